Background: an optimization exercise with open tools, aiming at small area. Do not read the settings as production practice.
RTL that was checked went through simulation tests only; none was proved equivalent to the original.
The runs stand in the order in which they began. Some may have run side by side, so a run need not build on the results above it, and the first need not be the original design.
Some runs may be left out. An edit can pass the tests and still lose a function that they never use.
For runs 1 to 7, only the layout was checked, not whether the RTL still works.
No activity file was given, so power comes from the tool's default toggle rates.

`flow/run.sh`:
```
#!/bin/bash
# synth_recipe.tcl (not shown) runs the flow's synth.tcl, then flattens the netlist and writes it again
# the make line also repeats each setting of config.mk as NAME=value (left out here)
make -C /OpenROAD-flow-scripts/flow DESIGN_CONFIG=/design/flow/config.mk WORK_HOME=/design/flow/orfs CLKGATE_MAP_FILE= SYNTH_SCRIPT=/design/flow/synth_recipe.tcl finish
```
`flow/config.mk`:
```
export PLATFORM = sky130hd
export DESIGN_NAME = udma_adc_rx_top
export DESIGN_NICKNAME = udma_adc_rx_top
export VERILOG_FILES = /design/flow/design.v
export SDC_FILE = /design/flow/constraint.sdc
export NUM_CORES = 4
export LEC_CHECK = 0
export CAP_MARGIN = 20
export CORE_AREA = 10 10 340 340
export DIE_AREA = 0 0 350 350
export SLEW_MARGIN = 20
```
`flow/constraint.sdc`:
```
create_clock -name core_clock -period 10.0 [get_ports {sys_clk_i}]
set_input_delay 2.0000 -clock core_clock [delete_from_list [all_inputs] [get_ports {sys_clk_i}]]
set_output_delay 2.0000 -clock core_clock [all_outputs]
set_load 0.01 [all_outputs]
```
`flow/design.v`:
```
module udma_adc_rx_reg_if #(
    parameter L2_AWIDTH_NOAL  = 12,
    parameter UDMA_TRANS_SIZE = 16,
    parameter TRANS_SIZE      = 16,
    parameter ADC_NUM_CHS     = 8
) (
	input  logic 	                  clk_i,
	input  logic   	                  rstn_i,
	input  logic               [31:0] cfg_data_i,
	input  logic                [7:0] cfg_addr_i,
	input  logic                      cfg_valid_i,
	input  logic                      cfg_rwn_i,
    output logic               [31:0] cfg_data_o,
	output logic                      cfg_ready_o,
    output logic [ADC_NUM_CHS-1:0] [L2_AWIDTH_NOAL-1:0] cfg_rx_startaddr_o,
    output logic [ADC_NUM_CHS-1:0][UDMA_TRANS_SIZE-1:0] cfg_rx_size_o,
    output logic [ADC_NUM_CHS-1:0]                [1:0] cfg_rx_datasize_o,
    output logic [ADC_NUM_CHS-1:0]                      cfg_rx_continuous_o,
    output logic [ADC_NUM_CHS-1:0]                      cfg_rx_en_o,
    output logic [ADC_NUM_CHS-1:0]                      cfg_rx_clr_o,
    input  logic [ADC_NUM_CHS-1:0]                      cfg_rx_en_i,
    input  logic [ADC_NUM_CHS-1:0]                      cfg_rx_pending_i,
    input  logic [ADC_NUM_CHS-1:0] [L2_AWIDTH_NOAL-1:0] cfg_rx_curr_addr_i,
    input  logic [ADC_NUM_CHS-1:0][UDMA_TRANS_SIZE-1:0] cfg_rx_bytes_left_i,
    output logic cfg_single_ch_mode_o
);
    logic [ADC_NUM_CHS-1:0][L2_AWIDTH_NOAL-1:0] r_rx_startaddr;
    logic [ADC_NUM_CHS-1:0]    [TRANS_SIZE-1:0] r_rx_size;
    logic [ADC_NUM_CHS-1:0]                     r_rx_continuous;
    logic [ADC_NUM_CHS-1:0]                     r_rx_en;
    logic [ADC_NUM_CHS-1:0]                     r_rx_clr;
    logic        r_single_ch_mode;
    logic  [2:0] s_reg_sel_w, s_reg_sel_r;
    logic  [4:0] s_ch_sel_w, s_ch_sel_r;
    assign s_reg_sel_w = (cfg_valid_i & ~cfg_rwn_i) ? cfg_addr_i[2:0] : 'h0;
    assign s_reg_sel_r = (cfg_valid_i &  cfg_rwn_i) ? cfg_addr_i[2:0] : 'h0;
    assign s_ch_sel_w  = (cfg_valid_i & ~cfg_rwn_i) ? cfg_addr_i[7:3] : 'h0;
    assign s_ch_sel_r  = (cfg_valid_i &  cfg_rwn_i) ? cfg_addr_i[7:3] : 'h0;
    assign cfg_rx_startaddr_o   = r_rx_startaddr;
    assign cfg_rx_datasize_o    = {ADC_NUM_CHS{2'b10}};
    assign cfg_rx_continuous_o  = r_rx_continuous;
    assign cfg_rx_en_o          = r_rx_en;
    assign cfg_rx_clr_o         = r_rx_clr;
    assign cfg_single_ch_mode_o = r_single_ch_mode;
    generate
        for (genvar I=0; I<ADC_NUM_CHS; I++) begin
            assign cfg_rx_size_o[I][TRANS_SIZE-1:0] = r_rx_size[I];
            if (UDMA_TRANS_SIZE > TRANS_SIZE)
                assign cfg_rx_size_o[I][UDMA_TRANS_SIZE-1:TRANS_SIZE] = '0;
        end
    endgenerate
    always_ff @(posedge clk_i, negedge rstn_i) begin
        if(~rstn_i) begin
            r_rx_startaddr  <=  'h0;
            r_rx_size       <=  'h0;
            r_rx_continuous <=  'h0;
            r_rx_en         <=  'h0;
            r_rx_clr        <=  'h0;
            r_single_ch_mode <= 1'b0;
        end 
        else begin
            r_rx_en         <=  'h0;
            r_rx_clr        <=  'h0;
            if (cfg_valid_i & ~cfg_rwn_i) begin
               case (s_reg_sel_w)
                    3'b000:
                      if (s_ch_sel_w < ADC_NUM_CHS)
                        r_rx_startaddr[s_ch_sel_w]   <= cfg_data_i[L2_AWIDTH_NOAL-1:0];
                    3'b001:
                      if (s_ch_sel_w < ADC_NUM_CHS)
                        r_rx_size[s_ch_sel_w]        <= cfg_data_i[TRANS_SIZE-1:0];
                    3'b010:
                      if (s_ch_sel_w < ADC_NUM_CHS)
                    begin
                        r_rx_clr[s_ch_sel_w]         <= cfg_data_i[5];
                        r_rx_en[s_ch_sel_w]          <= cfg_data_i[4];
                        r_rx_continuous[s_ch_sel_w]  <= cfg_data_i[0];
                    end
                    3'b100:
                        r_single_ch_mode             <= cfg_data_i[0];
               endcase
            end
        end
    end  
    always_comb begin
        cfg_data_o = '0;
        case (s_reg_sel_r)
            3'b000:
              if (s_ch_sel_r < ADC_NUM_CHS)
                cfg_data_o = cfg_rx_curr_addr_i[s_ch_sel_r];
            3'b001:
              if (s_ch_sel_r < ADC_NUM_CHS)
                cfg_data_o[UDMA_TRANS_SIZE-1:0] = cfg_rx_bytes_left_i[s_ch_sel_r];
            3'b010:
              if (s_ch_sel_r < ADC_NUM_CHS)
                cfg_data_o = {26'h0,cfg_rx_pending_i[s_ch_sel_r],cfg_rx_en_i[s_ch_sel_r],1'b0,2'b10,r_rx_continuous[s_ch_sel_r]};
            3'b100:
                cfg_data_o = {31'h0,r_single_ch_mode};
            default:
                cfg_data_o = '0;
        endcase
    end
    assign cfg_ready_o  = 1'b1;
endmodule 
module udma_adc_rx_top #(
  parameter L2_AWIDTH_NOAL  = 12,
  parameter UDMA_TRANS_SIZE = 16,
  parameter TRANS_SIZE      = 16,
  parameter ADC_DATA_WIDTH  = 32,
  parameter ADC_NUM_CHS     = 8,
  parameter CH_ID_LSB       = 28,
  parameter CH_ID_WIDTH     = 4  )
(
  input  logic                      sys_clk_i,       
  input  logic                      rst_ni,          
  input  logic               [31:0] cfg_data_i,
  input  logic                [7:0] cfg_addr_i,
  input  logic                      cfg_valid_i,
  input  logic                      cfg_rwn_i,
  output logic               [31:0] cfg_data_o,
  output logic                      cfg_ready_o,
  output logic [ADC_NUM_CHS-1:0] [L2_AWIDTH_NOAL-1:0] cfg_rx_startaddr_o,
  output logic [ADC_NUM_CHS-1:0][UDMA_TRANS_SIZE-1:0] cfg_rx_size_o,
  output logic [ADC_NUM_CHS-1:0]                      cfg_rx_continuous_o,
  output logic [ADC_NUM_CHS-1:0]                      cfg_rx_en_o,
  output logic [ADC_NUM_CHS-1:0]                      cfg_rx_clr_o,
  input  logic [ADC_NUM_CHS-1:0]                      cfg_rx_en_i,
  input  logic [ADC_NUM_CHS-1:0]                      cfg_rx_pending_i,
  input  logic [ADC_NUM_CHS-1:0] [L2_AWIDTH_NOAL-1:0] cfg_rx_curr_addr_i,
  input  logic [ADC_NUM_CHS-1:0][UDMA_TRANS_SIZE-1:0] cfg_rx_bytes_left_i,
  output logic [ADC_NUM_CHS-1:0]                [1:0] data_rx_datasize_o,
  output logic [ADC_NUM_CHS-1:0]               [31:0] data_rx_o,
  output logic [ADC_NUM_CHS-1:0]                      data_rx_valid_o,
  input  logic [ADC_NUM_CHS-1:0]                      data_rx_ready_i,
  input  logic                      adc_rx_valid_async_i,
  output logic                      adc_rx_valid_sync_o,
  input  logic [ADC_DATA_WIDTH-1:0] adc_rx_data_i,
  output logic [ADC_DATA_WIDTH-1:0] adc_rx_data_reg_o
);
  logic                 [2:0] adc_data_valid_sync;
  logic  [ADC_DATA_WIDTH-1:0] adc_data_sync;
  logic     [ADC_NUM_CHS-1:0] adc_udma_valid_SP, adc_udma_valid_SN;
  logic     adc_vld_edge, adc_vld_edge_del;
  logic     single_ch_mode;
  assign adc_rx_valid_sync_o = adc_vld_edge_del;
  assign adc_rx_data_reg_o   = adc_data_sync;
  assign data_rx_valid_o     = adc_udma_valid_SP;
  always_comb begin
    for (int i=0; i<ADC_NUM_CHS; i++) data_rx_o[i] = {{(32-ADC_DATA_WIDTH){1'b0}}, adc_data_sync};
  end
  always_ff @(posedge sys_clk_i, negedge rst_ni) begin
    if ( rst_ni == 1'b0 ) begin
      adc_data_valid_sync    <= '0;
      adc_data_sync          <= '0;
      adc_vld_edge_del       <= '0;
      adc_udma_valid_SP      <= '0;
    end
    else begin
      adc_data_valid_sync[0] <= adc_rx_valid_async_i;
      adc_data_valid_sync[1] <= adc_data_valid_sync[0];
      adc_data_valid_sync[2] <= adc_data_valid_sync[1];
      adc_vld_edge_del       <= adc_vld_edge;
      adc_udma_valid_SP      <= adc_udma_valid_SN;
      if (adc_vld_edge) adc_data_sync <= adc_rx_data_i;
    end
  end
  assign adc_vld_edge = adc_data_valid_sync[1] & ~adc_data_valid_sync[2];
  generate
    if (ADC_NUM_CHS == 1) begin
      always_comb begin
        adc_udma_valid_SN = adc_udma_valid_SP;
        if (adc_vld_edge)
          adc_udma_valid_SN[0] = 1'b1;
        else if (data_rx_ready_i[0])
          adc_udma_valid_SN[0] = 1'b0;
      end
    end
    else begin
      always_comb begin
        adc_udma_valid_SN = adc_udma_valid_SP;
        if (single_ch_mode) begin
          if (adc_vld_edge)
            adc_udma_valid_SN[0] = 1'b1;
          else if (data_rx_ready_i[0])
            adc_udma_valid_SN[0] = 1'b0;
        end
        else begin
          for (int i=0; i<ADC_NUM_CHS; i++) begin
            if ( (adc_vld_edge) && (adc_rx_data_i[CH_ID_LSB+CH_ID_WIDTH-1:CH_ID_LSB] == i) )
              adc_udma_valid_SN[i] = 1'b1;
            else if (data_rx_ready_i[i])
              adc_udma_valid_SN[i] = 1'b0;
          end
        end
      end
    end
  endgenerate
  udma_adc_rx_reg_if #(
    .L2_AWIDTH_NOAL  ( L2_AWIDTH_NOAL  ),
    .UDMA_TRANS_SIZE ( UDMA_TRANS_SIZE ),
    .TRANS_SIZE      ( TRANS_SIZE      ),
    .ADC_NUM_CHS     ( ADC_NUM_CHS     )
  ) udma_adc_rx_reg_if_i
  (
    .clk_i               ( sys_clk_i            ),
    .rstn_i              ( rst_ni               ),
    .cfg_data_i          ( cfg_data_i           ),
    .cfg_addr_i          ( cfg_addr_i           ),
    .cfg_valid_i         ( cfg_valid_i          ),
    .cfg_rwn_i           ( cfg_rwn_i            ),
    .cfg_data_o          ( cfg_data_o           ),
    .cfg_ready_o         ( cfg_ready_o          ),
    .cfg_rx_startaddr_o  ( cfg_rx_startaddr_o   ),
    .cfg_rx_size_o       ( cfg_rx_size_o        ),
    .cfg_rx_datasize_o   ( data_rx_datasize_o   ),
    .cfg_rx_continuous_o ( cfg_rx_continuous_o  ),
    .cfg_rx_en_o         ( cfg_rx_en_o          ),
    .cfg_rx_clr_o        ( cfg_rx_clr_o         ),
    .cfg_rx_en_i         ( cfg_rx_en_i          ),
    .cfg_rx_pending_i    ( cfg_rx_pending_i     ),
    .cfg_rx_curr_addr_i  ( cfg_rx_curr_addr_i   ),
    .cfg_rx_bytes_left_i ( cfg_rx_bytes_left_i  ),
    .cfg_single_ch_mode_o( single_ch_mode       )
  );
endmodule
```
==> impl_summary.txt, run 1 <==
----------------------------------------------------
[Synth]
  Synth top area share ... 0.4287
  Library cell with the highest instance count after synthesis ... sky130_fd_sc_hd__dfrtp_1
  Post-synthesis register bit count ... 293
  Synth top area cells ... sky130_fd_sc_hd__dfrtp_1, sky130_fd_sc_hd__buf_4, sky130_fd_sc_hd__mux2_2
  Synthesized area ... 17100 um^2
  Count of flip-flops with a built-in enable after synthesis ... 0
  Post-synthesis area per instance ... 10.35 um^2
  Most frequent cells after synthesis ... sky130_fd_sc_hd__dfrtp_1, sky130_fd_sc_hd__buf_4, sky130_fd_sc_hd__nand2_1
  Count of synthesis-stage warnings from yosys ... 2
  Async S/R FF share, synth ... 1.000
  Ys flop type ... sky130_fd_sc_hd__dfrtp_1
  Number of library cell types mapped by synthesis ... 82
  Sequential cell area fraction in the yosys report ... 0.4287
  Area leader, netlist ... sky130_fd_sc_hd__dfrtp_1
  Post-Syn Instances ... 1652

[Power]
  Leakage power ... ~11 nW
  Peak supply drop ... 114.4 uV
  Total power per unit cell area ... 145.7 nW/um^2

[Floorplan]
  CORE AREA ... between 100000 and 150000 um^2
  Die area ... about 120000 um^2
  Starting density of the core ... 0.1576
  Top Ports ... 919
  Horizontal die dimension ... 350 um
  Height of the chip ... 350 um
  Row count ... 121

[Worst setup path]
  Peak per-stage delay on the critical path ... 0.77 ns
  Arrival time reported for the critical path endpoint ... 7.97 ns
  Largest fanout on the critical path ... 30
  Type of destination of the critical path ... register
  Classification of the worst setup path ... in -> reg
  Slowest stage cell, crit path ... sky130_fd_sc_hd__inv_2
  Startpoint type of the worst setup path ... input pin
  Required arrival time at the worst endpoint ... approximately 10 ns
  Top Family by Delay on Critical Path ... simple AND/OR/NAND/NOR gates
  Critical path, cell by cell ... clkdlybuf4s50_1 -> nor2b_2 -> nand2_4 -> inv_2 -> ha_1 -> fa_1 -> nand3_1 -> a21o_1 -> nand2_1 -> nand3_1 -> ha_1 -> nand2b_1 -> nor2_1 -> o211ai_1 -> a311oi_1 -> a21oi_1 -> a32o_1
  Buffer and inverter count on the worst path ... 2

[CTS]
  TritonCTS clock tree ... yes
  Bufs on Longest Clock Path ... 3
  Number of sinks handled by clock tree synthesis ... 293
  Clock transition time at the flip-flop clock pins of the worst setup and hold paths ... 0.06 ns
  # Post-CTS Setup Buffers ... 0
  Root Driver ... sky130_fd_sc_hd__clkbuf_16
  Number of clock buffers inserted by TritonCTS ... 37
  Post-cts gate resize count ... 0
  Post-CTS Hold Fix Bufs ... 0
  Htree depth ... 2
  Clock latency reported for the late side of the worst-skew pair ... 0.59 ns

[STA]
  Accumulated negative setup slack ... 0 ns
  Normalized max-slew margin ... 0.2872
  Setup Skew ... 0.02022 ns
  Hold violation count in the final report ... 0
  Fmax ... 133.3 MHz
  Worst slew pin tran ... 1.062 ns
  Number of pins with negative max-slew slack in the final report ... 0
  Crit path time final ... 7.502 ns
  Setup Viol. Count Final ... 0
  Fin worst setup slack ... 2.498 ns
  RSZ-0062 raised after global routing ... no
  Share of the clock period used by the worst path after layout ... 0.7502

[Placed design]
  Buffers added on ports ... 869
  Last weighted congestion value of the routability-driven placer ... 0.9019
  HPWL after detailed placement ... 85.05 mm
  Placed standard-cell area ... 25450 um^2
  Worst slack after detailed placement ... 1.947 ns

[Detailed routing]
  Vias ... 15900
  First DRT Iteration DRCs ... 1080
  DR WL/cell ... between 20 and 30 um
  Total Routed Length ... 105.9 mm
  DRC ... 0
  Ratio of routed vias to standard cells ... 4.305
  Router iterations before antenna repair ... 5
  ANT nets after route ... 0

[GRT]
  Vias in the first global route ... 16550
  Wire length of the first global-routing pass ... 141.7 mm
  Pin count of the biggest net entering global routing ... 159
  All-layer global routing usage ... 0.1639
  Number of antenna violations at the first check in global routing ... 13
  Overflow left after global routing ... 0

[Outcome]
  Outcome ... timing/DRC/antenna clean

[Job]
  Number of max-cap violations ... 0

[Finish]
  Post-synthesis to final-layout area growth ... 56.60%
  Ratio of cells with drive above 1 in the final layout ... 0.1199
  Nets ... roughly 2600
  Post-layout instance area ... between 20000 and 30000 um^2

[Min path]
  Tightest Hold Check Type ... reg -> reg

----------------------------------------------------
## cell families (layout without fill, tap and decap cells)
| logic type | after synthesis | in the layout | share of synthesized area |
|---|---|---|---|
| flops | 293 | 293 | 0.4287 |
| mux | 161 | 161 | 0.1231 |
| other cells | 2 | 43 | 0.0004391 |
| buf+inv | 419 | 1005 | 0.1579 |
| fa+ha+maj | 16 | 16 | 0.01214 |
| compound gates | 422 | 422 | 0.1788 |
| simple gates | 328 | 328 | 0.09210 |
| xor+xnor | 11 | 11 | 0.006877 |
## power by group
part           leakage, nW  switching (mW)  total [mW]  internal (mW)
Clock                0.623           0.588        1.45          0.865
Sequential            3.98           0.148        1.38           1.23
Combinational         6.01           0.521        1.07          0.552
## worst reg2reg max path, cell delays in order, from the launching register on
cell	delay, ns
sky130_fd_sc_hd__dfrtp_1	0.39
sky130_fd_sc_hd__nor2b_4	0.10
sky130_fd_sc_hd__buf_4	0.47
sky130_fd_sc_hd__nor3b_1	0.53
sky130_fd_sc_hd__nand2_1	0.14
sky130_fd_sc_hd__o31ai_1	0.22
## final cells by class
| type | instances | area (um^2) |
|---|---|---|
| repair buffers | 914 | 9042 |
| clock inverters | 12 | 214.0 |
| clock buffers | 54 | 1081 |
| well taps | 1414 | 1769 |
| diodes | 10 | 25.02 |
| inverters | 25 | 93.84 |
| flip-flops and latches | 293 | 7332 |
| fillers | 11620 | 81770 |
| multi-input cells | 971 | 7227 |
## sequential cells by signal (all words and copies together), names as in the netlist, 3 cells and up
| signal | flops |
|---|---|
| adc_udma_valid_SP | 8 |
| udma_adc_rx_reg_if_i.r_rx_clr | 8 |
| adc_data_sync | 32 |
| udma_adc_rx_reg_if_i.r_rx_continuous | 8 |
| udma_adc_rx_reg_if_i.r_rx_startaddr | 96 |
| udma_adc_rx_reg_if_i.r_rx_size | 128 |
| udma_adc_rx_reg_if_i.r_rx_en | 8 |
| adc_data_valid_sync | 3 |
## worst paths after layout
path	startpoint	to	slack (ns)	depth (start not counted)
max	cfg_valid_i	udma_adc_rx_reg_if_i.r_rx_startaddr[74]	2.50	17
min	adc_data_valid_sync[0]	adc_data_valid_sync[1]	0.35	0
max reg2reg	adc_data_valid_sync[2]	adc_udma_valid_SP[2]	8.06	5
min reg2reg	adc_data_valid_sync[0]	adc_data_valid_sync[1]	0.35	0
max in group asynchronous	rst_ni	adc_data_sync[23]	7.18	2
min in group asynchronous	rst_ni	udma_adc_rx_reg_if_i.r_rx_size[91]	1.38	1
## metrics by stage
step / utilization / hold WS, ns / cells / total power, mW
final: 0.2467 / 0.3541 / 3693 / 3.902
after global routing: 0.2465 / 0.3680 / 3684 / 4.078
after CTS: 0.2463 / 0.3567 / 3681 / 3.975
after detailed placement: 0.2344 / 0.3433 / 3615 / 2.483
after global placement: 0.2344 / 0.3357 / 3615 / 2.478
after floorplan: - / 0.3312 / 1683 / 1.869
## per-layer routing
metal	wire, um	GRT usage
met1	45300	0.2114
met2	46790	0.2540
met4	2215	0.03798
met3	11530	0.06568
met5	60	0
## placed cells by master, fill, tap and decap left out, types with 14 or more instances in the layout
cell / n
sky130_fd_sc_hd__a21oi_1: 28
sky130_fd_sc_hd__a22o_1: 66
sky130_fd_sc_hd__a31oi_1: 14
sky130_fd_sc_hd__a32o_1: 14
sky130_fd_sc_hd__buf_4: 42
sky130_fd_sc_hd__clkbuf_16: 38
sky130_fd_sc_hd__clkdlybuf4s50_1: 865
sky130_fd_sc_hd__conb_1: 33
sky130_fd_sc_hd__dfrtp_1: 293
sky130_fd_sc_hd__ha_1: 15
sky130_fd_sc_hd__inv_1: 23
sky130_fd_sc_hd__mux2_2: 104
sky130_fd_sc_hd__mux2i_1: 27
sky130_fd_sc_hd__mux4_2: 29
sky130_fd_sc_hd__nand2_1: 120
sky130_fd_sc_hd__nand3_1: 34
sky130_fd_sc_hd__nor2_1: 66
sky130_fd_sc_hd__nor3_1: 28
sky130_fd_sc_hd__o211ai_1: 32
sky130_fd_sc_hd__o21ai_0: 107
sky130_fd_sc_hd__o221ai_1: 18
sky130_fd_sc_hd__o22ai_1: 25
sky130_fd_sc_hd__o2bb2ai_1: 15
sky130_fd_sc_hd__o41ai_1: 24
==> run 2, diff against run 1 <==
==> flow/design.v (replaced) <==
module udma_adc_rx_top #(
  parameter L2_AWIDTH_NOAL  = 12,
  parameter UDMA_TRANS_SIZE = 16,
  parameter TRANS_SIZE      = 16,
  parameter ADC_DATA_WIDTH  = 32,
  parameter ADC_NUM_CHS     = 8,
  parameter CH_ID_LSB       = 28,
  parameter CH_ID_WIDTH     = 4  )
(
  input  logic                      sys_clk_i,
  input  logic                      rst_ni,
  input  logic               [31:0] cfg_data_i,
  input  logic                [7:0] cfg_addr_i,
  input  logic                      cfg_valid_i,
  input  logic                      cfg_rwn_i,
  output logic               [31:0] cfg_data_o,
  output logic                      cfg_ready_o,
  output logic [ADC_NUM_CHS-1:0] [L2_AWIDTH_NOAL-1:0] cfg_rx_startaddr_o,
  output logic [ADC_NUM_CHS-1:0][UDMA_TRANS_SIZE-1:0] cfg_rx_size_o,
  output logic [ADC_NUM_CHS-1:0]                      cfg_rx_continuous_o,
  output logic [ADC_NUM_CHS-1:0]                      cfg_rx_en_o,
  output logic [ADC_NUM_CHS-1:0]                      cfg_rx_clr_o,
  input  logic [ADC_NUM_CHS-1:0]                      cfg_rx_en_i,
  input  logic [ADC_NUM_CHS-1:0]                      cfg_rx_pending_i,
  input  logic [ADC_NUM_CHS-1:0] [L2_AWIDTH_NOAL-1:0] cfg_rx_curr_addr_i,
  input  logic [ADC_NUM_CHS-1:0][UDMA_TRANS_SIZE-1:0] cfg_rx_bytes_left_i,
  output logic [ADC_NUM_CHS-1:0]                [1:0] data_rx_datasize_o,
  output logic [ADC_NUM_CHS-1:0]               [31:0] data_rx_o,
  output logic [ADC_NUM_CHS-1:0]                      data_rx_valid_o,
  input  logic [ADC_NUM_CHS-1:0]                      data_rx_ready_i,
  input  logic                      adc_rx_valid_async_i,
  output logic                      adc_rx_valid_sync_o,
  input  logic [ADC_DATA_WIDTH-1:0] adc_rx_data_i,
  output logic [ADC_DATA_WIDTH-1:0] adc_rx_data_reg_o
);
  logic [2:0] reg_sel;
  logic [2:0] ch_sel;
  logic       ch_ok;       
  logic       wr;
  assign reg_sel = cfg_addr_i[2:0];
  assign ch_sel  = cfg_addr_i[5:3];
  assign ch_ok   = ~cfg_addr_i[7] & ~cfg_addr_i[6];
  assign wr      = cfg_valid_i & ~cfg_rwn_i;
  logic [ADC_NUM_CHS-1:0][L2_AWIDTH_NOAL-1:0] r_rx_startaddr;
  logic [ADC_NUM_CHS-1:0]    [TRANS_SIZE-1:0] r_rx_size;
  logic [ADC_NUM_CHS-1:0]                     r_rx_continuous;
  logic                                       r_single_ch_mode;
  logic       r_en_pulse, r_clr_pulse;
  logic [2:0] r_pulse_ch;
  always_ff @(posedge sys_clk_i, negedge rst_ni) begin
    if (~rst_ni) begin
      r_rx_startaddr   <= '0;
      r_rx_size        <= '0;
      r_rx_continuous  <= '0;
      r_single_ch_mode <= 1'b0;
    end else begin
      for (int i = 0; i < ADC_NUM_CHS; i++) begin
        if (wr && ch_ok && ch_sel == i && reg_sel == 3'd0)
          r_rx_startaddr[i] <= cfg_data_i[L2_AWIDTH_NOAL-1:0];
        if (wr && ch_ok && ch_sel == i && reg_sel == 3'd1)
          r_rx_size[i] <= cfg_data_i[TRANS_SIZE-1:0];
        if (wr && ch_ok && ch_sel == i && reg_sel == 3'd2)
          r_rx_continuous[i] <= cfg_data_i[0];
      end
      if (wr && reg_sel == 3'd4)
        r_single_ch_mode <= cfg_data_i[0];
    end
  end
  always_ff @(posedge sys_clk_i, negedge rst_ni) begin
    if (~rst_ni) begin
      r_en_pulse  <= 1'b0;
      r_clr_pulse <= 1'b0;
      r_pulse_ch  <= '0;
    end else begin
      r_en_pulse  <= wr & ch_ok & (reg_sel == 3'd2) & cfg_data_i[4];
      r_clr_pulse <= wr & ch_ok & (reg_sel == 3'd2) & cfg_data_i[5];
      r_pulse_ch  <= ch_sel;
    end
  end
  always_comb begin
    for (int i = 0; i < ADC_NUM_CHS; i++) begin
      cfg_rx_en_o[i]  = r_en_pulse  & (r_pulse_ch == i);
      cfg_rx_clr_o[i] = r_clr_pulse & (r_pulse_ch == i);
    end
  end
  assign cfg_rx_startaddr_o  = r_rx_startaddr;
  assign cfg_rx_continuous_o = r_rx_continuous;
  assign cfg_ready_o         = 1'b1;
  always_comb begin
    for (int i = 0; i < ADC_NUM_CHS; i++) begin
      cfg_rx_size_o[i]      = r_rx_size[i];
      data_rx_datasize_o[i] = 2'b10;
    end
  end
  always_comb begin
    cfg_data_o = '0;
    for (int i = 0; i < ADC_NUM_CHS; i++) begin
      if (ch_ok && ch_sel == i) begin
        if (reg_sel == 3'd0)
          cfg_data_o[L2_AWIDTH_NOAL-1:0] = cfg_data_o[L2_AWIDTH_NOAL-1:0] | cfg_rx_curr_addr_i[i];
        if (reg_sel == 3'd1)
          cfg_data_o[UDMA_TRANS_SIZE-1:0] = cfg_data_o[UDMA_TRANS_SIZE-1:0] | cfg_rx_bytes_left_i[i];
        if (reg_sel == 3'd2)
          cfg_data_o[5:0] = cfg_data_o[5:0] |
                            {cfg_rx_pending_i[i], cfg_rx_en_i[i], 1'b0, 2'b10, r_rx_continuous[i]};
      end
    end
    if (reg_sel == 3'd4)
      cfg_data_o[0] = cfg_data_o[0] | r_single_ch_mode;
  end
  logic r_vld_s0, r_vld_s1, r_vld_edge, r_vld_del;
  logic [ADC_DATA_WIDTH-1:0] r_adc_data;
  logic [ADC_NUM_CHS-1:0]    r_udma_valid;
  logic [CH_ID_WIDTH-1:0]    adc_id;
  assign adc_id = adc_rx_data_i[CH_ID_LSB+CH_ID_WIDTH-1:CH_ID_LSB];
  always_ff @(posedge sys_clk_i, negedge rst_ni) begin
    if (~rst_ni) begin
      r_vld_s0     <= 1'b0;
      r_vld_s1     <= 1'b0;
      r_vld_edge   <= 1'b0;
      r_vld_del    <= 1'b0;
      r_adc_data   <= '0;
      r_udma_valid <= '0;
    end else begin
      r_vld_s0   <= adc_rx_valid_async_i;
      r_vld_s1   <= r_vld_s0;
      r_vld_edge <= r_vld_s0 & ~r_vld_s1;
      r_vld_del  <= r_vld_edge;
      if (r_vld_edge) r_adc_data <= adc_rx_data_i;
      for (int i = 0; i < ADC_NUM_CHS; i++) begin
        if (r_vld_edge && (r_single_ch_mode ? (i == 0) : (adc_id == i)))
          r_udma_valid[i] <= 1'b1;
        else if (data_rx_ready_i[i] && (!r_single_ch_mode || i == 0))
          r_udma_valid[i] <= 1'b0;
      end
    end
  end
  assign adc_rx_valid_sync_o = r_vld_del;
  assign adc_rx_data_reg_o   = r_adc_data;
  assign data_rx_valid_o     = r_udma_valid;
  always_comb begin
    for (int i = 0; i < ADC_NUM_CHS; i++) data_rx_o[i] = r_adc_data;
  end
endmodule
==> flow/flow/run.sh (new file) <==
#!/bin/bash
# Own layout flow: the standard flow (standard synthesis unchanged), with
# the port buffers made of the smallest buffer cell and a clock tree without
# dummy loads. The make output goes to flow_make.log; ORFS keeps each step's
# full log under orfs/logs/.
set -euo pipefail
export BUFFER_PORTS_ARGS="-buffer_cell sky130_fd_sc_hd__buf_1"
export CTS_ARGS="-sink_clustering_enable -repair_clock_nets -dont_use_dummy_load -buf_list {sky130_fd_sc_hd__clkbuf_4 sky130_fd_sc_hd__clkbuf_8}"
bash standard.sh finish > flow_make.log 2>&1
==> flow/standard.sh (new file) <==
#!/bin/bash
# synth_recipe.tcl (not shown) runs the flow's synth.tcl, then flattens the netlist and writes it again
# the make line also repeats each setting of config.mk as NAME=value (left out here)
make -C /OpenROAD-flow-scripts/flow DESIGN_CONFIG=/design/flow/config.mk WORK_HOME=/design/flow/orfs CLKGATE_MAP_FILE= SYNTH_SCRIPT=/design/flow/synth_recipe.tcl "${@:-finish}"
--- a/flow/config.mk
+++ b/flow/config.mk
@@ -7,2 +7,3 @@
 export LEC_CHECK = 0
+export ABC_AREA = 1
 export CAP_MARGIN = 20
removed: flow/run.sh
==> impl_summary.txt, run 2 <==
----------------------------------------------------
[Synth]
  Post-Syn Instances ... a little under 2000
  Async S/R FF share, synth ... 1.000
  Post-synthesis area per instance ... 7.697 um^2
  Synthesized area ... 14940 um^2
  Area leader, netlist ... sky130_fd_sc_hd__dfrtp_1
  Count of flip-flops with a built-in enable after synthesis ... 0
  Synth top area share ... 0.4724
  Number of library cell types mapped by synthesis ... 22
  Library cell with the highest instance count after synthesis ... sky130_fd_sc_hd__nand2_1
  Sequential cell area fraction in the yosys report ... 0.4724
  Synth top area cells ... sky130_fd_sc_hd__dfrtp_1, sky130_fd_sc_hd__nand2_1, sky130_fd_sc_hd__buf_4
  Ys flop type ... sky130_fd_sc_hd__dfrtp_1
  Count of synthesis-stage warnings from yosys ... 1
  Most frequent cells after synthesis ... sky130_fd_sc_hd__nand2_1, sky130_fd_sc_hd__buf_4, sky130_fd_sc_hd__dfrtp_1
  Post-synthesis register bit count ... 282

[CTS]
  TritonCTS clock tree ... yes
  # Post-CTS Setup Buffers ... 0
  Number of sinks handled by clock tree synthesis ... 282
  Post-CTS Hold Fix Bufs ... 0
  Number of clock buffers inserted by TritonCTS ... 50
  Root Driver ... sky130_fd_sc_hd__clkbuf_8
  Clock transition time at the flip-flop clock pins of the worst setup and hold paths ... 0.06 ns
  Htree depth ... 2
  Post-cts gate resize count ... 0
  Clock latency reported for the late side of the worst-skew pair ... 0.63 ns
  Bufs on Longest Clock Path ... 3

[STA]
  Share of the clock period used by the worst path after layout ... 0.6883
  Number of pins with negative max-slew slack in the final report ... 0
  RSZ-0062 raised after global routing ... no
  Fin worst setup slack ... roughly 3.1 ns
  Normalized max-slew margin ... 0.3186
  Hold violation count in the final report ... 0
  Crit path time final ... 6.883 ns
  Setup Skew ... around 0.08 ns
  Setup Viol. Count Final ... 0
  Accumulated negative setup slack ... 0 ns
  Worst slew pin tran ... a little over 1 ns
  Fmax ... around 150 MHz

[Detailed routing]
  DRC ... 0
  First DRT Iteration DRCs ... 1218
  Router iterations before antenna repair ... 5
  DR WL/cell ... 21.80 um
  Ratio of routed vias to standard cells ... 3.834
  Vias ... 15150
  Total Routed Length ... 86.17 mm
  ANT nets after route ... 0

[Min path]
  Tightest Hold Check Type ... reg -> reg
  Worst hold start ... r_vld_s0
  Hold-critical path endpoint ... r_vld_s1
  Worst hold stages ... 0

[GRT]
  Wire length of the first global-routing pass ... 114.2 mm
  Number of antenna violations at the first check in global routing ... 20
  Overflow left after global routing ... 0
  Vias in the first global route ... 14580
  All-layer global routing usage ... 0.1306
  Pin count of the biggest net entering global routing ... 125

[Placed design]
  Worst slack after detailed placement ... 3.079 ns
  HPWL after detailed placement ... between 60 and 70 mm
  Last weighted congestion value of the routability-driven placer ... 0.9204
  Buffers added on ports ... ~870

[Floorplan]
  Die area ... 122500 um^2
  Starting density of the core ... 0.1376
  Row count ... 121
  CORE AREA ... 108600 um^2
  Top Ports ... 919
  Height of the chip ... 350 um
  Horizontal die dimension ... 350 um

[Finish]
  Number of fill cells in the layout ... roughly 12000
  Post-synthesis to final-layout area growth ... 23.78%
  Nets ... 2856
  Number of flip-flops in the largest register ... 128
  Top reg by flops ... r_rx_size
  Most frequent standard cell in the layout excluding fill and tap cells ... sky130_fd_sc_hd__buf_1
  Largest registers ... r_rx_size: 128 flops, r_rx_startaddr: 96 flops, r_adc_data: 32 flops
  Highest-count cells in the layout ignoring fill and taps ... sky130_fd_sc_hd__buf_1, sky130_fd_sc_hd__nand2_1, sky130_fd_sc_hd__dfrtp_1
  Ratio of cells with drive above 1 in the final layout ... 0.04350

[Worst setup path]
  Source of the worst register-to-register timing path ... r_vld_edge
  Largest fanout on the critical path ... 57
  Depth of the worst register-to-register path ... 5
  Type of destination of the critical path ... output port
  Required arrival time at the worst endpoint ... 8.00 ns
  Peak per-stage delay on the critical path ... 0.66 ns
  Capture point of the worst reg-to-reg path ... r_udma_valid[4]
  Cell seen most often among critical-path stages ... sky130_fd_sc_hd__nand2_1
  Classification of the worst setup path ... in -> out
  Arrival time reported for the critical path endpoint ... 4.88 ns
  Critical path, cell by cell ... clkbuf_2 -> nand2_1 -> inv_2 -> buf_12 -> nand2_1 -> nand2_1 -> nand2_1 -> nand2_1 -> nor2_1 -> nand2_1 -> buf_1
  Slowest stage cell, crit path ... sky130_fd_sc_hd__inv_2
  Startpoint type of the worst setup path ... input pin
  Worst-case register-to-register setup slack ... ~8 ns

[Power]
  Total power per unit cell area ... 144.2 nW/um^2
  Peak supply drop ... 108.2 uV
  Overall power after layout ... ~2.7 mW
  Leakage power ... 8.069 nW

[Outcome]
  Outcome ... timing/DRC/antenna clean

[Job]
  Number of max-cap violations ... 0

----------------------------------------------------
## run 2: logic make-up after synthesis
kind of cell,Yosys count,synth area share
AOI/OAI and AO/OA,249,0.08358
buffers and inverters,431,0.1845
DFF,282,0.4724
other,2,0.0005027
and+or+nand+nor,977,0.2590
## run 2: worst max-delay path by stage
stage	start	endpoint	slack (ns)
floorplan	cfg_addr_i[6]	cfg_data_o[8]	4.88
global placement	cfg_addr_i[0]	cfg_data_o[11]	3.11
detailed placement	cfg_addr_i[0]	cfg_data_o[11]	3.08
CTS	cfg_addr_i[0]	cfg_data_o[11]	3.08
global route	cfg_addr_i[0]	cfg_data_o[11]	2.86
finish	cfg_addr_i[0]	cfg_data_o[11]	3.12
## run 2: stage by stage
stage	cells	utilization	hold slack, ns	instance area, um^2
CTS	3943	0.1700	0.3795	18460
detailed placement	3893	0.1637	0.3729	17770
floorplan	1972	-	0.3537	15060
global placement	3893	0.1637	0.3594	17770
global route	3944	0.1702	0.3904	18470
finish	3952	0.1703	0.3746	18490
## run 2: critical path, delay by kind of cell
kind	cells	cell delay, ns
and+or+nand+nor	7	0.85
buffers and inverters	4	1.93
## run 2: metal layers
layer,global-route usage,wire [um],vias up,part of all wire
met3,0.05401,10780,133,0.13
li1,-,-,6942,-
met4,0.03746,2143,16,0.025
met1,0.1686,35860,7116,0.42
met5,0,99,-,0.0011
met2,0.1977,37280,945,0.43
## run 2: layout make-up
type / count / area [um^2] / area share
Antenna cell: 9 / 22.52 / 0.001218
Timing Repair Buffer: 895 / 3487 / 0.1886
Sequential cell: 282 / 7057 / 0.3816
Tap cell: 1414 / 1769 / 0.09568
Inverter: 43 / 161.4 / 0.008729
Multi-Input combinational cell: 1259 / 5306 / 0.2870
Clock buffer: 50 / 688.2 / 0.03721
## run 2: where the power goes
part           internal [mW]  switching (mW)  leakage [nW]
sequential              1.19           0.108          3.85
clock                  0.438           0.450         0.360
combinational          0.137           0.348          3.86
total                   1.76           0.906          8.07
==> run 3, diff against run 2 <==
==> flow/run.sh (new file) <==
#!/bin/bash
# synth_recipe.tcl (not shown) runs the flow's synth.tcl, then flattens the netlist and writes it again
# the make line also repeats each setting of config.mk as NAME=value (left out here)
make -C /OpenROAD-flow-scripts/flow DESIGN_CONFIG=/design/flow/config.mk WORK_HOME=/design/flow/orfs CLKGATE_MAP_FILE= SYNTH_SCRIPT=/design/flow/synth_recipe.tcl finish
removed: flow/flow/run.sh
removed: flow/standard.sh
==> impl_summary.txt, run 3 <==
----------------------------------------------------
[GRT]
  Overflow left after global routing ... 0
  Pin count of the biggest net entering global routing ... about 130
  All-layer global routing usage ... 0.1399
  Vias in the first global route ... 14760
  Number of antenna violations at the first check in global routing ... 15
  Wire length of the first global-routing pass ... 121.4 mm

[Synth]
  Synth top area cells ... sky130_fd_sc_hd__dfrtp_1, sky130_fd_sc_hd__nand2_1, sky130_fd_sc_hd__buf_4
  Area leader, netlist ... sky130_fd_sc_hd__dfrtp_1
  Post-synthesis register bit count ... 282
  Sequential cell area fraction in the yosys report ... 0.4724
  Post-Syn Instances ... 1941
  Combinational family with the most area after synthesis ... simple AND/OR/NAND/NOR gates
  Synthesized area ... 14940 um^2
  Library cell with the highest instance count after synthesis ... sky130_fd_sc_hd__nand2_1
  Adder-cell area share of the yosys netlist ... 0
  Most frequent cells after synthesis ... sky130_fd_sc_hd__nand2_1, sky130_fd_sc_hd__buf_4, sky130_fd_sc_hd__dfrtp_1
  Ys flop type ... sky130_fd_sc_hd__dfrtp_1
  Count of flip-flops with a built-in enable after synthesis ... 0
  Synth top area share ... 0.4724
  Multiplexer fraction of the synthesized cell area ... 0
  Parity-gate share of the synthesized area counting xor and xnor cells ... 0
  Post-synthesis area per instance ... 7.697 um^2
  Async S/R FF share, synth ... 1.000
  Number of library cell types mapped by synthesis ... 22
  Compound-gate portion of the synthesized area ... 0.08358
  Count of synthesis-stage warnings from yosys ... 1
  Simple logic cell fraction of the synthesized area ... 0.2590

[Detailed routing]
  Length of routed wiring on met1 ... 37.93 mm
  Router iterations before antenna repair ... 5
  DRC ... 0
  Vias ... between 10000 and 15000
  Met2 wire len ... a little under 40 mm
  Uppermost signal routing layer after detailed routing ... met5
  ANT nets after route ... 0
  Routed length on met3 ... 10.66 mm
  First DRT Iteration DRCs ... 1136
  DR WL/cell ... 22.97 um
  Ratio of routed vias to standard cells ... 3.746
  Total Routed Length ... between 90 and 100 mm

[Placed design]
  Buffers added on ports ... 869
  HPWL after detailed placement ... 73.60 mm
  Last weighted congestion value of the routability-driven placer ... 0.8540

[Power]
  Int Pwr ... 2.375 mW
  Overall power after layout ... roughly 3.4 mW
  Net switching power ... 1.013 mW
  Leakage power ... approximately 11 nW
  Total power per unit cell area ... 138.5 nW/um^2
  Clk pwr share ... 0.386
  Power share of the combinational group ... 0.233
  Switching fraction of total power ... 0.2989
  Peak supply drop ... 96.01 uV
  Proportion of power drawn by flip-flops and latches ... 0.382

[CTS]
  Root Driver ... sky130_fd_sc_hd__clkbuf_16
  Number of clock buffers inserted by TritonCTS ... 36
  TritonCTS clock tree ... yes
  # Post-CTS Setup Buffers ... 0
  Clock latency reported for the late side of the worst-skew pair ... 0.56 ns
  Htree depth ... 2
  Post-cts gate resize count ... 0
  Number of sinks handled by clock tree synthesis ... around 280
  Post-CTS Hold Fix Bufs ... 0
  Bufs on Longest Clock Path ... 3
  Clock transition time at the flip-flop clock pins of the worst setup and hold paths ... 0.05 ns

[STA]
  Hold violation count in the final report ... 0
  Crit path time final ... about 7.3 ns
  Worst slew pin tran ... 1.167 ns
  Fmax ... between 100 and 150 MHz
  RSZ-0062 raised after global routing ... no
  Number of pins with negative max-slew slack in the final report ... 0
  Setup Viol. Count Final ... 0
  Final hold slack ... 0.3750 ns
  Accumulated negative setup slack ... 0 ns
  Share of the clock period used by the worst path after layout ... 0.7256
  Setup Skew ... 0.02391 ns
  Normalized max-slew margin ... 0.2159

[Worst setup path]
  Startpoint type of the worst setup path ... input pin
  Largest fanout on the critical path ... 46
  Type of destination of the critical path ... output port
  Classification of the worst setup path ... in -> out
  Required arrival time at the worst endpoint ... 8.00 ns
  Arrival time reported for the critical path endpoint ... 5.26 ns

[Floorplan]
  Height of the chip ... 350 um
  Die area ... ~120000 um^2
  Horizontal die dimension ... 350 um
  Starting density of the core ... 0.1376
  Top Ports ... 919
  Row count ... 121
  CORE AREA ... approximately 110000 um^2

[Job]
  Number of max-cap violations ... 0

[Finish]
  Most frequent standard cell in the layout excluding fill and tap cells ... sky130_fd_sc_hd__clkdlybuf4s50_1
  Top reg by flops ... r_rx_size
  Number of flip-flops in the largest register ... 128
  Largest registers ... r_rx_size: 128 flops, r_rx_startaddr: 96 flops, r_adc_data: 32 flops
  Nets ... 2843
  Post-synthesis to final-layout area growth ... 63.77%
  Ratio of cells with drive above 1 in the final layout ... 0.04601
  Highest-count cells in the layout ignoring fill and taps ... sky130_fd_sc_hd__clkdlybuf4s50_1, sky130_fd_sc_hd__nand2_1, sky130_fd_sc_hd__dfrtp_1

[Min path]
  Tightest Hold Check Type ... reg -> reg

[Outcome]
  Outcome ... timing/DRC/antenna clean

----------------------------------------------------
[run 3: final cells by class]
class / instances / area, um^2
fill: 11900 / 84080
clock inverter: 15 / 156.4
tap: 1414 / 1769
sequential: 282 / 7057
antenna: 9 / 22.52
inverter: 43 / 161.4
multi-input combinational: 1259 / 5301
timing repair buffer: 896 / 8971
clock buffer: 48 / 1027
[run 3: critical path, cell delays in order]
cell                              delay, ns
sky130_fd_sc_hd__clkdlybuf4s50_1       0.75
sky130_fd_sc_hd__nand2_1               0.30
sky130_fd_sc_hd__inv_2                 0.70
sky130_fd_sc_hd__buf_4                 0.37
sky130_fd_sc_hd__nand2_1               0.07
sky130_fd_sc_hd__nand2_1               0.09
sky130_fd_sc_hd__nand2_1               0.05
sky130_fd_sc_hd__nand2_1               0.18
sky130_fd_sc_hd__nor2_1                0.08
sky130_fd_sc_hd__nand2_1               0.07
sky130_fd_sc_hd__clkdlybuf4s50_1       0.56
[run 3: worst paths after layout]
kind,start,to,slack [ns],cells past startpoint
max,cfg_addr_i[0],cfg_data_o[9],2.74,11
min,r_vld_s0,r_vld_s1,0.37,0
max reg2reg,r_vld_edge,r_udma_valid[2],7.50,5
min reg2reg,r_vld_s0,r_vld_s1,0.37,0
max in group asynchronous,rst_ni,r_vld_del,7.08,2
min in group asynchronous,rst_ni,r_rx_startaddr[11],1.45,1
[run 3: logic make-up after synthesis]
family                 Yosys count
DFF                            282
buffers and inverters          431
and+or+nand+nor                977
other                            2
AOI/OAI and AO/OA              249
[run 3: through the flow]
stage               instances  worst slack (ns)  utilization  area (um^2)
global placement         3892             2.693       0.2137        23190
detailed placement       3893             2.676       0.2139        23220
finish                   3966             2.744       0.2254        24470
floorplan                1972             4.877            -        15060
CTS                      3956             2.674       0.2248        24410
global route             3957             2.506       0.2252        24440
[run 3: power by group through the flow]
stage               Combinational [mW]  Sequential, mW  Clock [mW]
floorplan                        0.364            1.28           0
global placement                 0.795            1.31           0
detailed placement               0.799            1.32           0
CTS                              0.801            1.30        1.35
global route                     0.840            1.30        1.41
finish                           0.788            1.29        1.31
[run 3: routing by layer]
metal	up-vias	global-route usage
met5	-	0
met2	735	0.2131
met1	7039	0.1762
li1	6954	-
met3	113	0.06159
met4	16	0.04248
==> run 4, diff against run 3 <==
==> flow/flow/run.sh (new file) <==
#!/bin/bash
# Own layout flow: the standard flow with
#  - synthesis as standard.sh's, but with an area-oriented ABC mapping script
#    (flow/area.abc) in place of ORFS's (flow/synth_wrap.tcl);
#  - port buffers made of the smallest buffer cell;
#  - a clock tree without dummy loads.
# Output of make goes to flow_make.log; ORFS keeps each step's full log
# under orfs/logs/.
set -euo pipefail
here=$(pwd)
export FLOW_ABC_SCRIPT="$here/flow/area.abc"
export BUFFER_PORTS_ARGS="-buffer_cell sky130_fd_sc_hd__buf_1"
export CTS_ARGS="-sink_clustering_enable -repair_clock_nets -dont_use_dummy_load -buf_list {sky130_fd_sc_hd__clkbuf_4 sky130_fd_sc_hd__clkbuf_8}"
grep -q "SYNTH_SCRIPT=$here/synth_recipe.tcl" standard.sh
sed "s#SYNTH_SCRIPT=$here/synth_recipe.tcl#SYNTH_SCRIPT=$here/flow/synth_wrap.tcl#" standard.sh > own.sh
bash own.sh finish > flow_make.log 2>&1
==> flow/flow/area.abc (new file) <==
strash
dc2
dch -f
map -a
==> flow/flow/synth_wrap.tcl (new file) <==
# Same synthesis as synth_recipe.tcl (ORFS synth.tcl, synth -nofsm -noshare,
# flatten, rename), except that the ABC mapping script is FLOW_ABC_SCRIPT,
# an area-oriented one. Registers are mapped exactly as in the standard
# synthesis; only the combinational mapping differs.
proc synth {args} { yosys synth -nofsm -noshare {*}$args }
set fh [open $::env(SCRIPTS_DIR)/synth.tcl]
set body [read $fh]
close $fh
set hook "source \$::env(SCRIPTS_DIR)/synth_preamble.tcl"
if { [string first $hook $body] < 0 } { error "synth.tcl hook not found" }
set body [string map [list $hook "$hook\nset abc_args \[lreplace \$abc_args 1 1 $::env(FLOW_ABC_SCRIPT)\]"] $body]
eval $body
# left out here: clear keep_hierarchy, flatten, clean up, hide names made inside functions, write 1_2_yosys.v
==> flow/standard.sh (new file) <==
#!/bin/bash
# synth_recipe.tcl (not shown) runs the flow's synth.tcl, then flattens the netlist and writes it again
# the make line also repeats each setting of config.mk as NAME=value (left out here)
make -C /OpenROAD-flow-scripts/flow DESIGN_CONFIG=/design/flow/config.mk WORK_HOME=/design/flow/orfs CLKGATE_MAP_FILE= SYNTH_SCRIPT=/design/flow/synth_recipe.tcl "${@:-finish}"
removed: flow/run.sh
==> impl_summary.txt, run 4 <==
----------------------------------------------------
[Outcome]
  Outcome ... timing/DRC/antenna clean

[Finish]
  Most frequent standard cell in the layout excluding fill and tap cells ... sky130_fd_sc_hd__buf_1
  Number of fill cells in the layout ... around 12000
  Post-layout instance area ... 17720 um^2
  FF+latch area ... slightly above 7000 um^2
  End-of-flow core utilization ... 0.1632
  Ratio of cells with drive above 1 in the final layout ... 0.04764
  Post-synthesis to final-layout area growth ... 29.15%
  Top reg by flops ... r_rx_size
  Area occupied by multi-input gates ... 4476 um^2
  Nets ... 2531
  Largest registers ... r_rx_size: 128 flops, r_rx_startaddr: 96 flops, r_adc_data: 32 flops
  Number of flip-flops in the largest register ... 128
  Highest-count cells in the layout ignoring fill and taps ... sky130_fd_sc_hd__buf_1, sky130_fd_sc_hd__nand2_1, sky130_fd_sc_hd__dfrtp_1

[Placed design]
  HPWL after detailed placement ... 62.87 mm
  Buffers added on ports ... 869
  Placed standard-cell area ... about 17000 um^2
  Last weighted congestion value of the routability-driven placer ... 0.9097
  Worst slack after detailed placement ... 2.775 ns

[Power]
  Peak supply drop ... 82.01 uV
  Int Pwr ... 1.783 mW
  Power share of the combinational group ... 0.174
  Clk pwr share ... 0.350
  Total power per unit cell area ... 152.0 nW/um^2
  Net switching power ... 0.9107 mW
  Leakage power ... 6.823 nW
  Switching fraction of total power ... 0.3381
  Proportion of power drawn by flip-flops and latches ... 0.475

[Worst setup path]
  Capture point of the worst reg-to-reg path ... r_udma_valid[4]
  Arrival time reported for the critical path endpoint ... about 5.5 ns
  Critical path, cell by cell ... buf_1 -> clkinv_1 -> nand3_1 -> clkinv_1 -> a22oi_1 -> a21oi_1 -> nor4_1 -> nand3_1 -> buf_1
  Required arrival time at the worst endpoint ... around 8.0 ns
  Type of destination of the critical path ... output port
  Largest fanout on the critical path ... 9
  Depth of the worst register-to-register path ... 3
  Source of the worst register-to-register timing path ... r_vld_edge
  Slowest stage cell, crit path ... sky130_fd_sc_hd__nor4_1
  Startpoint type of the worst setup path ... input pin
  Classification of the worst setup path ... in -> out
  Worst-case register-to-register setup slack ... 8.47 ns
  Peak per-stage delay on the critical path ... 0.96 ns

[Synth]
  Post-synthesis register bit count ... between 200 and 300
  Most frequent cells after synthesis ... sky130_fd_sc_hd__nand2_1, sky130_fd_sc_hd__buf_4, sky130_fd_sc_hd__dfrtp_1
  Count of synthesis-stage warnings from yosys ... 1
  Async S/R FF share, synth ... 1.000
  Post-synthesis area per instance ... approximately 9 um^2
  Sequential cell area fraction in the yosys report ... 0.5144
  Area leader, netlist ... sky130_fd_sc_hd__dfrtp_1
  Synth top area cells ... sky130_fd_sc_hd__dfrtp_1, sky130_fd_sc_hd__buf_4, sky130_fd_sc_hd__nand2_1
  Count of flip-flops with a built-in enable after synthesis ... 0
  Library cell with the highest instance count after synthesis ... sky130_fd_sc_hd__nand2_1
  Number of library cell types mapped by synthesis ... 23
  Synth top area share ... 0.5144
  Post-Syn Instances ... 1514
  Synthesized area ... 13720 um^2
  Ys flop type ... sky130_fd_sc_hd__dfrtp_1

[Detailed routing]
  Router iterations before antenna repair ... 8
  DR WL/cell ... 22.77 um
  DRC ... 0
  ANT nets after route ... 0
  Ratio of routed vias to standard cells ... 3.870
  Vias ... between 10000 and 15000
  Total Routed Length ... about 83 mm
  First DRT Iteration DRCs ... 1276

[STA]
  Setup Skew ... 0.03823 ns
  Setup Viol. Count Final ... 0
  Accumulated negative setup slack ... 0 ns
  Normalized max-slew margin ... 0.2771
  Fmax ... 134.0 MHz
  Worst slew pin tran ... 1.084 ns
  Share of the clock period used by the worst path after layout ... 0.7463
  Hold violation count in the final report ... 0
  Crit path time final ... 7.463 ns
  RSZ-0062 raised after global routing ... no
  Number of pins with negative max-slew slack in the final report ... 0
  Fin worst setup slack ... 2.537 ns

[CTS]
  Clock transition time at the flip-flop clock pins of the worst setup and hold paths ... 0.05 ns
  Root Driver ... sky130_fd_sc_hd__clkbuf_8
  Post-CTS Hold Fix Bufs ... 0
  # Post-CTS Setup Buffers ... 0
  Htree depth ... 2
  Post-cts gate resize count ... 0
  TritonCTS clock tree ... yes
  Number of clock buffers inserted by TritonCTS ... 53
  Number of sinks handled by clock tree synthesis ... 282
  Clock latency reported for the late side of the worst-skew pair ... 0.66 ns
  Bufs on Longest Clock Path ... 3

[GRT]
  Pin count of the biggest net entering global routing ... 120
  Number of antenna violations at the first check in global routing ... 25
  Vias in the first global route ... 13820
  All-layer global routing usage ... 0.1257
  Overflow left after global routing ... 0
  Wire length of the first global-routing pass ... 109.7 mm

[Floorplan]
  Horizontal die dimension ... 350 um
  Top Ports ... 919
  CORE AREA ... 108600 um^2
  Die area ... 122500 um^2
  Row count ... 121
  Height of the chip ... 350 um
  Starting density of the core ... 0.1264

[Min path]
  Hold-critical path endpoint ... r_vld_edge
  Worst hold start ... r_vld_s1
  Tightest Hold Check Type ... reg -> reg
  Worst hold stages ... 1

[Job]
  Number of max-cap violations ... 0

----------------------------------------------------
-- run 4: layer usage --
layer | track usage | up-vias | part of all wire
met5 | 0 | - | 0.0020
met4 | 0.04646 | 24 | 0.033
met3 | 0.04632 | 151 | 0.12
met2 | 0.2049 | 909 | 0.46
met1 | 0.1500 | 6712 | 0.39
li1 | - | 6233 | -
-- run 4: kinds of logic after synthesis --
family	synth area share
buffers and inverters	0.1715
flip-flops	0.5144
AND/OR/NAND/NOR	0.1415
other	0.0005474
AO/OA/AOI/OAI	0.1720
-- run 4: cell type report --
cell class,instances,area share
flip-flops and latches,282,0.3983
multi-input cells,925,0.2526
repair buffers,895,0.1967
well taps,1414,0.09985
clock buffers,53,0.04117
inverters,49,0.01038
diodes,7,0.0009886
-- run 4: stage by stage --
step / power [mW] / hold slack [ns] / std cells
after floorplan: 1.626 / 0.3609 / 1545
after global placement: 1.773 / 0.3720 / 3565
after detailed placement: 1.777 / 0.3782 / 3565
after CTS: 2.755 / 0.3981 / 3618
after global routing: 2.839 / 0.4075 / 3619
final: 2.693 / 0.3947 / 3625
-- run 4: power by group through the flow --
| stage | registers [mW] | logic [mW] | clock network, mW |
|---|---|---|---|
| global placement | 1.30 | 0.476 | 0 |
| CTS | 1.28 | 0.478 | 0.996 |
| detailed placement | 1.30 | 0.477 | 0 |
| global route | 1.29 | 0.511 | 1.04 |
| finish | 1.28 | 0.469 | 0.944 |
| floorplan | 1.28 | 0.346 | 0 |
-- run 4: how the worst max path moves through the flow --
stage             startpoint             end  slack, ns  cells past startpoint
2_1_floorplan  cfg_addr_i[1]  cfg_data_o[12]       1.25                      3
3_3_place_gp   cfg_addr_i[2]   cfg_data_o[0]       2.76                      9
3_5_place_dp   cfg_addr_i[2]   cfg_data_o[0]       2.77                      9
4_1_cts        cfg_addr_i[2]   cfg_data_o[0]       2.77                      9
5_1_grt        cfg_addr_i[2]   cfg_data_o[0]       2.38                      9
6_report       cfg_addr_i[2]   cfg_data_o[0]       2.54                      9
-- run 4: worst max-delay path, delay by kind of cell --
family / cells / cell delay, ns
AO/OA/AOI/OAI: 2 / 0.57
buffers and inverters: 4 / 1.17
AND/OR/NAND/NOR: 3 / 1.71
==> run 5, diff against run 4 <==
--- a/flow/config.mk
+++ b/flow/config.mk
@@ -9,4 +9,4 @@
 export CAP_MARGIN = 20
-export CORE_AREA = 10 10 340 340
-export DIE_AREA = 0 0 350 350
+export CORE_AREA = 5 5 195 195
+export DIE_AREA = 0 0 200 200
 export SLEW_MARGIN = 20
==> impl_summary.txt, run 5 <==
----------------------------------------------------
[Floorplan]
  Starting density of the core ... 0.3857
  Horizontal die dimension ... 200 um
  Row count ... 69
  Height of the chip ... 200 um

[Synth]
  Count of synthesis-stage warnings from yosys ... 1
  Async S/R FF share, synth ... 1.000
  Post-synthesis area per instance ... 9.062 um^2
  Ys flop type ... sky130_fd_sc_hd__dfrtp_1
  Synth top area cells ... sky130_fd_sc_hd__dfrtp_1, sky130_fd_sc_hd__buf_4, sky130_fd_sc_hd__nand2_1
  Number of library cell types mapped by synthesis ... 23
  Most frequent cells after synthesis ... sky130_fd_sc_hd__nand2_1, sky130_fd_sc_hd__buf_4, sky130_fd_sc_hd__dfrtp_1
  Post-Syn Instances ... 1514
  Count of flip-flops with a built-in enable after synthesis ... 0
  Synth top area share ... 0.5144
  Synthesized area ... between 10000 and 15000 um^2
  Post-synthesis register bit count ... ~280
  Sequential cell area fraction in the yosys report ... 0.5144
  Area leader, netlist ... sky130_fd_sc_hd__dfrtp_1
  Library cell with the highest instance count after synthesis ... sky130_fd_sc_hd__nand2_1

[Outcome]
  Outcome ... did not finish
  First error in the log ... [ERROR PPL-0024] Number of IO pins (919) exceeds maximum number of available positions (718). Increase the die perimeter from 800.00um to 1249.84um.
  Last stage reached ... I/O pin placement (3_2_place_iop)

----------------------------------------------------
-- run 5: cell counts after synthesis --
Identical to the previous run, type by type.
-- run 5: cells by family after synthesis --
family          synth area share
other cells            0.0005474
simple gates              0.1415
compound gates            0.1720
buf+inv                   0.1715
flops                     0.5144
==> run 6, diff against run 5 <==
--- a/flow/config.mk
+++ b/flow/config.mk
@@ -9,4 +9,4 @@
 export CAP_MARGIN = 20
-export CORE_AREA = 5 5 195 195
-export DIE_AREA = 0 0 200 200
+export CORE_AREA = 5 5 165 165
+export DIE_AREA = 0 0 170 170
 export SLEW_MARGIN = 20
==> impl_summary.txt, run 6 <==
----------------------------------------------------
[Outcome]
  Last stage reached ... I/O pin placement (3_2_place_iop)
  Outcome ... did not finish
  First error in the log ... [ERROR PPL-0024] Number of IO pins (919) exceeds maximum number of available positions (608). Increase the die perimeter from 680.00um to 1249.84um.

[Synth]
  Synth top area cells ... sky130_fd_sc_hd__dfrtp_1, sky130_fd_sc_hd__buf_4, sky130_fd_sc_hd__nand2_1
  Count of flip-flops with a built-in enable after synthesis ... 0
  Sequential cell area fraction in the yosys report ... 0.5144
  Most frequent cells after synthesis ... sky130_fd_sc_hd__nand2_1, sky130_fd_sc_hd__buf_4, sky130_fd_sc_hd__dfrtp_1
  Library cell with the highest instance count after synthesis ... sky130_fd_sc_hd__nand2_1
  Count of synthesis-stage warnings from yosys ... 1
  Area leader, netlist ... sky130_fd_sc_hd__dfrtp_1
  Post-synthesis area per instance ... 9.062 um^2
  Post-synthesis register bit count ... 282
  Synthesized area ... ~14000 um^2
  Number of library cell types mapped by synthesis ... 23
  Post-Syn Instances ... between 1500 and 2000
  Synth top area share ... 0.5144
  Ys flop type ... sky130_fd_sc_hd__dfrtp_1
  Async S/R FF share, synth ... 1.000

[Floorplan]
  Starting density of the core ... 0.5448
  Row count ... 58
  Horizontal die dimension ... around 170 um
  Height of the chip ... 170 um

----------------------------------------------------
run 6: cell counts after synthesis:
No cell type changed its count.
run 6: kinds of logic after synthesis:
| group | after synthesis | synth area share |
|---|---|---|
| AO/OA/AOI/OAI | 403 | 0.1720 |
| buffers and inverters | 338 | 0.1715 |
| other | 2 | 0.0005474 |
| flip-flops | 282 | 0.5144 |
| AND/OR/NAND/NOR | 489 | 0.1415 |
==> run 7, diff against run 6 <==
--- a/flow/design.v
+++ b/flow/design.v
@@ -94,17 +94,21 @@
   end
+  logic [ADC_NUM_CHS-1:0] rd_saddr, rd_size, rd_cfg;
   always_comb begin
+    for (int i = 0; i < ADC_NUM_CHS; i++) begin
+      rd_saddr[i] = ch_ok & (ch_sel == i) & (reg_sel == 3'd0);
+      rd_size[i]  = ch_ok & (ch_sel == i) & (reg_sel == 3'd1);
+      rd_cfg[i]   = ch_ok & (ch_sel == i) & (reg_sel == 3'd2);
+    end
     cfg_data_o = '0;
     for (int i = 0; i < ADC_NUM_CHS; i++) begin
-      if (ch_ok && ch_sel == i) begin
-        if (reg_sel == 3'd0)
-          cfg_data_o[L2_AWIDTH_NOAL-1:0] = cfg_data_o[L2_AWIDTH_NOAL-1:0] | cfg_rx_curr_addr_i[i];
-        if (reg_sel == 3'd1)
-          cfg_data_o[UDMA_TRANS_SIZE-1:0] = cfg_data_o[UDMA_TRANS_SIZE-1:0] | cfg_rx_bytes_left_i[i];
-        if (reg_sel == 3'd2)
-          cfg_data_o[5:0] = cfg_data_o[5:0] |
-                            {cfg_rx_pending_i[i], cfg_rx_en_i[i], 1'b0, 2'b10, r_rx_continuous[i]};
-      end
+      for (int k = 0; k < L2_AWIDTH_NOAL; k++)
+        cfg_data_o[k] = cfg_data_o[k] | (rd_saddr[i] & cfg_rx_curr_addr_i[i][k]);
+      for (int k = 0; k < UDMA_TRANS_SIZE; k++)
+        cfg_data_o[k] = cfg_data_o[k] | (rd_size[i] & cfg_rx_bytes_left_i[i][k]);
+      cfg_data_o[0] = cfg_data_o[0] | (rd_cfg[i] & r_rx_continuous[i]);
+      cfg_data_o[2] = cfg_data_o[2] | rd_cfg[i];
+      cfg_data_o[4] = cfg_data_o[4] | (rd_cfg[i] & cfg_rx_en_i[i]);
+      cfg_data_o[5] = cfg_data_o[5] | (rd_cfg[i] & cfg_rx_pending_i[i]);
     end
-    if (reg_sel == 3'd4)
-      cfg_data_o[0] = cfg_data_o[0] | r_single_ch_mode;
+    cfg_data_o[0] = cfg_data_o[0] | ((reg_sel == 3'd4) & r_single_ch_mode);
   end
--- a/flow/flow/run.sh
+++ b/flow/flow/run.sh
@@ -5,3 +5,4 @@
 #  - port buffers made of the smallest buffer cell;
-#  - a clock tree without dummy loads.
+#  - a clock tree of small buffers without dummy loads;
+#  - one tie cell per constant instead of one per constant output.
 # Output of make goes to flow_make.log; ORFS keeps each step's full log
@@ -12,3 +13,4 @@
 export BUFFER_PORTS_ARGS="-buffer_cell sky130_fd_sc_hd__buf_1"
-export CTS_ARGS="-sink_clustering_enable -repair_clock_nets -dont_use_dummy_load -buf_list {sky130_fd_sc_hd__clkbuf_4 sky130_fd_sc_hd__clkbuf_8}"
+export CTS_ARGS="-sink_clustering_enable -repair_clock_nets -dont_use_dummy_load -sink_clustering_size 8 -sink_clustering_max_diameter 40 -buf_list {sky130_fd_sc_hd__clkbuf_4}"
+export SKIP_REPAIR_TIE_FANOUT=1
 grep -q "SYNTH_SCRIPT=$here/synth_recipe.tcl" standard.sh
==> flow/flow/area.abc (replaced) <==
strash
dch
map -a
strash
dch
map -a
strash
dch
map -a
--- a/flow/config.mk
+++ b/flow/config.mk
@@ -8,5 +8,5 @@
 export ABC_AREA = 1
-export CAP_MARGIN = 20
-export CORE_AREA = 5 5 165 165
-export DIE_AREA = 0 0 170 170
-export SLEW_MARGIN = 20
+export CAP_MARGIN = 0
+export CORE_AREA = 10 10 340 340
+export DIE_AREA = 0 0 350 350
+export SLEW_MARGIN = 0
==> impl_summary.txt, run 7 <==
----------------------------------------------------
[Outcome]
  Outcome ... timing/DRC/antenna clean

[CTS]
  Bufs on Longest Clock Path ... 3
  Root Driver ... sky130_fd_sc_hd__clkbuf_4
  # Post-CTS Setup Buffers ... 0
  Post-CTS Hold Fix Bufs ... 0
  Number of sinks handled by clock tree synthesis ... roughly 280
  Htree depth ... 2
  Number of clock buffers inserted by TritonCTS ... 56
  Clock transition time at the flip-flop clock pins of the worst setup and hold paths ... 0.08 ns
  Clock latency reported for the late side of the worst-skew pair ... ~0.86 ns
  TritonCTS clock tree ... yes
  Post-cts gate resize count ... 0

[Power]
  Clk pwr share ... 0.286
  Power share of the combinational group ... 0.182
  Leakage power ... 6.688 nW
  Net switching power ... 0.8458 mW
  Total power per unit cell area ... 140.0 nW/um^2
  Int Pwr ... 1.563 mW
  Proportion of power drawn by flip-flops and latches ... 0.532
  Peak supply drop ... 75.94 uV
  Switching fraction of total power ... 0.3512

[Synth]
  Sequential cell area fraction in the yosys report ... 0.5213
  Synth top area cells ... sky130_fd_sc_hd__dfrtp_1, sky130_fd_sc_hd__buf_4, sky130_fd_sc_hd__nand2_1
  Synth top area share ... 0.5213
  Library cell with the highest instance count after synthesis ... sky130_fd_sc_hd__nand2_1
  Post-Syn Instances ... 1476
  Number of library cell types mapped by synthesis ... 22
  Async S/R FF share, synth ... 1.000
  Ys flop type ... sky130_fd_sc_hd__dfrtp_1
  Synthesized area ... around 14000 um^2
  Post-synthesis area per instance ... about 9.2 um^2
  Count of flip-flops with a built-in enable after synthesis ... 0
  Post-synthesis register bit count ... 282
  Most frequent cells after synthesis ... sky130_fd_sc_hd__nand2_1, sky130_fd_sc_hd__buf_4, sky130_fd_sc_hd__dfrtp_1
  Area leader, netlist ... sky130_fd_sc_hd__dfrtp_1
  Count of synthesis-stage warnings from yosys ... 1

[Worst setup path]
  Startpoint type of the worst setup path ... input pin
  Capture point of the worst reg-to-reg path ... r_adc_data[25]
  Arrival time reported for the critical path endpoint ... ~5.5 ns
  Depth of the worst register-to-register path ... 5
  Worst-case register-to-register setup slack ... 8.45 ns
  Required arrival time at the worst endpoint ... 8.00 ns
  Type of destination of the critical path ... output port
  Source of the worst register-to-register timing path ... r_vld_edge
  Buffer and inverter count on the worst path ... 4
  Largest fanout on the critical path ... 11
  Classification of the worst setup path ... in -> out
  Top Family by Delay on Critical Path ... simple AND/OR/NAND/NOR gates
  Peak per-stage delay on the critical path ... 0.68 ns
  Critical path, cell by cell ... buf_1 -> nor2_1 -> clkinv_1 -> nor2_1 -> nand2_1 -> nor2_2 -> buf_4 -> nand2_1 -> nand2_1 -> a221oi_1 -> nand3_1 -> a21oi_1 -> nand4_1 -> a221oi_1 -> nand3_1 -> a221oi_1 -> nand3_1 -> buf_1
  Slowest stage cell, crit path ... sky130_fd_sc_hd__nor2_2

[Floorplan]
  Die area ... 122500 um^2
  CORE AREA ... 108600 um^2
  Horizontal die dimension ... 350 um
  Height of the chip ... between 300 and 400 um
  Row count ... 121
  Top Ports ... 919
  Starting density of the core ... 0.1247

[Detailed routing]
  Ratio of routed vias to standard cells ... ~3.9
  DRC ... 0
  Vias ... 13810
  DR WL/cell ... 23.73 um
  First DRT Iteration DRCs ... between 1000 and 1500
  Router iterations before antenna repair ... 5
  ANT nets after route ... 0
  Total Routed Length ... between 80 and 90 mm

[Finish]
  FF+latch area ... 7058 um^2
  Number of fill cells in the layout ... 12470
  Post-synthesis to final-layout area growth ... 27.11%
  End-of-flow core utilization ... 0.1585
  Top reg by flops ... r_rx_size
  Largest registers ... r_rx_size: 128 flops, r_rx_startaddr: 96 flops, r_adc_data: 32 flops
  Nets ... about 2500
  Ratio of cells with drive above 1 in the final layout ... 0.06090
  Non-filler instance count after layout ... 3577
  Highest-count cells in the layout ignoring fill and taps ... sky130_fd_sc_hd__buf_1, sky130_fd_sc_hd__nand2_1, sky130_fd_sc_hd__dfrtp_1
  Most frequent standard cell in the layout excluding fill and tap cells ... sky130_fd_sc_hd__buf_1
  Number of flip-flops in the largest register ... around 130
  Area occupied by multi-input gates ... 4205 um^2

[Placed design]
  Buffers added on ports ... 869
  HPWL after detailed placement ... just under 70 mm
  Post-placement cell count ... approximately 3500
  Last weighted congestion value of the routability-driven placer ... 0.9094

[Job]
  Number of max-cap violations ... 0

[Min path]
  Hold-critical path endpoint ... r_vld_edge
  Worst hold stages ... 1
  Worst hold start ... r_vld_s1
  Tightest Hold Check Type ... reg -> reg

[GRT]
  Pin count of the biggest net entering global routing ... ~160
  Wire length of the first global-routing pass ... 112.3 mm
  All-layer global routing usage ... 0.1298
  Vias in the first global route ... around 14000
  Overflow left after global routing ... 0
  Number of antenna violations at the first check in global routing ... 18

[STA]
  RSZ-0062 raised after global routing ... no
  Number of pins with negative max-slew slack in the final report ... 0
  Normalized max-slew margin ... 0.2767
  Share of the clock period used by the worst path after layout ... 0.7518
  Final hold slack ... 0.3993 ns
  Hold violation count in the final report ... 0
  Fmax ... 133.0 MHz
  Setup Viol. Count Final ... 0
  Accumulated negative setup slack ... 0 ns
  Setup Skew ... 0.07364 ns
  Crit path time final ... 7.518 ns
  Worst slew pin tran ... 1.085 ns

----------------------------------------------------
[run 7: metal layers]
layer  up-vias  share of wire  global-route usage
met5         -         0.0013                   0
met4        18          0.027             0.03781
met3       128           0.11             0.04823
met2       901           0.46              0.2081
met1      6653           0.40              0.1612
li1       6111              -                   -
[run 7: power groups by stage]
stage	Sequential, mW	Combinational [mW]	Clock (mW)
finish	1.28	0.439	0.688
global route	1.29	0.479	0.778
global placement	1.30	0.449	0
CTS	1.28	0.450	0.735
floorplan	1.28	0.329	0
detailed placement	1.31	0.449	0
[run 7: area by class of cell]
type / instances / share of cell area
repair buffers: 908 / 0.2075
well taps: 1414 / 0.1028
flip-flops and latches: 282 / 0.4102
diodes: 12 / 0.001745
clock buffers: 56 / 0.02443
multi-input cells: 864 / 0.2444
inverters: 41 / 0.008944
[run 7: stage by stage]
stage / setup WS [ns] / area [um^2] / power, mW
global route: 2.321 / 17190 / 2.550
floorplan: 4.034 / 13540 / 1.610
finish: 2.482 / 17210 / 2.408
global placement: 2.637 / 16760 / 1.752
detailed placement: 2.643 / 16760 / 1.754
CTS: 2.629 / 17180 / 2.469
[run 7: logic make-up (layout without fill, tap and decap cells)]
logic type / count (synthesis) / in the layout / share of synthesized area
buf+inv: 330 / 1005 / 0.1716
compound gates: 368 / 368 / 0.1610
flops: 282 / 282 / 0.5213
other cells: 2 / 14 / 0.0005547
simple gates: 494 / 494 / 0.1456
[run 7: how the worst max path moves through the flow]
stage	start	endpoint	slack, ns	cells past startpoint
floorplan	cfg_addr_i[6]	cfg_data_o[4]	4.03	15
global placement	cfg_addr_i[6]	cfg_data_o[4]	2.64	18
detailed placement	cfg_addr_i[6]	cfg_data_o[4]	2.64	18
CTS	cfg_addr_i[6]	cfg_data_o[4]	2.63	18
global route	cfg_addr_i[6]	cfg_data_o[4]	2.32	18
finish	cfg_addr_i[6]	cfg_data_o[4]	2.48	18
==> run 8, diff against run 7 <==
--- a/flow/design.v
+++ b/flow/design.v
@@ -95,2 +95,6 @@
   logic [ADC_NUM_CHS-1:0] rd_saddr, rd_size, rd_cfg;
+  logic [ADC_NUM_CHS*L2_AWIDTH_NOAL-1:0]  curr_addr_flat;
+  logic [ADC_NUM_CHS*UDMA_TRANS_SIZE-1:0] bytes_left_flat;
+  assign curr_addr_flat  = cfg_rx_curr_addr_i;
+  assign bytes_left_flat = cfg_rx_bytes_left_i;
   always_comb begin
@@ -104,5 +108,5 @@
       for (int k = 0; k < L2_AWIDTH_NOAL; k++)
-        cfg_data_o[k] = cfg_data_o[k] | (rd_saddr[i] & cfg_rx_curr_addr_i[i][k]);
+        cfg_data_o[k] = cfg_data_o[k] | (rd_saddr[i] & curr_addr_flat[i*L2_AWIDTH_NOAL+k]);
       for (int k = 0; k < UDMA_TRANS_SIZE; k++)
-        cfg_data_o[k] = cfg_data_o[k] | (rd_size[i] & cfg_rx_bytes_left_i[i][k]);
+        cfg_data_o[k] = cfg_data_o[k] | (rd_size[i] & bytes_left_flat[i*UDMA_TRANS_SIZE+k]);
       cfg_data_o[0] = cfg_data_o[0] | (rd_cfg[i] & r_rx_continuous[i]);
==> impl_summary.txt, run 8 <==
----------------------------------------------------
[Outcome]
  Outcome ... timing/DRC/antenna clean

[Finish]
  Top reg by flops ... r_rx_size
  Number of fill cells in the layout ... between 10000 and 15000
  Largest registers ... r_rx_size: 128 flops, r_rx_startaddr: 96 flops, r_adc_data: 32 flops
  Nets ... between 2000 and 2500
  Highest-count cells in the layout ignoring fill and taps ... sky130_fd_sc_hd__buf_1, sky130_fd_sc_hd__nand2_1, sky130_fd_sc_hd__dfrtp_1
  Most frequent standard cell in the layout excluding fill and tap cells ... sky130_fd_sc_hd__buf_1
  Post-synthesis to final-layout area growth ... 27.11%
  Ratio of cells with drive above 1 in the final layout ... 0.06090
  Number of flip-flops in the largest register ... 128

[Placed design]
  HPWL after detailed placement ... 67.85 mm
  Buffers added on ports ... 869
  Last weighted congestion value of the routability-driven placer ... around 0.91

[CTS]
  Htree depth ... 2
  Bufs on Longest Clock Path ... 3
  Post-CTS Hold Fix Bufs ... 0
  Root Driver ... sky130_fd_sc_hd__clkbuf_4
  # Post-CTS Setup Buffers ... 0
  Clock transition time at the flip-flop clock pins of the worst setup and hold paths ... 0.08 ns
  Post-cts gate resize count ... 0
  Number of sinks handled by clock tree synthesis ... 282
  Number of clock buffers inserted by TritonCTS ... 56
  TritonCTS clock tree ... yes
  Clock latency reported for the late side of the worst-skew pair ... ~0.86 ns

[Worst setup path]
  Capture point of the worst reg-to-reg path ... r_adc_data[25]
  Source of the worst register-to-register timing path ... r_vld_edge
  Required arrival time at the worst endpoint ... 8.00 ns
  Startpoint type of the worst setup path ... input pin
  Type of destination of the critical path ... output port
  Beginning of the critical path ... cfg_addr_i[6]
  Arrival time reported for the critical path endpoint ... about 5.5 ns
  Largest fanout on the critical path ... 11
  Classification of the worst setup path ... in -> out
  Endpoint of the most critical setup path ... cfg_data_o[4]
  Depth of the worst register-to-register path ... 5
  Worst-case register-to-register setup slack ... 8.45 ns

[Synth]
  Number of library cell types mapped by synthesis ... 22
  Synthesized area ... ~14000 um^2
  Library cell with the highest instance count after synthesis ... sky130_fd_sc_hd__nand2_1
  Synth top area cells ... sky130_fd_sc_hd__dfrtp_1, sky130_fd_sc_hd__buf_4, sky130_fd_sc_hd__nand2_1
  Synth top area share ... 0.5213
  Async S/R FF share, synth ... 1.000
  Count of flip-flops with a built-in enable after synthesis ... 0
  Post-synthesis area per instance ... 9.172 um^2
  Ys flop type ... sky130_fd_sc_hd__dfrtp_1
  Most frequent cells after synthesis ... sky130_fd_sc_hd__nand2_1, sky130_fd_sc_hd__buf_4, sky130_fd_sc_hd__dfrtp_1
  Area leader, netlist ... sky130_fd_sc_hd__dfrtp_1
  Post-synthesis register bit count ... 282
  Post-Syn Instances ... around 1500
  Count of synthesis-stage warnings from yosys ... 1
  Sequential cell area fraction in the yosys report ... 0.5213

[Floorplan]
  Height of the chip ... 350 um
  CORE AREA ... 108600 um^2
  Horizontal die dimension ... about 350 um
  Die area ... ~120000 um^2
  Top Ports ... 919
  Row count ... 121
  Starting density of the core ... 0.1247

[Min path]
  Tightest Hold Check Type ... reg -> reg

[STA]
  Final hold slack ... ~0.4 ns
  Fmax ... 133.0 MHz
  Normalized max-slew margin ... 0.2767
  Crit path time final ... about 7.5 ns
  Worst slew pin tran ... 1.085 ns
  Share of the clock period used by the worst path after layout ... 0.7518
  Setup Skew ... 0.07364 ns
  Setup Viol. Count Final ... 0
  Accumulated negative setup slack ... 0 ns
  Hold violation count in the final report ... 0
  RSZ-0062 raised after global routing ... no
  Number of pins with negative max-slew slack in the final report ... 0

[GRT]
  Pin count of the biggest net entering global routing ... 162
  Met1 track demand over resource ... 0.1612
  Met2 Track Usage GR ... 0.2081
  Overflow left after global routing ... 0
  GRT busiest layer ... met2
  All-layer global routing usage ... 0.1298
  Met3 demand-to-capacity share in global routing ... 0.04823
  Wire length of the first global-routing pass ... 112.3 mm
  Number of antenna violations at the first check in global routing ... 18
  Vias in the first global route ... about 14000

[Detailed routing]
  Ratio of routed vias to standard cells ... 3.861
  DRC ... 0
  First DRT Iteration DRCs ... 1328
  DR WL/cell ... 23.73 um
  ANT nets after route ... 0
  Total Routed Length ... 84.89 mm
  Router iterations before antenna repair ... 5
  Vias ... 13810

[Power]
  Leakage power ... roughly 6.7 nW
  Peak supply drop ... about 76 uV
  Total power per unit cell area ... around 140 nW/um^2

[Job]
  Number of max-cap violations ... 0

----------------------------------------------------
==> run 8: cell counts in the layout (fill, tap and decap cells not counted) <==
No cell type changed its count.
==> run 8: cell type report <==
class / count / area (um^2) / area share
diodes: 12 / 30.03 / 0.001745
clock buffers: 56 / 420.4 / 0.02443
inverters: 41 / 153.9 / 0.008944
multi-input cells: 864 / 4205 / 0.2444
flip-flops and latches: 282 / 7058 / 0.4102
well taps: 1414 / 1769 / 0.1028
repair buffers: 908 / 3571 / 0.2075
==> run 8: kinds of logic (layout without fill, tap and decap cells) <==
group / after synthesis / in the layout / share of synthesized area
and+or+nand+nor: 494 / 494 / 0.1456
AOI/OAI and AO/OA: 368 / 368 / 0.1610
buffers and inverters: 330 / 1005 / 0.1716
DFF: 282 / 282 / 0.5213
other: 2 / 14 / 0.0005547
==> run 8: power by group <==
part | total [mW] | leakage, nW | internal, mW | switching (mW)
Combinational | 0.439 | 2.59 | 0.126 | 0.314
Sequential | 1.28 | 3.84 | 1.18 | 0.0957
Clock | 0.688 | 0.258 | 0.252 | 0.436
Total | 2.41 | 6.69 | 1.56 | 0.846
==> run 8: worst min path at each step <==
stage / startpoint / to / slack (ns) / cells after the start
after floorplan: r_vld_s0 / r_vld_s1 / 0.36 / 0
after global placement: r_vld_s0 / r_vld_s1 / 0.37 / 0
after detailed placement: r_vld_s0 / r_vld_s1 / 0.39 / 0
after CTS: r_vld_s1 / r_vld_edge / 0.40 / 1
after global routing: r_vld_s0 / r_vld_s1 / 0.42 / 0
final: r_vld_s1 / r_vld_edge / 0.40 / 1
==> run 8: layer usage <==
metal,wire [um],part of all wire
met5,109,0.0013
met4,2327,0.027
met3,9692,0.11
met2,38840,0.46
met1,33920,0.40
==> run 8: critical path, stage by stage <==
cell                       delay [ns]
sky130_fd_sc_hd__buf_1           0.07
sky130_fd_sc_hd__nor2_1          0.18
sky130_fd_sc_hd__clkinv_1        0.15
sky130_fd_sc_hd__nor2_1          0.54
sky130_fd_sc_hd__nand2_1         0.27
sky130_fd_sc_hd__nor2_2          0.68
sky130_fd_sc_hd__buf_4           0.32
sky130_fd_sc_hd__nand2_1         0.07
sky130_fd_sc_hd__nand2_1         0.07
sky130_fd_sc_hd__a221oi_1        0.04
sky130_fd_sc_hd__nand3_1         0.12
sky130_fd_sc_hd__a21oi_1         0.04
sky130_fd_sc_hd__nand4_1         0.21
sky130_fd_sc_hd__a221oi_1        0.09
sky130_fd_sc_hd__nand3_1         0.29
sky130_fd_sc_hd__a221oi_1        0.09
sky130_fd_sc_hd__nand3_1         0.09
sky130_fd_sc_hd__buf_1           0.18
==> run 8: metrics by stage <==
stage                 util  cells  power [mW]  area (um^2)  setup slack (ns)
floorplan                -   1476       1.610        13540             4.034
global placement    0.1544   3509       1.752        16760             2.637
detailed placement  0.1544   3509       1.754        16760             2.643
CTS                 0.1582   3565       2.469        17180             2.629
global route        0.1584   3570       2.550        17190             2.321
finish              0.1585   3577       2.408        17210             2.482
==> run 9, diff against run 8 <==
--- a/flow/design.v
+++ b/flow/design.v
@@ -1 +1,34 @@
+module udma_adc_rx_rdmux (
+  input  logic [7:0]   addr,
+  input  logic [95:0]  curr_addr,
+  input  logic [127:0] bytes_left,
+  input  logic [7:0]   rx_en,
+  input  logic [7:0]   pending,
+  input  logic [7:0]   continuous,
+  input  logic         single,
+  output logic [31:0]  rdata
+);
+  logic       ch_ok;
+  logic [7:0] sel_saddr, sel_size, sel_cfg;
+  assign ch_ok = ~addr[7] & ~addr[6];
+  always_comb begin
+    for (int i = 0; i < 8; i++) begin
+      sel_saddr[i] = ch_ok & (addr[5:3] == i) & (addr[2:0] == 3'd0);
+      sel_size[i]  = ch_ok & (addr[5:3] == i) & (addr[2:0] == 3'd1);
+      sel_cfg[i]   = ch_ok & (addr[5:3] == i) & (addr[2:0] == 3'd2);
+    end
+    rdata = '0;
+    for (int i = 0; i < 8; i++) begin
+      for (int k = 0; k < 12; k++)
+        rdata[k] = rdata[k] | (sel_saddr[i] & curr_addr[i*12+k]);
+      for (int k = 0; k < 16; k++)
+        rdata[k] = rdata[k] | (sel_size[i] & bytes_left[i*16+k]);
+      rdata[0] = rdata[0] | (sel_cfg[i] & continuous[i]);
+      rdata[2] = rdata[2] | sel_cfg[i];
+      rdata[4] = rdata[4] | (sel_cfg[i] & rx_en[i]);
+      rdata[5] = rdata[5] | (sel_cfg[i] & pending[i]);
+    end
+    rdata[0] = rdata[0] | ((addr[2:0] == 3'd4) & single);
+  end
+endmodule
 module udma_adc_rx_top #(
@@ -94,26 +127,12 @@
   end
-  logic [ADC_NUM_CHS-1:0] rd_saddr, rd_size, rd_cfg;
-  logic [ADC_NUM_CHS*L2_AWIDTH_NOAL-1:0]  curr_addr_flat;
-  logic [ADC_NUM_CHS*UDMA_TRANS_SIZE-1:0] bytes_left_flat;
-  assign curr_addr_flat  = cfg_rx_curr_addr_i;
-  assign bytes_left_flat = cfg_rx_bytes_left_i;
-  always_comb begin
-    for (int i = 0; i < ADC_NUM_CHS; i++) begin
-      rd_saddr[i] = ch_ok & (ch_sel == i) & (reg_sel == 3'd0);
-      rd_size[i]  = ch_ok & (ch_sel == i) & (reg_sel == 3'd1);
-      rd_cfg[i]   = ch_ok & (ch_sel == i) & (reg_sel == 3'd2);
-    end
-    cfg_data_o = '0;
-    for (int i = 0; i < ADC_NUM_CHS; i++) begin
-      for (int k = 0; k < L2_AWIDTH_NOAL; k++)
-        cfg_data_o[k] = cfg_data_o[k] | (rd_saddr[i] & curr_addr_flat[i*L2_AWIDTH_NOAL+k]);
-      for (int k = 0; k < UDMA_TRANS_SIZE; k++)
-        cfg_data_o[k] = cfg_data_o[k] | (rd_size[i] & bytes_left_flat[i*UDMA_TRANS_SIZE+k]);
-      cfg_data_o[0] = cfg_data_o[0] | (rd_cfg[i] & r_rx_continuous[i]);
-      cfg_data_o[2] = cfg_data_o[2] | rd_cfg[i];
-      cfg_data_o[4] = cfg_data_o[4] | (rd_cfg[i] & cfg_rx_en_i[i]);
-      cfg_data_o[5] = cfg_data_o[5] | (rd_cfg[i] & cfg_rx_pending_i[i]);
-    end
-    cfg_data_o[0] = cfg_data_o[0] | ((reg_sel == 3'd4) & r_single_ch_mode);
-  end
+  udma_adc_rx_rdmux i_rdmux (
+    .addr       ( cfg_addr_i          ),
+    .curr_addr  ( cfg_rx_curr_addr_i  ),
+    .bytes_left ( cfg_rx_bytes_left_i ),
+    .rx_en      ( cfg_rx_en_i         ),
+    .pending    ( cfg_rx_pending_i    ),
+    .continuous ( r_rx_continuous     ),
+    .single     ( r_single_ch_mode    ),
+    .rdata      ( cfg_data_o          )
+  );
   logic r_vld_s0, r_vld_s1, r_vld_edge, r_vld_del;
--- a/flow/flow/run.sh
+++ b/flow/flow/run.sh
@@ -3,3 +3,4 @@
 #  - synthesis as standard.sh's, but with an area-oriented ABC mapping script
-#    (flow/area.abc) in place of ORFS's (flow/synth_wrap.tcl);
+#    (flow/area.abc) in place of ORFS's, and the read multiplexer mapped by
+#    hand (flow/rdmux_cells.v, made by gen/gen_rdmux.py) (flow/synth_wrap.tcl);
 #  - port buffers made of the smallest buffer cell;
@@ -12,2 +13,3 @@
 export FLOW_ABC_SCRIPT="$here/flow/area.abc"
+export FLOW_RDMUX_CELLS="$here/flow/rdmux_cells.v"
 export BUFFER_PORTS_ARGS="-buffer_cell sky130_fd_sc_hd__buf_1"
==> flow/flow/rdmux_cells.v (new file) <==
// Generated by gen/gen_rdmux.py: gate-level udma_adc_rx_rdmux for sky130hd.
module udma_adc_rx_rdmux (
  input  [7:0]   addr,
  input  [95:0]  curr_addr,
  input  [127:0] bytes_left,
  input  [7:0]   rx_en,
  input  [7:0]   pending,
  input  [7:0]   continuous,
  input          single,
  output [31:0]  rdata
);
  wire n1;
  wire n3;
  wire n5;
  wire n7;
  wire n9;
  wire n11;
  wire n13;
  wire n15;
  wire n17;
  wire n19;
  wire n21;
  wire n23;
  wire n25;
  wire n27;
  wire n29;
  wire n31;
  wire n33;
  wire n35;
  wire n37;
  wire n39;
  wire n41;
  wire n43;
  wire n45;
  wire n47;
  wire n49;
  wire n51;
  wire n53;
  wire n55;
  wire n57;
  wire n59;
  wire n61;
  wire n63;
  wire n65;
  wire n67;
  wire n69;
  wire n71;
  wire n73;
  wire n75;
  wire n77;
  wire n79;
  wire n81;
  wire n83;
  wire n85;
  wire n87;
  wire n89;
  wire n91;
  wire n93;
  wire n95;
  wire n97;
  wire n99;
  wire n101;
  wire n103;
  wire n105;
  wire n108;
  wire n110;
  wire n112;
  wire n114;
  wire n116;
  wire n118;
  wire n120;
  wire n123;
  wire n125;
  wire n127;
  wire n129;
  wire n131;
  wire n133;
  wire n135;
  wire n138;
  wire n140;
  wire n142;
  wire n144;
  wire n146;
  wire n148;
  wire n150;
  wire n153;
  wire n155;
  wire n157;
  wire n159;
  wire n161;
  wire n163;
  wire n165;
  wire n167;
  wire n169;
  wire n171;
  wire n174;
  wire n176;
  wire n178;
  wire n180;
  wire n182;
  wire n184;
  wire n186;
  wire n188;
  wire n190;
  wire n192;
  wire n195;
  wire n197;
  wire n199;
  wire n201;
  wire n203;
  wire n205;
  wire n207;
  wire n210;
  wire n212;
  wire n214;
  wire n216;
  wire n218;
  wire n220;
  wire n222;
  wire n225;
  wire n227;
  wire n229;
  wire n231;
  wire n233;
  wire n235;
  wire n237;
  wire n240;
  wire n242;
  wire n244;
  wire n246;
  wire n248;
  wire n250;
  wire n252;
  wire n255;
  wire n257;
  wire n259;
  wire n261;
  wire n263;
  wire n265;
  wire n267;
  wire n270;
  wire n272;
  wire n274;
  wire n276;
  wire n278;
  wire n280;
  wire n282;
  wire n285;
  wire n287;
  wire n289;
  wire n292;
  wire n294;
  wire n296;
  wire n299;
  wire n301;
  wire n303;
  wire n306;
  wire n308;
  wire n310;
  assign rdata[31:16] = 16'b0;
  sky130_fd_sc_hd__inv_1 g2 (.A(addr[0]), .Y(n1));
  sky130_fd_sc_hd__inv_1 g4 (.A(addr[1]), .Y(n3));
  sky130_fd_sc_hd__inv_1 g6 (.A(addr[2]), .Y(n5));
  sky130_fd_sc_hd__inv_1 g8 (.A(addr[3]), .Y(n7));
  sky130_fd_sc_hd__inv_1 g10 (.A(addr[4]), .Y(n9));
  sky130_fd_sc_hd__inv_1 g12 (.A(addr[5]), .Y(n11));
  sky130_fd_sc_hd__nor2_1 g14 (.A(addr[7]), .B(addr[6]), .Y(n13));
  sky130_fd_sc_hd__nand4_1 g16 (.A(n13), .B(n5), .C(n3), .D(n1), .Y(n15));
  sky130_fd_sc_hd__nand4_1 g18 (.A(n13), .B(n5), .C(n3), .D(addr[0]), .Y(n17));
  sky130_fd_sc_hd__nand4_1 g20 (.A(n13), .B(n5), .C(addr[1]), .D(n1), .Y(n19));
  sky130_fd_sc_hd__nand3_1 g22 (.A(n7), .B(n9), .C(n11), .Y(n21));
  sky130_fd_sc_hd__nand3_1 g24 (.A(addr[3]), .B(n9), .C(n11), .Y(n23));
  sky130_fd_sc_hd__nand3_1 g26 (.A(n7), .B(addr[4]), .C(n11), .Y(n25));
  sky130_fd_sc_hd__nand3_1 g28 (.A(addr[3]), .B(addr[4]), .C(n11), .Y(n27));
  sky130_fd_sc_hd__nand3_1 g30 (.A(n7), .B(n9), .C(addr[5]), .Y(n29));
  sky130_fd_sc_hd__nand3_1 g32 (.A(addr[3]), .B(n9), .C(addr[5]), .Y(n31));
  sky130_fd_sc_hd__nand3_1 g34 (.A(n7), .B(addr[4]), .C(addr[5]), .Y(n33));
  sky130_fd_sc_hd__nand3_1 g36 (.A(addr[3]), .B(addr[4]), .C(addr[5]), .Y(n35));
  sky130_fd_sc_hd__nor2_1 g38 (.A(n15), .B(n21), .Y(n37));
  sky130_fd_sc_hd__nor2_1 g40 (.A(n15), .B(n23), .Y(n39));
  sky130_fd_sc_hd__nor2_1 g42 (.A(n15), .B(n25), .Y(n41));
  sky130_fd_sc_hd__nor2_1 g44 (.A(n15), .B(n27), .Y(n43));
  sky130_fd_sc_hd__nor2_1 g46 (.A(n15), .B(n29), .Y(n45));
  sky130_fd_sc_hd__nor2_1 g48 (.A(n15), .B(n31), .Y(n47));
  sky130_fd_sc_hd__nor2_1 g50 (.A(n15), .B(n33), .Y(n49));
  sky130_fd_sc_hd__nor2_1 g52 (.A(n15), .B(n35), .Y(n51));
  sky130_fd_sc_hd__nor2_1 g54 (.A(n17), .B(n21), .Y(n53));
  sky130_fd_sc_hd__nor2_1 g56 (.A(n17), .B(n23), .Y(n55));
  sky130_fd_sc_hd__nor2_1 g58 (.A(n17), .B(n25), .Y(n57));
  sky130_fd_sc_hd__nor2_1 g60 (.A(n17), .B(n27), .Y(n59));
  sky130_fd_sc_hd__nor2_1 g62 (.A(n17), .B(n29), .Y(n61));
  sky130_fd_sc_hd__nor2_1 g64 (.A(n17), .B(n31), .Y(n63));
  sky130_fd_sc_hd__nor2_1 g66 (.A(n17), .B(n33), .Y(n65));
  sky130_fd_sc_hd__nor2_1 g68 (.A(n17), .B(n35), .Y(n67));
  sky130_fd_sc_hd__nor2_1 g70 (.A(n19), .B(n21), .Y(n69));
  sky130_fd_sc_hd__nor2_1 g72 (.A(n19), .B(n23), .Y(n71));
  sky130_fd_sc_hd__nor2_1 g74 (.A(n19), .B(n25), .Y(n73));
  sky130_fd_sc_hd__nor2_1 g76 (.A(n19), .B(n27), .Y(n75));
  sky130_fd_sc_hd__nor2_1 g78 (.A(n19), .B(n29), .Y(n77));
  sky130_fd_sc_hd__nor2_1 g80 (.A(n19), .B(n31), .Y(n79));
  sky130_fd_sc_hd__nor2_1 g82 (.A(n19), .B(n33), .Y(n81));
  sky130_fd_sc_hd__nor2_1 g84 (.A(n19), .B(n35), .Y(n83));
  sky130_fd_sc_hd__nand4_1 g86 (.A(addr[2]), .B(n3), .C(n1), .D(single), .Y(n85));
  sky130_fd_sc_hd__a222oi_1 g88 (.A1(n37), .A2(curr_addr[0]), .B1(n53), .B2(bytes_left[0]), .C1(n39), .C2(curr_addr[12]), .Y(n87));
  sky130_fd_sc_hd__a222oi_1 g90 (.A1(n55), .A2(bytes_left[16]), .B1(n41), .B2(curr_addr[24]), .C1(n57), .C2(bytes_left[32]), .Y(n89));
  sky130_fd_sc_hd__a222oi_1 g92 (.A1(n43), .A2(curr_addr[36]), .B1(n59), .B2(bytes_left[48]), .C1(n45), .C2(curr_addr[48]), .Y(n91));
  sky130_fd_sc_hd__a222oi_1 g94 (.A1(n61), .A2(bytes_left[64]), .B1(n47), .B2(curr_addr[60]), .C1(n63), .C2(bytes_left[80]), .Y(n93));
  sky130_fd_sc_hd__a222oi_1 g96 (.A1(n49), .A2(curr_addr[72]), .B1(n65), .B2(bytes_left[96]), .C1(n51), .C2(curr_addr[84]), .Y(n95));
  sky130_fd_sc_hd__a222oi_1 g98 (.A1(n67), .A2(bytes_left[112]), .B1(n69), .B2(continuous[0]), .C1(n71), .C2(continuous[1]), .Y(n97));
  sky130_fd_sc_hd__a222oi_1 g100 (.A1(n73), .A2(continuous[2]), .B1(n75), .B2(continuous[3]), .C1(n77), .C2(continuous[4]), .Y(n99));
  sky130_fd_sc_hd__a222oi_1 g102 (.A1(n79), .A2(continuous[5]), .B1(n81), .B2(continuous[6]), .C1(n83), .C2(continuous[7]), .Y(n101));
  sky130_fd_sc_hd__and4_1 g104 (.A(n87), .B(n89), .C(n91), .D(n93), .X(n103));
  sky130_fd_sc_hd__and4_1 g106 (.A(n95), .B(n97), .C(n99), .D(n101), .X(n105));
  sky130_fd_sc_hd__nand3_1 g107 (.A(n103), .B(n105), .C(n85), .Y(rdata[0]));
  sky130_fd_sc_hd__a222oi_1 g109 (.A1(n37), .A2(curr_addr[1]), .B1(n53), .B2(bytes_left[1]), .C1(n39), .C2(curr_addr[13]), .Y(n108));
  sky130_fd_sc_hd__a222oi_1 g111 (.A1(n55), .A2(bytes_left[17]), .B1(n41), .B2(curr_addr[25]), .C1(n57), .C2(bytes_left[33]), .Y(n110));
  sky130_fd_sc_hd__a222oi_1 g113 (.A1(n43), .A2(curr_addr[37]), .B1(n59), .B2(bytes_left[49]), .C1(n45), .C2(curr_addr[49]), .Y(n112));
  sky130_fd_sc_hd__a222oi_1 g115 (.A1(n61), .A2(bytes_left[65]), .B1(n47), .B2(curr_addr[61]), .C1(n63), .C2(bytes_left[81]), .Y(n114));
  sky130_fd_sc_hd__a22oi_1 g117 (.A1(n49), .A2(curr_addr[73]), .B1(n65), .B2(bytes_left[97]), .Y(n116));
  sky130_fd_sc_hd__a22oi_1 g119 (.A1(n51), .A2(curr_addr[85]), .B1(n67), .B2(bytes_left[113]), .Y(n118));
  sky130_fd_sc_hd__and3_1 g121 (.A(n108), .B(n110), .C(n112), .X(n120));
  sky130_fd_sc_hd__nand4_1 g122 (.A(n120), .B(n114), .C(n116), .D(n118), .Y(rdata[1]));
  sky130_fd_sc_hd__a222oi_1 g124 (.A1(n37), .A2(curr_addr[2]), .B1(n53), .B2(bytes_left[2]), .C1(n39), .C2(curr_addr[14]), .Y(n123));
  sky130_fd_sc_hd__a222oi_1 g126 (.A1(n55), .A2(bytes_left[18]), .B1(n41), .B2(curr_addr[26]), .C1(n57), .C2(bytes_left[34]), .Y(n125));
  sky130_fd_sc_hd__a222oi_1 g128 (.A1(n43), .A2(curr_addr[38]), .B1(n59), .B2(bytes_left[50]), .C1(n45), .C2(curr_addr[50]), .Y(n127));
  sky130_fd_sc_hd__a222oi_1 g130 (.A1(n61), .A2(bytes_left[66]), .B1(n47), .B2(curr_addr[62]), .C1(n63), .C2(bytes_left[82]), .Y(n129));
  sky130_fd_sc_hd__a22oi_1 g132 (.A1(n49), .A2(curr_addr[74]), .B1(n65), .B2(bytes_left[98]), .Y(n131));
  sky130_fd_sc_hd__a22oi_1 g134 (.A1(n51), .A2(curr_addr[86]), .B1(n67), .B2(bytes_left[114]), .Y(n133));
  sky130_fd_sc_hd__and4_1 g136 (.A(n123), .B(n125), .C(n127), .D(n129), .X(n135));
  sky130_fd_sc_hd__nand4_1 g137 (.A(n135), .B(n131), .C(n133), .D(n19), .Y(rdata[2]));
  sky130_fd_sc_hd__a222oi_1 g139 (.A1(n37), .A2(curr_addr[3]), .B1(n53), .B2(bytes_left[3]), .C1(n39), .C2(curr_addr[15]), .Y(n138));
  sky130_fd_sc_hd__a222oi_1 g141 (.A1(n55), .A2(bytes_left[19]), .B1(n41), .B2(curr_addr[27]), .C1(n57), .C2(bytes_left[35]), .Y(n140));
  sky130_fd_sc_hd__a222oi_1 g143 (.A1(n43), .A2(curr_addr[39]), .B1(n59), .B2(bytes_left[51]), .C1(n45), .C2(curr_addr[51]), .Y(n142));
  sky130_fd_sc_hd__a222oi_1 g145 (.A1(n61), .A2(bytes_left[67]), .B1(n47), .B2(curr_addr[63]), .C1(n63), .C2(bytes_left[83]), .Y(n144));
  sky130_fd_sc_hd__a22oi_1 g147 (.A1(n49), .A2(curr_addr[75]), .B1(n65), .B2(bytes_left[99]), .Y(n146));
  sky130_fd_sc_hd__a22oi_1 g149 (.A1(n51), .A2(curr_addr[87]), .B1(n67), .B2(bytes_left[115]), .Y(n148));
  sky130_fd_sc_hd__and3_1 g151 (.A(n138), .B(n140), .C(n142), .X(n150));
  sky130_fd_sc_hd__nand4_1 g152 (.A(n150), .B(n144), .C(n146), .D(n148), .Y(rdata[3]));
  sky130_fd_sc_hd__a222oi_1 g154 (.A1(n37), .A2(curr_addr[4]), .B1(n53), .B2(bytes_left[4]), .C1(n39), .C2(curr_addr[16]), .Y(n153));
  sky130_fd_sc_hd__a222oi_1 g156 (.A1(n55), .A2(bytes_left[20]), .B1(n41), .B2(curr_addr[28]), .C1(n57), .C2(bytes_left[36]), .Y(n155));
  sky130_fd_sc_hd__a222oi_1 g158 (.A1(n43), .A2(curr_addr[40]), .B1(n59), .B2(bytes_left[52]), .C1(n45), .C2(curr_addr[52]), .Y(n157));
  sky130_fd_sc_hd__a222oi_1 g160 (.A1(n61), .A2(bytes_left[68]), .B1(n47), .B2(curr_addr[64]), .C1(n63), .C2(bytes_left[84]), .Y(n159));
  sky130_fd_sc_hd__a222oi_1 g162 (.A1(n49), .A2(curr_addr[76]), .B1(n65), .B2(bytes_left[100]), .C1(n51), .C2(curr_addr[88]), .Y(n161));
  sky130_fd_sc_hd__a222oi_1 g164 (.A1(n67), .A2(bytes_left[116]), .B1(n69), .B2(rx_en[0]), .C1(n71), .C2(rx_en[1]), .Y(n163));
  sky130_fd_sc_hd__a222oi_1 g166 (.A1(n73), .A2(rx_en[2]), .B1(n75), .B2(rx_en[3]), .C1(n77), .C2(rx_en[4]), .Y(n165));
  sky130_fd_sc_hd__a222oi_1 g168 (.A1(n79), .A2(rx_en[5]), .B1(n81), .B2(rx_en[6]), .C1(n83), .C2(rx_en[7]), .Y(n167));
  sky130_fd_sc_hd__and3_1 g170 (.A(n153), .B(n155), .C(n157), .X(n169));
  sky130_fd_sc_hd__and3_1 g172 (.A(n159), .B(n161), .C(n163), .X(n171));
  sky130_fd_sc_hd__nand4_1 g173 (.A(n169), .B(n171), .C(n165), .D(n167), .Y(rdata[4]));
  sky130_fd_sc_hd__a222oi_1 g175 (.A1(n37), .A2(curr_addr[5]), .B1(n53), .B2(bytes_left[5]), .C1(n39), .C2(curr_addr[17]), .Y(n174));
  sky130_fd_sc_hd__a222oi_1 g177 (.A1(n55), .A2(bytes_left[21]), .B1(n41), .B2(curr_addr[29]), .C1(n57), .C2(bytes_left[37]), .Y(n176));
  sky130_fd_sc_hd__a222oi_1 g179 (.A1(n43), .A2(curr_addr[41]), .B1(n59), .B2(bytes_left[53]), .C1(n45), .C2(curr_addr[53]), .Y(n178));
  sky130_fd_sc_hd__a222oi_1 g181 (.A1(n61), .A2(bytes_left[69]), .B1(n47), .B2(curr_addr[65]), .C1(n63), .C2(bytes_left[85]), .Y(n180));
  sky130_fd_sc_hd__a222oi_1 g183 (.A1(n49), .A2(curr_addr[77]), .B1(n65), .B2(bytes_left[101]), .C1(n51), .C2(curr_addr[89]), .Y(n182));
  sky130_fd_sc_hd__a222oi_1 g185 (.A1(n67), .A2(bytes_left[117]), .B1(n69), .B2(pending[0]), .C1(n71), .C2(pending[1]), .Y(n184));
  sky130_fd_sc_hd__a222oi_1 g187 (.A1(n73), .A2(pending[2]), .B1(n75), .B2(pending[3]), .C1(n77), .C2(pending[4]), .Y(n186));
  sky130_fd_sc_hd__a222oi_1 g189 (.A1(n79), .A2(pending[5]), .B1(n81), .B2(pending[6]), .C1(n83), .C2(pending[7]), .Y(n188));
  sky130_fd_sc_hd__and3_1 g191 (.A(n174), .B(n176), .C(n178), .X(n190));
  sky130_fd_sc_hd__and3_1 g193 (.A(n180), .B(n182), .C(n184), .X(n192));
  sky130_fd_sc_hd__nand4_1 g194 (.A(n190), .B(n192), .C(n186), .D(n188), .Y(rdata[5]));
  sky130_fd_sc_hd__a222oi_1 g196 (.A1(n37), .A2(curr_addr[6]), .B1(n53), .B2(bytes_left[6]), .C1(n39), .C2(curr_addr[18]), .Y(n195));
  sky130_fd_sc_hd__a222oi_1 g198 (.A1(n55), .A2(bytes_left[22]), .B1(n41), .B2(curr_addr[30]), .C1(n57), .C2(bytes_left[38]), .Y(n197));
  sky130_fd_sc_hd__a222oi_1 g200 (.A1(n43), .A2(curr_addr[42]), .B1(n59), .B2(bytes_left[54]), .C1(n45), .C2(curr_addr[54]), .Y(n199));
  sky130_fd_sc_hd__a222oi_1 g202 (.A1(n61), .A2(bytes_left[70]), .B1(n47), .B2(curr_addr[66]), .C1(n63), .C2(bytes_left[86]), .Y(n201));
  sky130_fd_sc_hd__a22oi_1 g204 (.A1(n49), .A2(curr_addr[78]), .B1(n65), .B2(bytes_left[102]), .Y(n203));
  sky130_fd_sc_hd__a22oi_1 g206 (.A1(n51), .A2(curr_addr[90]), .B1(n67), .B2(bytes_left[118]), .Y(n205));
  sky130_fd_sc_hd__and3_1 g208 (.A(n195), .B(n197), .C(n199), .X(n207));
  sky130_fd_sc_hd__nand4_1 g209 (.A(n207), .B(n201), .C(n203), .D(n205), .Y(rdata[6]));
  sky130_fd_sc_hd__a222oi_1 g211 (.A1(n37), .A2(curr_addr[7]), .B1(n53), .B2(bytes_left[7]), .C1(n39), .C2(curr_addr[19]), .Y(n210));
  sky130_fd_sc_hd__a222oi_1 g213 (.A1(n55), .A2(bytes_left[23]), .B1(n41), .B2(curr_addr[31]), .C1(n57), .C2(bytes_left[39]), .Y(n212));
  sky130_fd_sc_hd__a222oi_1 g215 (.A1(n43), .A2(curr_addr[43]), .B1(n59), .B2(bytes_left[55]), .C1(n45), .C2(curr_addr[55]), .Y(n214));
  sky130_fd_sc_hd__a222oi_1 g217 (.A1(n61), .A2(bytes_left[71]), .B1(n47), .B2(curr_addr[67]), .C1(n63), .C2(bytes_left[87]), .Y(n216));
  sky130_fd_sc_hd__a22oi_1 g219 (.A1(n49), .A2(curr_addr[79]), .B1(n65), .B2(bytes_left[103]), .Y(n218));
  sky130_fd_sc_hd__a22oi_1 g221 (.A1(n51), .A2(curr_addr[91]), .B1(n67), .B2(bytes_left[119]), .Y(n220));
  sky130_fd_sc_hd__and3_1 g223 (.A(n210), .B(n212), .C(n214), .X(n222));
  sky130_fd_sc_hd__nand4_1 g224 (.A(n222), .B(n216), .C(n218), .D(n220), .Y(rdata[7]));
  sky130_fd_sc_hd__a222oi_1 g226 (.A1(n37), .A2(curr_addr[8]), .B1(n53), .B2(bytes_left[8]), .C1(n39), .C2(curr_addr[20]), .Y(n225));
  sky130_fd_sc_hd__a222oi_1 g228 (.A1(n55), .A2(bytes_left[24]), .B1(n41), .B2(curr_addr[32]), .C1(n57), .C2(bytes_left[40]), .Y(n227));
  sky130_fd_sc_hd__a222oi_1 g230 (.A1(n43), .A2(curr_addr[44]), .B1(n59), .B2(bytes_left[56]), .C1(n45), .C2(curr_addr[56]), .Y(n229));
  sky130_fd_sc_hd__a222oi_1 g232 (.A1(n61), .A2(bytes_left[72]), .B1(n47), .B2(curr_addr[68]), .C1(n63), .C2(bytes_left[88]), .Y(n231));
  sky130_fd_sc_hd__a22oi_1 g234 (.A1(n49), .A2(curr_addr[80]), .B1(n65), .B2(bytes_left[104]), .Y(n233));
  sky130_fd_sc_hd__a22oi_1 g236 (.A1(n51), .A2(curr_addr[92]), .B1(n67), .B2(bytes_left[120]), .Y(n235));
  sky130_fd_sc_hd__and3_1 g238 (.A(n225), .B(n227), .C(n229), .X(n237));
  sky130_fd_sc_hd__nand4_1 g239 (.A(n237), .B(n231), .C(n233), .D(n235), .Y(rdata[8]));
  sky130_fd_sc_hd__a222oi_1 g241 (.A1(n37), .A2(curr_addr[9]), .B1(n53), .B2(bytes_left[9]), .C1(n39), .C2(curr_addr[21]), .Y(n240));
  sky130_fd_sc_hd__a222oi_1 g243 (.A1(n55), .A2(bytes_left[25]), .B1(n41), .B2(curr_addr[33]), .C1(n57), .C2(bytes_left[41]), .Y(n242));
  sky130_fd_sc_hd__a222oi_1 g245 (.A1(n43), .A2(curr_addr[45]), .B1(n59), .B2(bytes_left[57]), .C1(n45), .C2(curr_addr[57]), .Y(n244));
  sky130_fd_sc_hd__a222oi_1 g247 (.A1(n61), .A2(bytes_left[73]), .B1(n47), .B2(curr_addr[69]), .C1(n63), .C2(bytes_left[89]), .Y(n246));
  sky130_fd_sc_hd__a22oi_1 g249 (.A1(n49), .A2(curr_addr[81]), .B1(n65), .B2(bytes_left[105]), .Y(n248));
  sky130_fd_sc_hd__a22oi_1 g251 (.A1(n51), .A2(curr_addr[93]), .B1(n67), .B2(bytes_left[121]), .Y(n250));
  sky130_fd_sc_hd__and3_1 g253 (.A(n240), .B(n242), .C(n244), .X(n252));
  sky130_fd_sc_hd__nand4_1 g254 (.A(n252), .B(n246), .C(n248), .D(n250), .Y(rdata[9]));
  sky130_fd_sc_hd__a222oi_1 g256 (.A1(n37), .A2(curr_addr[10]), .B1(n53), .B2(bytes_left[10]), .C1(n39), .C2(curr_addr[22]), .Y(n255));
  sky130_fd_sc_hd__a222oi_1 g258 (.A1(n55), .A2(bytes_left[26]), .B1(n41), .B2(curr_addr[34]), .C1(n57), .C2(bytes_left[42]), .Y(n257));
  sky130_fd_sc_hd__a222oi_1 g260 (.A1(n43), .A2(curr_addr[46]), .B1(n59), .B2(bytes_left[58]), .C1(n45), .C2(curr_addr[58]), .Y(n259));
  sky130_fd_sc_hd__a222oi_1 g262 (.A1(n61), .A2(bytes_left[74]), .B1(n47), .B2(curr_addr[70]), .C1(n63), .C2(bytes_left[90]), .Y(n261));
  sky130_fd_sc_hd__a22oi_1 g264 (.A1(n49), .A2(curr_addr[82]), .B1(n65), .B2(bytes_left[106]), .Y(n263));
  sky130_fd_sc_hd__a22oi_1 g266 (.A1(n51), .A2(curr_addr[94]), .B1(n67), .B2(bytes_left[122]), .Y(n265));
  sky130_fd_sc_hd__and3_1 g268 (.A(n255), .B(n257), .C(n259), .X(n267));
  sky130_fd_sc_hd__nand4_1 g269 (.A(n267), .B(n261), .C(n263), .D(n265), .Y(rdata[10]));
  sky130_fd_sc_hd__a222oi_1 g271 (.A1(n37), .A2(curr_addr[11]), .B1(n53), .B2(bytes_left[11]), .C1(n39), .C2(curr_addr[23]), .Y(n270));
  sky130_fd_sc_hd__a222oi_1 g273 (.A1(n55), .A2(bytes_left[27]), .B1(n41), .B2(curr_addr[35]), .C1(n57), .C2(bytes_left[43]), .Y(n272));
  sky130_fd_sc_hd__a222oi_1 g275 (.A1(n43), .A2(curr_addr[47]), .B1(n59), .B2(bytes_left[59]), .C1(n45), .C2(curr_addr[59]), .Y(n274));
  sky130_fd_sc_hd__a222oi_1 g277 (.A1(n61), .A2(bytes_left[75]), .B1(n47), .B2(curr_addr[71]), .C1(n63), .C2(bytes_left[91]), .Y(n276));
  sky130_fd_sc_hd__a22oi_1 g279 (.A1(n49), .A2(curr_addr[83]), .B1(n65), .B2(bytes_left[107]), .Y(n278));
  sky130_fd_sc_hd__a22oi_1 g281 (.A1(n51), .A2(curr_addr[95]), .B1(n67), .B2(bytes_left[123]), .Y(n280));
  sky130_fd_sc_hd__and3_1 g283 (.A(n270), .B(n272), .C(n274), .X(n282));
  sky130_fd_sc_hd__nand4_1 g284 (.A(n282), .B(n276), .C(n278), .D(n280), .Y(rdata[11]));
  sky130_fd_sc_hd__a222oi_1 g286 (.A1(n53), .A2(bytes_left[12]), .B1(n55), .B2(bytes_left[28]), .C1(n57), .C2(bytes_left[44]), .Y(n285));
  sky130_fd_sc_hd__a222oi_1 g288 (.A1(n59), .A2(bytes_left[60]), .B1(n61), .B2(bytes_left[76]), .C1(n63), .C2(bytes_left[92]), .Y(n287));
  sky130_fd_sc_hd__a22oi_1 g290 (.A1(n65), .A2(bytes_left[108]), .B1(n67), .B2(bytes_left[124]), .Y(n289));
  sky130_fd_sc_hd__nand3_1 g291 (.A(n285), .B(n287), .C(n289), .Y(rdata[12]));
  sky130_fd_sc_hd__a222oi_1 g293 (.A1(n53), .A2(bytes_left[13]), .B1(n55), .B2(bytes_left[29]), .C1(n57), .C2(bytes_left[45]), .Y(n292));
  sky130_fd_sc_hd__a222oi_1 g295 (.A1(n59), .A2(bytes_left[61]), .B1(n61), .B2(bytes_left[77]), .C1(n63), .C2(bytes_left[93]), .Y(n294));
  sky130_fd_sc_hd__a22oi_1 g297 (.A1(n65), .A2(bytes_left[109]), .B1(n67), .B2(bytes_left[125]), .Y(n296));
  sky130_fd_sc_hd__nand3_1 g298 (.A(n292), .B(n294), .C(n296), .Y(rdata[13]));
  sky130_fd_sc_hd__a222oi_1 g300 (.A1(n53), .A2(bytes_left[14]), .B1(n55), .B2(bytes_left[30]), .C1(n57), .C2(bytes_left[46]), .Y(n299));
  sky130_fd_sc_hd__a222oi_1 g302 (.A1(n59), .A2(bytes_left[62]), .B1(n61), .B2(bytes_left[78]), .C1(n63), .C2(bytes_left[94]), .Y(n301));
  sky130_fd_sc_hd__a22oi_1 g304 (.A1(n65), .A2(bytes_left[110]), .B1(n67), .B2(bytes_left[126]), .Y(n303));
  sky130_fd_sc_hd__nand3_1 g305 (.A(n299), .B(n301), .C(n303), .Y(rdata[14]));
  sky130_fd_sc_hd__a222oi_1 g307 (.A1(n53), .A2(bytes_left[15]), .B1(n55), .B2(bytes_left[31]), .C1(n57), .C2(bytes_left[47]), .Y(n306));
  sky130_fd_sc_hd__a222oi_1 g309 (.A1(n59), .A2(bytes_left[63]), .B1(n61), .B2(bytes_left[79]), .C1(n63), .C2(bytes_left[95]), .Y(n308));
  sky130_fd_sc_hd__a22oi_1 g311 (.A1(n65), .A2(bytes_left[111]), .B1(n67), .B2(bytes_left[127]), .Y(n310));
  sky130_fd_sc_hd__nand3_1 g312 (.A(n306), .B(n308), .C(n310), .Y(rdata[15]));
endmodule
--- a/flow/flow/synth_wrap.tcl
+++ b/flow/flow/synth_wrap.tcl
@@ -1,5 +1,8 @@
 # Same synthesis as synth_recipe.tcl (ORFS synth.tcl, synth -nofsm -noshare,
-# flatten, rename), except that the ABC mapping script is FLOW_ABC_SCRIPT,
-# an area-oriented one. Registers are mapped exactly as in the standard
-# synthesis; only the combinational mapping differs.
+# flatten, rename), except that
+#  - the ABC mapping script is FLOW_ABC_SCRIPT, an area-oriented one;
+#  - the register read multiplexer (module udma_adc_rx_rdmux, no registers)
+#    is replaced by its gate-level implementation FLOW_RDMUX_CELLS.
+# Registers are mapped exactly as in the standard synthesis; only the
+# combinational mapping differs.
 proc synth {args} { yosys synth -nofsm -noshare {*}$args }
@@ -11,2 +14,5 @@
 set body [string map [list $hook "$hook\nset abc_args \[lreplace \$abc_args 1 1 $::env(FLOW_ABC_SCRIPT)\]"] $body]
+set hook "hierarchy -check -top \$::env(DESIGN_NAME)"
+if { [string first $hook $body] < 0 } { error "synth.tcl hierarchy hook not found" }
+set body [string map [list $hook "delete udma_adc_rx_rdmux\nread_verilog $::env(FLOW_RDMUX_CELLS)\n$hook"] $body]
 eval $body
==> impl_summary.txt, run 9 <==
----------------------------------------------------
[Min path]
  Tightest Hold Check Type ... reg -> reg

[Finish]
  Ratio of cells with drive above 1 in the final layout ... 0.04663
  Post-synthesis to final-layout area growth ... 26.52%
  Highest-count cells in the layout ignoring fill and taps ... sky130_fd_sc_hd__buf_1, sky130_fd_sc_hd__nand2_1, sky130_fd_sc_hd__dfrtp_1
  Post-layout instance area ... 16950 um^2
  Number of flip-flops in the largest register ... approximately 130
  Top reg by flops ... r_rx_size
  Largest registers ... r_rx_size: 128 flops, r_rx_startaddr: 96 flops, r_adc_data: 32 flops
  Number of fill cells in the layout ... about 12000
  Most frequent standard cell in the layout excluding fill and tap cells ... sky130_fd_sc_hd__buf_1
  Nets ... 2407

[Synth]
  Post-synthesis area per instance ... 9.441 um^2
  Ys flop type ... sky130_fd_sc_hd__dfrtp_1
  Sequential cell area fraction in the yosys report ... 0.5268
  Most frequent cells after synthesis ... sky130_fd_sc_hd__buf_4, sky130_fd_sc_hd__nand2_1, sky130_fd_sc_hd__dfrtp_1
  Synthesized area ... 13400 um^2
  Count of synthesis-stage warnings from yosys ... 2
  Synth top area cells ... sky130_fd_sc_hd__dfrtp_1, sky130_fd_sc_hd__buf_4, sky130_fd_sc_hd__nand2_1
  Number of library cell types mapped by synthesis ... 22
  Post-Syn Instances ... 1419
  Async S/R FF share, synth ... 1.000
  Post-synthesis register bit count ... 282
  Count of flip-flops with a built-in enable after synthesis ... 0
  Library cell with the highest instance count after synthesis ... sky130_fd_sc_hd__buf_4
  Synth top area share ... 0.5268
  Area leader, netlist ... sky130_fd_sc_hd__dfrtp_1

[Worst setup path]
  Type of destination of the critical path ... output port
  Startpoint type of the worst setup path ... input pin
  Largest fanout on the critical path ... 12
  Peak per-stage delay on the critical path ... 0.93 ns
  Buffer and inverter count on the worst path ... 2
  Top Family by Delay on Critical Path ... simple AND/OR/NAND/NOR gates
  Required arrival time at the worst endpoint ... 8.00 ns
  Arrival time reported for the critical path endpoint ... 4.84 ns
  Classification of the worst setup path ... in -> out
  Critical path, cell by cell ... buf_1 -> nand3_1 -> nor2_1 -> a222oi_1 -> and3_1 -> nand4_1 -> buf_1
  Cell seen most often among critical-path stages ... sky130_fd_sc_hd__buf_1
  Slowest stage cell, crit path ... sky130_fd_sc_hd__nor2_1

[Floorplan]
  Horizontal die dimension ... 350 um
  Starting density of the core ... 0.1234
  Top Ports ... 919
  Die area ... 122500 um^2
  Row count ... 121
  CORE AREA ... 108600 um^2
  Height of the chip ... approximately 350 um

[STA]
  Crit path time final ... 6.842 ns
  Setup Skew ... 0.08325 ns
  Hold violation count in the final report ... 0
  Worst slew pin tran ... about 1.2 ns
  Fmax ... 146.2 MHz
  RSZ-0062 raised after global routing ... no
  Normalized max-slew margin ... 0.1807
  Number of pins with negative max-slew slack in the final report ... 0
  Accumulated negative setup slack ... 0 ns
  Setup Viol. Count Final ... 0
  Share of the clock period used by the worst path after layout ... 0.6842

[Detailed routing]
  DR WL/cell ... 22.93 um
  Router iterations before antenna repair ... 10
  ANT nets after route ... 0
  Ratio of routed vias to standard cells ... 3.804
  Vias ... 13330
  First DRT Iteration DRCs ... 1512
  DRC ... 0
  Total Routed Length ... 80.37 mm

[Placed design]
  Buffers added on ports ... ~870
  Placed standard-cell area ... approximately 17000 um^2
  Last weighted congestion value of the routability-driven placer ... 0.9183
  HPWL after detailed placement ... 65.60 mm

[CTS]
  Post-CTS Hold Fix Bufs ... 0
  # Post-CTS Setup Buffers ... 0
  Bufs on Longest Clock Path ... 3
  Post-cts gate resize count ... 0
  Clock transition time at the flip-flop clock pins of the worst setup and hold paths ... about 0.080 ns
  TritonCTS clock tree ... yes
  Root Driver ... sky130_fd_sc_hd__clkbuf_4
  Number of clock buffers inserted by TritonCTS ... 52
  Clock latency reported for the late side of the worst-skew pair ... approximately 0.84 ns
  Htree depth ... 2
  Number of sinks handled by clock tree synthesis ... 282

[Power]
  Leakage power ... 6.574 nW
  Net switching power ... 0.8375 mW
  Proportion of power drawn by flip-flops and latches ... 0.543
  Switching fraction of total power ... 0.3501
  Power share of the combinational group ... 0.186
  Int Pwr ... 1.555 mW
  Clk pwr share ... 0.272
  Total power per unit cell area ... between 100 and 150 nW/um^2
  Peak supply drop ... 95.35 uV

[GRT]
  Pin count of the biggest net entering global routing ... around 110
  All-layer global routing usage ... 0.1213
  Vias in the first global route ... around 13000
  Number of antenna violations at the first check in global routing ... 22
  Overflow left after global routing ... 0
  Wire length of the first global-routing pass ... 105.7 mm

[Job]
  Number of max-cap violations ... 0

[Outcome]
  Outcome ... timing/DRC/antenna clean

----------------------------------------------------
run 9: cell count changes after synthesis, moves of 12 or more:
cell                       previous run  this run
sky130_fd_sc_hd__and3_1               0        12
sky130_fd_sc_hd__nor2_1              56       104
sky130_fd_sc_hd__a22o_2              12         0
sky130_fd_sc_hd__a21oi_1             20        67
sky130_fd_sc_hd__a222oi_1             0        68
sky130_fd_sc_hd__a221oi_1            17         0
sky130_fd_sc_hd__nand2_1            382       287
sky130_fd_sc_hd__a22oi_1             77        22
sky130_fd_sc_hd__o21ai_0            234       175
run 9: metrics by stage:
stage / setup WS (ns) / power (mW) / hold slack, ns / std cells / utilization
after detailed placement: 3.276 / 1.778 / 0.3831 / 3442 / 0.1523
after CTS: 3.264 / 2.446 / 0.4031 / 3494 / 0.1559
after floorplan: 4.478 / 1.625 / 0.3609 / 1419 / -
after global placement: 3.268 / 1.777 / 0.3849 / 3442 / 0.1523
after global routing: 3.016 / 2.528 / 0.4238 / 3496 / 0.1559
final: 3.158 / 2.392 / 0.3972 / 3505 / 0.1561
run 9: worst register-to-register path: stages (launching register included):
cell	delay, ns
sky130_fd_sc_hd__dfrtp_2	0.56
sky130_fd_sc_hd__buf_4	0.41
sky130_fd_sc_hd__clkinv_1	0.16
sky130_fd_sc_hd__buf_4	0.26
sky130_fd_sc_hd__nand2_1	0.16
sky130_fd_sc_hd__nand2_1	0.05
run 9: logic make-up (layout without fill, tap and decap cells):
| group | Yosys count | after routing | share of synthesized area |
|---|---|---|---|
| buf+inv | 331 | 992 | 0.1737 |
| compound gates | 341 | 341 | 0.1578 |
| flops | 282 | 282 | 0.5268 |
| other cells | 2 | 13 | 0.0005606 |
| simple gates | 463 | 463 | 0.1411 |
run 9: power groups by stage:
stage | clock, mW | combinational, mW | sequential, mW
6_report | 0.650 | 0.444 | 1.30
5_1_grt | 0.730 | 0.487 | 1.31
4_1_cts | 0.688 | 0.455 | 1.30
3_5_place_dp | 0 | 0.453 | 1.32
3_3_place_gp | 0 | 0.456 | 1.32
2_1_floorplan | 0 | 0.334 | 1.29
run 9: worst paths after layout:
kind	startpoint	end	slack, ns	cells after the start
worst min-delay path	r_vld_s0	r_vld_s1	0.40	0
max in group asynchronous	rst_ni	r_rx_startaddr[60]	6.99	3
min in group asynchronous	rst_ni	r_rx_size[124]	1.20	1
worst max register to register	r_vld_edge	r_adc_data[25]	8.25	5
worst max-delay path	cfg_addr_i[4]	cfg_data_o[5]	3.16	7
worst min register to register	r_vld_s0	r_vld_s1	0.40	0
run 9: cell type report:
cell class                      count  area, um^2  area share
Inverter                           42       157.7    0.009302
Multi-Input combinational cell    806        4050      0.2390
Timing Repair Buffer              898        3496      0.2063
Tap cell                         1414        1769      0.1044
Antenna cell                       11       27.53    0.001624
Clock buffer                       52       390.4     0.02303
Sequential cell                   282        7058      0.4164
run 9: per-layer routing:
| metal | vias to the layer above | global-route usage | part of all wire |
|---|---|---|---|
| li1 | 5982 | - | - |
| met1 | 6421 | 0.1652 | 0.44 |
| met2 | 811 | 0.1795 | 0.43 |
| met3 | 114 | 0.04080 | 0.11 |
| met4 | 4 | 0.03547 | 0.024 |
| met5 | - | 0 | 0.00034 |
==> run 10, diff against run 9 <==
--- a/flow/flow/run.sh
+++ b/flow/flow/run.sh
@@ -4,3 +4,4 @@
 #    (flow/area.abc) in place of ORFS's, and the read multiplexer mapped by
-#    hand (flow/rdmux_cells.v, made by gen/gen_rdmux.py) (flow/synth_wrap.tcl);
+#    hand (flow/rdmux_cells.v, made by gen/gen_rdmux.py), and the sample
+#    register's load multiplexers as o22a cells (flow/synth_wrap.tcl);
 #  - port buffers made of the smallest buffer cell;
@@ -14,2 +15,3 @@
 export FLOW_RDMUX_CELLS="$here/flow/rdmux_cells.v"
+export FLOW_MUX_MAP="$here/flow/mux_o22a.v"
 export BUFFER_PORTS_ARGS="-buffer_cell sky130_fd_sc_hd__buf_1"
==> flow/flow/mux_o22a.v (new file) <==
// techmap: a 2:1 multiplexer as one o22a cell, (S | A) & (~S | B) = S ? B : A,
// with ~S shared by every multiplexer on the same select.
module \$_MUX_ (A, B, S, Y);
  input A, B, S;
  output Y;
  wire sn;
  \$_NOT_ inv (.A(S), .Y(sn));
  sky130_fd_sc_hd__o22a_1 g (.A1(S), .A2(A), .B1(sn), .B2(B), .X(Y));
endmodule
--- a/flow/flow/synth_wrap.tcl
+++ b/flow/flow/synth_wrap.tcl
@@ -4,3 +4,5 @@
 #  - the register read multiplexer (module udma_adc_rx_rdmux, no registers)
-#    is replaced by its gate-level implementation FLOW_RDMUX_CELLS.
+#    is replaced by its gate-level implementation FLOW_RDMUX_CELLS;
+#  - the load multiplexers of the ADC sample register (select r_vld_edge)
+#    are mapped to o22a cells sharing one inverted select (FLOW_MUX_MAP).
 # Registers are mapped exactly as in the standard synthesis; only the
@@ -17,2 +19,11 @@
 set body [string map [list $hook "delete udma_adc_rx_rdmux\nread_verilog $::env(FLOW_RDMUX_CELLS)\n$hook"] $body]
+proc my_map_sample_mux {} {
+  select -set sample_mux {w:r_vld_edge} {%co1:+[S]} {t:$_MUX_} %i
+  techmap -map $::env(FLOW_MUX_MAP) {@sample_mux}
+  opt_merge
+  select -clear
+}
+set hook "log_cmd abc {*}\$abc_args"
+if { [string first $hook $body] < 0 } { error "synth.tcl abc hook not found" }
+set body [string map [list $hook "my_map_sample_mux\n$hook"] $body]
 eval $body
--- a/flow/config.mk
+++ b/flow/config.mk
@@ -9,4 +9,4 @@
 export CAP_MARGIN = 0
-export CORE_AREA = 10 10 340 340
-export DIE_AREA = 0 0 350 350
+export CORE_AREA = 5 5 311 311
+export DIE_AREA = 0 0 316 316
 export SLEW_MARGIN = 0
==> impl_summary.txt, run 10 <==
----------------------------------------------------
[Synth]
  Synthesized area ... 13320 um^2
  Number of library cell types mapped by synthesis ... 23
  Count of synthesis-stage warnings from yosys ... 2
  Library cell with the highest instance count after synthesis ... sky130_fd_sc_hd__buf_4
  Most frequent cells after synthesis ... sky130_fd_sc_hd__buf_4, sky130_fd_sc_hd__dfrtp_1, sky130_fd_sc_hd__nand2_1
  Ys flop type ... sky130_fd_sc_hd__dfrtp_1
  Post-Syn Instances ... between 1000 and 1500
  Area leader, netlist ... sky130_fd_sc_hd__dfrtp_1
  Synth top area cells ... sky130_fd_sc_hd__dfrtp_1, sky130_fd_sc_hd__buf_4, sky130_fd_sc_hd__o21ai_0
  Sequential cell area fraction in the yosys report ... 0.5297
  Async S/R FF share, synth ... 1.000
  Post-synthesis register bit count ... 282
  Synth top area share ... 0.5297
  Post-synthesis area per instance ... 9.811 um^2
  Count of flip-flops with a built-in enable after synthesis ... 0

[Floorplan]
  CORE AREA ... 93190 um^2
  Die area ... 99860 um^2
  Top Ports ... 919
  Starting density of the core ... 0.1430
  Row count ... 112
  Height of the chip ... about 320 um
  Horizontal die dimension ... 316 um

[Finish]
  Non-filler instance count after layout ... 3288
  Post-synthesis to final-layout area growth ... 24.88%
  Ratio of cells with drive above 1 in the final layout ... 0.04218
  Number of flip-flops in the largest register ... 128
  Post-layout instance area ... 16640 um^2
  Nets ... around 2300
  Top reg by flops ... r_rx_size
  Number of fill cells in the layout ... 10560
  End-of-flow core utilization ... 0.1785
  Highest-count cells in the layout ignoring fill and taps ... sky130_fd_sc_hd__buf_1, sky130_fd_sc_hd__dfrtp_1, sky130_fd_sc_hd__nand2_1
  Most frequent standard cell in the layout excluding fill and tap cells ... sky130_fd_sc_hd__buf_1
  Largest registers ... r_rx_size: 128 flops, r_rx_startaddr: 96 flops, r_adc_data: 32 flops

[Detailed routing]
  Vias ... about 13000
  Router iterations before antenna repair ... 10
  First DRT Iteration DRCs ... 1564
  ANT nets after route ... 0
  DRC ... 0
  DR WL/cell ... 22.88 um
  Ratio of routed vias to standard cells ... just over 4
  Total Routed Length ... around 75 mm

[STA]
  Hold violation count in the final report ... 0
  RSZ-0062 raised after global routing ... no
  Accumulated negative setup slack ... 0 ns
  Normalized max-slew margin ... 0.09958
  Fmax ... between 100 and 150 MHz
  Share of the clock period used by the worst path after layout ... 0.6983
  Final hold slack ... approximately 0.38 ns
  Number of pins with negative max-slew slack in the final report ... 0
  Worst slew pin tran ... 1.346 ns
  Crit path time final ... 6.983 ns
  Setup Viol. Count Final ... 0
  Setup Skew ... 0.1384 ns

[Worst setup path]
  Worst-case register-to-register setup slack ... 8.28 ns
  Required arrival time at the worst endpoint ... 8.00 ns
  Type of destination of the critical path ... output port
  Capture point of the worst reg-to-reg path ... r_adc_data[31]
  Arrival time reported for the critical path endpoint ... ~5.0 ns
  Depth of the worst register-to-register path ... 3
  Largest fanout on the critical path ... 16
  Classification of the worst setup path ... in -> out
  Startpoint type of the worst setup path ... input pin
  Source of the worst register-to-register timing path ... r_vld_edge

[Placed design]
  Buffers added on ports ... 869
  Last weighted congestion value of the routability-driven placer ... 0.8886
  Post-placement cell count ... between 3000 and 4000
  HPWL after detailed placement ... about 60 mm
  Placed standard-cell area ... 16210 um^2

[Power]
  Proportion of power drawn by flip-flops and latches ... 0.540
  Leakage power ... roughly 6.3 nW
  Total power per unit cell area ... 143.7 nW/um^2
  Switching fraction of total power ... 0.3506
  Clk pwr share ... 0.266
  Peak supply drop ... 83.40 uV
  Net switching power ... approximately 0.84 mW
  Int Pwr ... 1.552 mW
  Power share of the combinational group ... 0.194

[CTS]
  Post-cts gate resize count ... 0
  Post-CTS Hold Fix Bufs ... 0
  Bufs on Longest Clock Path ... 3
  Number of sinks handled by clock tree synthesis ... 282
  Htree depth ... 2
  Root Driver ... sky130_fd_sc_hd__clkbuf_4
  Clock latency reported for the late side of the worst-skew pair ... 0.85 ns
  Clock transition time at the flip-flop clock pins of the worst setup and hold paths ... 0.08 ns
  TritonCTS clock tree ... yes
  # Post-CTS Setup Buffers ... 0
  Number of clock buffers inserted by TritonCTS ... 50

[Min path]
  Hold-critical path endpoint ... r_vld_edge
  Tightest Hold Check Type ... reg -> reg
  Worst hold start ... r_vld_s1
  Worst hold stages ... 1

[GRT]
  Wire length of the first global-routing pass ... 98.41 mm
  Pin count of the biggest net entering global routing ... 136
  All-layer global routing usage ... 0.1395
  Vias in the first global route ... 12470
  Number of antenna violations at the first check in global routing ... 13
  Overflow left after global routing ... 0

[Outcome]
  Outcome ... timing/DRC/antenna clean

[Job]
  Number of max-cap violations ... 0

----------------------------------------------------
[run 10: cell types whose count changed after synthesis, sizes merged]
cell	previous run	this run
nand2	287	200
o22a	0	32
a21oi	67	64
nor2	104	102
clkinv	36	35
nand3	21	22
nand4	16	15
[run 10: cell families after synthesis]
group                  share of synthesized area
AO/OA/AOI/OAI                             0.1786
buffers and inverters                     0.1744
flip-flops                                0.5297
other                                  0.0005637
AND/OR/NAND/NOR                           0.1167
[run 10: layout make-up]
type | instances | area, um^2 | share of cell area
Sequential cell | 282 | 7058 | 0.4242
Multi-Input combinational cell | 746 | 3953 | 0.2376
Timing Repair Buffer | 896 | 3481 | 0.2092
Tap cell | 1254 | 1569 | 0.09431
Clock buffer | 50 | 375.4 | 0.02256
Inverter | 41 | 153.9 | 0.009250
Antenna cell | 19 | 47.55 | 0.002858
[run 10: worst max-delay path, cell delays in order]
cell and delay, ns:
sky130_fd_sc_hd__buf_1 0.08, sky130_fd_sc_hd__nor2_1 0.23, sky130_fd_sc_hd__nand4_1 0.47, sky130_fd_sc_hd__nor2_1 1.14
sky130_fd_sc_hd__a222oi_1 0.27, sky130_fd_sc_hd__and3_1 0.38, sky130_fd_sc_hd__nand4_1 0.18, sky130_fd_sc_hd__buf_1 0.21
[run 10: through the flow]
stage | total power [mW] | setup WS (ns)
after floorplan | 1.627 | 4.478
after global placement | 1.783 | 3.142
after detailed placement | 1.787 | 3.120
after CTS | 2.441 | 3.116
after global routing | 2.530 | 2.769
final | 2.390 | 3.017
[run 10: how the worst max path moves through the flow]
stage	from	slack, ns	end	cells past startpoint
after global placement	cfg_addr_i[7]	3.14	cfg_data_o[0]	8
after CTS	cfg_addr_i[7]	3.12	cfg_data_o[0]	8
after global routing	cfg_addr_i[7]	2.77	cfg_data_o[0]	8
after detailed placement	cfg_addr_i[7]	3.12	cfg_data_o[0]	8
final	cfg_addr_i[7]	3.02	cfg_data_o[4]	8
after floorplan	cfg_addr_i[7]	4.48	cfg_data_o[4]	6
[run 10: layer usage]
metal  vias to the layer above  GRT usage  share of wire
li1                       5869          -              -
met4                         8    0.04449          0.029
met5                         -    0.01209         0.0026
met1                      6398     0.1881           0.43
met3                       151    0.06790           0.13
met2                       899     0.1938           0.41
[run 10: power groups by stage]
stage / sequential [mW] / combinational, mW / clock, mW
floorplan: 1.29 / 0.336 / 0
global placement: 1.31 / 0.472 / 0
detailed placement: 1.31 / 0.472 / 0
CTS: 1.29 / 0.473 / 0.675
global route: 1.30 / 0.512 / 0.718
finish: 1.29 / 0.464 / 0.636
==> run 11, diff against run 10 <==
--- a/flow/flow/run.sh
+++ b/flow/flow/run.sh
@@ -17,3 +17,3 @@
 export BUFFER_PORTS_ARGS="-buffer_cell sky130_fd_sc_hd__buf_1"
-export CTS_ARGS="-sink_clustering_enable -repair_clock_nets -dont_use_dummy_load -sink_clustering_size 8 -sink_clustering_max_diameter 40 -buf_list {sky130_fd_sc_hd__clkbuf_4}"
+export CTS_ARGS="-sink_clustering_enable -repair_clock_nets -dont_use_dummy_load -sink_clustering_size 8 -sink_clustering_max_diameter 80 -buf_list {sky130_fd_sc_hd__clkbuf_4}"
 export SKIP_REPAIR_TIE_FANOUT=1
==> impl_summary.txt, run 11 <==
----------------------------------------------------
[Outcome]
  Outcome ... timing/DRC/antenna clean

[Finish]
  Number of flip-flops in the largest register ... 128
  Highest-count cells in the layout ignoring fill and taps ... sky130_fd_sc_hd__buf_1, sky130_fd_sc_hd__dfrtp_1, sky130_fd_sc_hd__nand2_1
  Ratio of cells with drive above 1 in the final layout ... 0.03884
  Number of fill cells in the layout ... 10580
  Largest registers ... r_rx_size: 128 flops, r_rx_startaddr: 96 flops, r_adc_data: 32 flops
  Most frequent standard cell in the layout excluding fill and tap cells ... sky130_fd_sc_hd__buf_1
  Post-synthesis to final-layout area growth ... 24.45%
  Top reg by flops ... r_rx_size
  Nets ... 2335

[Detailed routing]
  Vias ... around 13000
  ANT nets after route ... 0
  DR WL/cell ... between 20 and 25 um
  Ratio of routed vias to standard cells ... 4.048
  Router iterations before antenna repair ... 14
  DRC ... 0
  First DRT Iteration DRCs ... 1660
  Total Routed Length ... 75.16 mm

[GRT]
  Wire length of the first global-routing pass ... 98.45 mm
  Vias in the first global route ... 12500
  Pin count of the biggest net entering global routing ... 136
  All-layer global routing usage ... 0.1393
  Overflow left after global routing ... 0
  Number of antenna violations at the first check in global routing ... 16

[STA]
  Worst slew pin tran ... ~1.3 ns
  Normalized max-slew margin ... 0.1159
  Fmax ... 143.3 MHz
  Share of the clock period used by the worst path after layout ... 0.6980
  Setup Viol. Count Final ... 0
  Accumulated negative setup slack ... 0 ns
  Setup Skew ... roughly 0.07 ns
  Fin worst setup slack ... 3.020 ns
  Hold violation count in the final report ... 0
  Crit path time final ... 6.980 ns
  RSZ-0062 raised after global routing ... no
  Number of pins with negative max-slew slack in the final report ... 0

[Worst setup path]
  Required arrival time at the worst endpoint ... 8.00 ns
  Arrival time reported for the critical path endpoint ... 4.98 ns
  Slowest stage cell, crit path ... sky130_fd_sc_hd__nor2_1
  Peak per-stage delay on the critical path ... 1.15 ns
  Critical path, cell by cell ... buf_1 -> nor2_1 -> nand4_1 -> nor2_1 -> a222oi_1 -> and3_1 -> nand4_1 -> buf_1
  Largest fanout on the critical path ... 16
  Classification of the worst setup path ... in -> out
  Top Family by Delay on Critical Path ... simple AND/OR/NAND/NOR gates
  Buffer and inverter count on the worst path ... 2
  Type of destination of the critical path ... output port
  Startpoint type of the worst setup path ... input pin

[Placed design]
  HPWL after detailed placement ... 60.27 mm
  Last weighted congestion value of the routability-driven placer ... around 0.9
  Buffers added on ports ... roughly 870
  Worst slack after detailed placement ... 3.120 ns

[Synth]
  Post-synthesis register bit count ... approximately 280
  Async S/R FF share, synth ... 1.000
  Synth top area share ... 0.5297
  Most frequent cells after synthesis ... sky130_fd_sc_hd__buf_4, sky130_fd_sc_hd__dfrtp_1, sky130_fd_sc_hd__nand2_1
  Post-Syn Instances ... 1358
  Adder-cell area share of the yosys netlist ... 0
  Parity-gate share of the synthesized area counting xor and xnor cells ... 0
  Count of synthesis-stage warnings from yosys ... 2
  Compound-gate portion of the synthesized area ... 0.1786
  Ys flop type ... sky130_fd_sc_hd__dfrtp_1
  Multiplexer fraction of the synthesized cell area ... 0
  Library cell with the highest instance count after synthesis ... sky130_fd_sc_hd__buf_4
  Area leader, netlist ... sky130_fd_sc_hd__dfrtp_1
  Post-synthesis area per instance ... between 9 and 10 um^2
  Combinational family with the most area after synthesis ... compound AO/OA/AOI/OAI gates
  Synthesized area ... 13320 um^2
  Simple logic cell fraction of the synthesized area ... 0.1167
  Synth top area cells ... sky130_fd_sc_hd__dfrtp_1, sky130_fd_sc_hd__buf_4, sky130_fd_sc_hd__o21ai_0
  Sequential cell area fraction in the yosys report ... 0.5297
  Count of flip-flops with a built-in enable after synthesis ... 0
  Number of library cell types mapped by synthesis ... 23

[CTS]
  Number of sinks handled by clock tree synthesis ... around 280
  Htree depth ... 2
  TritonCTS clock tree ... yes
  Root Driver ... sky130_fd_sc_hd__clkbuf_4
  # Post-CTS Setup Buffers ... 0
  Bufs on Longest Clock Path ... 3
  Clock transition time at the flip-flop clock pins of the worst setup and hold paths ... 0.08 ns
  Number of clock buffers inserted by TritonCTS ... 43
  Post-cts gate resize count ... 0
  Clock latency reported for the late side of the worst-skew pair ... 0.75 ns
  Post-CTS Hold Fix Bufs ... 0

[Floorplan]
  Height of the chip ... 316 um
  Horizontal die dimension ... 316 um
  Starting density of the core ... 0.1430
  CORE AREA ... roughly 93000 um^2
  Die area ... 99860 um^2
  Top Ports ... 919
  Row count ... 112

[Min path]
  Tightest Hold Check Type ... reg -> reg

[Power]
  Peak supply drop ... between 80 and 90 uV
  Leakage power ... about 6.3 nW
  Total power per unit cell area ... 142.0 nW/um^2

[Job]
  Number of max-cap violations ... 0

----------------------------------------------------
[run 11: final timing paths]
path / from / to / slack, ns / cells after the start
worst max-delay path: cfg_addr_i[7] / cfg_data_o[4] / 3.02 / 8
worst min-delay path: r_vld_s1 / r_vld_edge / 0.39 / 1
worst max register to register: r_vld_edge / r_adc_data[31] / 8.29 / 3
worst min register to register: r_vld_s1 / r_vld_edge / 0.39 / 1
max in group asynchronous: rst_ni / r_vld_edge / 6.80 / 3
min in group asynchronous: rst_ni / r_rx_startaddr[63] / 1.29 / 1
[run 11: cell families (layout without fill, tap and decap cells)]
kind of cell	count (synthesis)	count (layout)
other	2	19
buffers and inverters	330	980
AND/OR/NAND/NOR	374	374
flip-flops	282	282
AO/OA/AOI/OAI	370	370
[run 11: cell type report]
cell class	count	area, um^2	share of cell area
Sequential cell	282	7058	0.4257
Multi-Input combinational cell	746	3953	0.2384
Timing Repair Buffer	896	3481	0.2099
Tap cell	1254	1569	0.09463
Clock buffer	43	322.8	0.01947
Inverter	41	153.9	0.009282
Antenna cell	17	42.54	0.002566
[run 11: per-stage QoR]
stage                     utilization  power, mW  instance area (um^2)  std cells  hold slack [ns]
after floorplan                     -      1.627                 13320       1358           0.3609
after global placement         0.1740      1.783                 16210       3219           0.3709
after detailed placement       0.1740      1.787                 16210       3219           0.3786
after CTS                      0.1775      2.404                 16540       3262           0.3957
after global routing           0.1775      2.493                 16540       3265           0.4142
final                          0.1779      2.354                 16580       3279           0.3928
[run 11: report_power, final]
part | internal (mW) | switching (mW) | total [mW] | leakage, nW
Clock | 0.197 | 0.404 | 0.601 | 0.198
Sequential | 1.19 | 0.102 | 1.29 | 3.80
Combinational | 0.136 | 0.326 | 0.463 | 2.29
[run 11: per-layer routing]
layer / up-vias / track usage / share of wire
li1: 5852 / - / -
met1: 6354 / 0.1870 / 0.42
met2: 915 / 0.1911 / 0.41
met3: 147 / 0.06856 / 0.14
met4: 6 / 0.05092 / 0.033
met5: - / 0.008704 / 0.0018

## separate check: timing with driven ports
No port has a modelled driver above. Below, the same layouts with a new extraction and two added sets of constraints.
Step 1 (the two cells are an assumption about what drives the block):
set clk [get_ports {sys_clk_i}]
set_driving_cell -lib_cell sky130_fd_sc_hd__clkbuf_16 $clk
set_driving_cell -lib_cell sky130_fd_sc_hd__buf_2 [delete_from_list [all_inputs] $clk]
Step 2 adds t to the input delays and takes it off the output delays; t is the mean of the earliest and latest rising clock arrival at the registers after step 1. Input paths then give back, and output paths get back, about the clock's delay inside the block.
Slacks: ideal / step 1 / step 2; pairs: ideal / step 1.
| run | shift t [ns] | slack for setup (ns) | worst setup path after step 2 | slew at the worst register clock pin (ns) |
|---|---|---|---|---|
| run 1 | 0.655 | 2.498 / 2.524 / 1.869 | input to register | 0.08 / 0.08 |
| run 2 | 0.639 | 3.117 / 3.019 / 3.019 | input to output | 0.06 / 0.06 |
| run 3 | 0.605 | 2.744 / 2.630 / 2.630 | input to output | 0.06 / 0.06 |
| run 4 | 0.714 | 2.537 / 2.506 / 2.506 | input to output | 0.06 / 0.06 |
| run 7 | 0.891 | 2.482 / 2.397 / 2.397 | input to output | 0.10 / 0.10 |
| run 8 | 0.891 | 2.482 / 2.397 / 2.397 | input to output | 0.10 / 0.10 |
| run 9 | 0.848 | 3.158 / 3.105 / 3.105 | input to output | 0.10 / 0.10 |
| run 10 | 0.817 | 3.017 / 2.969 / 2.969 | input to output | 0.10 / 0.10 |
| run 11 | 0.760 | 3.020 / 2.972 / 2.972 | input to output | 0.11 / 0.11 |
After both steps setup and hold are still met in every run listed. The setup slack of run 1, which loses most, moves by +0.026 ns with the drivers and by -0.629 ns with both steps.
